From an optimization exercise on the open Yosys and OpenROAD flow, aimed at small area and a short achievable clock period; shortcuts taken in it are not production practice. In this exercise RTL edits were held to simulation tests only and were not proved equivalent to the original. Order is by start time. A run may have started before the one above it ended, and the first run may already hold edits. Not every run is shown, and edits may drop behaviour that the tests do not exercise. Power and IR drop assume default switching activity.

[flow/design.v]
`timescale 1ns / 1ps
module cpu(clk, rst, display, f, imem_addr, imem_data, dmem_addr, dmem_we, dmem_wdata, dmem_rdata);
	input clk, rst;
	input [3:0] display;
	output reg [31:0] f;
	output [5:0] imem_addr;
	input [31:0] imem_data;
	output [5:0] dmem_addr;
	output dmem_we;
	output [31:0] dmem_wdata;
	input [31:0] dmem_rdata;
	reg [31:0] PC;
	reg [1023:0] rf;
	reg [31:0] valid;
	wire [31:0] I = imem_data;
	wire [5:0] opcode = I[31:26];
	wire [4:0] rs = I[25:21];
	wire [4:0] rt = I[20:16];
	wire [4:0] rd = I[15:11];
	wire [5:0] func = I[5:0];
	wire [15:0] imm = I[15:0];
	wire op_r    = opcode == 6'b000000;
	wire op_j    = opcode == 6'b000010;
	wire op_jal  = opcode == 6'b000011;
	wire op_addi = opcode == 6'b001000;
	wire op_andi = opcode == 6'b001100;
	wire op_xori = opcode == 6'b001110;
	wire op_sltiu= opcode == 6'b001011;
	wire op_lw   = opcode == 6'b100011;
	wire op_sw   = opcode == 6'b101011;
	wire op_beq  = opcode == 6'b000100;
	wire op_bne  = opcode == 6'b000101;
	wire f_sub  = op_r & (func == 6'b100010);
	wire f_and  = op_r & (func == 6'b100100);
	wire f_or   = op_r & (func == 6'b100101);
	wire f_xor  = op_r & (func == 6'b100110);
	wire f_nor  = op_r & (func == 6'b100111);
	wire f_sltu = op_r & (func == 6'b101011);
	wire f_sllv = op_r & (func == 6'b000100);
	wire f_jr   = op_r & (func == 6'b001000);
	wire use_imm = op_addi | op_andi | op_xori | op_sltiu | op_lw | op_sw;
	wire sext    = op_addi | op_lw | op_sw;
	wire alu_and = f_and | op_andi;
	wire alu_or  = f_or;
	wire alu_xor = f_xor | op_xori;
	wire alu_nor = f_nor;
	wire alu_slt = f_sltu | op_sltiu;
	wire alu_sll = f_sllv;
	wire alu_sub = f_sub | op_beq | op_bne;
	wire alu_add = ~(alu_and | alu_or | alu_xor | alu_nor | alu_slt | alu_sll | alu_sub);
	wire do_sub  = alu_sub | alu_slt;
	wire write_reg = ~(f_jr | op_j | op_sw | op_beq | op_bne);
	wire wr_rt     = op_addi | op_andi | op_xori | op_sltiu | op_lw;
	wire [4:0] W_Addr = op_jal ? 5'b11111 : (wr_rt ? rt : rd);
	wire [31:0] selA = valid & (32'b1 << rs);
	wire [31:0] selB = valid & (32'b1 << rt);
	reg [31:0] A, RB;
	integer i;
	always @(*) begin
		A = 32'b0; RB = 32'b0;
		for (i = 0; i < 32; i = i + 1) begin
			A  = A  | (rf[i*32 +: 32] & {32{selA[i]}});
			RB = RB | (rf[i*32 +: 32] & {32{selB[i]}});
		end
	end
	wire [31:0] imm_ext = {{16{sext & imm[15]}}, imm};
	wire [31:0] B = use_imm ? imm_ext : RB;
	wire [31:0] Bx = B ^ {32{do_sub}};
	wire [32:0] sum = {1'b0, A} + {1'b0, Bx} + {32'b0, do_sub};
	wire [31:0] S = sum[31:0];
	wire cout = sum[32];
	wire lt = ~cout;
	wire [31:0] shl = (|A[31:5]) ? 32'b0 : (B << A[4:0]);
	wire [31:0] F = ({32{alu_add | alu_sub}} & S)
	              | ({32{alu_and}} & (A & B))
	              | ({32{alu_or}}  & (A | B))
	              | ({32{alu_xor}} & (A ^ B))
	              | ({32{alu_nor}} & ~(A | B))
	              | ({32{alu_slt}} & {31'b0, lt})
	              | ({32{alu_sll}} & shl);
	wire ZF = ~|F;
	wire OF = (alu_add | alu_sub) & (A[31] ^ B[31] ^ S[31] ^ (alu_sub ? lt : cout));
	wire [31:0] PC4 = PC + 32'd4;
	wire take_br = (op_beq & ZF) | (op_bne & ~ZF);
	always @(posedge clk or posedge rst) begin
		if (rst) PC <= 32'b0;
		else if (f_jr) PC <= A;
		else if (op_j | op_jal) PC <= {PC4[31:28], I[25:0], 2'b00};
		else if (take_br) PC <= PC4 + {14'b0, imm, 2'b00};
		else PC <= PC4;
	end
	wire [31:0] W_Data = op_jal ? PC4 : (op_lw ? dmem_rdata : F);
	wire [31:0] wsel = {32{write_reg}} & (32'b1 << W_Addr);
	always @(posedge clk or posedge rst) begin
		if (rst) valid <= 32'b0;
		else valid <= valid | wsel;
	end
	always @(posedge clk) begin
		for (i = 0; i < 32; i = i + 1)
			if (wsel[i]) rf[i*32 +: 32] <= W_Data;
	end
	assign imem_addr = PC[7:2];
	assign dmem_addr = F[7:2];
	assign dmem_we = op_sw;
	assign dmem_wdata = RB;
	always @(*) begin
		case (display)
		4'b1000: f = PC;
		4'b0100: f = {30'b0, ZF, OF};
		4'b0010: f = dmem_rdata;
		4'b0001: f = F;
		default: f = 32'b0;
		endcase
	end
endmodule
[flow/run.sh]
#!/bin/bash
# synth_recipe.tcl (not shown) runs the flow's synth.tcl, then flattens the netlist and writes it again
# the make line also repeats each setting of config.mk as NAME=value (left out here)
make -C /OpenROAD-flow-scripts/flow DESIGN_CONFIG=/design/flow/config.mk WORK_HOME=/design/flow/orfs CLKGATE_MAP_FILE= SYNTH_SCRIPT=/design/flow/synth_recipe.tcl finish
[flow/config.mk]
export PLATFORM = sky130hd
export DESIGN_NAME = cpu
export DESIGN_NICKNAME = cpu
export VERILOG_FILES = /design/flow/design.v
export SDC_FILE = /design/flow/constraint.sdc
export NUM_CORES = 4
export LEC_CHECK = 0
export ABC_AREA = 1
export CAP_MARGIN = 20
export CORE_MARGIN = 2
export CORE_UTILIZATION = 45
export PLACE_DENSITY = 0.6
export SETUP_SLACK_MARGIN = 0.5
export SLEW_MARGIN = 20
[flow/constraint.sdc]
create_clock -name core_clock -period 12.0 [get_ports {clk}]
set_input_delay 2.4000 -clock core_clock [delete_from_list [all_inputs] [get_ports {clk}]]
set_output_delay 2.4000 -clock core_clock [all_outputs]
set_load 0.01 [all_outputs]
==> results of run 1 <==
## synthesized netlist by cell type (19+ instances only)
cell type     n
buf_4        24
inv_2        20
a31oi_1      19
nor2_2       21
or2_2        28
nor3_1       51
buf_1        24
nor2_1      881
nand4_1     383
nand3_1     625
inv_1       607
a221oi_1     25
o21ai_1      19
clkbuf_1    179
xor2_1       72
nand2_1    2539
buf_2       126
o221ai_1     21
edfxtp_1   1024
dfrtp_1      64
o21ai_0     507
a22oi_1      27
a21oi_1     140
ha_1        113
## flip-flops by register name, summed over array words and instances (netlist names)
name,cells
rf,1024
PC,32
valid,32
## power breakdown
group / internal [W] / switching (W)
Sequential: 0.00497 / 0.000114
Combinational: 0.00114 / 0.00338
Clock: 0.00220 / 0.00167
## layer usage
| metal | up-vias | wire [um] |
|---|---|---|
| met1 | 30050 | 124000 |
| li1 | 26880 | - |
| met5 | - | 117 |
| met4 | 18 | 29180 |
| met3 | 1139 | 48720 |
| met2 | 5073 | 140900 |
## tightest hold or removal path, cell delays in order (launching register included)
cell	delay [ns]
dfrtp_1	0.32
inv_1	0.06
o21ai_0	0.08
## logic make-up after synthesis
family	share of synthesized area (%)
and+or+nand+nor	31.04
muxes	0.01600
DFF	51.73
adders and majority gates	2.325
buffers and inverters	6.636
AOI/OAI and AO/OA	7.126
xor gates and xnor gates	1.134
## what timing repair did
item / 4_1_cts / 5_1_grt
gates resized for setup: 3 / 34
gates cloned: 0 / 2
setup buffers: 4 / 12
hold buffers: 0 / 0
pin swaps: 2 / 5
setup endpoints to repair: 1 / 7
## stage by stage
stage	power, W	std cells	cell area [sq um]
3_5_place_dp	0.009439	9806	69820
6_report	0.01348	10070	74270
3_3_place_gp	0.009440	9805	69790
5_1_grt	0.01374	10050	74230
2_1_floorplan	0.007010	7691	62540
4_1_cts	0.01323	10030	73910
## layout make-up
class	instances	area share (%)
Tap cell	1794	3.022
Timing Repair Buffer	707	8.383
Antenna cell	19	0.06402
Multi-Input combinational cell	5595	36.27
Clock buffer	142	4.197
Inverter	642	3.250
Sequential cell	1088	43.56
Clock inverter	78	1.253
## worst max path at each step
stage,from,end,cells after the start
after floorplan,imem_data[31],f[1],33
after global placement,imem_data[16],f[1],35
after detailed placement,imem_data[16],f[1],35
after CTS,imem_data[16],f[1],36
after global routing,imem_data[18],f[1],35
final,imem_data[18],f[1],31
==> results by group, run 1 <==
Hold path
  • Worst min path class: flop to flop
  • Hold path start: valid[7]
  • Worst Hold End: valid[7]
  • Hold Path Depth: 2

Global routing
  • Vias in the first global route: 57970
  • Initial antenna violation count: 27
  • Largest net degree at the start of global routing: 77
  • Met3 Use GR: 15.95%
  • GR Util All Layers: 47.18%
  • Global Route met2 Usage: 67.49%
  • First-pass GRT wire length: 461600 um
  • M1 GR Usage: 59.92%
  • Aggregate global routing overflow: 0
  • Grt peak-use layer: met2

Route
  • Residual DRC count: 0
  • Final WL: 342900 um
  • Vias/cell: 6.274
  • Post-route ant nets: 0
  • Via Count: 63150
  • First drt pass iteration count: 6
  • Wire per inst: 34.07 um
  • Starting DRT DRC Count: 10500

Clock tree
  • Num CTS Buffers: 120
  • Clock sinks: 1088
  • Clk latency of the worst-skew pair: 0.82 ns
  • Clk slew on worst S/H paths: 0.06 ns
  • CTS root buf: clkbuf_16
  • H-tree Lvls: 3
  • CTS tree: done
  • Max Root-Sink Buffers: 3

Placed design
  • HPWL after detailed placement: 247500 um
  • Placer Congestion: 1.075
  • PortBufs: 146
  • Dpl ws: 0.3374 ns

Final layout
  • FILL cells: 12880
  • Synth-to-layout area growth: 18.75%
  • Leading cell types in the layout, fill and taps excluded: 2532 x nand2_1, 1024 x edfxtp_1, 802 x nor2_1
  • Final #Nets: 8339
  • Core Util, Final: 53.95%
  • Most common cell after layout, fill and taps aside: nand2_1
  • Flip-flop and latch area: 32350 sq um
  • Area of the multi-input gates: 26940 sq um
  • Share of post-route cells with drive strength above 1: 11.79%

Timing
  • Unrepaired setup endpoints after global routing: false
  • Final-report hold violation count: 0
  • Finish-stage setup viols: 0
  • Worst Skew: 0.08400 ns
  • Final period util: 94.12%
  • Setup TNS: 0 ns
  • Slew headroom: 11.95%
  • Actual slew at the worst max-slew pin: 1.321 ns
  • Fin crit period: 11.29 ns
  • Final Max Slew Viols: 0
  • Final hold slack: 0.4964 ns
  • Final worst setup slack: 0.7055 ns
  • F_max: 88.54 MHz

Die
  • Placeable Area: 137700 sq um
  • Rows: 136
  • Die area: 142000 sq um
  • Boundary pin count: 147
  • Die width: 376.8 um
  • Die Span Y: 376.8 um
  • Initial Util: 45.43%

Power and ir drop
  • Worst vdd ir: 0.1352 mV
  • PwrDens: 181.4 nW/um^2
  • Leak: 32.28 nW

Setup path
  • Reg-to-Reg Start: valid[10]
  • Critical path class: primary input to output pin
  • Reg2Reg Setup Slack: 5.02 ns
  • Reg-to-reg endpoint: PC[17]
  • Startpoint types: primary input
  • Top Family by Delay on Critical Path: simple AND/OR/NAND/NOR gates
  • Arrival time at the worst endpoint: 8.89 ns
  • R2R cell count: 41
  • CP Max Fanout: 36
  • Largest stage delay on the critical path: 0.59 ns
  • Crit-path slowest cell: clkdlybuf4s50_1
  • Worst path required time: 9.60 ns
  • Buf/Inv on CP: 8
  • CP Capture Type: output pin

Yosys
  • Top area cells in the synthesized netlist: edfxtp_1 49%, nand2_1 15%, nor2_1 5.3%, nand3_1 5.0%, o21ai_0 4.1%
  • Yosys warns: 1
  • Post-synth top flop: edfxtp_1
  • EDFF count, synth: 1024
  • Cell variety after synth: 58
  • Mapped Cells: 7691
  • Share of flip-flops with an asynchronous set or reset: 5.882%
  • FF+latch count, synth: 1088
  • Syn avg cell area: 8.132 sq um
  • Cell accounting for the most synthesized area: edfxtp_1
  • Post-Syn Area: 62540 sq um
  • Synth Net Count: 7876
  • Yosys top cell area share: 49.16%
  • Register area share after synthesis: 51.73%

Run
  • Maximum capacitance violations: 0

Status
  • Status: timing/DRC/antenna clean
==> inputs of run 2 (changes only) <==
--- a/flow/design.v
+++ b/flow/design.v
@@ -1,2 +1,752 @@
 `timescale 1ns / 1ps
+module g_inv(input a, output y);
+	assign y = ~a;
+endmodule
+module g_nand2(input a, b, output y);
+	assign y = ~(a & b);
+endmodule
+module g_nor2(input a, b, output y);
+	assign y = ~(a | b);
+endmodule
+module g_xor2(input a, b, output y);
+	assign y = a ^ b;
+endmodule
+module g_xnor2(input a, b, output y);
+	assign y = ~(a ^ b);
+endmodule
+module g_aoi21(input a1, a2, b1, output y);
+	assign y = ~((a1 & a2) | b1);
+endmodule
+module g_oai21(input a1, a2, b1, output y);
+	assign y = ~((a1 | a2) & b1);
+endmodule
+module g_nmaj3(input a, b, c, output y);
+	assign y = ~((a & b) | (c & (a | b)));
+endmodule
+module g_a222oi(input a1, a2, b1, b2, c1, c2, output y);
+	assign y = ~((a1 & a2) | (b1 & b2) | (c1 & c2));
+endmodule
+module g_a22oi(input a1, a2, b1, b2, output y);
+	assign y = ~((a1 & a2) | (b1 & b2));
+endmodule
+module g_nand4(input a, b, c, d, output y);
+	assign y = ~(a & b & c & d);
+endmodule
+module g_nand3(input a, b, c, output y);
+	assign y = ~(a & b & c);
+endmodule
+module g_nor3(input a, b, c, output y);
+	assign y = ~(a | b | c);
+endmodule
+module rdbit(input [31:0] d, input [31:0] s, output yn);
+	wire [10:0] t;
+	genvar k;
+	generate for (k = 0; k < 10; k = k + 1) begin : g
+		g_a222oi u(.a1(d[3*k]), .a2(s[3*k]), .b1(d[3*k+1]), .b2(s[3*k+1]), .c1(d[3*k+2]), .c2(s[3*k+2]), .y(t[k]));
+	end endgenerate
+	g_a22oi u10(.a1(d[30]), .a2(s[30]), .b1(d[31]), .b2(s[31]), .y(t[10]));
+	wire n0, n1, n2;
+	g_nand4 v0(.a(t[0]), .b(t[1]), .c(t[2]), .d(t[3]), .y(n0));
+	g_nand4 v1(.a(t[4]), .b(t[5]), .c(t[6]), .d(t[7]), .y(n1));
+	g_nand3 v2(.a(t[8]), .b(t[9]), .c(t[10]), .y(n2));
+	g_nor3 w(.a(n0), .b(n1), .c(n2), .y(yn));
+endmodule
+module ksadd(input [31:0] a, input [31:0] b, input cin, output [31:0] s, output cout, output [31:0] gn, output [31:0] pn);
+	wire [31:0] p0n;
+	wire g0_0, p0_0;
+	g_nmaj3 ug0_0(.a(a[0]), .b(b[0]), .c(cin), .y(g0_0));
+	g_xnor2 up0_0(.a(a[0]), .b(b[0]), .y(p0_0));
+	assign p0n[0] = p0_0;
+	assign gn[0] = g0_0;
+	assign pn[0] = p0_0;
+	wire g0_1, p0_1;
+	g_nand2 ug0_1(.a(a[1]), .b(b[1]), .y(g0_1));
+	g_xnor2 up0_1(.a(a[1]), .b(b[1]), .y(p0_1));
+	assign p0n[1] = p0_1;
+	assign gn[1] = g0_1;
+	assign pn[1] = p0_1;
+	wire g0_2, p0_2;
+	g_nand2 ug0_2(.a(a[2]), .b(b[2]), .y(g0_2));
+	g_xnor2 up0_2(.a(a[2]), .b(b[2]), .y(p0_2));
+	assign p0n[2] = p0_2;
+	assign gn[2] = g0_2;
+	assign pn[2] = p0_2;
+	wire g0_3, p0_3;
+	g_nand2 ug0_3(.a(a[3]), .b(b[3]), .y(g0_3));
+	g_xnor2 up0_3(.a(a[3]), .b(b[3]), .y(p0_3));
+	assign p0n[3] = p0_3;
+	assign gn[3] = g0_3;
+	assign pn[3] = p0_3;
+	wire g0_4, p0_4;
+	g_nand2 ug0_4(.a(a[4]), .b(b[4]), .y(g0_4));
+	g_xnor2 up0_4(.a(a[4]), .b(b[4]), .y(p0_4));
+	assign p0n[4] = p0_4;
+	assign gn[4] = g0_4;
+	assign pn[4] = p0_4;
+	wire g0_5, p0_5;
+	g_nand2 ug0_5(.a(a[5]), .b(b[5]), .y(g0_5));
+	g_xnor2 up0_5(.a(a[5]), .b(b[5]), .y(p0_5));
+	assign p0n[5] = p0_5;
+	assign gn[5] = g0_5;
+	assign pn[5] = p0_5;
+	wire g0_6, p0_6;
+	g_nand2 ug0_6(.a(a[6]), .b(b[6]), .y(g0_6));
+	g_xnor2 up0_6(.a(a[6]), .b(b[6]), .y(p0_6));
+	assign p0n[6] = p0_6;
+	assign gn[6] = g0_6;
+	assign pn[6] = p0_6;
+	wire g0_7, p0_7;
+	g_nand2 ug0_7(.a(a[7]), .b(b[7]), .y(g0_7));
+	g_xnor2 up0_7(.a(a[7]), .b(b[7]), .y(p0_7));
+	assign p0n[7] = p0_7;
+	assign gn[7] = g0_7;
+	assign pn[7] = p0_7;
+	wire g0_8, p0_8;
+	g_nand2 ug0_8(.a(a[8]), .b(b[8]), .y(g0_8));
+	g_xnor2 up0_8(.a(a[8]), .b(b[8]), .y(p0_8));
+	assign p0n[8] = p0_8;
+	assign gn[8] = g0_8;
+	assign pn[8] = p0_8;
+	wire g0_9, p0_9;
+	g_nand2 ug0_9(.a(a[9]), .b(b[9]), .y(g0_9));
+	g_xnor2 up0_9(.a(a[9]), .b(b[9]), .y(p0_9));
+	assign p0n[9] = p0_9;
+	assign gn[9] = g0_9;
+	assign pn[9] = p0_9;
+	wire g0_10, p0_10;
+	g_nand2 ug0_10(.a(a[10]), .b(b[10]), .y(g0_10));
+	g_xnor2 up0_10(.a(a[10]), .b(b[10]), .y(p0_10));
+	assign p0n[10] = p0_10;
+	assign gn[10] = g0_10;
+	assign pn[10] = p0_10;
+	wire g0_11, p0_11;
+	g_nand2 ug0_11(.a(a[11]), .b(b[11]), .y(g0_11));
+	g_xnor2 up0_11(.a(a[11]), .b(b[11]), .y(p0_11));
+	assign p0n[11] = p0_11;
+	assign gn[11] = g0_11;
+	assign pn[11] = p0_11;
+	wire g0_12, p0_12;
+	g_nand2 ug0_12(.a(a[12]), .b(b[12]), .y(g0_12));
+	g_xnor2 up0_12(.a(a[12]), .b(b[12]), .y(p0_12));
+	assign p0n[12] = p0_12;
+	assign gn[12] = g0_12;
+	assign pn[12] = p0_12;
+	wire g0_13, p0_13;
+	g_nand2 ug0_13(.a(a[13]), .b(b[13]), .y(g0_13));
+	g_xnor2 up0_13(.a(a[13]), .b(b[13]), .y(p0_13));
+	assign p0n[13] = p0_13;
+	assign gn[13] = g0_13;
+	assign pn[13] = p0_13;
+	wire g0_14, p0_14;
+	g_nand2 ug0_14(.a(a[14]), .b(b[14]), .y(g0_14));
+	g_xnor2 up0_14(.a(a[14]), .b(b[14]), .y(p0_14));
+	assign p0n[14] = p0_14;
+	assign gn[14] = g0_14;
+	assign pn[14] = p0_14;
+	wire g0_15, p0_15;
+	g_nand2 ug0_15(.a(a[15]), .b(b[15]), .y(g0_15));
+	g_xnor2 up0_15(.a(a[15]), .b(b[15]), .y(p0_15));
+	assign p0n[15] = p0_15;
+	assign gn[15] = g0_15;
+	assign pn[15] = p0_15;
+	wire g0_16, p0_16;
+	g_nand2 ug0_16(.a(a[16]), .b(b[16]), .y(g0_16));
+	g_xnor2 up0_16(.a(a[16]), .b(b[16]), .y(p0_16));
+	assign p0n[16] = p0_16;
+	assign gn[16] = g0_16;
+	assign pn[16] = p0_16;
+	wire g0_17, p0_17;
+	g_nand2 ug0_17(.a(a[17]), .b(b[17]), .y(g0_17));
+	g_xnor2 up0_17(.a(a[17]), .b(b[17]), .y(p0_17));
+	assign p0n[17] = p0_17;
+	assign gn[17] = g0_17;
+	assign pn[17] = p0_17;
+	wire g0_18, p0_18;
+	g_nand2 ug0_18(.a(a[18]), .b(b[18]), .y(g0_18));
+	g_xnor2 up0_18(.a(a[18]), .b(b[18]), .y(p0_18));
+	assign p0n[18] = p0_18;
+	assign gn[18] = g0_18;
+	assign pn[18] = p0_18;
+	wire g0_19, p0_19;
+	g_nand2 ug0_19(.a(a[19]), .b(b[19]), .y(g0_19));
+	g_xnor2 up0_19(.a(a[19]), .b(b[19]), .y(p0_19));
+	assign p0n[19] = p0_19;
+	assign gn[19] = g0_19;
+	assign pn[19] = p0_19;
+	wire g0_20, p0_20;
+	g_nand2 ug0_20(.a(a[20]), .b(b[20]), .y(g0_20));
+	g_xnor2 up0_20(.a(a[20]), .b(b[20]), .y(p0_20));
+	assign p0n[20] = p0_20;
+	assign gn[20] = g0_20;
+	assign pn[20] = p0_20;
+	wire g0_21, p0_21;
+	g_nand2 ug0_21(.a(a[21]), .b(b[21]), .y(g0_21));
+	g_xnor2 up0_21(.a(a[21]), .b(b[21]), .y(p0_21));
+	assign p0n[21] = p0_21;
+	assign gn[21] = g0_21;
+	assign pn[21] = p0_21;
+	wire g0_22, p0_22;
+	g_nand2 ug0_22(.a(a[22]), .b(b[22]), .y(g0_22));
+	g_xnor2 up0_22(.a(a[22]), .b(b[22]), .y(p0_22));
+	assign p0n[22] = p0_22;
+	assign gn[22] = g0_22;
+	assign pn[22] = p0_22;
+	wire g0_23, p0_23;
+	g_nand2 ug0_23(.a(a[23]), .b(b[23]), .y(g0_23));
+	g_xnor2 up0_23(.a(a[23]), .b(b[23]), .y(p0_23));
+	assign p0n[23] = p0_23;
+	assign gn[23] = g0_23;
+	assign pn[23] = p0_23;
+	wire g0_24, p0_24;
+	g_nand2 ug0_24(.a(a[24]), .b(b[24]), .y(g0_24));
+	g_xnor2 up0_24(.a(a[24]), .b(b[24]), .y(p0_24));
+	assign p0n[24] = p0_24;
+	assign gn[24] = g0_24;
+	assign pn[24] = p0_24;
+	wire g0_25, p0_25;
+	g_nand2 ug0_25(.a(a[25]), .b(b[25]), .y(g0_25));
+	g_xnor2 up0_25(.a(a[25]), .b(b[25]), .y(p0_25));
+	assign p0n[25] = p0_25;
+	assign gn[25] = g0_25;
+	assign pn[25] = p0_25;
+	wire g0_26, p0_26;
+	g_nand2 ug0_26(.a(a[26]), .b(b[26]), .y(g0_26));
+	g_xnor2 up0_26(.a(a[26]), .b(b[26]), .y(p0_26));
+	assign p0n[26] = p0_26;
+	assign gn[26] = g0_26;
+	assign pn[26] = p0_26;
+	wire g0_27, p0_27;
+	g_nand2 ug0_27(.a(a[27]), .b(b[27]), .y(g0_27));
+	g_xnor2 up0_27(.a(a[27]), .b(b[27]), .y(p0_27));
+	assign p0n[27] = p0_27;
+	assign gn[27] = g0_27;
+	assign pn[27] = p0_27;
+	wire g0_28, p0_28;
+	g_nand2 ug0_28(.a(a[28]), .b(b[28]), .y(g0_28));
+	g_xnor2 up0_28(.a(a[28]), .b(b[28]), .y(p0_28));
+	assign p0n[28] = p0_28;
+	assign gn[28] = g0_28;
+	assign pn[28] = p0_28;
+	wire g0_29, p0_29;
+	g_nand2 ug0_29(.a(a[29]), .b(b[29]), .y(g0_29));
+	g_xnor2 up0_29(.a(a[29]), .b(b[29]), .y(p0_29));
+	assign p0n[29] = p0_29;
+	assign gn[29] = g0_29;
+	assign pn[29] = p0_29;
+	wire g0_30, p0_30;
+	g_nand2 ug0_30(.a(a[30]), .b(b[30]), .y(g0_30));
+	g_xnor2 up0_30(.a(a[30]), .b(b[30]), .y(p0_30));
+	assign p0n[30] = p0_30;
+	assign gn[30] = g0_30;
+	assign pn[30] = p0_30;
+	wire g0_31, p0_31;
+	g_nand2 ug0_31(.a(a[31]), .b(b[31]), .y(g0_31));
+	g_xnor2 up0_31(.a(a[31]), .b(b[31]), .y(p0_31));
+	assign p0n[31] = p0_31;
+	assign gn[31] = g0_31;
+	assign pn[31] = p0_31;
+	wire g1_1;
+	g_oai21 ug1_1(.a1(p0_1), .a2(g0_0), .b1(g0_1), .y(g1_1));
+	wire g1_2;
+	g_oai21 ug1_2(.a1(p0_2), .a2(g0_1), .b1(g0_2), .y(g1_2));
+	wire p1_2;
+	g_nor2 up1_2(.a(p0_2), .b(p0_1), .y(p1_2));
+	wire g1_3;
+	g_oai21 ug1_3(.a1(p0_3), .a2(g0_2), .b1(g0_3), .y(g1_3));
+	wire p1_3;
+	g_nor2 up1_3(.a(p0_3), .b(p0_2), .y(p1_3));
+	wire g1_4;
+	g_oai21 ug1_4(.a1(p0_4), .a2(g0_3), .b1(g0_4), .y(g1_4));
+	wire p1_4;
+	g_nor2 up1_4(.a(p0_4), .b(p0_3), .y(p1_4));
+	wire g1_5;
+	g_oai21 ug1_5(.a1(p0_5), .a2(g0_4), .b1(g0_5), .y(g1_5));
+	wire p1_5;
+	g_nor2 up1_5(.a(p0_5), .b(p0_4), .y(p1_5));
+	wire g1_6;
+	g_oai21 ug1_6(.a1(p0_6), .a2(g0_5), .b1(g0_6), .y(g1_6));
+	wire p1_6;
+	g_nor2 up1_6(.a(p0_6), .b(p0_5), .y(p1_6));
+	wire g1_7;
+	g_oai21 ug1_7(.a1(p0_7), .a2(g0_6), .b1(g0_7), .y(g1_7));
+	wire p1_7;
+	g_nor2 up1_7(.a(p0_7), .b(p0_6), .y(p1_7));
+	wire g1_8;
+	g_oai21 ug1_8(.a1(p0_8), .a2(g0_7), .b1(g0_8), .y(g1_8));
+	wire p1_8;
+	g_nor2 up1_8(.a(p0_8), .b(p0_7), .y(p1_8));
+	wire g1_9;
+	g_oai21 ug1_9(.a1(p0_9), .a2(g0_8), .b1(g0_9), .y(g1_9));
+	wire p1_9;
+	g_nor2 up1_9(.a(p0_9), .b(p0_8), .y(p1_9));
+	wire g1_10;
+	g_oai21 ug1_10(.a1(p0_10), .a2(g0_9), .b1(g0_10), .y(g1_10));
+	wire p1_10;
+	g_nor2 up1_10(.a(p0_10), .b(p0_9), .y(p1_10));
+	wire g1_11;
+	g_oai21 ug1_11(.a1(p0_11), .a2(g0_10), .b1(g0_11), .y(g1_11));
+	wire p1_11;
+	g_nor2 up1_11(.a(p0_11), .b(p0_10), .y(p1_11));
+	wire g1_12;
+	g_oai21 ug1_12(.a1(p0_12), .a2(g0_11), .b1(g0_12), .y(g1_12));
+	wire p1_12;
+	g_nor2 up1_12(.a(p0_12), .b(p0_11), .y(p1_12));
+	wire g1_13;
+	g_oai21 ug1_13(.a1(p0_13), .a2(g0_12), .b1(g0_13), .y(g1_13));
+	wire p1_13;
+	g_nor2 up1_13(.a(p0_13), .b(p0_12), .y(p1_13));
+	wire g1_14;
+	g_oai21 ug1_14(.a1(p0_14), .a2(g0_13), .b1(g0_14), .y(g1_14));
+	wire p1_14;
+	g_nor2 up1_14(.a(p0_14), .b(p0_13), .y(p1_14));
+	wire g1_15;
+	g_oai21 ug1_15(.a1(p0_15), .a2(g0_14), .b1(g0_15), .y(g1_15));
+	wire p1_15;
+	g_nor2 up1_15(.a(p0_15), .b(p0_14), .y(p1_15));
+	wire g1_16;
+	g_oai21 ug1_16(.a1(p0_16), .a2(g0_15), .b1(g0_16), .y(g1_16));
+	wire p1_16;
+	g_nor2 up1_16(.a(p0_16), .b(p0_15), .y(p1_16));
+	wire g1_17;
+	g_oai21 ug1_17(.a1(p0_17), .a2(g0_16), .b1(g0_17), .y(g1_17));
+	wire p1_17;
+	g_nor2 up1_17(.a(p0_17), .b(p0_16), .y(p1_17));
+	wire g1_18;
+	g_oai21 ug1_18(.a1(p0_18), .a2(g0_17), .b1(g0_18), .y(g1_18));
+	wire p1_18;
+	g_nor2 up1_18(.a(p0_18), .b(p0_17), .y(p1_18));
+	wire g1_19;
+	g_oai21 ug1_19(.a1(p0_19), .a2(g0_18), .b1(g0_19), .y(g1_19));
+	wire p1_19;
+	g_nor2 up1_19(.a(p0_19), .b(p0_18), .y(p1_19));
+	wire g1_20;
+	g_oai21 ug1_20(.a1(p0_20), .a2(g0_19), .b1(g0_20), .y(g1_20));
+	wire p1_20;
+	g_nor2 up1_20(.a(p0_20), .b(p0_19), .y(p1_20));
+	wire g1_21;
+	g_oai21 ug1_21(.a1(p0_21), .a2(g0_20), .b1(g0_21), .y(g1_21));
+	wire p1_21;
+	g_nor2 up1_21(.a(p0_21), .b(p0_20), .y(p1_21));
+	wire g1_22;
+	g_oai21 ug1_22(.a1(p0_22), .a2(g0_21), .b1(g0_22), .y(g1_22));
+	wire p1_22;
+	g_nor2 up1_22(.a(p0_22), .b(p0_21), .y(p1_22));
+	wire g1_23;
+	g_oai21 ug1_23(.a1(p0_23), .a2(g0_22), .b1(g0_23), .y(g1_23));
+	wire p1_23;
+	g_nor2 up1_23(.a(p0_23), .b(p0_22), .y(p1_23));
+	wire g1_24;
+	g_oai21 ug1_24(.a1(p0_24), .a2(g0_23), .b1(g0_24), .y(g1_24));
+	wire p1_24;
+	g_nor2 up1_24(.a(p0_24), .b(p0_23), .y(p1_24));
+	wire g1_25;
+	g_oai21 ug1_25(.a1(p0_25), .a2(g0_24), .b1(g0_25), .y(g1_25));
+	wire p1_25;
+	g_nor2 up1_25(.a(p0_25), .b(p0_24), .y(p1_25));
+	wire g1_26;
+	g_oai21 ug1_26(.a1(p0_26), .a2(g0_25), .b1(g0_26), .y(g1_26));
+	wire p1_26;
+	g_nor2 up1_26(.a(p0_26), .b(p0_25), .y(p1_26));
+	wire g1_27;
+	g_oai21 ug1_27(.a1(p0_27), .a2(g0_26), .b1(g0_27), .y(g1_27));
+	wire p1_27;
+	g_nor2 up1_27(.a(p0_27), .b(p0_26), .y(p1_27));
+	wire g1_28;
+	g_oai21 ug1_28(.a1(p0_28), .a2(g0_27), .b1(g0_28), .y(g1_28));
+	wire p1_28;
+	g_nor2 up1_28(.a(p0_28), .b(p0_27), .y(p1_28));
+	wire g1_29;
+	g_oai21 ug1_29(.a1(p0_29), .a2(g0_28), .b1(g0_29), .y(g1_29));
+	wire p1_29;
+	g_nor2 up1_29(.a(p0_29), .b(p0_28), .y(p1_29));
+	wire g1_30;
+	g_oai21 ug1_30(.a1(p0_30), .a2(g0_29), .b1(g0_30), .y(g1_30));
+	wire p1_30;
+	g_nor2 up1_30(.a(p0_30), .b(p0_29), .y(p1_30));
+	wire g1_31;
+	g_oai21 ug1_31(.a1(p0_31), .a2(g0_30), .b1(g0_31), .y(g1_31));
+	wire p1_31;
+	g_nor2 up1_31(.a(p0_31), .b(p0_30), .y(p1_31));
+	wire gi_0;
+	g_inv ugi_0(.a(g0_0), .y(gi_0));
+	wire g2_2;
+	g_aoi21 ug2_2(.a1(p1_2), .a2(gi_0), .b1(g1_2), .y(g2_2));
+	wire g2_3;
+	g_aoi21 ug2_3(.a1(p1_3), .a2(g1_1), .b1(g1_3), .y(g2_3));
+	wire g2_4;
+	g_aoi21 ug2_4(.a1(p1_4), .a2(g1_2), .b1(g1_4), .y(g2_4));
+	wire p2_4;
+	g_nand2 up2_4(.a(p1_4), .b(p1_2), .y(p2_4));
+	wire g2_5;
+	g_aoi21 ug2_5(.a1(p1_5), .a2(g1_3), .b1(g1_5), .y(g2_5));
+	wire p2_5;
+	g_nand2 up2_5(.a(p1_5), .b(p1_3), .y(p2_5));
+	wire g2_6;
+	g_aoi21 ug2_6(.a1(p1_6), .a2(g1_4), .b1(g1_6), .y(g2_6));
+	wire p2_6;
+	g_nand2 up2_6(.a(p1_6), .b(p1_4), .y(p2_6));
+	wire g2_7;
+	g_aoi21 ug2_7(.a1(p1_7), .a2(g1_5), .b1(g1_7), .y(g2_7));
+	wire p2_7;
+	g_nand2 up2_7(.a(p1_7), .b(p1_5), .y(p2_7));
+	wire g2_8;
+	g_aoi21 ug2_8(.a1(p1_8), .a2(g1_6), .b1(g1_8), .y(g2_8));
+	wire p2_8;
+	g_nand2 up2_8(.a(p1_8), .b(p1_6), .y(p2_8));
+	wire g2_9;
+	g_aoi21 ug2_9(.a1(p1_9), .a2(g1_7), .b1(g1_9), .y(g2_9));
+	wire p2_9;
+	g_nand2 up2_9(.a(p1_9), .b(p1_7), .y(p2_9));
+	wire g2_10;
+	g_aoi21 ug2_10(.a1(p1_10), .a2(g1_8), .b1(g1_10), .y(g2_10));
+	wire p2_10;
+	g_nand2 up2_10(.a(p1_10), .b(p1_8), .y(p2_10));
+	wire g2_11;
+	g_aoi21 ug2_11(.a1(p1_11), .a2(g1_9), .b1(g1_11), .y(g2_11));
+	wire p2_11;
+	g_nand2 up2_11(.a(p1_11), .b(p1_9), .y(p2_11));
+	wire g2_12;
+	g_aoi21 ug2_12(.a1(p1_12), .a2(g1_10), .b1(g1_12), .y(g2_12));
+	wire p2_12;
+	g_nand2 up2_12(.a(p1_12), .b(p1_10), .y(p2_12));
+	wire g2_13;
+	g_aoi21 ug2_13(.a1(p1_13), .a2(g1_11), .b1(g1_13), .y(g2_13));
+	wire p2_13;
+	g_nand2 up2_13(.a(p1_13), .b(p1_11), .y(p2_13));
+	wire g2_14;
+	g_aoi21 ug2_14(.a1(p1_14), .a2(g1_12), .b1(g1_14), .y(g2_14));
+	wire p2_14;
+	g_nand2 up2_14(.a(p1_14), .b(p1_12), .y(p2_14));
+	wire g2_15;
+	g_aoi21 ug2_15(.a1(p1_15), .a2(g1_13), .b1(g1_15), .y(g2_15));
+	wire p2_15;
+	g_nand2 up2_15(.a(p1_15), .b(p1_13), .y(p2_15));
+	wire g2_16;
+	g_aoi21 ug2_16(.a1(p1_16), .a2(g1_14), .b1(g1_16), .y(g2_16));
+	wire p2_16;
+	g_nand2 up2_16(.a(p1_16), .b(p1_14), .y(p2_16));
+	wire g2_17;
+	g_aoi21 ug2_17(.a1(p1_17), .a2(g1_15), .b1(g1_17), .y(g2_17));
+	wire p2_17;
+	g_nand2 up2_17(.a(p1_17), .b(p1_15), .y(p2_17));
+	wire g2_18;
+	g_aoi21 ug2_18(.a1(p1_18), .a2(g1_16), .b1(g1_18), .y(g2_18));
+	wire p2_18;
+	g_nand2 up2_18(.a(p1_18), .b(p1_16), .y(p2_18));
+	wire g2_19;
+	g_aoi21 ug2_19(.a1(p1_19), .a2(g1_17), .b1(g1_19), .y(g2_19));
+	wire p2_19;
+	g_nand2 up2_19(.a(p1_19), .b(p1_17), .y(p2_19));
+	wire g2_20;
+	g_aoi21 ug2_20(.a1(p1_20), .a2(g1_18), .b1(g1_20), .y(g2_20));
+	wire p2_20;
+	g_nand2 up2_20(.a(p1_20), .b(p1_18), .y(p2_20));
+	wire g2_21;
+	g_aoi21 ug2_21(.a1(p1_21), .a2(g1_19), .b1(g1_21), .y(g2_21));
+	wire p2_21;
+	g_nand2 up2_21(.a(p1_21), .b(p1_19), .y(p2_21));
+	wire g2_22;
+	g_aoi21 ug2_22(.a1(p1_22), .a2(g1_20), .b1(g1_22), .y(g2_22));
+	wire p2_22;
+	g_nand2 up2_22(.a(p1_22), .b(p1_20), .y(p2_22));
+	wire g2_23;
+	g_aoi21 ug2_23(.a1(p1_23), .a2(g1_21), .b1(g1_23), .y(g2_23));
+	wire p2_23;
+	g_nand2 up2_23(.a(p1_23), .b(p1_21), .y(p2_23));
+	wire g2_24;
+	g_aoi21 ug2_24(.a1(p1_24), .a2(g1_22), .b1(g1_24), .y(g2_24));
+	wire p2_24;
+	g_nand2 up2_24(.a(p1_24), .b(p1_22), .y(p2_24));
+	wire g2_25;
+	g_aoi21 ug2_25(.a1(p1_25), .a2(g1_23), .b1(g1_25), .y(g2_25));
+	wire p2_25;
+	g_nand2 up2_25(.a(p1_25), .b(p1_23), .y(p2_25));
+	wire g2_26;
+	g_aoi21 ug2_26(.a1(p1_26), .a2(g1_24), .b1(g1_26), .y(g2_26));
+	wire p2_26;
+	g_nand2 up2_26(.a(p1_26), .b(p1_24), .y(p2_26));
+	wire g2_27;
+	g_aoi21 ug2_27(.a1(p1_27), .a2(g1_25), .b1(g1_27), .y(g2_27));
+	wire p2_27;
+	g_nand2 up2_27(.a(p1_27), .b(p1_25), .y(p2_27));
+	wire g2_28;
+	g_aoi21 ug2_28(.a1(p1_28), .a2(g1_26), .b1(g1_28), .y(g2_28));
+	wire p2_28;
+	g_nand2 up2_28(.a(p1_28), .b(p1_26), .y(p2_28));
+	wire g2_29;
+	g_aoi21 ug2_29(.a1(p1_29), .a2(g1_27), .b1(g1_29), .y(g2_29));
+	wire p2_29;
+	g_nand2 up2_29(.a(p1_29), .b(p1_27), .y(p2_29));
+	wire g2_30;
+	g_aoi21 ug2_30(.a1(p1_30), .a2(g1_28), .b1(g1_30), .y(g2_30));
+	wire p2_30;
+	g_nand2 up2_30(.a(p1_30), .b(p1_28), .y(p2_30));
+	wire g2_31;
+	g_aoi21 ug2_31(.a1(p1_31), .a2(g1_29), .b1(g1_31), .y(g2_31));
+	wire p2_31;
+	g_nand2 up2_31(.a(p1_31), .b(p1_29), .y(p2_31));
+	wire g3_4;
+	g_oai21 ug3_4(.a1(p2_4), .a2(g0_0), .b1(g2_4), .y(g3_4));
+	wire gi_1;
+	g_inv ugi_1(.a(g1_1), .y(gi_1));
+	wire g3_5;
+	g_oai21 ug3_5(.a1(p2_5), .a2(gi_1), .b1(g2_5), .y(g3_5));
+	wire g3_6;
+	g_oai21 ug3_6(.a1(p2_6), .a2(g2_2), .b1(g2_6), .y(g3_6));
+	wire g3_7;
+	g_oai21 ug3_7(.a1(p2_7), .a2(g2_3), .b1(g2_7), .y(g3_7));
+	wire g3_8;
+	g_oai21 ug3_8(.a1(p2_8), .a2(g2_4), .b1(g2_8), .y(g3_8));
+	wire p3_8;
+	g_nor2 up3_8(.a(p2_8), .b(p2_4), .y(p3_8));
+	wire g3_9;
+	g_oai21 ug3_9(.a1(p2_9), .a2(g2_5), .b1(g2_9), .y(g3_9));
+	wire p3_9;
+	g_nor2 up3_9(.a(p2_9), .b(p2_5), .y(p3_9));
+	wire g3_10;
+	g_oai21 ug3_10(.a1(p2_10), .a2(g2_6), .b1(g2_10), .y(g3_10));
+	wire p3_10;
+	g_nor2 up3_10(.a(p2_10), .b(p2_6), .y(p3_10));
+	wire g3_11;
+	g_oai21 ug3_11(.a1(p2_11), .a2(g2_7), .b1(g2_11), .y(g3_11));
+	wire p3_11;
+	g_nor2 up3_11(.a(p2_11), .b(p2_7), .y(p3_11));
+	wire g3_12;
+	g_oai21 ug3_12(.a1(p2_12), .a2(g2_8), .b1(g2_12), .y(g3_12));
+	wire p3_12;
+	g_nor2 up3_12(.a(p2_12), .b(p2_8), .y(p3_12));
+	wire g3_13;
+	g_oai21 ug3_13(.a1(p2_13), .a2(g2_9), .b1(g2_13), .y(g3_13));
+	wire p3_13;
+	g_nor2 up3_13(.a(p2_13), .b(p2_9), .y(p3_13));
+	wire g3_14;
+	g_oai21 ug3_14(.a1(p2_14), .a2(g2_10), .b1(g2_14), .y(g3_14));
+	wire p3_14;
+	g_nor2 up3_14(.a(p2_14), .b(p2_10), .y(p3_14));
+	wire g3_15;
+	g_oai21 ug3_15(.a1(p2_15), .a2(g2_11), .b1(g2_15), .y(g3_15));
+	wire p3_15;
+	g_nor2 up3_15(.a(p2_15), .b(p2_11), .y(p3_15));
+	wire g3_16;
+	g_oai21 ug3_16(.a1(p2_16), .a2(g2_12), .b1(g2_16), .y(g3_16));
+	wire p3_16;
+	g_nor2 up3_16(.a(p2_16), .b(p2_12), .y(p3_16));
+	wire g3_17;
+	g_oai21 ug3_17(.a1(p2_17), .a2(g2_13), .b1(g2_17), .y(g3_17));
+	wire p3_17;
+	g_nor2 up3_17(.a(p2_17), .b(p2_13), .y(p3_17));
+	wire g3_18;
+	g_oai21 ug3_18(.a1(p2_18), .a2(g2_14), .b1(g2_18), .y(g3_18));
+	wire p3_18;
+	g_nor2 up3_18(.a(p2_18), .b(p2_14), .y(p3_18));
+	wire g3_19;
+	g_oai21 ug3_19(.a1(p2_19), .a2(g2_15), .b1(g2_19), .y(g3_19));
+	wire p3_19;
+	g_nor2 up3_19(.a(p2_19), .b(p2_15), .y(p3_19));
+	wire g3_20;
+	g_oai21 ug3_20(.a1(p2_20), .a2(g2_16), .b1(g2_20), .y(g3_20));
+	wire p3_20;
+	g_nor2 up3_20(.a(p2_20), .b(p2_16), .y(p3_20));
+	wire g3_21;
+	g_oai21 ug3_21(.a1(p2_21), .a2(g2_17), .b1(g2_21), .y(g3_21));
+	wire p3_21;
+	g_nor2 up3_21(.a(p2_21), .b(p2_17), .y(p3_21));
+	wire g3_22;
+	g_oai21 ug3_22(.a1(p2_22), .a2(g2_18), .b1(g2_22), .y(g3_22));
+	wire p3_22;
+	g_nor2 up3_22(.a(p2_22), .b(p2_18), .y(p3_22));
+	wire g3_23;
+	g_oai21 ug3_23(.a1(p2_23), .a2(g2_19), .b1(g2_23), .y(g3_23));
+	wire p3_23;
+	g_nor2 up3_23(.a(p2_23), .b(p2_19), .y(p3_23));
+	wire g3_24;
+	g_oai21 ug3_24(.a1(p2_24), .a2(g2_20), .b1(g2_24), .y(g3_24));
+	wire p3_24;
+	g_nor2 up3_24(.a(p2_24), .b(p2_20), .y(p3_24));
+	wire g3_25;
+	g_oai21 ug3_25(.a1(p2_25), .a2(g2_21), .b1(g2_25), .y(g3_25));
+	wire p3_25;
+	g_nor2 up3_25(.a(p2_25), .b(p2_21), .y(p3_25));
+	wire g3_26;
+	g_oai21 ug3_26(.a1(p2_26), .a2(g2_22), .b1(g2_26), .y(g3_26));
+	wire p3_26;
+	g_nor2 up3_26(.a(p2_26), .b(p2_22), .y(p3_26));
+	wire g3_27;
+	g_oai21 ug3_27(.a1(p2_27), .a2(g2_23), .b1(g2_27), .y(g3_27));
+	wire p3_27;
+	g_nor2 up3_27(.a(p2_27), .b(p2_23), .y(p3_27));
+	wire g3_28;
+	g_oai21 ug3_28(.a1(p2_28), .a2(g2_24), .b1(g2_28), .y(g3_28));
+	wire p3_28;
+	g_nor2 up3_28(.a(p2_28), .b(p2_24), .y(p3_28));
+	wire g3_29;
+	g_oai21 ug3_29(.a1(p2_29), .a2(g2_25), .b1(g2_29), .y(g3_29));
+	wire p3_29;
+	g_nor2 up3_29(.a(p2_29), .b(p2_25), .y(p3_29));
+	wire g3_30;
+	g_oai21 ug3_30(.a1(p2_30), .a2(g2_26), .b1(g2_30), .y(g3_30));
+	wire p3_30;
+	g_nor2 up3_30(.a(p2_30), .b(p2_26), .y(p3_30));
+	wire g3_31;
+	g_oai21 ug3_31(.a1(p2_31), .a2(g2_27), .b1(g2_31), .y(g3_31));
+	wire p3_31;
+	g_nor2 up3_31(.a(p2_31), .b(p2_27), .y(p3_31));
+	wire g4_8;
+	g_aoi21 ug4_8(.a1(p3_8), .a2(gi_0), .b1(g3_8), .y(g4_8));
+	wire g4_9;
+	g_aoi21 ug4_9(.a1(p3_9), .a2(g1_1), .b1(g3_9), .y(g4_9));
+	wire gi_2;
+	g_inv ugi_2(.a(g2_2), .y(gi_2));
+	wire g4_10;
+	g_aoi21 ug4_10(.a1(p3_10), .a2(gi_2), .b1(g3_10), .y(g4_10));
+	wire gi_3;
+	g_inv ugi_3(.a(g2_3), .y(gi_3));
+	wire g4_11;
+	g_aoi21 ug4_11(.a1(p3_11), .a2(gi_3), .b1(g3_11), .y(g4_11));
+	wire g4_12;
+	g_aoi21 ug4_12(.a1(p3_12), .a2(g3_4), .b1(g3_12), .y(g4_12));
+	wire g4_13;
+	g_aoi21 ug4_13(.a1(p3_13), .a2(g3_5), .b1(g3_13), .y(g4_13));
+	wire g4_14;
+	g_aoi21 ug4_14(.a1(p3_14), .a2(g3_6), .b1(g3_14), .y(g4_14));
+	wire g4_15;
+	g_aoi21 ug4_15(.a1(p3_15), .a2(g3_7), .b1(g3_15), .y(g4_15));
+	wire g4_16;
+	g_aoi21 ug4_16(.a1(p3_16), .a2(g3_8), .b1(g3_16), .y(g4_16));
+	wire p4_16;
+	g_nand2 up4_16(.a(p3_16), .b(p3_8), .y(p4_16));
+	wire g4_17;
+	g_aoi21 ug4_17(.a1(p3_17), .a2(g3_9), .b1(g3_17), .y(g4_17));
+	wire p4_17;
+	g_nand2 up4_17(.a(p3_17), .b(p3_9), .y(p4_17));
+	wire g4_18;
+	g_aoi21 ug4_18(.a1(p3_18), .a2(g3_10), .b1(g3_18), .y(g4_18));
+	wire p4_18;
+	g_nand2 up4_18(.a(p3_18), .b(p3_10), .y(p4_18));
+	wire g4_19;
+	g_aoi21 ug4_19(.a1(p3_19), .a2(g3_11), .b1(g3_19), .y(g4_19));
+	wire p4_19;
+	g_nand2 up4_19(.a(p3_19), .b(p3_11), .y(p4_19));
+	wire g4_20;
+	g_aoi21 ug4_20(.a1(p3_20), .a2(g3_12), .b1(g3_20), .y(g4_20));
+	wire p4_20;
+	g_nand2 up4_20(.a(p3_20), .b(p3_12), .y(p4_20));
+	wire g4_21;
+	g_aoi21 ug4_21(.a1(p3_21), .a2(g3_13), .b1(g3_21), .y(g4_21));
+	wire p4_21;
+	g_nand2 up4_21(.a(p3_21), .b(p3_13), .y(p4_21));
+	wire g4_22;
+	g_aoi21 ug4_22(.a1(p3_22), .a2(g3_14), .b1(g3_22), .y(g4_22));
+	wire p4_22;
+	g_nand2 up4_22(.a(p3_22), .b(p3_14), .y(p4_22));
+	wire g4_23;
+	g_aoi21 ug4_23(.a1(p3_23), .a2(g3_15), .b1(g3_23), .y(g4_23));
+	wire p4_23;
+	g_nand2 up4_23(.a(p3_23), .b(p3_15), .y(p4_23));
+	wire g4_24;
+	g_aoi21 ug4_24(.a1(p3_24), .a2(g3_16), .b1(g3_24), .y(g4_24));
+	wire p4_24;
+	g_nand2 up4_24(.a(p3_24), .b(p3_16), .y(p4_24));
+	wire g4_25;
+	g_aoi21 ug4_25(.a1(p3_25), .a2(g3_17), .b1(g3_25), .y(g4_25));
+	wire p4_25;
+	g_nand2 up4_25(.a(p3_25), .b(p3_17), .y(p4_25));
+	wire g4_26;
+	g_aoi21 ug4_26(.a1(p3_26), .a2(g3_18), .b1(g3_26), .y(g4_26));
+	wire p4_26;
+	g_nand2 up4_26(.a(p3_26), .b(p3_18), .y(p4_26));
+	wire g4_27;
+	g_aoi21 ug4_27(.a1(p3_27), .a2(g3_19), .b1(g3_27), .y(g4_27));
+	wire p4_27;
+	g_nand2 up4_27(.a(p3_27), .b(p3_19), .y(p4_27));
+	wire g4_28;
+	g_aoi21 ug4_28(.a1(p3_28), .a2(g3_20), .b1(g3_28), .y(g4_28));
+	wire p4_28;
+	g_nand2 up4_28(.a(p3_28), .b(p3_20), .y(p4_28));
+	wire g4_29;
+	g_aoi21 ug4_29(.a1(p3_29), .a2(g3_21), .b1(g3_29), .y(g4_29));
+	wire p4_29;
+	g_nand2 up4_29(.a(p3_29), .b(p3_21), .y(p4_29));
+	wire g4_30;
+	g_aoi21 ug4_30(.a1(p3_30), .a2(g3_22), .b1(g3_30), .y(g4_30));
+	wire p4_30;
+	g_nand2 up4_30(.a(p3_30), .b(p3_22), .y(p4_30));
+	wire g4_31;
+	g_aoi21 ug4_31(.a1(p3_31), .a2(g3_23), .b1(g3_31), .y(g4_31));
+	wire p4_31;
+	g_nand2 up4_31(.a(p3_31), .b(p3_23), .y(p4_31));
+	wire g5_16;
+	g_oai21 ug5_16(.a1(p4_16), .a2(g0_0), .b1(g4_16), .y(g5_16));
+	wire g5_17;
+	g_oai21 ug5_17(.a1(p4_17), .a2(gi_1), .b1(g4_17), .y(g5_17));
+	wire g5_18;
+	g_oai21 ug5_18(.a1(p4_18), .a2(g2_2), .b1(g4_18), .y(g5_18));
+	wire g5_19;
+	g_oai21 ug5_19(.a1(p4_19), .a2(g2_3), .b1(g4_19), .y(g5_19));
+	wire gi_4;
+	g_inv ugi_4(.a(g3_4), .y(gi_4));
+	wire g5_20;
+	g_oai21 ug5_20(.a1(p4_20), .a2(gi_4), .b1(g4_20), .y(g5_20));
+	wire gi_5;
+	g_inv ugi_5(.a(g3_5), .y(gi_5));
+	wire g5_21;
+	g_oai21 ug5_21(.a1(p4_21), .a2(gi_5), .b1(g4_21), .y(g5_21));
+	wire gi_6;
+	g_inv ugi_6(.a(g3_6), .y(gi_6));
+	wire g5_22;
+	g_oai21 ug5_22(.a1(p4_22), .a2(gi_6), .b1(g4_22), .y(g5_22));
+	wire gi_7;
+	g_inv ugi_7(.a(g3_7), .y(gi_7));
+	wire g5_23;
+	g_oai21 ug5_23(.a1(p4_23), .a2(gi_7), .b1(g4_23), .y(g5_23));
+	wire g5_24;
+	g_oai21 ug5_24(.a1(p4_24), .a2(g4_8), .b1(g4_24), .y(g5_24));
+	wire g5_25;
+	g_oai21 ug5_25(.a1(p4_25), .a2(g4_9), .b1(g4_25), .y(g5_25));
+	wire g5_26;
+	g_oai21 ug5_26(.a1(p4_26), .a2(g4_10), .b1(g4_26), .y(g5_26));
+	wire g5_27;
+	g_oai21 ug5_27(.a1(p4_27), .a2(g4_11), .b1(g4_27), .y(g5_27));
+	wire g5_28;
+	g_oai21 ug5_28(.a1(p4_28), .a2(g4_12), .b1(g4_28), .y(g5_28));
+	wire g5_29;
+	g_oai21 ug5_29(.a1(p4_29), .a2(g4_13), .b1(g4_29), .y(g5_29));
+	wire g5_30;
+	g_oai21 ug5_30(.a1(p4_30), .a2(g4_14), .b1(g4_30), .y(g5_30));
+	wire g5_31;
+	g_oai21 ug5_31(.a1(p4_31), .a2(g4_15), .b1(g4_31), .y(g5_31));
+	g_xnor2 us0(.a(p0_0), .b(cin), .y(s[0]));
+	g_xor2 us1(.a(p0_1), .b(g0_0), .y(s[1]));
+	g_xnor2 us2(.a(p0_2), .b(g1_1), .y(s[2]));
+	g_xor2 us3(.a(p0_3), .b(g2_2), .y(s[3]));
+	g_xor2 us4(.a(p0_4), .b(g2_3), .y(s[4]));
+	g_xnor2 us5(.a(p0_5), .b(g3_4), .y(s[5]));
+	g_xnor2 us6(.a(p0_6), .b(g3_5), .y(s[6]));
+	g_xnor2 us7(.a(p0_7), .b(g3_6), .y(s[7]));
+	g_xnor2 us8(.a(p0_8), .b(g3_7), .y(s[8]));
+	g_xor2 us9(.a(p0_9), .b(g4_8), .y(s[9]));
+	g_xor2 us10(.a(p0_10), .b(g4_9), .y(s[10]));
+	g_xor2 us11(.a(p0_11), .b(g4_10), .y(s[11]));
+	g_xor2 us12(.a(p0_12), .b(g4_11), .y(s[12]));
+	g_xor2 us13(.a(p0_13), .b(g4_12), .y(s[13]));
+	g_xor2 us14(.a(p0_14), .b(g4_13), .y(s[14]));
+	g_xor2 us15(.a(p0_15), .b(g4_14), .y(s[15]));
+	g_xor2 us16(.a(p0_16), .b(g4_15), .y(s[16]));
+	g_xnor2 us17(.a(p0_17), .b(g5_16), .y(s[17]));
+	g_xnor2 us18(.a(p0_18), .b(g5_17), .y(s[18]));
+	g_xnor2 us19(.a(p0_19), .b(g5_18), .y(s[19]));
+	g_xnor2 us20(.a(p0_20), .b(g5_19), .y(s[20]));
+	g_xnor2 us21(.a(p0_21), .b(g5_20), .y(s[21]));
+	g_xnor2 us22(.a(p0_22), .b(g5_21), .y(s[22]));
+	g_xnor2 us23(.a(p0_23), .b(g5_22), .y(s[23]));
+	g_xnor2 us24(.a(p0_24), .b(g5_23), .y(s[24]));
+	g_xnor2 us25(.a(p0_25), .b(g5_24), .y(s[25]));
+	g_xnor2 us26(.a(p0_26), .b(g5_25), .y(s[26]));
+	g_xnor2 us27(.a(p0_27), .b(g5_26), .y(s[27]));
+	g_xnor2 us28(.a(p0_28), .b(g5_27), .y(s[28]));
+	g_xnor2 us29(.a(p0_29), .b(g5_28), .y(s[29]));
+	g_xnor2 us30(.a(p0_30), .b(g5_29), .y(s[30]));
+	g_xnor2 us31(.a(p0_31), .b(g5_30), .y(s[31]));
+	assign cout = g5_31;
+endmodule
 module cpu(clk, rst, display, f, imem_addr, imem_data, dmem_addr, dmem_we, dmem_wdata, dmem_rdata);
@@ -49,3 +799,4 @@
 	wire alu_sub = f_sub | op_beq | op_bne;
-	wire alu_add = ~(alu_and | alu_or | alu_xor | alu_nor | alu_slt | alu_sll | alu_sub);
+	wire alu_log = alu_and | alu_or | alu_xor | alu_nor;
+	wire alu_ari = ~(alu_log | alu_slt | alu_sll);
 	wire do_sub  = alu_sub | alu_slt;
@@ -56,30 +807,55 @@
 	wire [31:0] selB = valid & (32'b1 << rt);
-	reg [31:0] A, RB;
-	integer i;
-	always @(*) begin
-		A = 32'b0; RB = 32'b0;
-		for (i = 0; i < 32; i = i + 1) begin
-			A  = A  | (rf[i*32 +: 32] & {32{selA[i]}});
-			RB = RB | (rf[i*32 +: 32] & {32{selB[i]}});
+	wire [31:0] An, RBn;
+	wire [31:0] A = ~An;
+	wire [31:0] RB = ~RBn;
+	genvar gb, gr;
+	generate for (gb = 0; gb < 32; gb = gb + 1) begin : rb
+		wire [31:0] col;
+		for (gr = 0; gr < 32; gr = gr + 1) begin : c
+			assign col[gr] = rf[gr*32 + gb];
 		end
-	end
+		rdbit ua(.d(col), .s(selA), .yn(An[gb]));
+		rdbit ub(.d(col), .s(selB), .yn(RBn[gb]));
+	end endgenerate
+	integer i;
 	wire [31:0] imm_ext = {{16{sext & imm[15]}}, imm};
-	wire [31:0] B = use_imm ? imm_ext : RB;
-	wire [31:0] Bx = B ^ {32{do_sub}};
-	wire [32:0] sum = {1'b0, A} + {1'b0, Bx} + {32'b0, do_sub};
-	wire [31:0] S = sum[31:0];
-	wire cout = sum[32];
+	wire [31:0] Bx = use_imm ? (imm_ext ^ {32{do_sub}}) : (RB ^ {32{do_sub}});
+	wire [31:0] S, gn, pn;
+	wire cout;
+	ksadd adder(.a(A), .b(Bx), .cin(do_sub), .s(S), .cout(cout), .gn(gn), .pn(pn));
 	wire lt = ~cout;
-	wire [31:0] shl = (|A[31:5]) ? 32'b0 : (B << A[4:0]);
-	wire [31:0] F = ({32{alu_add | alu_sub}} & S)
-	              | ({32{alu_and}} & (A & B))
-	              | ({32{alu_or}}  & (A | B))
-	              | ({32{alu_xor}} & (A ^ B))
-	              | ({32{alu_nor}} & ~(A | B))
+	wire [31:0] sh0 = A[0] ? {Bx[30:0], 1'b0} : Bx;
+	wire [31:0] sh1 = A[1] ? {sh0[29:0], 2'b0} : sh0;
+	wire [31:0] sh2 = A[2] ? {sh1[27:0], 4'b0} : sh1;
+	wire [31:0] sh3 = A[3] ? {sh2[23:0], 8'b0} : sh2;
+	wire [31:0] sh4 = A[4] ? {sh3[15:0], 16'b0} : sh3;
+	wire [31:0] shl = (|A[31:5]) ? 32'b0 : sh4;
+	wire [31:0] AorB = ~(gn & pn);
+	wire [31:0] L = ({32{alu_and}} & ~gn)
+	              | ({32{alu_or}}  & AorB)
+	              | ({32{alu_xor}} & ~pn)
+	              | ({32{alu_nor}} & ~AorB);
+	wire [31:0] F = ({32{alu_ari}} & S)
 	              | ({32{alu_slt}} & {31'b0, lt})
-	              | ({32{alu_sll}} & shl);
-	wire ZF = ~|F;
-	wire OF = (alu_add | alu_sub) & (A[31] ^ B[31] ^ S[31] ^ (alu_sub ? lt : cout));
-	wire [31:0] PC4 = PC + 32'd4;
-	wire take_br = (op_beq & ZF) | (op_bne & ~ZF);
+	              | ({32{alu_sll}} & shl)
+	              | L;
+	wire z_add = ~|(~pn ^ {AorB[30:0], 1'b0});
+	wire z_sub = ~|pn;
+	wire z_sll = (|A[31:5]) | ~|(Bx & (32'hffffffff >> A[4:0]));
+	wire [16:0] icl;
+	wire [14:0] ich;
+	assign icl[0] = 1'b1;
+	assign ich[0] = 1'b1;
+	genvar gk;
+	generate for (gk = 0; gk < 16; gk = gk + 1) begin : incl
+		assign icl[gk+1] = icl[gk] & PC[gk+2];
+	end
+	for (gk = 0; gk < 14; gk = gk + 1) begin : inch
+		assign ich[gk+1] = ich[gk] & PC[gk+18];
+	end endgenerate
+	wire [13:0] PChi1 = PC[31:18] ^ ich[13:0];
+	wire [31:0] PC4 = {icl[16] ? PChi1 : PC[31:18], PC[17:2] ^ icl[15:0], PC[1:0]};
+	wire [17:0] brl = {1'b0, PC[17:2], 1'b1} + {1'b0, imm, 1'b1};
+	wire [31:0] BR = {brl[17] ? PChi1 : PC[31:18], brl[16:1], PC[1:0]};
+	wire take_br = (op_beq & z_sub) | (op_bne & ~z_sub);
 	always @(posedge clk or posedge rst) begin
@@ -88,3 +864,3 @@
 		else if (op_j | op_jal) PC <= {PC4[31:28], I[25:0], 2'b00};
-		else if (take_br) PC <= PC4 + {14'b0, imm, 2'b00};
+		else if (take_br) PC <= BR;
 		else PC <= PC4;
@@ -105,10 +881,21 @@
 	assign dmem_wdata = RB;
+	wire d_pc = display == 4'b1000;
+	wire d_fl = display == 4'b0100;
+	wire d_rd = display == 4'b0010;
+	wire d_f  = display == 4'b0001;
+	wire s_ari = d_f & alu_ari;
+	wire s_sll = d_f & alu_sll;
+	wire s_slt = d_f & alu_slt;
+	wire s_of  = d_fl & alu_ari;
+	wire s_zsub = d_fl & alu_sub;
+	wire s_zadd = d_fl & alu_ari & ~alu_sub;
+	wire s_zslt = d_fl & alu_slt;
+	wire s_zsll = d_fl & alu_sll;
+	wire s_zlog = d_fl & alu_log;
+	wire [31:0] f_early = ({32{d_pc}} & PC) | ({32{d_rd}} & dmem_rdata) | ({32{d_f}} & L);
 	always @(*) begin
-		case (display)
-		4'b1000: f = PC;
-		4'b0100: f = {30'b0, ZF, OF};
-		4'b0010: f = dmem_rdata;
-		4'b0001: f = F;
-		default: f = 32'b0;
-		endcase
+		f = ({32{s_ari}} & S) | ({32{s_sll}} & shl) | f_early;
+		f[0] = f[0] | (s_slt & lt) | (s_of & (A[31] ~^ Bx[31]) & (S[31] ^ A[31]));
+		f[1] = f[1] | (z_sub & s_zsub) | (z_add & s_zadd) | (~lt & s_zslt)
+		            | (z_sll & s_zsll) | (~|L & s_zlog);
 	end
==> flow/flow/run.sh (new file) <==
#!/bin/bash
# Layout flow: the standard ORFS flow (standard.sh: standard synthesis, floorplan, place,
# CTS, route, finish), unchanged except that buffer_ports buffers the ports with plain
# buffers (sky130 buf_1, which the resizer may size up later) instead of the delay buffers
# (clkdlybuf4s50_1) it picks on its own. Every port still gets its buffer.
# make's output goes to standard_flow.log; ORFS keeps each step's full log under orfs/logs/.
set -euo pipefail
export BUFFER_PORTS_ARGS="-buffer_cell sky130_fd_sc_hd__buf_1"
bash standard.sh finish > standard_flow.log 2>&1
==> flow/standard.sh (new file) <==
#!/bin/bash
# synth_recipe.tcl (not shown) runs the flow's synth.tcl, then flattens the netlist and writes it again
# the make line also repeats each setting of config.mk as NAME=value (left out here)
make -C /OpenROAD-flow-scripts/flow DESIGN_CONFIG=/design/flow/config.mk WORK_HOME=/design/flow/orfs CLKGATE_MAP_FILE= SYNTH_SCRIPT=/design/flow/synth_recipe.tcl "${@:-finish}"
--- a/flow/config.mk
+++ b/flow/config.mk
@@ -7,8 +7,9 @@
 export LEC_CHECK = 0
-export ABC_AREA = 1
 export CAP_MARGIN = 20
 export CORE_MARGIN = 2
-export CORE_UTILIZATION = 45
-export PLACE_DENSITY = 0.6
-export SETUP_SLACK_MARGIN = 0.5
+export CORE_UTILIZATION = 55
+export CTS_BUF_LIST = sky130_fd_sc_hd__clkbuf_8
+export PLACE_DENSITY = 0.65
+export SETUP_SLACK_MARGIN = 2.5
 export SLEW_MARGIN = 20
+export SYNTH_HIERARCHICAL = 1
removed: flow/run.sh
==> run 2 against run 1 <==
Effect of this change: still clean; clock power shrank 26%; wire length shrank 24%; first-iteration DRC count increased by 28%; clock-buffer cell count grew 30; die area is 28% lower; utilization is 14 points higher; maximum frequency is 12% higher; setup slack better by 1.2 ns; via count decreased by 20%; critical path type unchanged; critical endpoint unchanged; largest cell class unchanged; largest power group unchanged; highest routed layer unchanged.
==> results by group, run 2 <==
Die
  • Initial Util: 55.50% (+10 points)
  • Boundary pin count: 147 (unchanged)
  • Rows: 115 (-15%)
  • Die area: 101900 sq um (-28%)
  • Placeable Area: 98420 sq um (-29%)
  • Die Span Y: 319.2 um (-15%)
  • Die width: 319.2 um (-15%)

Global routing
  • GR Util All Layers: 49.82% (+2.6 points)
  • Largest net degree at the start of global routing: 65 (-16%)
  • Vias in the first global route: 46210 (-20%)
  • First-pass GRT wire length: 354500 um (-23%)
  • Aggregate global routing overflow: 0 (unchanged)
  • Initial antenna violation count: 10 (-63%)

Clock tree
  • Clk slew on worst S/H paths: 0.06 ns (about the same)
  • Num CTS Buffers: 170 (+42%)
  • CTS root buf: clkbuf_8
  • CTS tree: done
  • Clk latency of the worst-skew pair: 0.93 ns (+0.11 ns)
  • Clock sinks: 1088 (unchanged)
  • H-tree Lvls: 4 (+1)
  • Max Root-Sink Buffers: 3 (unchanged)
  • # hold bufs at CTS: 0 (unchanged)

Setup path
  • Worst path required time: 9.60 ns (about the same)
  • Reg2Reg Setup Slack: 5.56 ns (+0.54 ns)
  • Largest stage delay on the critical path: 0.72 ns (+0.13 ns)
  • CP Capture Type: output pin
  • Critical path class: primary input to output pin
  • Startpoint types: primary input
  • Arrival time at the worst endpoint: 7.69 ns (-1.20 ns)
  • CP Max Fanout: 6 (-83%)
  • Worst path most repeated cell: buf_4
  • Worst path cell trace: buf_12 -> buf_6 -> and3_4 -> and3_4 -> buf_4 -> buf_12 -> buf_4 -> a222oi_1 -> nand4_1 -> nor3_4 -> buf_4 -> nor2_1 -> a21oi_2 -> nand2_1 -> xnor2_1 -> a31oi_1 -> nand4_1 -> nor4_4 -> nand4b_1 -> a31o_2 -> buf_6
  • Crit-path slowest cell: a31oi_1

Yosys
  • Cell variety after synth: 87 (+50%)
  • Synth cell count leaders: 1024 x edfxtp_1, 643 x a222oi_1, 280 x nand2_1, 176 x nor2_1, 153 x nand4_1
  • Mapped Cells: 4160 (-46%)
  • FF+latch count, synth: 1088 (unchanged)
  • Count leader, synth: edfxtp_1
  • Post-Syn Area: 54630 sq um (-13%)
  • Syn avg cell area: 13.13 sq um (+61%)
  • Yosys warns: 7 (+6)
  • Post-synth top flop: edfxtp_1
  • Register area share after synthesis: 59.22% (+7.5 points)
  • Share of flip-flops with an asynchronous set or reset: 5.882% (unchanged)
  • Synth Net Count: 4274 (-46%)
  • Top area cells in the synthesized netlist: edfxtp_1 56%, a222oi_1 12%, dfrtp_1 2.9%, xnor2_1 2.3%, nand2_1 1.9%
  • Cell accounting for the most synthesized area: edfxtp_1
  • EDFF count, synth: 1024 (unchanged)
  • Yosys top cell area share: 56.29% (+7.1 points)

Route
  • Post-route ant nets: 0 (unchanged)
  • Starting DRT DRC Count: 13440 (+28%)
  • Via Count: 50500 (-20%)
  • Vias/cell: 8.116 (+29%)
  • First drt pass iteration count: 17 (+11)
  • Residual DRC count: 0 (unchanged)
  • Final WL: 261400 um (-24%)
  • Wire per inst: 42.02 um (+23%)

Final layout
  • Share of post-route cells with drive strength above 1: 30.10% (+18 points)
  • Top reg by flops: rf
  • Finished Layout Cells: 6222 (-38%)
  • Max reg flops: 1024 (unchanged)
  • Leading cell types in the layout, fill and taps excluded: 1024 x edfxtp_1, 643 x a222oi_1, 415 x buf_4
  • Most common cell after layout, fill and taps aside: edfxtp_1
  • Final #Nets: 4917 (-41%)
  • Synth-to-layout area growth: 22.18%
  • Core Util, Final: 67.81% (+14 points)
  • Largest registers: rf x1024, PC x32, valid x32

Power and ir drop
  • Sw frac: 39.29% (+0.95 points)
  • Clock Power Share: 21.6% (-7.1 points)
  • Seq pwr share: 40.1% (+2.4 points)
  • Cell-internal power: 0.008053 W (-3.1%)
  • Leak: 23.00 nW (-29%)
  • Worst vdd ir: 0.1255 mV (-7.1%)
  • Comb pwr share: 38.3% (+4.7 points)
  • PwrDens: 198.7 nW/um^2 (+9.5%)
  • Switching power: 0.005212 W (+0.88%)

Timing
  • Fin crit period: 10.09 ns (-1.207 ns)
  • Setup TNS: 0 ns (unchanged)
  • Slew headroom: 20.33% (+8.4 points)
  • Final Max Slew Viols: 0 (unchanged)
  • Final worst setup slack: 1.912 ns (+1.207 ns)
  • F_max: 99.13 MHz (+12%)
  • Worst Skew: 0.07881 ns (-0.005196 ns)
  • Actual slew at the worst max-slew pin: 1.192 ns (-0.1292 ns)
  • Final period util: 84.07% (-10 points)
  • Finish-stage setup viols: 0 (unchanged)
  • Final-report hold violation count: 0 (unchanged)
  • Unrepaired setup endpoints after global routing: true

Placed design
  • Placed cells: 5639 (-42%)
  • Placer Congestion: 1.076 (+0.15%)
  • PortBufs: 146 (unchanged)
  • Dpl ws: 0.6500 ns (+0.3126 ns)
  • HPWL after detailed placement: 160200 um (-35%)

Hold path
  • Worst min path class: flop to flop

Run
  • Maximum capacitance violations: 0 (unchanged)

Status
  • Status: timing/DRC/antenna clean
-- run 2: changes by cell type after synthesis, sizes merged, moves of 346 or more --
cell    delta
a222oi   +643
inv      -516
nand2   -2269
nand3    -508
nor2     -736
o21ai    -346
-- run 2: critical path, delay by kind of cell --
family                    cells  cell delay, ns
xor gates and xnor gates      1            0.18
and+or+nand+nor               9            2.65
AOI/OAI and AO/OA             4            1.43
buffers and inverters         7            0.98
-- run 2: cell type report --
cell class	count	area, sq um
antenna	11	27.53
clock buffer	172	2367
clock inverter	121	623.1
fill	7245	31680
inverter	113	437.9
multi-input combinational	2797	24350
sequential	1088	32350
tap	1287	1610
timing repair buffer	633	4971
-- run 2: timing repair --
| item | 4_1_cts | 5_1_grt |
|---|---|---|
| endpoints found under the setup margin | 38 | 36 |
| buffers inserted | 158 | 78 |
| gates resized for setup | 543 | 192 |
| gates cloned | 39 | 4 |
| pin swaps | 176 | 125 |
-- run 2: logic make-up after synthesis --
group | count (synthesis) | synth area share [%]
flops | 1088 | 59.22
xor+xnor | 171 | 2.755
compound gates | 1380 | 21.54
fa+ha+maj | 44 | 1.022
mux | 105 | 2.517
simple gates | 1058 | 10.21
buf+inv | 314 | 2.726
-- run 2: power groups by stage --
stage / Combinational, W / Clock (W) / Sequential [W]
finish: 0.00508 / 0.00287 / 0.00532
global route: 0.00517 / 0.00303 / 0.00532
CTS: 0.00456 / 0.00286 / 0.00529
detailed placement: 0.00399 / 0 / 0.00532
floorplan: 0.00216 / 0 / 0.00530
global placement: 0.00397 / 0 / 0.00531
-- run 2: stage by stage --
| stage | hold slack, ns | area [sq um] | total power [W] |
|---|---|---|---|
| finish | 0.4948 | 66740 | 0.01326 |
| global route | 0.5224 | 66720 | 0.01353 |
| CTS | 0.4867 | 65140 | 0.01270 |
| detailed placement | 0.4612 | 58140 | 0.009311 |
| global placement | 0.4623 | 58140 | 0.009287 |
| floorplan | 0.4450 | 54670 | 0.007452 |
-- run 2: final timing paths --
kind / from / endpoint / cells past startpoint
hold reg to reg: valid[27] / valid[27] / 1
setup / recovery: imem_data[16] / f[1] / 21
min in group asynchronous: rst / PC[10] / 3
max in group asynchronous: rst / valid[2] / 3
hold / removal: valid[27] / valid[27] / 1
setup reg to reg: valid[0] / rf[860] / 21
-- run 2: Yosys stat by module (local to each module, per instance), a selection --
| module | cells inside | flops+latches |
|---|---|---|
| cpu | 2804 | 1088 |
| g_nmaj3 | 2 | 0 |
| g_a222oi | 1 | 0 |
| g_nor3 | 1 | 0 |
| g_xnor2 | 1 | 0 |
| g_xor2 | 1 | 0 |
| g_aoi21 | 1 | 0 |
| g_nand4 | 1 | 0 |
| g_nor2 | 1 | 0 |
| g_nand2 | 1 | 0 |
-- run 2: metal layers --
| layer | global-route usage (%) | share of wire, % | vias up |
|---|---|---|---|
| met1 | 62.89 | 33 | 24470 |
| li1 | - | - | 19480 |
| met4 | 36.05 | 9.5 | 4 |
| met3 | 20.70 | 18 | 1159 |
| met5 | 0.4255 | 0.024 | - |
| met2 | 68.78 | 40 | 5379 |
==> inputs of run 3 (changes only) <==
==> flow/design.v (replaced) <==
`timescale 1ns / 1ps
module g_inv(input a, output y);
	assign y = ~a;
endmodule
module g_nand2(input a, b, output y);
	assign y = ~(a & b);
endmodule
module g_nor2(input a, b, output y);
	assign y = ~(a | b);
endmodule
module g_xor2(input a, b, output y);
	assign y = a ^ b;
endmodule
module g_xnor2(input a, b, output y);
	assign y = ~(a ^ b);
endmodule
module g_aoi21(input a1, a2, b1, output y);
	assign y = ~((a1 & a2) | b1);
endmodule
module g_oai21(input a1, a2, b1, output y);
	assign y = ~((a1 | a2) & b1);
endmodule
module g_nmaj3(input a, b, c, output y);
	assign y = ~((a & b) | (c & (a | b)));
endmodule
module g_mux2i(input a0, a1, s, output y);
	assign y = ~(s ? a1 : a0);
endmodule
module g_maj3nn(input an, bn, c, output y);
	assign y = (~an & ~bn) | (c & (~an | ~bn));
endmodule
module g_or3(input a, b, c, output y);
	assign y = a | b | c;
endmodule
module g_fsel(input a, b, c, d, e, output y);
	assign y = (a & b) | (c & d) | e;
endmodule
module g_fsel5(input a, b, c, d, e, g, h, output y);
	assign y = (a & b) | (c & d) | e | g | h;
endmodule
module g_a222oi(input a1, a2, b1, b2, c1, c2, output y);
	assign y = ~((a1 & a2) | (b1 & b2) | (c1 & c2));
endmodule
module g_a22oi(input a1, a2, b1, b2, output y);
	assign y = ~((a1 & a2) | (b1 & b2));
endmodule
module g_nand4(input a, b, c, d, output y);
	assign y = ~(a & b & c & d);
endmodule
module g_nand3(input a, b, c, output y);
	assign y = ~(a & b & c);
endmodule
module g_nor3(input a, b, c, output y);
	assign y = ~(a | b | c);
endmodule
module rdbit(input [31:0] d, input [31:0] s, output yn);
	wire [10:0] t;
	genvar k;
	generate for (k = 0; k < 10; k = k + 1) begin : g
		g_a222oi u(.a1(d[3*k]), .a2(s[3*k]), .b1(d[3*k+1]), .b2(s[3*k+1]), .c1(d[3*k+2]), .c2(s[3*k+2]), .y(t[k]));
	end endgenerate
	g_a22oi u10(.a1(d[30]), .a2(s[30]), .b1(d[31]), .b2(s[31]), .y(t[10]));
	wire n0, n1, n2;
	g_nand4 v0(.a(t[0]), .b(t[1]), .c(t[2]), .d(t[3]), .y(n0));
	g_nand4 v1(.a(t[4]), .b(t[5]), .c(t[6]), .d(t[7]), .y(n1));
	g_nand3 v2(.a(t[8]), .b(t[9]), .c(t[10]), .y(n2));
	g_nor3 w(.a(n0), .b(n1), .c(n2), .y(yn));
endmodule
module rdbit2(input [31:0] d, input [31:0] s, output yn, output y);
	wire [10:0] t;
	genvar k;
	generate for (k = 0; k < 10; k = k + 1) begin : g
		g_a222oi u(.a1(d[3*k]), .a2(s[3*k]), .b1(d[3*k+1]), .b2(s[3*k+1]), .c1(d[3*k+2]), .c2(s[3*k+2]), .y(t[k]));
	end endgenerate
	g_a22oi u10(.a1(d[30]), .a2(s[30]), .b1(d[31]), .b2(s[31]), .y(t[10]));
	wire n0, n1, n2;
	g_nand4 v0(.a(t[0]), .b(t[1]), .c(t[2]), .d(t[3]), .y(n0));
	g_nand4 v1(.a(t[4]), .b(t[5]), .c(t[6]), .d(t[7]), .y(n1));
	g_nand3 v2(.a(t[8]), .b(t[9]), .c(t[10]), .y(n2));
	g_nor3 w(.a(n0), .b(n1), .c(n2), .y(yn));
	g_or3 x(.a(n0), .b(n1), .c(n2), .y(y));
endmodule
module ksadd(input [31:0] an, input [31:0] bn, input cin, output [31:0] s, output coutn,
	output [31:0] g, output [31:0] p);
	wire g0_0, p0_0;
	g_maj3nn ug0_0(.an(an[0]), .bn(bn[0]), .c(cin), .y(g0_0));
	g_nor2 ugx_0(.a(an[0]), .b(bn[0]), .y(g[0]));
	g_xor2 up0_0(.a(an[0]), .b(bn[0]), .y(p0_0));
	assign p[0] = p0_0;
	wire g0_1, p0_1;
	g_nor2 ug0_1(.a(an[1]), .b(bn[1]), .y(g0_1));
	assign g[1] = g0_1;
	g_xor2 up0_1(.a(an[1]), .b(bn[1]), .y(p0_1));
	assign p[1] = p0_1;
	wire g0_2, p0_2;
	g_nor2 ug0_2(.a(an[2]), .b(bn[2]), .y(g0_2));
	assign g[2] = g0_2;
	g_xor2 up0_2(.a(an[2]), .b(bn[2]), .y(p0_2));
	assign p[2] = p0_2;
	wire g0_3, p0_3;
	g_nor2 ug0_3(.a(an[3]), .b(bn[3]), .y(g0_3));
	assign g[3] = g0_3;
	g_xor2 up0_3(.a(an[3]), .b(bn[3]), .y(p0_3));
	assign p[3] = p0_3;
	wire g0_4, p0_4;
	g_nor2 ug0_4(.a(an[4]), .b(bn[4]), .y(g0_4));
	assign g[4] = g0_4;
	g_xor2 up0_4(.a(an[4]), .b(bn[4]), .y(p0_4));
	assign p[4] = p0_4;
	wire g0_5, p0_5;
	g_nor2 ug0_5(.a(an[5]), .b(bn[5]), .y(g0_5));
	assign g[5] = g0_5;
	g_xor2 up0_5(.a(an[5]), .b(bn[5]), .y(p0_5));
	assign p[5] = p0_5;
	wire g0_6, p0_6;
	g_nor2 ug0_6(.a(an[6]), .b(bn[6]), .y(g0_6));
	assign g[6] = g0_6;
	g_xor2 up0_6(.a(an[6]), .b(bn[6]), .y(p0_6));
	assign p[6] = p0_6;
	wire g0_7, p0_7;
	g_nor2 ug0_7(.a(an[7]), .b(bn[7]), .y(g0_7));
	assign g[7] = g0_7;
	g_xor2 up0_7(.a(an[7]), .b(bn[7]), .y(p0_7));
	assign p[7] = p0_7;
	wire g0_8, p0_8;
	g_nor2 ug0_8(.a(an[8]), .b(bn[8]), .y(g0_8));
	assign g[8] = g0_8;
	g_xor2 up0_8(.a(an[8]), .b(bn[8]), .y(p0_8));
	assign p[8] = p0_8;
	wire g0_9, p0_9;
	g_nor2 ug0_9(.a(an[9]), .b(bn[9]), .y(g0_9));
	assign g[9] = g0_9;
	g_xor2 up0_9(.a(an[9]), .b(bn[9]), .y(p0_9));
	assign p[9] = p0_9;
	wire g0_10, p0_10;
	g_nor2 ug0_10(.a(an[10]), .b(bn[10]), .y(g0_10));
	assign g[10] = g0_10;
	g_xor2 up0_10(.a(an[10]), .b(bn[10]), .y(p0_10));
	assign p[10] = p0_10;
	wire g0_11, p0_11;
	g_nor2 ug0_11(.a(an[11]), .b(bn[11]), .y(g0_11));
	assign g[11] = g0_11;
	g_xor2 up0_11(.a(an[11]), .b(bn[11]), .y(p0_11));
	assign p[11] = p0_11;
	wire g0_12, p0_12;
	g_nor2 ug0_12(.a(an[12]), .b(bn[12]), .y(g0_12));
	assign g[12] = g0_12;
	g_xor2 up0_12(.a(an[12]), .b(bn[12]), .y(p0_12));
	assign p[12] = p0_12;
	wire g0_13, p0_13;
	g_nor2 ug0_13(.a(an[13]), .b(bn[13]), .y(g0_13));
	assign g[13] = g0_13;
	g_xor2 up0_13(.a(an[13]), .b(bn[13]), .y(p0_13));
	assign p[13] = p0_13;
	wire g0_14, p0_14;
	g_nor2 ug0_14(.a(an[14]), .b(bn[14]), .y(g0_14));
	assign g[14] = g0_14;
	g_xor2 up0_14(.a(an[14]), .b(bn[14]), .y(p0_14));
	assign p[14] = p0_14;
	wire g0_15, p0_15;
	g_nor2 ug0_15(.a(an[15]), .b(bn[15]), .y(g0_15));
	assign g[15] = g0_15;
	g_xor2 up0_15(.a(an[15]), .b(bn[15]), .y(p0_15));
	assign p[15] = p0_15;
	wire g0_16, p0_16;
	g_nor2 ug0_16(.a(an[16]), .b(bn[16]), .y(g0_16));
	assign g[16] = g0_16;
	g_xor2 up0_16(.a(an[16]), .b(bn[16]), .y(p0_16));
	assign p[16] = p0_16;
	wire g0_17, p0_17;
	g_nor2 ug0_17(.a(an[17]), .b(bn[17]), .y(g0_17));
	assign g[17] = g0_17;
	g_xor2 up0_17(.a(an[17]), .b(bn[17]), .y(p0_17));
	assign p[17] = p0_17;
	wire g0_18, p0_18;
	g_nor2 ug0_18(.a(an[18]), .b(bn[18]), .y(g0_18));
	assign g[18] = g0_18;
	g_xor2 up0_18(.a(an[18]), .b(bn[18]), .y(p0_18));
	assign p[18] = p0_18;
	wire g0_19, p0_19;
	g_nor2 ug0_19(.a(an[19]), .b(bn[19]), .y(g0_19));
	assign g[19] = g0_19;
	g_xor2 up0_19(.a(an[19]), .b(bn[19]), .y(p0_19));
	assign p[19] = p0_19;
	wire g0_20, p0_20;
	g_nor2 ug0_20(.a(an[20]), .b(bn[20]), .y(g0_20));
	assign g[20] = g0_20;
	g_xor2 up0_20(.a(an[20]), .b(bn[20]), .y(p0_20));
	assign p[20] = p0_20;
	wire g0_21, p0_21;
	g_nor2 ug0_21(.a(an[21]), .b(bn[21]), .y(g0_21));
	assign g[21] = g0_21;
	g_xor2 up0_21(.a(an[21]), .b(bn[21]), .y(p0_21));
	assign p[21] = p0_21;
	wire g0_22, p0_22;
	g_nor2 ug0_22(.a(an[22]), .b(bn[22]), .y(g0_22));
	assign g[22] = g0_22;
	g_xor2 up0_22(.a(an[22]), .b(bn[22]), .y(p0_22));
	assign p[22] = p0_22;
	wire g0_23, p0_23;
	g_nor2 ug0_23(.a(an[23]), .b(bn[23]), .y(g0_23));
	assign g[23] = g0_23;
	g_xor2 up0_23(.a(an[23]), .b(bn[23]), .y(p0_23));
	assign p[23] = p0_23;
	wire g0_24, p0_24;
	g_nor2 ug0_24(.a(an[24]), .b(bn[24]), .y(g0_24));
	assign g[24] = g0_24;
	g_xor2 up0_24(.a(an[24]), .b(bn[24]), .y(p0_24));
	assign p[24] = p0_24;
	wire g0_25, p0_25;
	g_nor2 ug0_25(.a(an[25]), .b(bn[25]), .y(g0_25));
	assign g[25] = g0_25;
	g_xor2 up0_25(.a(an[25]), .b(bn[25]), .y(p0_25));
	assign p[25] = p0_25;
	wire g0_26, p0_26;
	g_nor2 ug0_26(.a(an[26]), .b(bn[26]), .y(g0_26));
	assign g[26] = g0_26;
	g_xor2 up0_26(.a(an[26]), .b(bn[26]), .y(p0_26));
	assign p[26] = p0_26;
	wire g0_27, p0_27;
	g_nor2 ug0_27(.a(an[27]), .b(bn[27]), .y(g0_27));
	assign g[27] = g0_27;
	g_xor2 up0_27(.a(an[27]), .b(bn[27]), .y(p0_27));
	assign p[27] = p0_27;
	wire g0_28, p0_28;
	g_nor2 ug0_28(.a(an[28]), .b(bn[28]), .y(g0_28));
	assign g[28] = g0_28;
	g_xor2 up0_28(.a(an[28]), .b(bn[28]), .y(p0_28));
	assign p[28] = p0_28;
	wire g0_29, p0_29;
	g_nor2 ug0_29(.a(an[29]), .b(bn[29]), .y(g0_29));
	assign g[29] = g0_29;
	g_xor2 up0_29(.a(an[29]), .b(bn[29]), .y(p0_29));
	assign p[29] = p0_29;
	wire g0_30, p0_30;
	g_nor2 ug0_30(.a(an[30]), .b(bn[30]), .y(g0_30));
	assign g[30] = g0_30;
	g_xor2 up0_30(.a(an[30]), .b(bn[30]), .y(p0_30));
	assign p[30] = p0_30;
	wire g0_31, p0_31;
	g_nor2 ug0_31(.a(an[31]), .b(bn[31]), .y(g0_31));
	assign g[31] = g0_31;
	g_xor2 up0_31(.a(an[31]), .b(bn[31]), .y(p0_31));
	assign p[31] = p0_31;
	wire g1_1;
	g_aoi21 ug1_1(.a1(p0_1), .a2(g0_0), .b1(g0_1), .y(g1_1));
	wire g1_2;
	g_aoi21 ug1_2(.a1(p0_2), .a2(g0_1), .b1(g0_2), .y(g1_2));
	wire p1_2;
	g_nand2 up1_2(.a(p0_2), .b(p0_1), .y(p1_2));
	wire g1_3;
	g_aoi21 ug1_3(.a1(p0_3), .a2(g0_2), .b1(g0_3), .y(g1_3));
	wire p1_3;
	g_nand2 up1_3(.a(p0_3), .b(p0_2), .y(p1_3));
	wire g1_4;
	g_aoi21 ug1_4(.a1(p0_4), .a2(g0_3), .b1(g0_4), .y(g1_4));
	wire p1_4;
	g_nand2 up1_4(.a(p0_4), .b(p0_3), .y(p1_4));
	wire g1_5;
	g_aoi21 ug1_5(.a1(p0_5), .a2(g0_4), .b1(g0_5), .y(g1_5));
	wire p1_5;
	g_nand2 up1_5(.a(p0_5), .b(p0_4), .y(p1_5));
	wire g1_6;
	g_aoi21 ug1_6(.a1(p0_6), .a2(g0_5), .b1(g0_6), .y(g1_6));
	wire p1_6;
	g_nand2 up1_6(.a(p0_6), .b(p0_5), .y(p1_6));
	wire g1_7;
	g_aoi21 ug1_7(.a1(p0_7), .a2(g0_6), .b1(g0_7), .y(g1_7));
	wire p1_7;
	g_nand2 up1_7(.a(p0_7), .b(p0_6), .y(p1_7));
	wire g1_8;
	g_aoi21 ug1_8(.a1(p0_8), .a2(g0_7), .b1(g0_8), .y(g1_8));
	wire p1_8;
	g_nand2 up1_8(.a(p0_8), .b(p0_7), .y(p1_8));
	wire g1_9;
	g_aoi21 ug1_9(.a1(p0_9), .a2(g0_8), .b1(g0_9), .y(g1_9));
	wire p1_9;
	g_nand2 up1_9(.a(p0_9), .b(p0_8), .y(p1_9));
	wire g1_10;
	g_aoi21 ug1_10(.a1(p0_10), .a2(g0_9), .b1(g0_10), .y(g1_10));
	wire p1_10;
	g_nand2 up1_10(.a(p0_10), .b(p0_9), .y(p1_10));
	wire g1_11;
	g_aoi21 ug1_11(.a1(p0_11), .a2(g0_10), .b1(g0_11), .y(g1_11));
	wire p1_11;
	g_nand2 up1_11(.a(p0_11), .b(p0_10), .y(p1_11));
	wire g1_12;
	g_aoi21 ug1_12(.a1(p0_12), .a2(g0_11), .b1(g0_12), .y(g1_12));
	wire p1_12;
	g_nand2 up1_12(.a(p0_12), .b(p0_11), .y(p1_12));
	wire g1_13;
	g_aoi21 ug1_13(.a1(p0_13), .a2(g0_12), .b1(g0_13), .y(g1_13));
	wire p1_13;
	g_nand2 up1_13(.a(p0_13), .b(p0_12), .y(p1_13));
	wire g1_14;
	g_aoi21 ug1_14(.a1(p0_14), .a2(g0_13), .b1(g0_14), .y(g1_14));
	wire p1_14;
	g_nand2 up1_14(.a(p0_14), .b(p0_13), .y(p1_14));
	wire g1_15;
	g_aoi21 ug1_15(.a1(p0_15), .a2(g0_14), .b1(g0_15), .y(g1_15));
	wire p1_15;
	g_nand2 up1_15(.a(p0_15), .b(p0_14), .y(p1_15));
	wire g1_16;
	g_aoi21 ug1_16(.a1(p0_16), .a2(g0_15), .b1(g0_16), .y(g1_16));
	wire p1_16;
	g_nand2 up1_16(.a(p0_16), .b(p0_15), .y(p1_16));
	wire g1_17;
	g_aoi21 ug1_17(.a1(p0_17), .a2(g0_16), .b1(g0_17), .y(g1_17));
	wire p1_17;
	g_nand2 up1_17(.a(p0_17), .b(p0_16), .y(p1_17));
	wire g1_18;
	g_aoi21 ug1_18(.a1(p0_18), .a2(g0_17), .b1(g0_18), .y(g1_18));
	wire p1_18;
	g_nand2 up1_18(.a(p0_18), .b(p0_17), .y(p1_18));
	wire g1_19;
	g_aoi21 ug1_19(.a1(p0_19), .a2(g0_18), .b1(g0_19), .y(g1_19));
	wire p1_19;
	g_nand2 up1_19(.a(p0_19), .b(p0_18), .y(p1_19));
	wire g1_20;
	g_aoi21 ug1_20(.a1(p0_20), .a2(g0_19), .b1(g0_20), .y(g1_20));
	wire p1_20;
	g_nand2 up1_20(.a(p0_20), .b(p0_19), .y(p1_20));
	wire g1_21;
	g_aoi21 ug1_21(.a1(p0_21), .a2(g0_20), .b1(g0_21), .y(g1_21));
	wire p1_21;
	g_nand2 up1_21(.a(p0_21), .b(p0_20), .y(p1_21));
	wire g1_22;
	g_aoi21 ug1_22(.a1(p0_22), .a2(g0_21), .b1(g0_22), .y(g1_22));
	wire p1_22;
	g_nand2 up1_22(.a(p0_22), .b(p0_21), .y(p1_22));
	wire g1_23;
	g_aoi21 ug1_23(.a1(p0_23), .a2(g0_22), .b1(g0_23), .y(g1_23));
	wire p1_23;
	g_nand2 up1_23(.a(p0_23), .b(p0_22), .y(p1_23));
	wire g1_24;
	g_aoi21 ug1_24(.a1(p0_24), .a2(g0_23), .b1(g0_24), .y(g1_24));
	wire p1_24;
	g_nand2 up1_24(.a(p0_24), .b(p0_23), .y(p1_24));
	wire g1_25;
	g_aoi21 ug1_25(.a1(p0_25), .a2(g0_24), .b1(g0_25), .y(g1_25));
	wire p1_25;
	g_nand2 up1_25(.a(p0_25), .b(p0_24), .y(p1_25));
	wire g1_26;
	g_aoi21 ug1_26(.a1(p0_26), .a2(g0_25), .b1(g0_26), .y(g1_26));
	wire p1_26;
	g_nand2 up1_26(.a(p0_26), .b(p0_25), .y(p1_26));
	wire g1_27;
	g_aoi21 ug1_27(.a1(p0_27), .a2(g0_26), .b1(g0_27), .y(g1_27));
	wire p1_27;
	g_nand2 up1_27(.a(p0_27), .b(p0_26), .y(p1_27));
	wire g1_28;
	g_aoi21 ug1_28(.a1(p0_28), .a2(g0_27), .b1(g0_28), .y(g1_28));
	wire p1_28;
	g_nand2 up1_28(.a(p0_28), .b(p0_27), .y(p1_28));
	wire g1_29;
	g_aoi21 ug1_29(.a1(p0_29), .a2(g0_28), .b1(g0_29), .y(g1_29));
	wire p1_29;
	g_nand2 up1_29(.a(p0_29), .b(p0_28), .y(p1_29));
	wire g1_30;
	g_aoi21 ug1_30(.a1(p0_30), .a2(g0_29), .b1(g0_30), .y(g1_30));
	wire p1_30;
	g_nand2 up1_30(.a(p0_30), .b(p0_29), .y(p1_30));
	wire g1_31;
	g_aoi21 ug1_31(.a1(p0_31), .a2(g0_30), .b1(g0_31), .y(g1_31));
	wire p1_31;
	g_nand2 up1_31(.a(p0_31), .b(p0_30), .y(p1_31));
	wire gi_0;
	g_inv ugi_0(.a(g0_0), .y(gi_0));
	wire g2_2;
	g_oai21 ug2_2(.a1(p1_2), .a2(gi_0), .b1(g1_2), .y(g2_2));
	wire g2_3;
	g_oai21 ug2_3(.a1(p1_3), .a2(g1_1), .b1(g1_3), .y(g2_3));
	wire g2_4;
	g_oai21 ug2_4(.a1(p1_4), .a2(g1_2), .b1(g1_4), .y(g2_4));
	wire p2_4;
	g_nor2 up2_4(.a(p1_4), .b(p1_2), .y(p2_4));
	wire g2_5;
	g_oai21 ug2_5(.a1(p1_5), .a2(g1_3), .b1(g1_5), .y(g2_5));
	wire p2_5;
	g_nor2 up2_5(.a(p1_5), .b(p1_3), .y(p2_5));
	wire g2_6;
	g_oai21 ug2_6(.a1(p1_6), .a2(g1_4), .b1(g1_6), .y(g2_6));
	wire p2_6;
	g_nor2 up2_6(.a(p1_6), .b(p1_4), .y(p2_6));
	wire g2_7;
	g_oai21 ug2_7(.a1(p1_7), .a2(g1_5), .b1(g1_7), .y(g2_7));
	wire p2_7;
	g_nor2 up2_7(.a(p1_7), .b(p1_5), .y(p2_7));
	wire g2_8;
	g_oai21 ug2_8(.a1(p1_8), .a2(g1_6), .b1(g1_8), .y(g2_8));
	wire p2_8;
	g_nor2 up2_8(.a(p1_8), .b(p1_6), .y(p2_8));
	wire g2_9;
	g_oai21 ug2_9(.a1(p1_9), .a2(g1_7), .b1(g1_9), .y(g2_9));
	wire p2_9;
	g_nor2 up2_9(.a(p1_9), .b(p1_7), .y(p2_9));
	wire g2_10;
	g_oai21 ug2_10(.a1(p1_10), .a2(g1_8), .b1(g1_10), .y(g2_10));
	wire p2_10;
	g_nor2 up2_10(.a(p1_10), .b(p1_8), .y(p2_10));
	wire g2_11;
	g_oai21 ug2_11(.a1(p1_11), .a2(g1_9), .b1(g1_11), .y(g2_11));
	wire p2_11;
	g_nor2 up2_11(.a(p1_11), .b(p1_9), .y(p2_11));
	wire g2_12;
	g_oai21 ug2_12(.a1(p1_12), .a2(g1_10), .b1(g1_12), .y(g2_12));
	wire p2_12;
	g_nor2 up2_12(.a(p1_12), .b(p1_10), .y(p2_12));
	wire g2_13;
	g_oai21 ug2_13(.a1(p1_13), .a2(g1_11), .b1(g1_13), .y(g2_13));
	wire p2_13;
	g_nor2 up2_13(.a(p1_13), .b(p1_11), .y(p2_13));
	wire g2_14;
	g_oai21 ug2_14(.a1(p1_14), .a2(g1_12), .b1(g1_14), .y(g2_14));
	wire p2_14;
	g_nor2 up2_14(.a(p1_14), .b(p1_12), .y(p2_14));
	wire g2_15;
	g_oai21 ug2_15(.a1(p1_15), .a2(g1_13), .b1(g1_15), .y(g2_15));
	wire p2_15;
	g_nor2 up2_15(.a(p1_15), .b(p1_13), .y(p2_15));
	wire g2_16;
	g_oai21 ug2_16(.a1(p1_16), .a2(g1_14), .b1(g1_16), .y(g2_16));
	wire p2_16;
	g_nor2 up2_16(.a(p1_16), .b(p1_14), .y(p2_16));
	wire g2_17;
	g_oai21 ug2_17(.a1(p1_17), .a2(g1_15), .b1(g1_17), .y(g2_17));
	wire p2_17;
	g_nor2 up2_17(.a(p1_17), .b(p1_15), .y(p2_17));
	wire g2_18;
	g_oai21 ug2_18(.a1(p1_18), .a2(g1_16), .b1(g1_18), .y(g2_18));
	wire p2_18;
	g_nor2 up2_18(.a(p1_18), .b(p1_16), .y(p2_18));
	wire g2_19;
	g_oai21 ug2_19(.a1(p1_19), .a2(g1_17), .b1(g1_19), .y(g2_19));
	wire p2_19;
	g_nor2 up2_19(.a(p1_19), .b(p1_17), .y(p2_19));
	wire g2_20;
	g_oai21 ug2_20(.a1(p1_20), .a2(g1_18), .b1(g1_20), .y(g2_20));
	wire p2_20;
	g_nor2 up2_20(.a(p1_20), .b(p1_18), .y(p2_20));
	wire g2_21;
	g_oai21 ug2_21(.a1(p1_21), .a2(g1_19), .b1(g1_21), .y(g2_21));
	wire p2_21;
	g_nor2 up2_21(.a(p1_21), .b(p1_19), .y(p2_21));
	wire g2_22;
	g_oai21 ug2_22(.a1(p1_22), .a2(g1_20), .b1(g1_22), .y(g2_22));
	wire p2_22;
	g_nor2 up2_22(.a(p1_22), .b(p1_20), .y(p2_22));
	wire g2_23;
	g_oai21 ug2_23(.a1(p1_23), .a2(g1_21), .b1(g1_23), .y(g2_23));
	wire p2_23;
	g_nor2 up2_23(.a(p1_23), .b(p1_21), .y(p2_23));
	wire g2_24;
	g_oai21 ug2_24(.a1(p1_24), .a2(g1_22), .b1(g1_24), .y(g2_24));
	wire p2_24;
	g_nor2 up2_24(.a(p1_24), .b(p1_22), .y(p2_24));
	wire g2_25;
	g_oai21 ug2_25(.a1(p1_25), .a2(g1_23), .b1(g1_25), .y(g2_25));
	wire p2_25;
	g_nor2 up2_25(.a(p1_25), .b(p1_23), .y(p2_25));
	wire g2_26;
	g_oai21 ug2_26(.a1(p1_26), .a2(g1_24), .b1(g1_26), .y(g2_26));
	wire p2_26;
	g_nor2 up2_26(.a(p1_26), .b(p1_24), .y(p2_26));
	wire g2_27;
	g_oai21 ug2_27(.a1(p1_27), .a2(g1_25), .b1(g1_27), .y(g2_27));
	wire p2_27;
	g_nor2 up2_27(.a(p1_27), .b(p1_25), .y(p2_27));
	wire g2_28;
	g_oai21 ug2_28(.a1(p1_28), .a2(g1_26), .b1(g1_28), .y(g2_28));
	wire p2_28;
	g_nor2 up2_28(.a(p1_28), .b(p1_26), .y(p2_28));
	wire g2_29;
	g_oai21 ug2_29(.a1(p1_29), .a2(g1_27), .b1(g1_29), .y(g2_29));
	wire p2_29;
	g_nor2 up2_29(.a(p1_29), .b(p1_27), .y(p2_29));
	wire g2_30;
	g_oai21 ug2_30(.a1(p1_30), .a2(g1_28), .b1(g1_30), .y(g2_30));
	wire p2_30;
	g_nor2 up2_30(.a(p1_30), .b(p1_28), .y(p2_30));
	wire g2_31;
	g_oai21 ug2_31(.a1(p1_31), .a2(g1_29), .b1(g1_31), .y(g2_31));
	wire p2_31;
	g_nor2 up2_31(.a(p1_31), .b(p1_29), .y(p2_31));
	wire g3_4;
	g_aoi21 ug3_4(.a1(p2_4), .a2(g0_0), .b1(g2_4), .y(g3_4));
	wire gi_1;
	g_inv ugi_1(.a(g1_1), .y(gi_1));
	wire g3_5;
	g_aoi21 ug3_5(.a1(p2_5), .a2(gi_1), .b1(g2_5), .y(g3_5));
	wire g3_6;
	g_aoi21 ug3_6(.a1(p2_6), .a2(g2_2), .b1(g2_6), .y(g3_6));
	wire g3_7;
	g_aoi21 ug3_7(.a1(p2_7), .a2(g2_3), .b1(g2_7), .y(g3_7));
	wire g3_8;
	g_aoi21 ug3_8(.a1(p2_8), .a2(g2_4), .b1(g2_8), .y(g3_8));
	wire p3_8;
	g_nand2 up3_8(.a(p2_8), .b(p2_4), .y(p3_8));
	wire g3_9;
	g_aoi21 ug3_9(.a1(p2_9), .a2(g2_5), .b1(g2_9), .y(g3_9));
	wire p3_9;
	g_nand2 up3_9(.a(p2_9), .b(p2_5), .y(p3_9));
	wire g3_10;
	g_aoi21 ug3_10(.a1(p2_10), .a2(g2_6), .b1(g2_10), .y(g3_10));
	wire p3_10;
	g_nand2 up3_10(.a(p2_10), .b(p2_6), .y(p3_10));
	wire g3_11;
	g_aoi21 ug3_11(.a1(p2_11), .a2(g2_7), .b1(g2_11), .y(g3_11));
	wire p3_11;
	g_nand2 up3_11(.a(p2_11), .b(p2_7), .y(p3_11));
	wire g3_12;
	g_aoi21 ug3_12(.a1(p2_12), .a2(g2_8), .b1(g2_12), .y(g3_12));
	wire p3_12;
	g_nand2 up3_12(.a(p2_12), .b(p2_8), .y(p3_12));
	wire g3_13;
	g_aoi21 ug3_13(.a1(p2_13), .a2(g2_9), .b1(g2_13), .y(g3_13));
	wire p3_13;
	g_nand2 up3_13(.a(p2_13), .b(p2_9), .y(p3_13));
	wire g3_14;
	g_aoi21 ug3_14(.a1(p2_14), .a2(g2_10), .b1(g2_14), .y(g3_14));
	wire p3_14;
	g_nand2 up3_14(.a(p2_14), .b(p2_10), .y(p3_14));
	wire g3_15;
	g_aoi21 ug3_15(.a1(p2_15), .a2(g2_11), .b1(g2_15), .y(g3_15));
	wire p3_15;
	g_nand2 up3_15(.a(p2_15), .b(p2_11), .y(p3_15));
	wire g3_16;
	g_aoi21 ug3_16(.a1(p2_16), .a2(g2_12), .b1(g2_16), .y(g3_16));
	wire p3_16;
	g_nand2 up3_16(.a(p2_16), .b(p2_12), .y(p3_16));
	wire g3_17;
	g_aoi21 ug3_17(.a1(p2_17), .a2(g2_13), .b1(g2_17), .y(g3_17));
	wire p3_17;
	g_nand2 up3_17(.a(p2_17), .b(p2_13), .y(p3_17));
	wire g3_18;
	g_aoi21 ug3_18(.a1(p2_18), .a2(g2_14), .b1(g2_18), .y(g3_18));
	wire p3_18;
	g_nand2 up3_18(.a(p2_18), .b(p2_14), .y(p3_18));
	wire g3_19;
	g_aoi21 ug3_19(.a1(p2_19), .a2(g2_15), .b1(g2_19), .y(g3_19));
	wire p3_19;
	g_nand2 up3_19(.a(p2_19), .b(p2_15), .y(p3_19));
	wire g3_20;
	g_aoi21 ug3_20(.a1(p2_20), .a2(g2_16), .b1(g2_20), .y(g3_20));
	wire p3_20;
	g_nand2 up3_20(.a(p2_20), .b(p2_16), .y(p3_20));
	wire g3_21;
	g_aoi21 ug3_21(.a1(p2_21), .a2(g2_17), .b1(g2_21), .y(g3_21));
	wire p3_21;
	g_nand2 up3_21(.a(p2_21), .b(p2_17), .y(p3_21));
	wire g3_22;
	g_aoi21 ug3_22(.a1(p2_22), .a2(g2_18), .b1(g2_22), .y(g3_22));
	wire p3_22;
	g_nand2 up3_22(.a(p2_22), .b(p2_18), .y(p3_22));
	wire g3_23;
	g_aoi21 ug3_23(.a1(p2_23), .a2(g2_19), .b1(g2_23), .y(g3_23));
	wire p3_23;
	g_nand2 up3_23(.a(p2_23), .b(p2_19), .y(p3_23));
	wire g3_24;
	g_aoi21 ug3_24(.a1(p2_24), .a2(g2_20), .b1(g2_24), .y(g3_24));
	wire p3_24;
	g_nand2 up3_24(.a(p2_24), .b(p2_20), .y(p3_24));
	wire g3_25;
	g_aoi21 ug3_25(.a1(p2_25), .a2(g2_21), .b1(g2_25), .y(g3_25));
	wire p3_25;
	g_nand2 up3_25(.a(p2_25), .b(p2_21), .y(p3_25));
	wire g3_26;
	g_aoi21 ug3_26(.a1(p2_26), .a2(g2_22), .b1(g2_26), .y(g3_26));
	wire p3_26;
	g_nand2 up3_26(.a(p2_26), .b(p2_22), .y(p3_26));
	wire g3_27;
	g_aoi21 ug3_27(.a1(p2_27), .a2(g2_23), .b1(g2_27), .y(g3_27));
	wire p3_27;
	g_nand2 up3_27(.a(p2_27), .b(p2_23), .y(p3_27));
	wire g3_28;
	g_aoi21 ug3_28(.a1(p2_28), .a2(g2_24), .b1(g2_28), .y(g3_28));
	wire p3_28;
	g_nand2 up3_28(.a(p2_28), .b(p2_24), .y(p3_28));
	wire g3_29;
	g_aoi21 ug3_29(.a1(p2_29), .a2(g2_25), .b1(g2_29), .y(g3_29));
	wire p3_29;
	g_nand2 up3_29(.a(p2_29), .b(p2_25), .y(p3_29));
	wire g3_30;
	g_aoi21 ug3_30(.a1(p2_30), .a2(g2_26), .b1(g2_30), .y(g3_30));
	wire p3_30;
	g_nand2 up3_30(.a(p2_30), .b(p2_26), .y(p3_30));
	wire g3_31;
	g_aoi21 ug3_31(.a1(p2_31), .a2(g2_27), .b1(g2_31), .y(g3_31));
	wire p3_31;
	g_nand2 up3_31(.a(p2_31), .b(p2_27), .y(p3_31));
	wire g4_8;
	g_oai21 ug4_8(.a1(p3_8), .a2(gi_0), .b1(g3_8), .y(g4_8));
	wire g4_9;
	g_oai21 ug4_9(.a1(p3_9), .a2(g1_1), .b1(g3_9), .y(g4_9));
	wire gi_2;
	g_inv ugi_2(.a(g2_2), .y(gi_2));
	wire g4_10;
	g_oai21 ug4_10(.a1(p3_10), .a2(gi_2), .b1(g3_10), .y(g4_10));
	wire gi_3;
	g_inv ugi_3(.a(g2_3), .y(gi_3));
	wire g4_11;
	g_oai21 ug4_11(.a1(p3_11), .a2(gi_3), .b1(g3_11), .y(g4_11));
	wire g4_12;
	g_oai21 ug4_12(.a1(p3_12), .a2(g3_4), .b1(g3_12), .y(g4_12));
	wire g4_13;
	g_oai21 ug4_13(.a1(p3_13), .a2(g3_5), .b1(g3_13), .y(g4_13));
	wire g4_14;
	g_oai21 ug4_14(.a1(p3_14), .a2(g3_6), .b1(g3_14), .y(g4_14));
	wire g4_15;
	g_oai21 ug4_15(.a1(p3_15), .a2(g3_7), .b1(g3_15), .y(g4_15));
	wire g4_16;
	g_oai21 ug4_16(.a1(p3_16), .a2(g3_8), .b1(g3_16), .y(g4_16));
	wire p4_16;
	g_nor2 up4_16(.a(p3_16), .b(p3_8), .y(p4_16));
	wire g4_17;
	g_oai21 ug4_17(.a1(p3_17), .a2(g3_9), .b1(g3_17), .y(g4_17));
	wire p4_17;
	g_nor2 up4_17(.a(p3_17), .b(p3_9), .y(p4_17));
	wire g4_18;
	g_oai21 ug4_18(.a1(p3_18), .a2(g3_10), .b1(g3_18), .y(g4_18));
	wire p4_18;
	g_nor2 up4_18(.a(p3_18), .b(p3_10), .y(p4_18));
	wire g4_19;
	g_oai21 ug4_19(.a1(p3_19), .a2(g3_11), .b1(g3_19), .y(g4_19));
	wire p4_19;
	g_nor2 up4_19(.a(p3_19), .b(p3_11), .y(p4_19));
	wire g4_20;
	g_oai21 ug4_20(.a1(p3_20), .a2(g3_12), .b1(g3_20), .y(g4_20));
	wire p4_20;
	g_nor2 up4_20(.a(p3_20), .b(p3_12), .y(p4_20));
	wire g4_21;
	g_oai21 ug4_21(.a1(p3_21), .a2(g3_13), .b1(g3_21), .y(g4_21));
	wire p4_21;
	g_nor2 up4_21(.a(p3_21), .b(p3_13), .y(p4_21));
	wire g4_22;
	g_oai21 ug4_22(.a1(p3_22), .a2(g3_14), .b1(g3_22), .y(g4_22));
	wire p4_22;
	g_nor2 up4_22(.a(p3_22), .b(p3_14), .y(p4_22));
	wire g4_23;
	g_oai21 ug4_23(.a1(p3_23), .a2(g3_15), .b1(g3_23), .y(g4_23));
	wire p4_23;
	g_nor2 up4_23(.a(p3_23), .b(p3_15), .y(p4_23));
	wire g4_24;
	g_oai21 ug4_24(.a1(p3_24), .a2(g3_16), .b1(g3_24), .y(g4_24));
	wire p4_24;
	g_nor2 up4_24(.a(p3_24), .b(p3_16), .y(p4_24));
	wire g4_25;
	g_oai21 ug4_25(.a1(p3_25), .a2(g3_17), .b1(g3_25), .y(g4_25));
	wire p4_25;
	g_nor2 up4_25(.a(p3_25), .b(p3_17), .y(p4_25));
	wire g4_26;
	g_oai21 ug4_26(.a1(p3_26), .a2(g3_18), .b1(g3_26), .y(g4_26));
	wire p4_26;
	g_nor2 up4_26(.a(p3_26), .b(p3_18), .y(p4_26));
	wire g4_27;
	g_oai21 ug4_27(.a1(p3_27), .a2(g3_19), .b1(g3_27), .y(g4_27));
	wire p4_27;
	g_nor2 up4_27(.a(p3_27), .b(p3_19), .y(p4_27));
	wire g4_28;
	g_oai21 ug4_28(.a1(p3_28), .a2(g3_20), .b1(g3_28), .y(g4_28));
	wire p4_28;
	g_nor2 up4_28(.a(p3_28), .b(p3_20), .y(p4_28));
	wire g4_29;
	g_oai21 ug4_29(.a1(p3_29), .a2(g3_21), .b1(g3_29), .y(g4_29));
	wire p4_29;
	g_nor2 up4_29(.a(p3_29), .b(p3_21), .y(p4_29));
	wire g4_30;
	g_oai21 ug4_30(.a1(p3_30), .a2(g3_22), .b1(g3_30), .y(g4_30));
	wire p4_30;
	g_nor2 up4_30(.a(p3_30), .b(p3_22), .y(p4_30));
	wire g4_31;
	g_oai21 ug4_31(.a1(p3_31), .a2(g3_23), .b1(g3_31), .y(g4_31));
	wire p4_31;
	g_nor2 up4_31(.a(p3_31), .b(p3_23), .y(p4_31));
	wire g5_16;
	g_aoi21 ug5_16(.a1(p4_16), .a2(g0_0), .b1(g4_16), .y(g5_16));
	wire g5_17;
	g_aoi21 ug5_17(.a1(p4_17), .a2(gi_1), .b1(g4_17), .y(g5_17));
	wire g5_18;
	g_aoi21 ug5_18(.a1(p4_18), .a2(g2_2), .b1(g4_18), .y(g5_18));
	wire g5_19;
	g_aoi21 ug5_19(.a1(p4_19), .a2(g2_3), .b1(g4_19), .y(g5_19));
	wire gi_4;
	g_inv ugi_4(.a(g3_4), .y(gi_4));
	wire g5_20;
	g_aoi21 ug5_20(.a1(p4_20), .a2(gi_4), .b1(g4_20), .y(g5_20));
	wire gi_5;
	g_inv ugi_5(.a(g3_5), .y(gi_5));
	wire g5_21;
	g_aoi21 ug5_21(.a1(p4_21), .a2(gi_5), .b1(g4_21), .y(g5_21));
	wire gi_6;
	g_inv ugi_6(.a(g3_6), .y(gi_6));
	wire g5_22;
	g_aoi21 ug5_22(.a1(p4_22), .a2(gi_6), .b1(g4_22), .y(g5_22));
	wire gi_7;
	g_inv ugi_7(.a(g3_7), .y(gi_7));
	wire g5_23;
	g_aoi21 ug5_23(.a1(p4_23), .a2(gi_7), .b1(g4_23), .y(g5_23));
	wire g5_24;
	g_aoi21 ug5_24(.a1(p4_24), .a2(g4_8), .b1(g4_24), .y(g5_24));
	wire g5_25;
	g_aoi21 ug5_25(.a1(p4_25), .a2(g4_9), .b1(g4_25), .y(g5_25));
	wire g5_26;
	g_aoi21 ug5_26(.a1(p4_26), .a2(g4_10), .b1(g4_26), .y(g5_26));
	wire g5_27;
	g_aoi21 ug5_27(.a1(p4_27), .a2(g4_11), .b1(g4_27), .y(g5_27));
	wire g5_28;
	g_aoi21 ug5_28(.a1(p4_28), .a2(g4_12), .b1(g4_28), .y(g5_28));
	wire g5_29;
	g_aoi21 ug5_29(.a1(p4_29), .a2(g4_13), .b1(g4_29), .y(g5_29));
	wire g5_30;
	g_aoi21 ug5_30(.a1(p4_30), .a2(g4_14), .b1(g4_30), .y(g5_30));
	wire g5_31;
	g_aoi21 ug5_31(.a1(p4_31), .a2(g4_15), .b1(g4_31), .y(g5_31));
	g_xor2 us0(.a(p0_0), .b(cin), .y(s[0]));
	g_xor2 us1(.a(p0_1), .b(g0_0), .y(s[1]));
	g_xnor2 us2(.a(p0_2), .b(g1_1), .y(s[2]));
	g_xor2 us3(.a(p0_3), .b(g2_2), .y(s[3]));
	g_xor2 us4(.a(p0_4), .b(g2_3), .y(s[4]));
	g_xnor2 us5(.a(p0_5), .b(g3_4), .y(s[5]));
	g_xnor2 us6(.a(p0_6), .b(g3_5), .y(s[6]));
	g_xnor2 us7(.a(p0_7), .b(g3_6), .y(s[7]));
	g_xnor2 us8(.a(p0_8), .b(g3_7), .y(s[8]));
	g_xor2 us9(.a(p0_9), .b(g4_8), .y(s[9]));
	g_xor2 us10(.a(p0_10), .b(g4_9), .y(s[10]));
	g_xor2 us11(.a(p0_11), .b(g4_10), .y(s[11]));
	g_xor2 us12(.a(p0_12), .b(g4_11), .y(s[12]));
	g_xor2 us13(.a(p0_13), .b(g4_12), .y(s[13]));
	g_xor2 us14(.a(p0_14), .b(g4_13), .y(s[14]));
	g_xor2 us15(.a(p0_15), .b(g4_14), .y(s[15]));
	g_xor2 us16(.a(p0_16), .b(g4_15), .y(s[16]));
	g_xnor2 us17(.a(p0_17), .b(g5_16), .y(s[17]));
	g_xnor2 us18(.a(p0_18), .b(g5_17), .y(s[18]));
	g_xnor2 us19(.a(p0_19), .b(g5_18), .y(s[19]));
	g_xnor2 us20(.a(p0_20), .b(g5_19), .y(s[20]));
	g_xnor2 us21(.a(p0_21), .b(g5_20), .y(s[21]));
	g_xnor2 us22(.a(p0_22), .b(g5_21), .y(s[22]));
	g_xnor2 us23(.a(p0_23), .b(g5_22), .y(s[23]));
	g_xnor2 us24(.a(p0_24), .b(g5_23), .y(s[24]));
	g_xnor2 us25(.a(p0_25), .b(g5_24), .y(s[25]));
	g_xnor2 us26(.a(p0_26), .b(g5_25), .y(s[26]));
	g_xnor2 us27(.a(p0_27), .b(g5_26), .y(s[27]));
	g_xnor2 us28(.a(p0_28), .b(g5_27), .y(s[28]));
	g_xnor2 us29(.a(p0_29), .b(g5_28), .y(s[29]));
	g_xnor2 us30(.a(p0_30), .b(g5_29), .y(s[30]));
	g_xnor2 us31(.a(p0_31), .b(g5_30), .y(s[31]));
	assign coutn = g5_31;
endmodule
module shl32(input [31:0] bn, input [4:0] s, output [31:0] y);
	wire [31:0] l0, l1, l2, l3;
	wire [4:0] sn = ~s;
	genvar i;
	generate for (i = 0; i < 32; i = i + 1) begin : st
		if (i >= 1) begin : a0
			g_mux2i m(.a0(bn[i]), .a1(bn[i-1]), .s(s[0]), .y(l0[i]));
		end else begin : z0
			g_nor2 m(.a(bn[i]), .b(s[0]), .y(l0[i]));
		end
		if (i >= 2) begin : a1
			g_mux2i m(.a0(l0[i]), .a1(l0[i-2]), .s(s[1]), .y(l1[i]));
		end else begin : z1
			g_nand2 m(.a(l0[i]), .b(sn[1]), .y(l1[i]));
		end
		if (i >= 4) begin : a2
			g_mux2i m(.a0(l1[i]), .a1(l1[i-4]), .s(s[2]), .y(l2[i]));
		end else begin : z2
			g_nor2 m(.a(l1[i]), .b(s[2]), .y(l2[i]));
		end
		if (i >= 8) begin : a3
			g_mux2i m(.a0(l2[i]), .a1(l2[i-8]), .s(s[3]), .y(l3[i]));
		end else begin : z3
			g_nand2 m(.a(l2[i]), .b(sn[3]), .y(l3[i]));
		end
		if (i >= 16) begin : a4
			g_mux2i m(.a0(l3[i]), .a1(l3[i-16]), .s(s[4]), .y(y[i]));
		end else begin : z4
			g_nor2 m(.a(l3[i]), .b(s[4]), .y(y[i]));
		end
	end endgenerate
endmodule
module cpu(clk, rst, display, f, imem_addr, imem_data, dmem_addr, dmem_we, dmem_wdata, dmem_rdata);
	input clk, rst;
	input [3:0] display;
	output [31:0] f;
	output [5:0] imem_addr;
	input [31:0] imem_data;
	output [5:0] dmem_addr;
	output dmem_we;
	output [31:0] dmem_wdata;
	input [31:0] dmem_rdata;
	reg [31:0] PC;
	reg [1023:0] rf;
	reg [31:0] valid;
	wire [31:0] I = imem_data;
	wire [5:0] opcode = I[31:26];
	wire [4:0] rs = I[25:21];
	wire [4:0] rt = I[20:16];
	wire [4:0] rd = I[15:11];
	wire [5:0] func = I[5:0];
	wire [15:0] imm = I[15:0];
	wire op_r    = opcode == 6'b000000;
	wire op_j    = opcode == 6'b000010;
	wire op_jal  = opcode == 6'b000011;
	wire op_addi = opcode == 6'b001000;
	wire op_andi = opcode == 6'b001100;
	wire op_xori = opcode == 6'b001110;
	wire op_sltiu= opcode == 6'b001011;
	wire op_lw   = opcode == 6'b100011;
	wire op_sw   = opcode == 6'b101011;
	wire op_beq  = opcode == 6'b000100;
	wire op_bne  = opcode == 6'b000101;
	wire f_sub  = op_r & (func == 6'b100010);
	wire f_and  = op_r & (func == 6'b100100);
	wire f_or   = op_r & (func == 6'b100101);
	wire f_xor  = op_r & (func == 6'b100110);
	wire f_nor  = op_r & (func == 6'b100111);
	wire f_sltu = op_r & (func == 6'b101011);
	wire f_sllv = op_r & (func == 6'b000100);
	wire f_jr   = op_r & (func == 6'b001000);
	wire use_imm = op_addi | op_andi | op_xori | op_sltiu | op_lw | op_sw;
	wire sext    = op_addi | op_lw | op_sw;
	wire alu_and = f_and | op_andi;
	wire alu_or  = f_or;
	wire alu_xor = f_xor | op_xori;
	wire alu_nor = f_nor;
	wire alu_slt = f_sltu | op_sltiu;
	wire alu_sll = f_sllv;
	wire alu_sub = f_sub | op_beq | op_bne;
	wire alu_log = alu_and | alu_or | alu_xor | alu_nor;
	wire alu_ari = ~(alu_log | alu_slt | alu_sll);
	wire do_sub  = alu_sub | alu_slt;
	wire write_reg = ~(f_jr | op_j | op_sw | op_beq | op_bne);
	wire wr_rt     = op_addi | op_andi | op_xori | op_sltiu | op_lw;
	wire [4:0] W_Addr = op_jal ? 5'b11111 : (wr_rt ? rt : rd);
	wire [31:0] selA = valid & (32'b1 << rs);
	wire [31:0] selB = valid & (32'b1 << rt);
	wire [31:0] An, RBn, RB;
	wire [31:0] A = ~An;
	genvar gb, gr;
	generate for (gb = 0; gb < 32; gb = gb + 1) begin : rb
		wire [31:0] col;
		for (gr = 0; gr < 32; gr = gr + 1) begin : c
			assign col[gr] = rf[gr*32 + gb];
		end
		rdbit ua(.d(col), .s(selA), .yn(An[gb]));
		rdbit2 ub(.d(col), .s(selB), .yn(RBn[gb]), .y(RB[gb]));
	end endgenerate
	integer i;
	wire [31:0] imm_ext = {{16{sext & imm[15]}}, imm};
	wire [31:0] immx = imm_ext ^ {32{do_sub}};
	wire s_bimm = use_imm;
	wire s_badd = ~use_imm & ~do_sub;
	wire s_bsub = ~use_imm & do_sub;
	wire [31:0] Bxn;
	generate for (gb = 0; gb < 32; gb = gb + 1) begin : bx
		g_a222oi u(.a1(s_bimm), .a2(immx[gb]), .b1(s_badd), .b2(RB[gb]), .c1(s_bsub), .c2(RBn[gb]), .y(Bxn[gb]));
	end endgenerate
	wire [31:0] Bx = ~Bxn;
	wire [31:0] S, g, p;
	wire coutn;
	ksadd adder(.an(An), .bn(Bxn), .cin(do_sub), .s(S), .coutn(coutn), .g(g), .p(p));
	wire lt = coutn;
	wire [31:0] shl_raw;
	shl32 shifter(.bn(Bxn), .s(A[4:0]), .y(shl_raw));
	wire big = |A[31:5];
	wire [31:0] shl = big ? 32'b0 : shl_raw;
	wire [31:0] AorB = g | p;
	wire [31:0] L = ({32{alu_and}} & g)
	              | ({32{alu_or}}  & AorB)
	              | ({32{alu_xor}} & p)
	              | ({32{alu_nor}} & ~AorB);
	wire [31:0] F = ({32{alu_ari}} & S)
	              | ({32{alu_slt}} & {31'b0, lt})
	              | ({32{alu_sll}} & shl)
	              | L;
	wire z_add = ~|(p ^ {AorB[30:0], 1'b0});
	wire z_sub = &p;
	wire z_sll = (|A[31:5]) | ~|(Bx & (32'hffffffff >> A[4:0]));
	wire [16:0] icl;
	wire [14:0] ich;
	assign icl[0] = 1'b1;
	assign ich[0] = 1'b1;
	genvar gk;
	generate for (gk = 0; gk < 16; gk = gk + 1) begin : incl
		assign icl[gk+1] = icl[gk] & PC[gk+2];
	end
	for (gk = 0; gk < 14; gk = gk + 1) begin : inch
		assign ich[gk+1] = ich[gk] & PC[gk+18];
	end endgenerate
	wire [13:0] PChi1 = PC[31:18] ^ ich[13:0];
	wire [31:0] PC4 = {icl[16] ? PChi1 : PC[31:18], PC[17:2] ^ icl[15:0], PC[1:0]};
	wire [17:0] brl = {1'b0, PC[17:2], 1'b1} + {1'b0, imm, 1'b1};
	wire [31:0] BR = {brl[17] ? PChi1 : PC[31:18], brl[16:1], PC[1:0]};
	wire take_br = (op_beq & z_sub) | (op_bne & ~z_sub);
	always @(posedge clk or posedge rst) begin
		if (rst) PC <= 32'b0;
		else if (f_jr) PC <= A;
		else if (op_j | op_jal) PC <= {PC4[31:28], I[25:0], 2'b00};
		else if (take_br) PC <= BR;
		else PC <= PC4;
	end
	wire [31:0] W_Data = op_jal ? PC4 : (op_lw ? dmem_rdata : F);
	wire [31:0] wsel = {32{write_reg}} & (32'b1 << W_Addr);
	always @(posedge clk or posedge rst) begin
		if (rst) valid <= 32'b0;
		else valid <= valid | wsel;
	end
	always @(posedge clk) begin
		for (i = 0; i < 32; i = i + 1)
			if (wsel[i]) rf[i*32 +: 32] <= W_Data;
	end
	assign imem_addr = PC[7:2];
	assign dmem_addr = F[7:2];
	assign dmem_we = op_sw;
	assign dmem_wdata = RB;
	wire d_pc = display == 4'b1000;
	wire d_fl = display == 4'b0100;
	wire d_rd = display == 4'b0010;
	wire d_f  = display == 4'b0001;
	wire s_ari = d_f & alu_ari;
	wire s_sll = d_f & alu_sll;
	wire s_slt = d_f & alu_slt;
	wire s_of  = d_fl & alu_ari;
	wire s_zsub = d_fl & alu_sub;
	wire s_zadd = d_fl & alu_ari & ~alu_sub;
	wire s_zslt = d_fl & alu_slt;
	wire s_zsll = d_fl & alu_sll;
	wire s_zlog = d_fl & alu_log;
	wire [31:0] f_early = ({32{d_pc}} & PC) | ({32{d_rd}} & dmem_rdata) | ({32{d_f}} & L);
	wire s_sllx = s_sll & ~big;
	wire f0_slt = s_slt & lt;
	wire f0_of  = s_of & (A[31] ~^ Bx[31]) & (S[31] ^ A[31]);
	wire f1_a = (z_sub & s_zsub) | (z_add & s_zadd);
	wire f1_b = (~lt & s_zslt) | (z_sll & s_zsll) | (~|L & s_zlog);
	g_fsel5 uf0(.a(s_ari), .b(S[0]), .c(s_sllx), .d(shl_raw[0]), .e(f_early[0]), .g(f0_slt), .h(f0_of), .y(f[0]));
	g_fsel5 uf1(.a(s_ari), .b(S[1]), .c(s_sllx), .d(shl_raw[1]), .e(f_early[1]), .g(f1_a), .h(f1_b), .y(f[1]));
	generate for (gb = 2; gb < 32; gb = gb + 1) begin : fo
		g_fsel u(.a(s_ari), .b(S[gb]), .c(s_sllx), .d(shl_raw[gb]), .e(f_early[gb]), .y(f[gb]));
	end endgenerate
endmodule
--- a/flow/config.mk
+++ b/flow/config.mk
@@ -11,4 +11,6 @@
 export CTS_BUF_LIST = sky130_fd_sc_hd__clkbuf_8
+export CTS_CLUSTER_DIAMETER = 50
+export CTS_CLUSTER_SIZE = 16
 export PLACE_DENSITY = 0.65
-export SETUP_SLACK_MARGIN = 2.5
+export SETUP_SLACK_MARGIN = 2.0
 export SLEW_MARGIN = 20
==> run 3 against run 2 <==
Effect of this change: combinational power shrank 9.8%; sequential cell count is the same; largest cell class unchanged; global-route usage shrank 1.3 points; final area shrank 8.4%.
==> results by group, run 3 <==
Status
  • Status: timing/DRC/antenna clean

Power and ir drop
  • Clock Power Share: 20.3% (-1.3 points)
  • Switching power: 0.005029 W (-3.5%)
  • Worst vdd ir: 0.1950 mV (+55%)
  • Cell-internal power: 0.007511 W (-6.7%)
  • Leak: 20.36 nW (-11%)
  • Total Power: 0.01254 W (-5.5%)
  • Seq pwr share: 43.1% (+3.0 points)
  • PwrDens: 205.0 nW/um^2 (+3.2%)
  • Comb pwr share: 36.5% (-1.8 points)
  • Sw frac: 40.11% (+0.82 points)

Setup path
  • Reg-to-reg endpoint: rf[273]
  • Startpoint types: primary input
  • Reg2Reg Setup Slack: 5.07 ns (-0.49 ns)
  • R2R cell count: 16 (-24%)
  • Crit-path slowest cell: mux2i_1
  • Reg-to-Reg Start: valid[15]
  • CP Max Fanout: 33 (+27)
  • CP Capture Type: output pin
  • Worst path cell trace: buf_2 -> and3b_1 -> and3_1 -> buf_4 -> a222oi_1 -> nand4_1 -> nor3_2 -> buf_4 -> inv_1 -> buf_4 -> mux2i_1 -> mux2i_1 -> mux2i_1 -> mux2i_1 -> a221o_1 -> buf_1
  • Critical path class: primary input to output pin
  • Worst path most repeated cell: mux2i_1
  • Arrival time at the worst endpoint: 7.71 ns (+0.02 ns)
  • Worst path required time: 9.60 ns (about the same)
  • Largest stage delay on the critical path: 0.60 ns (-0.12 ns)

Clock tree
  • Clk slew on worst S/H paths: 0.09 ns (+0.03 ns)
  • CTS root buf: clkbuf_8
  • Clock sinks: 1088 (unchanged)
  • H-tree Lvls: 3 (-1)
  • Clk latency of the worst-skew pair: 0.85 ns (-0.08 ns)
  • Max Root-Sink Buffers: 3 (unchanged)
  • Num CTS Buffers: 104 (-39%)
  • CTS tree: done

Yosys
  • Synth Area in Compound Gates: 22.08% (+0.53 points)
  • FF+latch count, synth: 1088 (unchanged)
  • Largest family of logic cells by synthesized area: compound AO/OA/AOI/OAI gates
  • Top area cells in the synthesized netlist: edfxtp_1 57%, a222oi_1 13%, dfrtp_1 3.0%, mux2i_1 3.0%, nand4_1 1.8%
  • EDFF count, synth: 1024 (unchanged)
  • Post-synth top flop: edfxtp_1
  • Mapped Cells: 3878 (-6.8%)
  • Yosys warns: 7 (unchanged)
  • Cell accounting for the most synthesized area: edfxtp_1
  • Post-synthesis mux area share: 3.076% (+0.56 points)
  • Synth Area in Adders: 1.082% (+0.061 points)
  • Share of flip-flops with an asynchronous set or reset: 5.882% (unchanged)
  • Cell variety after synth: 88 (+1.1%)
  • XOR/XNOR Fraction of Synth Area: 1.800% (-0.96 points)
  • Count leader, synth: edfxtp_1
  • Synth Net Count: 3992 (-6.6%)
  • Post-Syn Area: 53530 sq um (-2.0%)
  • Synth Area in Simple Gates: 9.422% (-0.79 points)
  • Register area share after synthesis: 60.43% (+1.2 points)
  • Syn avg cell area: 13.80 sq um (+5.1%)
  • Yosys top cell area share: 57.44% (+1.1 points)
  • Synth cell count leaders: 1024 x edfxtp_1, 686 x a222oi_1, 238 x nor2_1, 160 x mux2i_1, 153 x nand4_1

Placed design
  • PortBufs: 146 (unchanged)
  • Dpl ws: 1.047 ns (+0.3968 ns)
  • HPWL after detailed placement: 172700 um (+7.8%)
  • Placer Congestion: 1.117 (+3.8%)

Final layout
  • Final #Nets: 4464 (-9.2%)
  • FILL cells: 7390 (+2.0%)
  • Top reg by flops: rf
  • Area of the multi-input gates: 21000 sq um (-14%)
  • Core Util, Final: 63.33% (-4.5 points)
  • Flip-flop and latch area: 32350 sq um (unchanged)
  • Largest registers: rf x1024, PC x32, valid x32
  • Max reg flops: 1024 (unchanged)
  • Share of post-route cells with drive strength above 1: 21.64% (-8.5 points)
  • Synth-to-layout area growth: 14.25%
  • Leading cell types in the layout, fill and taps excluded: 1024 x edfxtp_1, 686 x a222oi_1, 343 x buf_4
  • Most common cell after layout, fill and taps aside: edfxtp_1

Global routing
  • Aggregate global routing overflow: 0 (unchanged)
  • GR Util All Layers: 48.53% (-1.3 points)
  • Largest net degree at the start of global routing: 65 (unchanged)
  • Initial antenna violation count: 21 (+11)
  • Vias in the first global route: 42270 (-8.5%)
  • First-pass GRT wire length: 335500 um (-5.4%)

Route
  • Wire per inst: 43.39 um (+3.3%)
  • First drt pass iteration count: 13 (-4)
  • Final WL: 248000 um (-5.1%)
  • Residual DRC count: 0 (unchanged)
  • Post-route ant nets: 0 (unchanged)
  • Vias/cell: 8.178 (+0.77%)
  • Starting DRT DRC Count: 12330 (-8.2%)
  • Via Count: 46760 (-7.4%)

Run
  • Maximum capacitance violations: 0 (unchanged)

Timing
  • Slew headroom: 24.46% (+4.1 points)
  • Fin crit period: 10.11 ns (+0.01854 ns)
  • Worst Skew: 0.06954 ns (-0.009268 ns)
  • Final worst setup slack: 1.894 ns (-0.01854 ns)
  • Final Max Slew Viols: 0 (unchanged)
  • Final-report hold violation count: 0 (unchanged)
  • Finish-stage setup viols: 0 (unchanged)
  • F_max: 98.95 MHz (-0.18%)
  • Final period util: 84.22% (+0.15 points)
  • Actual slew at the worst max-slew pin: 1.133 ns (-0.05862 ns)
  • Unrepaired setup endpoints after global routing: false
  • Setup TNS: 0 ns (unchanged)

Hold path
  • Worst min path class: flop to flop
  • Hold path start: valid[6]
  • Hold Path Depth: 1 (unchanged)
  • Worst Hold End: valid[6]

Die
  • Die Span Y: 316.0 um (-0.99%)
  • Rows: 114 (-0.87%)
  • Die width: 316.0 um (-0.99%)
  • Placeable Area: 96570 sq um (-1.9%)
  • Boundary pin count: 147 (unchanged)
  • Initial Util: 55.44% (-0.067 points)
  • Die area: 99840 sq um (-2.0%)
[run 3: through the flow]
stage	instance area [sq um]	instances	hold slack, ns
after floorplan	53530	3878	0.4393
after global placement	57380	5434	0.4584
after detailed placement	57430	5438	0.4633
after CTS	60620	5681	0.4849
after global routing	61140	5708	0.5115
final	61160	5717	0.4952
[run 3: how the worst max path moves through the flow]
stage	start	endpoint	slack, ns	depth (start not counted)
2_1_floorplan	imem_data[30]	f[0]	2.27	19
3_3_place_gp	imem_data[26]	f[0]	0.71	20
3_5_place_dp	imem_data[16]	f[0]	1.05	23
4_1_cts	imem_data[16]	f[0]	1.98	25
5_1_grt	imem_data[18]	f[0]	1.96	24
6_report	imem_data[24]	f[31]	1.89	16
[run 3: worst max-delay path: cells and delay by family]
kind	cells	cell delay, ns
buffers and inverters	6	1.48
muxes	4	1.43
AOI/OAI and AO/OA	2	0.81
and+or+nand+nor	4	1.54
[run 3: area by class of cell]
cell class	count	share of cell area, %
flip-flops and latches	1088	52.90
multi-input cells	2585	34.33
repair buffers	517	5.935
well taps	1276	2.610
clock buffers	108	2.430
clock inverters	79	1.426
inverters	54	0.3314
diodes	10	0.04092
[run 3: metal layers]
layer	vias up	part of all wire, %	track usage (%)
met5	-	0.12	1.326
met4	20	8.9	34.06
met3	903	17	19.43
met2	4472	41	67.92
met1	23080	33	61.36
li1	18280	-	-
[run 3: power groups by stage]
stage / Sequential [W] / Clock (W) / Combinational [W]
floorplan: 0.00542 / 0 / 0.00215
global placement: 0.00547 / 0 / 0.00416
detailed placement: 0.00547 / 0 / 0.00418
CTS: 0.00539 / 0.00254 / 0.00427
global route: 0.00542 / 0.00269 / 0.00465
finish: 0.00541 / 0.00255 / 0.00458
[run 3: cell families after synthesis]
kind of cell | after synthesis
adder cells (fa/ha/maj) | 46
buffers and inverters | 205
flip-flops | 1088
AND/OR/NAND/NOR | 918
AO/OA/AOI/OAI | 1347
XOR/XNOR | 110
multiplexers | 164
[run 3: timing repair]
item,in CTS,in global routing
gates resized for setup,87,77
cloned,0,1
endpoints found under the setup margin,38,25
setup buffers,56,25
pin swaps,48,39
hold buffers,0,0
[run 3: per-module statistics from Yosys (local to each module, per instance), excerpt]
| module | area [sq um] | cells inside | flip-flops and latches |
|---|---|---|---|
| g_maj3nn | 18.77 | 3 | 0 |
| g_inv | 3.754 | 1 | 0 |
| g_aoi21 | 8.758 | 1 | 0 |
| ksadd | 473.0 | 63 | 0 |
| g_a22oi | 12.51 | 1 | 0 |
| shl32 | 7.507 | 2 | 0 |
| g_nand2 | 3.754 | 1 | 0 |
| cpu | 39790 | 2259 | 1088 |
| g_mux2i | 10.01 | 1 | 0 |
| g_xnor2 | 8.758 | 1 | 0 |
| g_nand4 | 6.256 | 1 | 0 |
==> inputs of run 4 (changes only) <==
--- a/flow/design.v
+++ b/flow/design.v
@@ -748,5 +748,4 @@
 endmodule
-module shl32(input [31:0] bn, input [4:0] s, output [31:0] y);
+module shl32(input [31:0] bn, input [4:0] s, input [4:0] sn, output [31:0] y);
 	wire [31:0] l0, l1, l2, l3;
-	wire [4:0] sn = ~s;
 	genvar i;
@@ -754,3 +753,3 @@
 		if (i >= 1) begin : a0
-			g_mux2i m(.a0(bn[i]), .a1(bn[i-1]), .s(s[0]), .y(l0[i]));
+			g_mux2i m(.a0(bn[i-1]), .a1(bn[i]), .s(sn[0]), .y(l0[i]));
 		end else begin : z0
@@ -759,3 +758,3 @@
 		if (i >= 2) begin : a1
-			g_mux2i m(.a0(l0[i]), .a1(l0[i-2]), .s(s[1]), .y(l1[i]));
+			g_mux2i m(.a0(l0[i-2]), .a1(l0[i]), .s(sn[1]), .y(l1[i]));
 		end else begin : z1
@@ -764,3 +763,3 @@
 		if (i >= 4) begin : a2
-			g_mux2i m(.a0(l1[i]), .a1(l1[i-4]), .s(s[2]), .y(l2[i]));
+			g_mux2i m(.a0(l1[i-4]), .a1(l1[i]), .s(sn[2]), .y(l2[i]));
 		end else begin : z2
@@ -769,3 +768,3 @@
 		if (i >= 8) begin : a3
-			g_mux2i m(.a0(l2[i]), .a1(l2[i-8]), .s(s[3]), .y(l3[i]));
+			g_mux2i m(.a0(l2[i-8]), .a1(l2[i]), .s(sn[3]), .y(l3[i]));
 		end else begin : z3
@@ -774,3 +773,3 @@
 		if (i >= 16) begin : a4
-			g_mux2i m(.a0(l3[i]), .a1(l3[i-16]), .s(s[4]), .y(y[i]));
+			g_mux2i m(.a0(l3[i-16]), .a1(l3[i]), .s(sn[4]), .y(y[i]));
 		end else begin : z4
@@ -863,3 +862,3 @@
 	wire [31:0] shl_raw;
-	shl32 shifter(.bn(Bxn), .s(A[4:0]), .y(shl_raw));
+	shl32 shifter(.bn(Bxn), .s(A[4:0]), .sn(An[4:0]), .y(shl_raw));
 	wire big = |A[31:5];
==> run 4 against run 3 <==
Effect of this change: largest cell class unchanged; combinational power hardly changed; register-to-register slack better by 0.20 ns; wire length is 1.3% lower; critical endpoint is now f[0]; hold slack worse by 0.012 ns; synthesized cell count hardly changed; first-iteration DRC count is 3.0% higher; still clean; non-clock buffer count is 12 higher.
==> results by group, run 4 <==
Yosys
  • Yosys top cell area share: 57.45% (about the same)
  • Syn avg cell area: 13.81 sq um (about the same)
  • Synth Net Count: 3990 (-0.050%)
  • Synth cell count leaders: 1024 x edfxtp_1, 686 x a222oi_1, 238 x nor2_1, 160 x mux2i_1, 153 x nand4_1
  • Cell accounting for the most synthesized area: edfxtp_1
  • Yosys warns: 7 (unchanged)
  • Share of flip-flops with an asynchronous set or reset: 5.882% (unchanged)
  • EDFF count, synth: 1024 (unchanged)
  • Post-Syn Area: 53530 sq um (about the same)
  • Cell variety after synth: 88 (unchanged)
  • Mapped Cells: 3876 (-0.052%)
  • Post-synth top flop: edfxtp_1
  • Register area share after synthesis: 60.44% (about the same)
  • FF+latch count, synth: 1088 (unchanged)
  • Top area cells in the synthesized netlist: edfxtp_1 57%, a222oi_1 13%, dfrtp_1 3.0%, mux2i_1 3.0%, nand4_1 1.8%
  • Count leader, synth: edfxtp_1

Route
  • Via Count: 46670 (-0.19%)
  • Starting DRT DRC Count: 12710 (+3.0%)
  • Residual DRC count: 0 (unchanged)
  • Wire per inst: 42.90 um (-1.1%)
  • First drt pass iteration count: 15 (+2)
  • Vias/cell: 8.174 (about the same)
  • Post-route ant nets: 0 (unchanged)
  • Final WL: 244900 um (-1.3%)

Clock tree
  • Clk latency of the worst-skew pair: 0.87 ns (+0.02 ns)
  • CTS tree: done
  • H-tree Lvls: 3 (unchanged)
  • Num CTS Buffers: 100 (-3.8%)
  • Max Root-Sink Buffers: 3 (unchanged)
  • # hold bufs at CTS: 0 (unchanged)
  • Clock sinks: 1088 (unchanged)
  • Clk slew on worst S/H paths: 0.09 ns (about the same)
  • CTS root buf: clkbuf_8

Setup path
  • Startpoint types: primary input
  • Worst path required time: 9.60 ns (about the same)
  • Critical path class: primary input to output pin
  • CP Capture Type: output pin
  • CP Max Fanout: 32 (-3.0%)
  • Arrival time at the worst endpoint: 7.82 ns (+0.11 ns)

Final layout
  • Max reg flops: 1024 (unchanged)
  • Core Util, Final: 63.31% (about the same)
  • FILL cells: 7390 (unchanged)
  • Leading cell types in the layout, fill and taps excluded: 1024 x edfxtp_1, 686 x a222oi_1, 359 x buf_4
  • Largest registers: rf x1024, PC x32, valid x32
  • Synth-to-layout area growth: 14.23% (about the same)
  • Final #Nets: 4471 (+0.16%)
  • Top reg by flops: rf
  • Share of post-route cells with drive strength above 1: 21.91% (+0.26 points)
  • Most common cell after layout, fill and taps aside: edfxtp_1

Die
  • Initial Util: 55.43% (about the same)
  • Die area: 99830 sq um (about the same)
  • Boundary pin count: 147 (unchanged)
  • Rows: 114 (unchanged)
  • Die Span Y: 316.0 um (about the same)
  • Placeable Area: 96570 sq um (unchanged)
  • Die width: 316.0 um (about the same)

Timing
  • Unrepaired setup endpoints after global routing: true
  • Final period util: 85.15% (+0.93 points)
  • Actual slew at the worst max-slew pin: 1.212 ns (+0.07921 ns)
  • Final-report hold violation count: 0 (unchanged)
  • Finish-stage setup viols: 0 (unchanged)
  • Final worst setup slack: 1.782 ns (-0.1111 ns)
  • Final Max Slew Viols: 0 (unchanged)
  • Fin crit period: 10.22 ns (+0.1111 ns)
  • Worst Skew: 0.1112 ns (+0.04169 ns)
  • F_max: 97.87 MHz (-1.1%)
  • Slew headroom: 18.96% (-5.5 points)
  • Setup TNS: 0 ns (unchanged)

Hold path
  • Worst min path class: flop to flop

Placed design
  • Placer Congestion: 1.094 (-2.0%)
  • PortBufs: 146 (unchanged)
  • HPWL after detailed placement: 171200 um (-0.85%)
  • Dpl ws: 0.8957 ns (-0.1512 ns)

Status
  • Status: timing/DRC/antenna clean

Global routing
  • GR Util All Layers: 47.80% (-0.73 points)
  • First-pass GRT wire length: 331800 um (-1.1%)
  • Aggregate global routing overflow: 0 (unchanged)
  • Vias in the first global route: 42480 (+0.51%)
  • Largest net degree at the start of global routing: 65 (unchanged)
  • Initial antenna violation count: 15 (-29%)

Power and ir drop
  • Total Power: 0.01240 W (-1.1%)
  • Worst vdd ir: 0.1499 mV (-23%)
  • Leak: 20.93 nW (+2.8%)
  • PwrDens: 202.8 nW/um^2 (-1.1%)

Run
  • Maximum capacitance violations: 0 (unchanged)
[run 4: changes by cell type after synthesis]
| cell | delta |
|---|---|
| inv_1 | -2 |
[run 4: what timing repair did]
item	CTS	global route
setup buffers	56	28
gates cloned	1	0
pin swaps	55	49
setup endpoints to repair	36	30
gates resized for setup	97	63
[run 4: layer usage]
layer	global-route usage, %	part of all wire (%)	up-vias
met5	0.5208	0.14	-
met4	28.04	7.4	22
met3	19.82	17	805
met2	67.48	41	4536
met1	61.81	34	23020
li1	-	-	18280
[run 4: final timing paths]
path | slack, ns | startpoint | cells past startpoint | endpoint
worst min-delay path | 0.48 | valid[10] | 1 | valid[10]
worst max-delay path | 1.78 | imem_data[19] | 21 | f[0]
max in group asynchronous | 9.45 | rst | 3 | valid[20]
worst max register to register | 5.27 | valid[9] | 13 | rf[460]
min in group asynchronous | 1.83 | rst | 3 | PC[4]
worst min register to register | 0.48 | valid[10] | 1 | valid[10]
[run 4: report_power, final]
group / switching [W] / internal (W)
Sequential: 0.000203 / 0.00522
Combinational: 0.00341 / 0.00120
Clock: 0.00141 / 0.000965
[run 4: cells by family after synthesis]
kind of cell / count (synthesis) / share of synthesized area (%)
AND/OR/NAND/NOR: 918 / 9.423
buffers and inverters: 203 / 2.099
adder cells (fa/ha/maj): 46 / 1.082
XOR/XNOR: 110 / 1.800
AO/OA/AOI/OAI: 1347 / 22.08
multiplexers: 164 / 3.076
flip-flops: 1088 / 60.44
[run 4: area by class of cell]
class / instances / area, sq um / share of cell area (%)
multi-input cells: 2586 / 21140 / 34.58
inverters: 52 / 195.2 / 0.3192
repair buffers: 529 / 3697 / 6.047
well taps: 1276 / 1597 / 2.611
flip-flops and latches: 1088 / 32350 / 52.91
diodes: 5 / 12.51 / 0.02046
clock buffers: 105 / 1445 / 2.364
clock inverters: 68 / 700.7 / 1.146
[run 4: critical path, stage by stage]
cell      delay, ns
buf_2          0.19
nor3b_1        0.21
and3_1         0.23
buf_12         0.19
a222oi_1       0.74
nand4_1        0.55
or3_4          0.53
a222oi_1       0.40
buf_4          0.26
xor2_4         0.27
nand2_1        0.15
nor2_2         0.20
nand2_1        0.10
o21ai_1        0.17
a21oi_2        0.07
xnor2_1        0.18
or3_1          0.34
a211oi_2       0.27
nor3_2         0.06
nand2_1        0.11
buf_1          0.17
[run 4: per-stage QoR]
step,cell area [sq um],std cells,hold slack [ns]
6_report,61140,5709,0.4836
4_1_cts,60570,5674,0.4823
5_1_grt,61130,5706,0.5025
3_3_place_gp,57570,5442,0.4599
2_1_floorplan,53550,3876,0.4393
3_5_place_dp,57600,5444,0.4624
[run 4: per-module statistics from Yosys (local to each module, per instance), a selection]
module / area, sq um / cells
g_nor3: 10.01 / 1
g_xor2: 8.758 / 1
g_inv: 3.754 / 1
g_a22oi: 12.51 / 1
g_nor2: 3.754 / 1
g_xnor2: 8.758 / 1
g_nand3: 5.005 / 1
ksadd: 473.0 / 63
==> inputs of run 5 (changes only) <==
--- a/flow/config.mk
+++ b/flow/config.mk
@@ -7,3 +7,3 @@
 export LEC_CHECK = 0
-export CAP_MARGIN = 20
+export CAP_MARGIN = 10
 export CORE_MARGIN = 2
@@ -15,3 +15,3 @@
 export SETUP_SLACK_MARGIN = 2.0
-export SLEW_MARGIN = 20
+export SLEW_MARGIN = 10
 export SYNTH_HIERARCHICAL = 1
==> run 5 against run 4 <==
Effect of this change: now fails the layout checks on antenna rules; wire length grew 0.22%; total power is 0.42% lower; critical endpoint is now f[21]; highest routed layer unchanged; utilization shrank 0.11 points.
==> results by group, run 5 <==
Setup path
  • Startpoint types: primary input
  • Worst path cell trace: buf_2 -> nor2b_2 -> buf_4 -> and3_1 -> buf_4 -> a222oi_1 -> nand4_1 -> nor3_2 -> nand4_1 -> nor4_1 -> nand2_1 -> nor3_2 -> buf_4 -> a221o_1 -> buf_1
  • Reg-to-Reg Start: valid[9]
  • Arrival time at the worst endpoint: 7.83 ns (about the same)
  • Top Family by Delay on Critical Path: simple AND/OR/NAND/NOR gates
  • Reg2Reg Setup Slack: 5.08 ns (-0.19 ns)
  • Worst path most repeated cell: buf_4
  • CP Capture Type: output pin
  • Buf/Inv on CP: 5 (+1)
  • Critical path class: primary input to output pin
  • Crit path to: f[21]
  • Crit-path slowest cell: nor3_2
  • Critical path depth: 15 (-29%)
  • Reg-to-reg endpoint: rf[80]
  • Worst path required time: 9.60 ns (about the same)
  • CP Max Fanout: 32 (unchanged)
  • Largest stage delay on the critical path: 0.88 ns (+0.14 ns)
  • R2R cell count: 13 (unchanged)
  • Worst Setup SP: imem_data[23]

Run
  • Maximum capacitance violations: 0 (unchanged)

Yosys
  • Top area cells in the synthesized netlist: edfxtp_1 57%, a222oi_1 13%, dfrtp_1 3.0%, mux2i_1 3.0%, nand4_1 1.8%
  • Yosys top cell area share: 57.45% (unchanged)
  • Yosys warns: 7 (unchanged)
  • Mapped Cells: 3876 (unchanged)
  • Synth cell count leaders: 1024 x edfxtp_1, 686 x a222oi_1, 238 x nor2_1, 160 x mux2i_1, 153 x nand4_1
  • FF+latch count, synth: 1088 (unchanged)
  • Post-synth top flop: edfxtp_1
  • Cell variety after synth: 88 (unchanged)
  • EDFF count, synth: 1024 (unchanged)
  • Post-Syn Area: 53530 sq um (unchanged)
  • Synth Net Count: 3990 (unchanged)
  • Cell accounting for the most synthesized area: edfxtp_1
  • Count leader, synth: edfxtp_1
  • Share of flip-flops with an asynchronous set or reset: 5.882% (unchanged)
  • Syn avg cell area: 13.81 sq um (unchanged)
  • Register area share after synthesis: 60.44% (unchanged)

Timing
  • Final hold slack: 0.4770 ns (-0.006656 ns)
  • Actual slew at the worst max-slew pin: 1.258 ns (+0.04590 ns)
  • Final-report hold violation count: 0 (unchanged)
  • Slew headroom: 15.92% (-3.0 points)
  • Unrepaired setup endpoints after global routing: true
  • F_max: 97.72 MHz (-0.16%)
  • Final worst setup slack: 1.766 ns (-0.01620 ns)
  • Final period util: 85.28% (+0.13 points)
  • Fin crit period: 10.23 ns (+0.01620 ns)
  • Worst Skew: 0.07854 ns (-0.03269 ns)
  • Finish-stage setup viols: 0 (unchanged)
  • Setup TNS: 0 ns (unchanged)
  • Final Max Slew Viols: 0 (unchanged)

Final layout
  • Post-route cell area: 61030 sq um (-0.18%)
  • Share of post-route cells with drive strength above 1: 21.45% (-0.45 points)
  • Most common cell after layout, fill and taps aside: edfxtp_1
  • Synth-to-layout area growth: 14.03%
  • Largest registers: rf x1024, PC x32, valid x32
  • Max reg flops: 1024 (unchanged)
  • Core Util, Final: 63.20% (-0.11 points)
  • FILL cells: 7427 (+0.50%)
  • Leading cell types in the layout, fill and taps excluded: 1024 x edfxtp_1, 686 x a222oi_1, 349 x buf_4
  • Area of the multi-input gates: 21120 sq um (-0.11%)
  • Top reg by flops: rf
  • Final #Nets: 4463 (-0.18%)
  • Flip-flop and latch area: 32350 sq um (unchanged)

Clock tree
  • Clk latency of the worst-skew pair: 0.85 ns (-0.02 ns)
  • CTS tree: done
  • Max Root-Sink Buffers: 3 (unchanged)
  • Num CTS Buffers: 100 (unchanged)
  • Clk slew on worst S/H paths: 0.09 ns (about the same)
  • Clock sinks: 1088 (unchanged)
  • H-tree Lvls: 3 (unchanged)
  • # hold bufs at CTS: 0 (unchanged)
  • CTS root buf: clkbuf_8

Die
  • Boundary pin count: 147 (unchanged)
  • Die width: 316.0 um (unchanged)
  • Placeable Area: 96570 sq um (unchanged)
  • Initial Util: 55.43% (unchanged)
  • Die Span Y: 316.0 um (unchanged)
  • Rows: 114 (unchanged)
  • Die area: 99830 sq um (unchanged)

Placed design
  • Placer Congestion: 1.094 (unchanged)
  • HPWL after detailed placement: 171100 um (about the same)
  • PortBufs: 146 (unchanged)
  • Dpl ws: 0.9279 ns (+0.03221 ns)
  • Area after DPL: 57570 sq um (about the same)

Status
  • Status: complete, but fails checks
  • Violated checks: antenna rules

Hold path
  • Worst min path class: flop to flop

Global routing
  • Vias in the first global route: 42530 (+0.11%)
  • Global Route met2 Usage: 67.94% (+0.46 points)
  • Largest net degree at the start of global routing: 65 (unchanged)
  • Met3 Use GR: 19.61% (-0.22 points)
  • Grt peak-use layer: met2
  • Aggregate global routing overflow: 0 (unchanged)
  • Initial antenna violation count: 16 (+1)
  • M1 GR Usage: 61.95% (+0.15 points)
  • GR Util All Layers: 47.85% (+0.050 points)
  • First-pass GRT wire length: 331500 um (about the same)

Power and ir drop
  • Leak: 20.86 nW (-0.32%)
  • Comb pwr share: 37.3% (+0.2 points)
  • PwrDens: 202.3 nW/um^2 (-0.24%)
  • Cell-internal power: 0.007346 W (-0.46%)
  • Seq pwr share: 43.9% (+0.2 points)
  • Clock Power Share: 18.8% (-0.4 points)
  • Sw frac: 40.51% (about the same)
  • Worst vdd ir: 0.1654 mV (+10%)
  • Switching power: 0.005003 W (-0.35%)

Route
  • Vias/cell: 8.193 (+0.23%)
  • First drt pass iteration count: 14 (-1)
  • Residual DRC count: 0 (unchanged)
  • Final WL: 245400 um (+0.22%)
  • Via Count: 46810 (+0.31%)
  • Starting DRT DRC Count: 12370 (-2.6%)
  • Wire per inst: 42.95 um (+0.14%)
  • Post-route ant nets: 1 (+1)
[run 5: cell counts after synthesis]
No cell type changed its count.
[run 5: area by class of cell]
class | count | share of cell area (%)
flip-flops and latches | 1088 | 53.01
multi-input cells | 2586 | 34.60
well taps | 1276 | 2.616
inverters | 52 | 0.3198
repair buffers | 521 | 6.007
clock inverters | 75 | 1.091
clock buffers | 102 | 2.300
diodes | 14 | 0.05740
[run 5: routing by layer]
layer,wire length (um),share of wire [%]
met1,83170,34
met2,102000,42
met3,41960,17
met4,18110,7.4
met5,248,0.10
[run 5: worst min-delay path by stage]
stage / from / end / slack [ns] / depth (start not counted)
6_report: valid[10] / valid[10] / 0.48 / 1
5_1_grt: valid[21] / valid[21] / 0.51 / 1
4_1_cts: valid[10] / valid[10] / 0.48 / 1
3_5_place_dp: valid[10] / valid[10] / 0.46 / 1
3_3_place_gp: valid[10] / valid[10] / 0.46 / 1
2_1_floorplan: valid[10] / valid[10] / 0.44 / 1
[run 5: what timing repair did]
item	4_1_cts	5_1_grt
resized for setup	99	69
setup endpoints to repair	37	37
cloned	1	1
pin swaps	46	47
setup buffers	45	34
[run 5: through the flow]
stage,std cells,total power [W]
6_report,5714,0.01235
3_3_place_gp,5442,0.009628
3_5_place_dp,5442,0.009646
4_1_cts,5665,0.01197
5_1_grt,5705,0.01255
2_1_floorplan,3876,0.007576
[run 5: worst reg2reg max path, cell delays in order, from the launching register on]
cell and delay (ns):
dfrtp_1 0.41, and3_1 0.43, a222oi_1 0.85, nand4_1 0.51, nor3_2 0.88, nand4_1 0.18, nor4_1 0.46, nand2_1 0.35
nor2_2 0.50, buf_4 0.47, a22oi_1 0.17, nand3_1 0.14, o21ai_0 0.29, a21oi_4 0.90
[run 5: cell families (layout without fill, tap and decap cells)]
| kind of cell | after synthesis | after routing | share of synthesized area, % |
|---|---|---|---|
| AOI/OAI and AO/OA | 1347 | 1347 | 22.08 |
| xor gates and xnor gates | 110 | 110 | 1.800 |
| adders and majority gates | 46 | 46 | 1.082 |
| buffers and inverters | 203 | 750 | 2.099 |
| DFF | 1088 | 1088 | 60.44 |
| muxes | 164 | 164 | 3.076 |
| other | 0 | 14 | 0 |
| and+or+nand+nor | 918 | 919 | 9.423 |
[run 5: per-module statistics from Yosys, one instance, submodules excluded, excerpt]
module | copies in the design | cells | area [sq um] | flip-flops and latches
g_xnor2 | 20 | 1 | 8.758 | 0
g_maj3nn | 1 | 3 | 18.77 | 0
g_nor3 | 64 | 1 | 10.01 | 0
cpu | 1 | 2259 | 39790 | 1088
g_xor2 | 44 | 1 | 8.758 | 0
g_inv | 8 | 1 | 3.754 | 0
g_oai21 | 54 | 1 | 5.005 | 0
[run 5: power by group through the flow]
stage	sequential, W	clock (W)	combinational, W
floorplan	0.00542	0	0.00215
global placement	0.00547	0	0.00415
detailed placement	0.00548	0	0.00416
CTS	0.00540	0.00232	0.00425
global route	0.00543	0.00246	0.00466
finish	0.00542	0.00232	0.00461
==> inputs of run 6 (changes only) <==
--- a/flow/design.v
+++ b/flow/design.v
@@ -748,4 +748,5 @@
 endmodule
-module shl32(input [31:0] bn, input [4:0] s, input [4:0] sn, output [31:0] y);
+module shl32(input [31:0] bn, input [4:0] s, output [31:0] y);
 	wire [31:0] l0, l1, l2, l3;
+	wire [4:0] sn = ~s;
 	genvar i;
@@ -753,3 +754,3 @@
 		if (i >= 1) begin : a0
-			g_mux2i m(.a0(bn[i-1]), .a1(bn[i]), .s(sn[0]), .y(l0[i]));
+			g_mux2i m(.a0(bn[i]), .a1(bn[i-1]), .s(s[0]), .y(l0[i]));
 		end else begin : z0
@@ -758,3 +759,3 @@
 		if (i >= 2) begin : a1
-			g_mux2i m(.a0(l0[i-2]), .a1(l0[i]), .s(sn[1]), .y(l1[i]));
+			g_mux2i m(.a0(l0[i]), .a1(l0[i-2]), .s(s[1]), .y(l1[i]));
 		end else begin : z1
@@ -763,3 +764,3 @@
 		if (i >= 4) begin : a2
-			g_mux2i m(.a0(l1[i-4]), .a1(l1[i]), .s(sn[2]), .y(l2[i]));
+			g_mux2i m(.a0(l1[i]), .a1(l1[i-4]), .s(s[2]), .y(l2[i]));
 		end else begin : z2
@@ -768,3 +769,3 @@
 		if (i >= 8) begin : a3
-			g_mux2i m(.a0(l2[i-8]), .a1(l2[i]), .s(sn[3]), .y(l3[i]));
+			g_mux2i m(.a0(l2[i]), .a1(l2[i-8]), .s(s[3]), .y(l3[i]));
 		end else begin : z3
@@ -773,3 +774,3 @@
 		if (i >= 16) begin : a4
-			g_mux2i m(.a0(l3[i-16]), .a1(l3[i]), .s(sn[4]), .y(y[i]));
+			g_mux2i m(.a0(l3[i]), .a1(l3[i-16]), .s(s[4]), .y(y[i]));
 		end else begin : z4
@@ -862,3 +863,3 @@
 	wire [31:0] shl_raw;
-	shl32 shifter(.bn(Bxn), .s(A[4:0]), .sn(An[4:0]), .y(shl_raw));
+	shl32 shifter(.bn(Bxn), .s(A[4:0]), .y(shl_raw));
 	wire big = |A[31:5];
--- a/flow/config.mk
+++ b/flow/config.mk
@@ -7,3 +7,3 @@
 export LEC_CHECK = 0
-export CAP_MARGIN = 10
+export CAP_MARGIN = 20
 export CORE_MARGIN = 2
@@ -13,5 +13,5 @@
 export CTS_CLUSTER_SIZE = 16
-export PLACE_DENSITY = 0.65
+export PLACE_DENSITY = 0.72
 export SETUP_SLACK_MARGIN = 2.0
-export SLEW_MARGIN = 10
+export SLEW_MARGIN = 20
 export SYNTH_HIERARCHICAL = 1
==> run 6 against run 5 <==
Effect of this change: now clean on timing, DRC and antenna; register-to-register slack gained 0.23 ns; utilization grew 0.72 points; first-iteration DRC count grew 14%; critical path type unchanged; critical endpoint is now f[1]; synthesized cell count is essentially flat; sequential power is essentially flat; hold slack gained 0.0050 ns; wire length shrank 2.6%; combinational power shrank 2%.
==> results by group, run 6 <==
Timing
  • Final-report hold violation count: 0 (unchanged)
  • Actual slew at the worst max-slew pin: 1.147 ns (-0.1111 ns)
  • Final Max Slew Viols: 0 (unchanged)
  • Worst Skew: 0.08278 ns (+0.004235 ns)
  • Finish-stage setup viols: 0 (unchanged)
  • F_max: 98.49 MHz (+0.79%)
  • Unrepaired setup endpoints after global routing: true
  • Setup TNS: 0 ns (unchanged)
  • Final period util: 84.61% (-0.67 points)
  • Fin crit period: 10.15 ns (-0.08023 ns)
  • Slew headroom: 23.52% (+7.6 points)

Yosys
  • Register area share after synthesis: 60.43% (about the same)
  • Synth Area in Compound Gates: 22.08% (about the same)
  • Synth cell count leaders: 1024 x edfxtp_1, 686 x a222oi_1, 238 x nor2_1, 160 x mux2i_1, 153 x nand4_1
  • XOR/XNOR Fraction of Synth Area: 1.800% (about the same)
  • Top area cells in the synthesized netlist: edfxtp_1 57%, a222oi_1 13%, dfrtp_1 3.0%, mux2i_1 3.0%, nand4_1 1.8%
  • Yosys warns: 7 (unchanged)
  • Synth Area in Simple Gates: 9.422% (about the same)
  • Synth Area in Adders: 1.082% (about the same)
  • Cell accounting for the most synthesized area: edfxtp_1
  • Mapped Cells: 3878 (+0.052%)
  • FF+latch count, synth: 1088 (unchanged)
  • EDFF count, synth: 1024 (unchanged)
  • Count leader, synth: edfxtp_1
  • Cell variety after synth: 88 (unchanged)
  • Share of flip-flops with an asynchronous set or reset: 5.882% (unchanged)
  • Post-Syn Area: 53530 sq um (about the same)
  • Syn avg cell area: 13.80 sq um (about the same)
  • Synth Net Count: 3992 (+0.050%)
  • Yosys top cell area share: 57.44% (about the same)
  • Post-synth top flop: edfxtp_1
  • Largest family of logic cells by synthesized area: compound AO/OA/AOI/OAI gates
  • Post-synthesis mux area share: 3.076% (about the same)

Clock tree
  • Num CTS Buffers: 104 (+4.0%)
  • # hold bufs at CTS: 0 (unchanged)
  • CTS root buf: clkbuf_8
  • Clock sinks: 1088 (unchanged)
  • Clk latency of the worst-skew pair: 0.85 ns (about the same)
  • Clk slew on worst S/H paths: 0.09 ns (about the same)
  • Max Root-Sink Buffers: 3 (unchanged)
  • H-tree Lvls: 3 (unchanged)
  • CTS tree: done

Route
  • Vias/cell: 8.220 (+0.33%)
  • Post-route ant nets: 0 (-1)
  • Residual DRC count: 0 (unchanged)
  • Wire per inst: 41.58 um (-3.2%)
  • Via Count: 47270 (+0.98%)
  • Starting DRT DRC Count: 14110 (+14%)
  • Final WL: 239100 um (-2.6%)
  • First drt pass iteration count: 13 (-1)

Setup path
  • CP Capture Type: output pin
  • Startpoint types: primary input
  • R2R cell count: 16 (+3)
  • Reg-to-Reg Start: valid[17]
  • Critical path class: primary input to output pin
  • Reg-to-reg endpoint: rf[458]
  • Reg2Reg Setup Slack: 5.31 ns (+0.23 ns)
  • CP Max Fanout: 16 (-50%)
  • Worst path required time: 9.60 ns (about the same)
  • Arrival time at the worst endpoint: 7.75 ns (-0.08 ns)

Final layout
  • Core Util, Final: 63.93% (+0.72 points)
  • Leading cell types in the layout, fill and taps excluded: 1024 x edfxtp_1, 686 x a222oi_1, 378 x buf_4
  • Most common cell after layout, fill and taps aside: edfxtp_1
  • Largest registers: rf x1024, PC x32, valid x32
  • Top reg by flops: rf
  • Max reg flops: 1024 (unchanged)
  • Synth-to-layout area growth: 15.32%
  • Share of post-route cells with drive strength above 1: 22.95% (+1.5 points)
  • Final #Nets: 4503 (+0.90%)

Hold path
  • Hold Path Depth: 1 (unchanged)
  • Worst min path class: flop to flop
  • Worst Hold End: valid[6]
  • Hold path start: valid[6]

Die
  • Placeable Area: 96570 sq um (unchanged)
  • Die width: 316.0 um (about the same)
  • Initial Util: 55.44% (about the same)
  • Die area: 99840 sq um (about the same)
  • Boundary pin count: 147 (unchanged)
  • Rows: 114 (unchanged)
  • Die Span Y: 316.0 um (about the same)

Global routing
  • Initial antenna violation count: 11 (-5)
  • First-pass GRT wire length: 327000 um (-1.4%)
  • Aggregate global routing overflow: 0 (unchanged)
  • GR Util All Layers: 46.67% (-1.2 points)
  • Largest net degree at the start of global routing: 65 (unchanged)
  • Vias in the first global route: 42970 (+1.0%)

Placed design
  • HPWL after detailed placement: 161800 um (-5.5%)
  • Placer Congestion: 1.100 (+0.50%)
  • PortBufs: 146 (unchanged)

Status
  • Status: timing/DRC/antenna clean

Power and ir drop
  • Leak: 20.63 nW (-1.1%)
  • Worst vdd ir: 0.2729 mV (+65%)
  • PwrDens: 203.3 nW/um^2 (+0.48%)

Run
  • Maximum capacitance violations: 0 (unchanged)
-- run 6: cell types whose count changed after synthesis, sizes merged --
cell | previous run | this run
inv | 51 | 53
-- run 6: how the worst max path moves through the flow --
stage / start / to / slack, ns / cells past startpoint
floorplan: imem_data[30] / f[0] / 2.27 / 19
finish: imem_data[18] / f[1] / 1.85 / 21
global route: imem_data[18] / f[0] / 1.95 / 24
global placement: imem_data[17] / f[1] / 0.72 / 18
CTS: imem_data[19] / f[0] / 2.00 / 22
detailed placement: imem_data[17] / f[0] / 0.70 / 21
-- run 6: what timing repair did --
item | in CTS | in global routing
pin swaps | 49 | 69
gates cloned | 0 | 2
resized for setup | 122 | 102
endpoints found under the setup margin | 38 | 24
setup buffers | 58 | 65
-- run 6: metal layers --
layer | track usage, % | routed length (um) | vias up
li1 | - | - | 18340
met1 | 57.65 | 75960 | 22920
met2 | 65.58 | 97300 | 4898
met3 | 19.97 | 42770 | 1101
met4 | 33.42 | 22880 | 8
met5 | 1.184 | 221 | -
-- run 6: cell families (layout without fill, tap and decap cells) --
logic type / Yosys count / after routing
buffers and inverters: 205 / 796
and+or+nand+nor: 918 / 919
adders and majority gates: 46 / 46
DFF: 1088 / 1088
muxes: 164 / 164
AOI/OAI and AO/OA: 1347 / 1347
xor gates and xnor gates: 110 / 111
other: 0 / 4
-- run 6: where the power goes --
| group | internal (W) | switching (W) |
|---|---|---|
| registers | 0.00522 | 0.000169 |
| clock network | 0.00122 | 0.00142 |
| logic | 0.00122 | 0.00330 |
-- run 6: modules after synthesis, one instance, submodules excluded, a selection --
module,times used,flops+latches
cpu,1,1088
g_maj3nn,1,0
g_nor3,64,0
g_a222oi,672,0
g_mux2i,129,0
g_fsel,30,0
g_aoi21,75,0
g_xnor2,20,0
shl32,1,0
g_inv,8,0
g_nand2,64,0
-- run 6: cell type report --
cell class              instances  area [sq um]
fillers                      7159         34830
flip-flops and latches       1088         32350
multi-input cells            2587         21240
repair buffers                554          3852
well taps                    1276          1597
clock buffers                 109          1500
clock inverters                79         977.2
inverters                      54         206.4
diodes                          4         10.01
-- run 6: critical path: stages --
cell and delay (ns):
buf_2 0.17, buf_4 0.19, and3b_2 0.28, and3_4 0.26, buf_6 0.20, a222oi_1 0.56, nand4_1 0.37, or3_4 0.47
a222oi_1 0.32, buf_4 0.26, buf_4 0.13, o21ai_0 0.07, a221o_1 0.34, o41ai_1 0.59, a41oi_1 0.37, o22ai_1 0.25
nand2b_1 0.10, o31ai_2 0.07, nor3_2 0.05, nand2_1 0.11, buf_1 0.17
-- run 6: through the flow --
step | instance area [sq um] | std cells | setup WS [ns] | power [W] | hold WS, ns
2_1_floorplan | 53530 | 3878 | 2.271 | 0.007570 | 0.4393
4_1_cts | 60740 | 5679 | 2.000 | 0.01214 | 0.4830
6_report | 61730 | 5751 | 1.847 | 0.01255 | 0.4820
3_3_place_gp | 57330 | 5431 | 0.7250 | 0.009444 | 0.4564
3_5_place_dp | 57370 | 5433 | 0.6964 | 0.009492 | 0.4595
5_1_grt | 61720 | 5748 | 1.945 | 0.01279 | 0.5053
==> inputs of run 7 (changes only) <==
--- a/flow/config.mk
+++ b/flow/config.mk
@@ -9,3 +9,3 @@
 export CORE_MARGIN = 2
-export CORE_UTILIZATION = 55
+export CORE_UTILIZATION = 60
 export CTS_BUF_LIST = sky130_fd_sc_hd__clkbuf_8
@@ -13,3 +13,3 @@
 export CTS_CLUSTER_SIZE = 16
-export PLACE_DENSITY = 0.72
+export PLACE_DENSITY = 0.7
 export SETUP_SLACK_MARGIN = 2.0
==> run 7 against run 6 <==
Effect of this change: still clean on timing, DRC and antenna; clock power shrank 5%; wire length shrank 1.6%; maximum frequency grew 0.18%; critical path depth decreased by 7; utilization increased by 4.9 points; clock-buffer cell count decreased by 6; hold slack improved by 0.016 ns; critical path type unchanged; critical endpoint is now f[23].
==> results by group, run 7 <==
Clock tree
  • Num CTS Buffers: 101 (-2.9%)
  • Clk slew on worst S/H paths: 0.09 ns (about the same)
  • Max Root-Sink Buffers: 3 (unchanged)
  • # hold bufs at CTS: 0 (unchanged)
  • H-tree Lvls: 3 (unchanged)
  • CTS root buf: clkbuf_8
  • Clock sinks: 1088 (unchanged)
  • CTS tree: done
  • Clk latency of the worst-skew pair: 0.84 ns (about the same)

Final layout
  • Synth-to-layout area growth: 13.65%
  • Max reg flops: 1024 (unchanged)
  • Leading cell types in the layout, fill and taps excluded: 1024 x edfxtp_1, 686 x a222oi_1, 340 x buf_4
  • Area of the multi-input gates: 21110 sq um (-0.58%)
  • Post-route cell area: 60840 sq um (-1.4%)
  • Share of post-route cells with drive strength above 1: 21.54% (-1.4 points)
  • Flip-flop and latch area: 32350 sq um (unchanged)
  • Finished Layout Cells: 5591 (-2.8%)
  • Most common cell after layout, fill and taps aside: edfxtp_1
  • Top reg by flops: rf
  • FILL cells: 6353 (-11%)
  • Final #Nets: 4445 (-1.3%)
  • Largest registers: rf x1024, PC x32, valid x32

Timing
  • F_max: 98.66 MHz (+0.18%)
  • Final period util: 84.46% (-0.15 points)
  • Worst Skew: 0.06045 ns (-0.02233 ns)
  • Slew headroom: 16.95% (-6.6 points)
  • Setup TNS: 0 ns (unchanged)
  • Final worst setup slack: 1.865 ns (+0.01808 ns)
  • Fin crit period: 10.14 ns (-0.01808 ns)
  • Final Max Slew Viols: 0 (unchanged)
  • Finish-stage setup viols: 0 (unchanged)
  • Final-report hold violation count: 0 (unchanged)
  • Actual slew at the worst max-slew pin: 1.246 ns (+0.09877 ns)
  • Unrepaired setup endpoints after global routing: true

Yosys
  • Cell variety after synth: 88 (unchanged)
  • Yosys warns: 7 (unchanged)
  • Register area share after synthesis: 60.43% (unchanged)
  • Cell accounting for the most synthesized area: edfxtp_1
  • Share of flip-flops with an asynchronous set or reset: 5.882% (unchanged)
  • Syn avg cell area: 13.80 sq um (unchanged)
  • FF+latch count, synth: 1088 (unchanged)
  • Post-synth top flop: edfxtp_1
  • Synth Net Count: 3992 (unchanged)
  • Count leader, synth: edfxtp_1
  • EDFF count, synth: 1024 (unchanged)
  • Synth cell count leaders: 1024 x edfxtp_1, 686 x a222oi_1, 238 x nor2_1, 160 x mux2i_1, 153 x nand4_1
  • Yosys top cell area share: 57.44% (unchanged)
  • Mapped Cells: 3878 (unchanged)
  • Post-Syn Area: 53530 sq um (unchanged)
  • Top area cells in the synthesized netlist: edfxtp_1 57%, a222oi_1 13%, dfrtp_1 3.0%, mux2i_1 3.0%, nand4_1 1.8%

Setup path
  • Worst path required time: 9.60 ns (about the same)
  • Critical path class: primary input to output pin
  • CP Capture Type: output pin
  • CP Max Fanout: 32 (+16)
  • Arrival time at the worst endpoint: 7.74 ns (about the same)
  • Startpoint types: primary input

Global routing
  • GR Util All Layers: 50.41% (+3.7 points)
  • First-pass GRT wire length: 322900 um (-1.2%)
  • Vias in the first global route: 42830 (-0.32%)
  • Largest net degree at the start of global routing: 65 (unchanged)
  • Initial antenna violation count: 11 (unchanged)
  • Aggregate global routing overflow: 0 (unchanged)

Placed design
  • Area after DPL: 57070 sq um (-0.52%)
  • HPWL after detailed placement: 156900 um (-3.0%)
  • Dpl ws: 0.8980 ns (+0.2016 ns)
  • Placer Congestion: 1.167 (+6.1%)
  • PortBufs: 146 (unchanged)
  • Placed cells: 5305 (-2.4%)

Route
  • Post-route ant nets: 0 (unchanged)
  • Final WL: 235400 um (-1.6%)
  • Wire per inst: 42.10 um (+1.2%)
  • First drt pass iteration count: 17 (+4)
  • Starting DRT DRC Count: 13350 (-5.4%)
  • Via Count: 47170 (-0.23%)
  • Residual DRC count: 0 (unchanged)
  • Vias/cell: 8.436 (+2.6%)

Power and ir drop
  • Worst vdd ir: 0.3607 mV (+32%)
  • Cell-internal power: 0.007507 W (-2.0%)
  • Comb pwr share: 36.1% (about the same)
  • Clock Power Share: 20.4% (-0.7 points)
  • Seq pwr share: 43.6% (+0.7 points)
  • PwrDens: 203.5 nW/um^2 (about the same)
  • Sw frac: 39.36% (+0.38 points)
  • Switching power: 0.004873 W (-0.41%)
  • Leak: 20.19 nW (-2.1%)

Die
  • Initial Util: 60.57% (+5.1 points)
  • Boundary pin count: 147 (unchanged)
  • Rows: 109 (-4.4%)
  • Die area: 91630 sq um (-8.2%)
  • Die width: 302.7 um (-4.2%)
  • Placeable Area: 88370 sq um (-8.5%)
  • Die Span Y: 302.7 um (-4.2%)

Hold path
  • Worst min path class: flop to flop

Status
  • Status: timing/DRC/antenna clean

Run
  • Maximum capacitance violations: 0 (unchanged)
-- run 7: cell types whose count changed in the layout (fill, tap and decap cells not counted), moves of 6 or more --
cell and delta:
buf_4 -38, and3_1 +11, buf_6 -11, diode_2 +11
and3_2 -10, inv_6 -9, nand3_1 +8, nand3_2 -7
clkbuf_8 -6, clkinv_4 +6, clkinv_8 -6
-- run 7: power by group through the flow --
stage,Clock [W],Sequential (W),Combinational [W]
2_1_floorplan,0,0.00542,0.00215
4_1_cts,0.00250,0.00537,0.00408
5_1_grt,0.00264,0.00541,0.00453
3_5_place_dp,0,0.00546,0.00399
6_report,0.00252,0.00539,0.00447
3_3_place_gp,0,0.00545,0.00395
-- run 7: worst max-delay path: stages --
cell      delay [ns]
clkbuf_2        0.17
and2_2          0.35
and3_1          0.34
buf_4           0.28
a222oi_1        0.30
nand4_1         0.78
nor3_4          0.86
nand4_1         0.19
nor4_2          0.54
nand2_1         0.26
nor3_2          0.16
buf_4           0.42
a221o_1         0.43
buf_1           0.19
-- run 7: final timing paths --
kind	from	to	slack [ns]	cells after the start
min in group asynchronous	rst	PC[7]	1.86	3
hold reg to reg	valid[28]	valid[28]	0.50	1
setup / recovery	imem_data[22]	f[23]	1.86	14
setup reg to reg	valid[8]	rf[526]	5.20	19
hold / removal	valid[28]	valid[28]	0.50	1
max in group asynchronous	rst	PC[26]	9.49	3
-- run 7: area by class of cell --
class / instances / share of cell area, %
antenna: 15 / 0.06170
clock buffer: 103 / 2.330
sequential: 1088 / 53.17
inverter: 54 / 0.3393
clock inverter: 80 / 1.448
timing repair buffer: 500 / 5.548
multi-input combinational: 2586 / 34.70
tap: 1165 / 2.396
-- run 7: metal layers --
metal	GRT usage, %	vias to the layer above	share of wire, %
met5	1.087	-	0.11
li1	-	18240	-
met2	68.83	5162	40
met4	34.76	8	9.4
met3	24.37	1108	19
met1	62.89	22650	32
-- run 7: cells by family after synthesis --
group                      after synthesis  synth area share [%]
buffers and inverters                  205                 2.113
xor gates and xnor gates               110                 1.800
adders and majority gates               46                 1.082
muxes                                  164                 3.076
AOI/OAI and AO/OA                     1347                 22.08
and+or+nand+nor                        918                 9.422
DFF                                   1088                 60.43
-- run 7: modules after synthesis, one instance, submodules excluded, excerpt --
module,copies in the design,area [sq um],cells inside,flip-flops and latches
g_maj3nn,1,18.77,3,0
g_nand3,64,5.005,1,0
shl32,1,7.507,2,0
cpu,1,39790,2259,1088
g_nand4,128,6.256,1,0
g_fsel5,2,21.27,3,0
ksadd,1,473.0,63,0
g_fsel,30,10.01,1,0
g_nand2,64,3.754,1,0
g_nor3,64,10.01,1,0
-- run 7: metrics by stage --
stage          power [W]  hold WS (ns)  util [%]
4_1_cts          0.01196        0.4893     68.12
3_5_place_dp    0.009449        0.4683     64.58
3_3_place_gp    0.009401        0.4656     64.51
6_report         0.01238        0.4982     68.84
5_1_grt          0.01258        0.5094     68.81
2_1_floorplan   0.007570        0.4393         -
-- run 7: repair_timing --
item	4_1_cts	5_1_grt
resized for setup	105	80
gates cloned	0	1
pin swaps	49	41
buffers inserted	59	28
setup endpoints to repair	38	38

-- port drivers added, routing unchanged --
The results above use ideal ports. As a check the final layouts listed here were re-extracted and re-timed, cells and wires unchanged. Step 1 assumes that a clkbuf_16 drives the clock port and a buf_2 every other input. Step 2 times the ports against the registers' clock, not the clock port: input delays grow and output delays shrink by t, the midpoint of the rising clock arrivals with the driver on. a / b / c = ideal / step 1 / step 2; a / b = the first two.
run | t (ns) | setup WS [ns] | latest minus earliest clock arrival (ns) | worst slew at a driven data input, ns | pins driven straight from the clock port
run 1 | 0.863 | 0.706 / 0.664 / 0.664 | 0.084 / 0.084 | 0.15 | 1
run 2 | 0.961 | 1.912 / 1.859 / 1.859 | 0.078 / 0.079 | 0.08 | 1
run 3 | 0.889 | 1.894 / 1.792 / 1.792 | 0.070 / 0.070 | 0.18 | 1
run 4 | 0.891 | 1.782 / 1.561 / 1.561 | 0.111 / 0.111 | 0.22 | 1
run 5 | 0.873 | 1.766 / 1.673 / 1.673 | 0.079 / 0.078 | 0.23 | 1
run 6 | 0.881 | 1.847 / 1.752 / 1.752 | 0.083 / 0.083 | 0.17 | 1
run 7 | 0.875 | 1.865 / 1.762 / 1.762 | 0.060 / 0.061 | 0.17 | 1
For run 4, which loses most, drivers alone change the setup slack by -0.221 ns; drivers and shift together by -0.221 ns.
